This is an optimization exercise on Yosys and OpenROAD, whose aim is small area, not a production implementation. RTL that was checked went through simulation tests only; none was proved equivalent to the original. Order is by start time. A run may have started before the one above it ended, and the first run may already hold edits. Some runs may be left out. An edit can pass the tests and still lose a function that they never use. No functional check of the RTL was part of runs 3 to 5 and 8. In runs 8 to 11, 13 and 14 the design's own scripts or RTL, not TritonCTS, make the clock network. The flow treats the clock pin as an ideal source. Dropping or thinning the clock tree relies on that and would not hold on a real chip. Power and IR drop assume default switching activity.

==> flow/design.v <==
module freq_div(clk_in, reset, tick_timer, tick_scan, tick_game);
localparam [31:0] TimeTimer = 32'd2500;
localparam [31:0] TimeScan  = 32'd2;
localparam [31:0] TimeGame  = 32'd500;
input clk_in, reset;
output tick_timer, tick_scan, tick_game;
reg clk_timer, clk_scan, clk_game;
reg [31:0] cnt_t, cnt_s, cnt_g;
assign tick_timer = (cnt_t == TimeTimer) && !clk_timer;
assign tick_scan  = (cnt_s == TimeScan)  && !clk_scan;
assign tick_game  = (cnt_g == TimeGame)  && !clk_game;
always@(posedge clk_in or negedge reset)
begin
	if(!reset)
	begin
		cnt_t <= 32'd0; clk_timer <= 1'b0;
		cnt_s <= 32'd0; clk_scan <= 1'b0;
		cnt_g <= 32'd0; clk_game <= 1'b0;
	end
	else
	begin
		if(cnt_t == TimeTimer)
		begin
			cnt_t <= 32'd0;
			clk_timer <= ~clk_timer;
		end
		else
		begin
			cnt_t <= cnt_t + 32'd1;
		end
		if(cnt_s == TimeScan)
		begin
			cnt_s <= 32'd0;
			clk_scan <= ~clk_scan;
		end
		else
		begin
			cnt_s <= cnt_s + 32'd1;
		end
		if(cnt_g == TimeGame)
		begin
			cnt_g <= 32'd0;
			clk_game <= ~clk_game;
		end
		else
		begin
			cnt_g <= cnt_g + 32'd1;
		end
	end
end
endmodule
module debounce(clk, btn_in, btn_out);
input clk, btn_in;
output reg btn_out;
reg [3:0] shift_reg;
always@(posedge clk)
begin
    shift_reg <= {shift_reg[2:0], btn_in};  
	 if (shift_reg == 4'b0000) begin  
        btn_out <= 1; 
    end
    else begin
        btn_out <= 0; 
    end
end
endmodule
module player_ctrl(clk, en, reset, game_over, btn_l, btn_r, player_x_out);
input clk, en, reset, game_over, btn_l, btn_r;
output reg [2:0] player_x_out;
always@(posedge clk or negedge reset)
begin
	if(!reset)
	begin
		player_x_out <= 3;
	end
	else if(en && !game_over)
	begin
		case ({btn_l, btn_r})
			2'b10: begin
				player_x_out <= player_x_out - 3'd1;
			end
			2'b01: begin
				player_x_out <= player_x_out + 3'd1;
			end
			default: begin
				player_x_out <= player_x_out;
			end
		endcase
	end
end
endmodule
module coin_generator(clk, en, reset, game_over, coin_caught, coin_x_out, coin_y_out, type_out);
input clk, en, reset, game_over, coin_caught;
output reg [2:0] coin_x_out; 
output reg [3:0] coin_y_out; 
output reg type_out; 
reg [15:0] random_val;  
always@(posedge clk or negedge reset)
begin
	if(!reset)
	begin
		coin_x_out <= 4;
		coin_y_out <= 0; 
		type_out <= 0;
		random_val <= 16'h1234;  
	end
	else if(en && !game_over)
	begin
		random_val <= {random_val[14:0], random_val[15] ^ random_val[13] ^ random_val[12] ^ random_val[10]};
		if(coin_caught || coin_y_out == 15)
		begin
			coin_y_out <= 0;  
			coin_x_out <= random_val[2:0];
			type_out <= random_val[3];
			if (random_val[3] == 1 && random_val[2:0] == 3'd7)
			begin
                coin_x_out <= 3'd6; 
            end
		end
		else
		begin
			coin_y_out <= coin_y_out + 1;
		end
	end
end
endmodule
module score_keeper(clk, en, reset, game_over, player_x, coin_x, coin_y, coin_type, caught, score_out);
input clk, en, reset, game_over, coin_type;
input [2:0] player_x, coin_x;
input [3:0] coin_y;
output reg caught; 
output reg [7:0] score_out;
always@(posedge clk or negedge reset)
begin
 if(!reset)
 begin
  score_out <= 0;
  caught <= 0;
 end
 else if (en && !game_over)
 begin
  caught <= 0;  
  if (coin_y == 4'd15) 
        begin
   if (coin_type == 0) 
   begin
    if (player_x == coin_x) 
    begin
      caught <= 1;
      if (score_out < 99)
       score_out <= score_out + 1;
    end
   end
   else 
   begin
    if ((player_x == coin_x) || (player_x == coin_x + 1)) 
    begin
      caught <= 1;
      if (score_out < 99)
       score_out <= score_out + 2;
    end
   end
  end
 end
end
endmodule
module game_core(
    clk, en, reset,
    btn_l, btn_r,
    time_up,
    player_x, 
    coin_x, coin_y, 
    coin_type,
    score
);
input clk, en, reset, btn_l, btn_r, time_up;
output coin_type;
output [2:0] player_x, coin_x;
output [3:0] coin_y;
output [7:0] score;
wire coin_caught; 
player_ctrl Player(
	.clk(clk), .en(en), .reset(reset), .game_over(time_up),
	.btn_l(btn_l), .btn_r(btn_r),
	.player_x_out(player_x)
);
coin_generator Coin(
	.clk(clk), .en(en), .reset(reset), .game_over(time_up),
	.coin_caught(coin_caught),
	.coin_x_out(coin_x), .coin_y_out(coin_y), .type_out(coin_type)
);
score_keeper Score(
	.clk(clk), .en(en), .reset(reset), .game_over(time_up),
	.player_x(player_x), .coin_x(coin_x), .coin_y(coin_y), .coin_type(coin_type),
	.caught(coin_caught),
	.score_out(score)
);
endmodule
module game_timer(clk, en, reset, seconds, time_up);
input clk, en, reset;
output reg [7:0] seconds;
output reg time_up;
always@(posedge clk or negedge reset)
begin
    if(!reset)
    begin
        seconds <= 8'd60;
        time_up <= 1'b0;
    end
    else if (en)
    begin
        if (seconds > 0)
        begin
            seconds <= seconds - 1'b1;  
            time_up <= 1'b0;
        end
        else
        begin
            seconds <= 8'd0;  
            time_up <= 1'b1;  
        end
    end
end
endmodule
module matrix_driver(
    input clk,
    input en,            
    input reset, 
    input [2:0] player_x, 
    input [2:0] coin_x, 
    input [3:0] coin_y,
    input coin_type,     
    output reg [7:0] row_out,
    output reg [15:0] col_out
);
    reg [2:0] scan_x;
    always @(posedge clk or negedge reset) begin
        if(!reset) begin
            scan_x <= 0;
            row_out <= 8'hFF;
            col_out <= 16'h0000;
        end
        else if (en) begin
            scan_x <= scan_x + 1;
            row_out <= ~(8'b00000001 << scan_x);
            col_out <= 16'h0000; 
            if(scan_x == player_x) begin
                col_out[15] <= 1'b1;  
            end
				if(scan_x == player_x + 3'd1) begin
					col_out[15] <= 1'b1;
					col_out[14] <= 1'b1;
				end
				if(scan_x == player_x - 3'd1) begin
					col_out[15] <= 1'b1;
					col_out[14] <= 1'b1;
				end
            if (coin_type == 1'b0) begin
                if (scan_x == coin_x) begin
                    col_out[coin_y] <= 1'b1;
                end
            end
            else begin
                if ((scan_x == coin_x) || (scan_x == coin_x + 3'd1)) begin
                    col_out[coin_y] <= 1'b1;
                end
            end
        end
    end
endmodule
module seg_decoder(in, out);
input [3:0] in;
output reg [6:0] out;
always@(in)
begin
	case(in)
		4'd0: out = 7'b1000000;
		4'd1: out = 7'b1111001;
		4'd2: out = 7'b0100100;
		4'd3: out = 7'b0110000;
		4'd4: out = 7'b0011001;
		4'd5: out = 7'b0010010;
		4'd6: out = 7'b0000010;
		4'd7: out = 7'b1111000;
		4'd8: out = 7'b0000000;
		4'd9: out = 7'b0010000;
		default: out = 7'b1111111;
	endcase
end
endmodule
module coin_catcher_game(
	clk, 
	reset,
	btn_left, btn_right,  
	dot_row, dot_col, 
	HEX_0, HEX_1, HEX_2, HEX_3, HEX_4, HEX_5 
);
input clk, reset, btn_left, btn_right;
output [7:0] dot_row;
output [15:0] dot_col;  
output [6:0] HEX_0, HEX_1, HEX_2, HEX_3, HEX_4, HEX_5;
wire tick_timer; 
wire tick_scan;  
wire tick_game;  
wire db_btn_left, db_btn_right;  
wire [7:0] score, seconds;
wire coin_type, game_over;
wire [2:0] player_x, coin_x; 
wire [3:0] coin_y; 
freq_div Clocks(
	.clk_in(clk), 
	.reset(reset), 
	.tick_timer(tick_timer), 
	.tick_scan(tick_scan), 
	.tick_game(tick_game)
);
debounce BtnL(.clk(clk), .btn_in(btn_left), .btn_out(db_btn_left));
debounce BtnR(.clk(clk), .btn_in(btn_right), .btn_out(db_btn_right));
game_core Game(
	.clk(clk), 
	.en(tick_game), 
	.reset(reset),
	.btn_l(db_btn_left), 
	.btn_r(db_btn_right),
	.time_up(game_over),
	.player_x(player_x),
	.coin_x(coin_x),
	.coin_y(coin_y),
	.coin_type(coin_type),
	.score(score)
);
game_timer Timer(
	.clk(clk),
	.en(tick_timer),
	.reset(reset),
	.seconds(seconds),
	.time_up(game_over)
);
matrix_driver Matrix(
	.clk(clk),
	.en(tick_scan),
	.reset(reset),
	.player_x(player_x),
	.coin_x(coin_x),
	.coin_y(coin_y),
	.coin_type(coin_type),
	.row_out(dot_row),
	.col_out(dot_col)
);
seg_decoder Hex0(.in(score % 10), .out(HEX_0)); 
seg_decoder Hex1(.in(score / 10), .out(HEX_1)); 
seg_decoder Hex4(.in(seconds % 10), .out(HEX_4)); 
seg_decoder Hex5(.in(seconds / 10), .out(HEX_5)); 
assign HEX_2 = 7'b1111111;
assign HEX_3 = 7'b1111111;
endmodule
==> flow/run.sh <==
#!/bin/bash
# synth_recipe.tcl (not shown) runs the flow's synth.tcl, then flattens the netlist and writes it again
# the make line also repeats each setting of config.mk as NAME=value (left out here)
make -C /OpenROAD-flow-scripts/flow DESIGN_CONFIG=/design/flow/config.mk WORK_HOME=/design/flow/orfs CLKGATE_MAP_FILE= SYNTH_SCRIPT=/design/flow/synth_recipe.tcl finish
==> flow/config.mk <==
export PLATFORM = sky130hd
export DESIGN_NAME = coin_catcher_game
export DESIGN_NICKNAME = coin_catcher_game
export VERILOG_FILES = /design/flow/design.v
export SDC_FILE = /design/flow/constraint.sdc
export NUM_CORES = 4
export LEC_CHECK = 0
export CAP_MARGIN = 20
export CORE_MARGIN = 2
export CORE_UTILIZATION = 40
export SLEW_MARGIN = 20
==> flow/constraint.sdc <==
create_clock -name core_clock -period 10.0 [get_ports {clk}]
set_input_delay 2.0000 -clock core_clock [delete_from_list [all_inputs] [get_ports {clk}]]
set_output_delay 2.0000 -clock core_clock [all_outputs]
set_load 0.01 [all_outputs]
==> results.sh, run 1 <==
export IMPL_cp_startpoint="Game.Score.score_out[1]"
export IMPL_worstHoldPathCells=0
export IMPL_tightest_slew_ps=1120
export IMPL_max_clock_freq_mhz=106
export IMPL_reg2reg_from="Clocks.cnt_g[0]"
export IMPL_period_share_pct=94.3
export IMPL_hold_path_endpoint="BtnR.shift_reg[2]"
export IMPL_numClockSinks=181
export IMPL_clk_pin_slew_ps=70
export IMPL_crit_top_cell="ha_1"
export IMPL_ctsHtreeMaxLevel=4
export IMPL_start_util_pct=40.5
export IMPL_ys_warn_count=12
export IMPL_die_w_um=175
export IMPL_synth_most_common_cell="nand2_1"
export IMPL_r2r_end="Game.Coin.coin_y_out[3]"
export IMPL_hp_class="register to register"
export IMPL_synth_top_area_share_pct=32.5
export IMPL_grt_start_max_net_pins=100
export IMPL_relSlewSlack_pct=24.9
export IMPL_io_pins=70
export IMPL_regArea_sq_um=4510
export IMPL_r2r_cells=8
export IMPL_die_area_sq_um=30500
export IMPL_dr_first_iter_drc_count=722
export IMPL_clockRootBuffer="clkbuf_16"
export IMPL_cp_required_ps=8000
export IMPL_gp_congestion=0.853
export IMPL_finalHoldViolCount=0
export IMPL_syn_area_per_cell_sq_um=8.91
export IMPL_synthTopCellsByArea="dfrtp_1 32%, xnor2_1 8.1%, ha_1 5.6%, nand2_1 5.2%, dfstp_2 4.5%"
export IMPL_synth_cell_types=101
export IMPL_finish_utilization_pct=45.3
export IMPL_dr_pass1_iters=5
export IMPL_port_buffer_count=55
export IMPL_via_count=9327
export IMPL_fin_worst_skew_ps=10.1
export IMPL_wl_per_cell_um=14.5
export IMPL_synth_compound_area_share_pct=17.2
export IMPL_max_stage_delay_ps=630
export IMPL_num_antenna_cells=0
export IMPL_grt_pass1_vias=8991
export IMPL_status="complete, no violations"
export IMPL_area_growth_pct=11.9
export IMPL_reg2reg_slack_ps=6940
export IMPL_synth_top_family_by_area="simple AND/OR/NAND/NOR gates"
export IMPL_fillCellCount=2782
export IMPL_crit_slowest_cell="or3_1"
export IMPL_final_layout_size_suffix_gt1_share_pct=8.53
export IMPL_route_detailed_vias_per_inst=5.42
export IMPL_timing_final_crit_period_ps=9430
export IMPL_synth_edf_count=0
export IMPL_start_kind="register"
export IMPL_cts_tree="built"
export IMPL_yosys_area_share_adder_pct=5.76
export IMPL_clkLatencyLatePin_ps=430
export IMPL_yosysSeqAreaShare_pct=38.7
export IMPL_core_sq_um=28700
export IMPL_rsz0062_at_grt="no"
export IMPL_holdCritStartpoint="BtnR.shift_reg[1]"
export IMPL_wirelength_um=24900
export IMPL_final_nets=1380
export IMPL_dpl_hpwl_um=17400
export IMPL_slew_viol_final=0
export IMPL_antenna_left=0
export IMPL_whs_ps=345
export IMPL_cp_arrival_ps=7430
export IMPL_die_y_um=175
export IMPL_grt_use_total_pct=16.7
export IMPL_multi_input_area_sq_um=6630
export IMPL_synthXorXnorAreaFrac_pct=10.4
export IMPL_cts_buffers_inserted=17
export IMPL_setup_violations=0
export IMPL_synth_top_area_cell="dfrtp_1"
export IMPL_overflow=0
export IMPL_synth_seq_cells=181
export IMPL_synthTopCellsByCount="162 x nand2_1, 151 x dfrtp_1, 108 x nor2_1, 108 x xnor2_1, 59 x o21ai_0"
export IMPL_ctsHoldBuffers=0
export IMPL_drc=0
export IMPL_syn_area_sq_um=11600
export IMPL_grt_pass1_wl_um=43400
export IMPL_post_place_ws_ps=746
export IMPL_crit_fanout=16
export IMPL_worst_slack_ps=575
export IMPL_rows=62
export IMPL_grt_antenna_before_repair=0
export IMPL_cap_violations=0
export IMPL_synth_flop_cell="dfrtp_1"
export IMPL_synth_simple_gate_area_share_pct=21.2
export IMPL_netlist_instances=1306
export IMPL_synthArstFlopShare_pct=94.5
export IMPL_clock_path_buffers=2
export IMPL_end_kind="output pin"
export IMPL_critical_path_class="register to output pin"
export IMPL_synth_area_mux_share_pct=1.83
export IMPL_reg_top3="Clocks.cnt_g (32), Clocks.cnt_s (32), Clocks.cnt_t (32)"
export IMPL_tns_ps=0
-- logic make-up (layout without fill, tap and decap cells) --
logic type,after synthesis,after routing
xor+xnor,138,138
fa+ha+maj,54,54
compound gates,282,282
buf+inv,128,146
flops,181,181
simple gates,502,502
other cells,1,14
mux,20,20
-- worst max-delay path by stage --
stage | endpoint | slack (ps)
after floorplan | HEX_0[5] | 2330
after global placement | HEX_0[5] | 890
after detailed placement | HEX_0[5] | 750
after CTS | HEX_0[5] | 260
after global routing | HEX_0[5] | 30
final | HEX_0[5] | 570
-- area by class of cell --
cell class              instances  area share [%]
clock buffers                  17            3.27
clock inverters                15            1.15
inverters                      46            1.36
multi-input cells            1010            50.9
flip-flops and latches        181            34.6
well taps                     384            3.69
repair buffers                 68            4.99
-- worst max-delay path: cells and delay by family, from the launching register on --
family | cells | cell delay [ps]
compound gates | 11 | 2530
simple gates | 6 | 1500
buf+inv | 4 | 1250
fa+ha+maj | 3 | 960
flops | 1 | 560
xor+xnor | 1 | 200
-- layer usage --
metal	vias to the layer above	GRT usage, %	share of wire, %
li1	4659	-	-
met1	4496	24.0	50
met2	152	26.5	47
met3	20	1.95	2.7
met4	0	5.07	1.0
met5	-	0	0
-- through the flow --
| step | instances | instance area, sq um |
|---|---|---|
| 6_report | 1721 | 13000 |
| 5_1_grt | 1721 | 13000 |
| 4_1_cts | 1721 | 13000 |
| 3_5_place_dp | 1689 | 12400 |
| 3_3_place_gp | 1689 | 12400 |
| 2_1_floorplan | 1319 | 11700 |
-- cells in the final DEF (no fill, tap or decap), types with 6 or more instances in the layout --
cell and count:
xnor2_1 106, buf_4 13, ha_1 52, or2_2 7
dfxtp_1 10, and3_1 19, and4_1 12, o21ai_1 6
nand4_1 23, nor2_1 108, nand3_1 53, dfstp_2 20
a22o_1 14, a31oi_1 11, a211oi_1 11, xor2_1 30
inv_1 39, a21oi_1 56, nand2b_1 6, clkinvlp_4 7
mux2i_1 10, clkdlybuf4s50_1 54, nor3_1 36, or3_1 11
dfrtp_1 150, mux2_2 10, a21o_1 18, nor2b_1 11
nand2_1 162, o22ai_1 9, clkbuf_16 17, conb_1 14
nor4_1 23, o211ai_1 10, o21ai_0 59
-- what timing repair did --
action,4_1_cts,5_1_grt
gates resized for setup,0,4
buffers inserted,0,0
setup endpoints to repair,0,6
Power of run 1 is not shown: the default activity estimate is doubtful for this run.
==> run 2, diff against run 1 <==
==> flow/design.v (replaced) <==
module freq_div(clk, reset, tick_scan, tick_game, tick_upd, tick_timer, free_btn);
input clk, reset;
output tick_scan, tick_game, tick_upd, tick_timer, free_btn;
reg ph;
reg [1:0] s;
reg [7:0] g;
reg [11:0] t;
wire odd = ~ph;
assign tick_scan  = odd & (s == 2'd1);
assign tick_game  = tick_scan & (g == 8'd255);
assign tick_upd   = tick_scan & (g == 8'd89);
assign tick_timer = odd & (t == 12'd4095);
assign free_btn = (g != 8'd89);
always @(posedge clk or negedge reset)
begin
	if (!reset) begin
		ph <= 1'b0;
		s <= 2'd0;
		g <= 8'd172;
		t <= 12'd2845;
	end else begin
		ph <= ~ph;
		if (odd) begin
			s <= (s == 2'd2) ? 2'd0 : s + 2'd1;
			t <= (t == 12'd4095) ? 12'd1595 : t + 12'd1;
		end
		if (tick_scan)
			g <= (g == 8'd255) ? 8'd89 : g + 8'd1;
	end
end
endmodule
module debounce(clk, hold, btn_in, btn_out);
input clk, hold, btn_in;
output reg btn_out;
reg [3:0] shift_reg;
always @(posedge clk)
begin
	shift_reg <= {shift_reg[2:0], btn_in};
	if (!hold)
		btn_out <= (shift_reg == 4'b0000);
end
endmodule
module player_ctrl(clk, en, reset, game_over, btn_l, btn_r, player_x_out);
input clk, en, reset, game_over, btn_l, btn_r;
output reg [2:0] player_x_out;
always @(posedge clk or negedge reset)
begin
	if (!reset)
		player_x_out <= 3'd3;
	else if (en && !game_over && (btn_l ^ btn_r))
		player_x_out <= btn_l ? player_x_out - 3'd1 : player_x_out + 3'd1;
end
endmodule
module coin_generator(clk, en, reset, game_over, coin_caught, hit,
	coin_x_out, coin_y_out, type_out, caught);
input clk, en, reset, game_over, coin_caught, hit;
output reg [2:0] coin_x_out;
output reg [3:0] coin_y_out;
output reg type_out;
output reg caught;
reg [15:0] random_val;
always @(posedge clk or negedge reset)
begin
	if (!reset) begin
		coin_x_out <= 3'd4;
		coin_y_out <= 4'd0;
		type_out <= 1'b0;
		caught <= 1'b0;
		random_val <= 16'h1234;
	end else if (en && !game_over) begin
		random_val <= {random_val[14:0], random_val[15] ^ random_val[13] ^ random_val[12] ^ random_val[10]};
		caught <= hit;
		if (coin_caught || coin_y_out == 4'd15) begin
			coin_y_out <= 4'd0;
			coin_x_out <= random_val[2:0];
			type_out <= random_val[3];
			if (random_val[3] && random_val[2:0] == 3'd7)
				coin_x_out <= 3'd6;
		end else
			coin_y_out <= coin_y_out + 4'd1;
	end
end
endmodule
module score_keeper(clk, en, reset, game_over, hit, two, sc_t, sc_u);
input clk, en, reset, game_over, hit, two;
output reg [3:0] sc_t, sc_u;
wire below99 = !((sc_t == 4'd9 && sc_u == 4'd9) || sc_t == 4'd10);
wire [4:0] sum = sc_u + (two ? 4'd2 : 4'd1);
always @(posedge clk or negedge reset)
begin
	if (!reset) begin
		sc_t <= 4'd0;
		sc_u <= 4'd0;
	end else if (en && !game_over && hit && below99) begin
		if (sum >= 5'd10) begin
			sc_u <= sum - 5'd10;
			sc_t <= sc_t + 4'd1;
		end else
			sc_u <= sum[3:0];
	end
end
endmodule
module game_core(clk, reset, en_score, en_upd, btn_l, btn_r, time_up,
	player_x, coin_x, coin_y, coin_type, sc_t, sc_u);
input clk, reset, en_score, en_upd, btn_l, btn_r, time_up;
output [2:0] player_x, coin_x;
output [3:0] coin_y;
output coin_type;
output [3:0] sc_t, sc_u;
wire caught;
wire hit = (coin_y == 4'd15) &&
	((player_x == coin_x) || (coin_type && (player_x == coin_x + 3'd1)));
player_ctrl Player(.clk(clk), .en(en_upd), .reset(reset), .game_over(time_up),
	.btn_l(btn_l), .btn_r(btn_r), .player_x_out(player_x));
coin_generator Coin(.clk(clk), .en(en_upd), .reset(reset), .game_over(time_up),
	.coin_caught(caught), .hit(hit),
	.coin_x_out(coin_x), .coin_y_out(coin_y), .type_out(coin_type), .caught(caught));
score_keeper Score(.clk(clk), .en(en_score), .reset(reset), .game_over(time_up),
	.hit(hit), .two(coin_type), .sc_t(sc_t), .sc_u(sc_u));
endmodule
module game_timer(clk, en, reset, sec_t, sec_u, time_up);
input clk, en, reset;
output reg [2:0] sec_t;
output reg [3:0] sec_u;
output time_up;
assign time_up = sec_u[3] & sec_u[2];
always @(posedge clk or negedge reset)
begin
	if (!reset) begin
		sec_t <= 3'd6;
		sec_u <= 4'd0;
	end else if (en && !time_up) begin
		if (sec_u == 4'd0) begin
			if (sec_t == 3'd0)
				sec_u <= 4'd15;
			else begin
				sec_u <= 4'd9;
				sec_t <= sec_t - 3'd1;
			end
		end else
			sec_u <= sec_u - 4'd1;
	end
end
endmodule
module matrix_driver(
	input clk,
	input en,
	input reset,
	input [2:0] player_x,
	input [2:0] coin_x,
	input [3:0] coin_y,
	input coin_type,
	output [7:0] row_out,
	output [15:0] col_out
);
reg [2:0] pos;
reg valid;
always @(posedge clk or negedge reset)
begin
	if (!reset) begin
		pos <= 3'd7;
		valid <= 1'b0;
	end else if (en) begin
		pos <= pos + 3'd1;
		valid <= 1'b1;
	end
end
wire near = (pos == player_x + 3'd1) || (pos == player_x - 3'd1);
wire pl = valid && (near || pos == player_x);
wire side = valid && near;
wire cn = valid && ((pos == coin_x) || (coin_type && pos == coin_x + 3'd1));
wire [15:0] coin_bits = cn ? (16'd1 << coin_y) : 16'd0;
assign col_out = coin_bits | {pl, side, 14'd0};
assign row_out = valid ? ~(8'd1 << pos) : 8'hFF;
endmodule
module seg_decoder(in, out);
input [3:0] in;
output reg [6:0] out;
always @(*)
begin
	case (in)
		4'd0: out = 7'b1000000;
		4'd1: out = 7'b1111001;
		4'd2: out = 7'b0100100;
		4'd3: out = 7'b0110000;
		4'd4: out = 7'b0011001;
		4'd5: out = 7'b0010010;
		4'd6: out = 7'b0000010;
		4'd7: out = 7'b1111000;
		4'd8: out = 7'b0000000;
		4'd9: out = 7'b0010000;
		4'd15: out = 7'b1000000;
		default: out = 7'b1111111;
	endcase
end
endmodule
module coin_catcher_game(
	clk,
	reset,
	btn_left, btn_right,
	dot_row, dot_col,
	HEX_0, HEX_1, HEX_2, HEX_3, HEX_4, HEX_5
);
input clk, reset, btn_left, btn_right;
output [7:0] dot_row;
output [15:0] dot_col;
output [6:0] HEX_0, HEX_1, HEX_2, HEX_3, HEX_4, HEX_5;
wire tick_scan, tick_game, tick_upd, tick_timer, free_btn;
freq_div Clocks(
	.clk(clk), .reset(reset),
	.tick_scan(tick_scan), .tick_game(tick_game),
	.tick_upd(tick_upd), .tick_timer(tick_timer), .free_btn(free_btn)
);
wire db_l, db_r;
wire hold_btn = tick_game | ~free_btn;
debounce BtnL(.clk(clk), .hold(hold_btn), .btn_in(btn_left),  .btn_out(db_l));
debounce BtnR(.clk(clk), .hold(hold_btn), .btn_in(btn_right), .btn_out(db_r));
wire over;
wire [2:0] sec_t;
wire [3:0] sec_u;
game_timer Timer(.clk(clk), .en(tick_timer), .reset(reset),
	.sec_t(sec_t), .sec_u(sec_u), .time_up(over));
wire [2:0] player_x, coin_x;
wire [3:0] coin_y;
wire coin_type;
wire [3:0] sc_t, sc_u;
game_core Game(
	.clk(clk), .reset(reset), .en_score(tick_game), .en_upd(tick_upd),
	.btn_l(db_l), .btn_r(db_r), .time_up(over),
	.player_x(player_x), .coin_x(coin_x), .coin_y(coin_y), .coin_type(coin_type),
	.sc_t(sc_t), .sc_u(sc_u)
);
matrix_driver Matrix(
	.clk(clk), .en(tick_scan), .reset(reset),
	.player_x(player_x), .coin_x(coin_x), .coin_y(coin_y), .coin_type(coin_type),
	.row_out(dot_row), .col_out(dot_col)
);
seg_decoder Hex0(.in(sc_u), .out(HEX_0));
seg_decoder Hex1(.in(sc_t), .out(HEX_1));
seg_decoder Hex4(.in(sec_u), .out(HEX_4));
seg_decoder Hex5(.in({1'b0, sec_t}), .out(HEX_5));
assign HEX_2 = 7'b1111111;
assign HEX_3 = 7'b1111111;
endmodule
--- a/flow/config.mk
+++ b/flow/config.mk
@@ -5,6 +5,7 @@
 export SDC_FILE = /design/flow/constraint.sdc
 export NUM_CORES = 4
 export LEC_CHECK = 0
+export ABC_AREA = 1
 export CAP_MARGIN = 20
 export CORE_MARGIN = 2
 export CORE_UTILIZATION = 40
==> results.sh, run 2 <==
export IMPL_status="complete, no violations"
export IMPL_final_cell_mix="155 x nand2_1, 79 x inv_1, 63 x o21ai_0, 54 x clkdlybuf4s50_1, 46 x dfrtp_1"
export IMPL_clkLatencyLatePin_ps=330
export IMPL_route_detailed_vias_per_inst=4.81
export IMPL_final_layout_size_suffix_gt1_share_pct=9.30
export IMPL_max_stage_delay_ps=590
export IMPL_via_count=4187
export IMPL_synth_flop_cell="dfrtp_1"
export IMPL_clock_path_buffers=2
export IMPL_hold_path_endpoint="BtnL.shift_reg[3]"
export IMPL_crit_top_cell="nor3_1"
export IMPL_cts_tree="built"
export IMPL_rsz0062_at_grt="no"
export IMPL_area_growth_pct=19.8
export IMPL_die_area_sq_um=13600
export IMPL_start_util_pct=40.6
export IMPL_relSlewSlack_pct=41.6
export IMPL_netlist_instances=640
export IMPL_synth_cell_types=48
export IMPL_layout_commonest_cell="nand2_1"
export IMPL_fin_worst_skew_ps=3.75
export IMPL_dpl_hpwl_um=7610
export IMPL_die_w_um=117
export IMPL_grt_pass1_wl_um=17500
export IMPL_wirelength_um=10100
export IMPL_finalHoldViolCount=0
export IMPL_port_buffer_count=55
export IMPL_synth_top_area_cell="dfrtp_1"
export IMPL_synth_top_area_share_pct=22.6
export IMPL_die_y_um=117
export IMPL_r2r_end="Game.Score.sc_u[2]"
export IMPL_crit_slowest_cell="clkdlybuf4s50_1"
export IMPL_dr_pass1_iters=4
export IMPL_yosysSeqAreaShare_pct=39.4
export IMPL_core_sq_um=12500
export IMPL_gp_congestion=0.810
export IMPL_ys_warn_count=8
export IMPL_syn_area_per_cell_sq_um=7.94
export IMPL_cts_resized=0
export IMPL_reg2reg_slack_ps=7440
export IMPL_clockRootBuffer="clkbuf_16"
export IMPL_synth_most_common_cell="nand2_1"
export IMPL_rows=41
export IMPL_fillCellCount=1224
export IMPL_top_register="Game.Coin.random_val"
export IMPL_syn_area_sq_um=5080
export IMPL_tns_ps=0
export IMPL_drc=0
export IMPL_io_pins=70
export IMPL_clk_pin_slew_ps=60
export IMPL_overflow=0
export IMPL_worstHoldPathCells=0
export IMPL_crit_fanout=15
export IMPL_cp_required_ps=8000
export IMPL_post_place_ws_ps=5740
export IMPL_cp_arrival_ps=2660
export IMPL_final_nets=743
export IMPL_antenna_left=0
export IMPL_grt_antenna_before_repair=0
export IMPL_holdCritStartpoint="BtnL.shift_reg[2]"
export IMPL_dr_first_iter_drc_count=194
export IMPL_cap_violations=0
export IMPL_reg_top3="Game.Coin.random_val (16), Clocks.t (12), Clocks.g (8)"
export IMPL_synthTopCellsByCount="155 x nand2_1, 79 x inv_1, 63 x o21ai_0"
export IMPL_max_clock_freq_mhz=215
export IMPL_path_cells="ha_1 > inv_1 > o21ai_0 > nor3_1 > nand3_1 > nand2_1 > nand2_2 > nor3_1 > clkdlybuf4s50_1"
export IMPL_num_antenna_cells=0
export IMPL_largest_reg_flops=16
export IMPL_ctsHtreeMaxLevel=3
export IMPL_grt_start_max_net_pins=71
export IMPL_cts_buffers_inserted=9
export IMPL_synth_seq_cells=80
export IMPL_grt_pass1_vias=3964
export IMPL_critical_path_class="register to output pin"
export IMPL_ctsHoldBuffers=0
export IMPL_instances_no_fill=871
export IMPL_synthArstFlopShare_pct=87.5
export IMPL_post_cts_setup_buffer_count=0
export IMPL_hp_class="register to register"
export IMPL_synthTopCellsByArea="dfrtp_1 23%, dfstp_2 12%, nand2_1 11%, ha_1 11%, o21ai_0 6.2%"
export IMPL_r2r_cells=12
export IMPL_period_share_pct=46.6
export IMPL_worst_slack_ps=5340
export IMPL_dp_cells=855
export IMPL_synth_edf_count=2
export IMPL_numClockSinks=80
export IMPL_slew_viol_final=0
export IMPL_timing_final_crit_period_ps=4660
export IMPL_setup_violations=0
export IMPL_wl_per_cell_um=11.6
export IMPL_end_kind="output pin"
export IMPL_tightest_slew_ps=877
export IMPL_reg2reg_from="Game.Coin.type_out"
export IMPL_start_kind="register"
export IMPL_grt_use_total_pct=16.0
==> run 2: cell count changes after synthesis, sizes merged, moves of 19 or more <==
cell and change:
and3 -19, nor4 -21, clkbuf -42, dfrtp -105
a21oi -41, nand3 -22, xnor2 -92, nor2 -62
inv +39
==> run 2: kinds of logic (layout without fill, tap and decap cells) <==
logic type	Yosys count	count (layout)	synth area share (%)
other	1	14	0.0738
AOI/OAI and AO/OA	98	98	10.4
DFF	80	80	39.4
buffers and inverters	109	155	9.45
and+or+nand+nor	276	276	24.1
adders and majority gates	45	45	11.2
xor gates and xnor gates	31	31	5.34
==> run 2: area by class of cell <==
cell class              instances  area, sq um  area share, %
inverters                      83          313           5.14
clock buffers                  11          253           4.15
flip-flops and latches         80         2000           32.9
multi-input cells             464         2650           43.5
clock inverters                 5          103           1.69
well taps                     172          215           3.54
repair buffers                 56          553           9.09
==> run 2: how the worst max path moves through the flow <==
stage / endpoint / from / slack, ps
finish: dot_col[8] / Game.Coin.coin_x_out[0] / 5340
global route: dot_col[8] / Game.Coin.coin_x_out[0] / 5150
CTS: dot_col[14] / Game.Coin.coin_x_out[0] / 5370
detailed placement: dot_col[14] / Game.Coin.coin_x_out[0] / 5740
global placement: dot_col[14] / Game.Coin.coin_x_out[0] / 5800
floorplan: dot_col[10] / Game.Coin.coin_x_out[0] / 6310
==> run 2: stage by stage <==
step | cell area, sq um | util, % | hold WS, ps
after floorplan | 5130 | - | 331
after global placement | 5730 | 45.8 | 339
after detailed placement | 5730 | 45.8 | 338
after CTS | 6090 | 48.6 | 354
after global routing | 6090 | 48.6 | 357
final | 6090 | 48.6 | 352
==> run 2: critical path: cells and delay by family (launching register included) <==
family	cells	cell delay, ps
flops	1	430
buf+inv	2	670
compound gates	1	70
fa+ha+maj	1	350
simple gates	5	800
==> run 2: layer usage <==
metal / GRT usage, % / routed length (um)
met5: 0 / 0
met4: 4.47 / 100
met3: 4.26 / 346
met2: 27.9 / 5020
met1: 19.5 / 4680
Power of run 2 is not shown: the default activity estimate is doubtful for this run.
==> run 3, diff against run 2 <==
==> flow/design.v (replaced) <==
module freq_div(clk, reset, tick_scan, tick_game, tick_timer);
input clk, reset;
output tick_scan, tick_game, tick_timer;
reg ph;
reg [1:0] m3;
reg [7:0] g;
reg [11:0] t;
wire g_end = (g[7] & ~g[5] & ~g[4] & g[2] & ~g[1] & g[0]);            
wire t_end = (~t[11] & t[9] & t[8] & ~t[7] & t[6] & ~t[4] & t[3] & ~t[2] & t[0]);  
assign tick_scan  = ~ph & m3[1];
assign tick_game  = tick_scan & g_end;
assign tick_timer = ~ph & t_end;
always @(posedge clk or negedge reset)
begin
	if (!reset) begin
		ph <= 1'b0;
		m3 <= 2'd0;
		g <= 8'b00001010;
		t <= 12'b111010010011;
	end else begin
		ph <= ~ph;
		m3 <= {m3[0], ~(m3[0] | m3[1])};
		g <= {g[6:4], g[3] & ~g_end, g[2:0], g[7] ^ g[2]};
		t <= {t[10:2], t[1] & ~t_end, t[0], t[11] ^ t[0]};
	end
end
endmodule
module debounce(clk, hold, btn_in, btn_out);
input clk, hold, btn_in;
output reg btn_out;
reg [3:0] shift_reg;
always @(posedge clk)
begin
	shift_reg <= {shift_reg[2:0], btn_in};
	if (!hold)
		btn_out <= (shift_reg == 4'b0000);
end
endmodule
module player_ctrl(clk, en, reset, btn_l, btn_r, player_x_out);
input clk, en, reset, btn_l, btn_r;
output reg [2:0] player_x_out;
always @(posedge clk or negedge reset)
begin
	if (!reset)
		player_x_out <= 3'd3;
	else if (en && (btn_l ^ btn_r))
		player_x_out <= player_x_out + {btn_l, btn_l, 1'b1};
end
endmodule
module coin_generator(clk, en, reset, hit, coin_x_out, coin_y_out, type_out, caught);
input clk, en, reset, hit;
output reg [2:0] coin_x_out;
output reg [3:0] coin_y_out;
output reg type_out;
output reg caught;
reg [15:0] random_val;
always @(posedge clk or negedge reset)
begin
	if (!reset) begin
		coin_x_out <= 3'd4;
		coin_y_out <= 4'd0;
		type_out <= 1'b0;
		caught <= 1'b0;
		random_val <= 16'h1234;
	end else if (en) begin
		random_val <= {random_val[14:0], random_val[15] ^ random_val[13] ^ random_val[12] ^ random_val[10]};
		caught <= hit;
		if (caught || coin_y_out == 4'd15) begin
			coin_y_out <= 4'd0;
			coin_x_out <= {random_val[2:1], random_val[0] & ~(random_val[3] & random_val[2] & random_val[1])};
			type_out <= random_val[3];
		end else
			coin_y_out <= coin_y_out + 4'd1;
	end
end
endmodule
module score_keeper(clk, en, reset, hit, two, sc_t, sc_u);
input clk, en, reset, hit, two;
output reg [1:0] sc_t;
output reg [3:0] sc_u;
wire [4:0] sum = sc_u + (two ? 4'd2 : 4'd1);
always @(posedge clk or negedge reset)
begin
	if (!reset) begin
		sc_t <= 2'd0;
		sc_u <= 4'd0;
	end else if (en && hit) begin
		if (sum >= 5'd10) begin
			sc_u <= sum - 5'd10;
			sc_t <= sc_t + 2'd1;
		end else
			sc_u <= sum[3:0];
	end
end
endmodule
module game_core(clk, reset, en_score, en_upd, btn_l, btn_r,
	player_x, coin_x, coin_y, coin_type, sc_t, sc_u);
input clk, reset, en_score, en_upd, btn_l, btn_r;
output [2:0] player_x, coin_x;
output [3:0] coin_y;
output coin_type;
output [1:0] sc_t;
output [3:0] sc_u;
wire caught;
wire [2:0] dx = player_x - coin_x;
wire hit = (coin_y == 4'd15) && ((dx == 3'd0) || (coin_type && dx == 3'd1));
player_ctrl Player(.clk(clk), .en(en_upd), .reset(reset),
	.btn_l(btn_l), .btn_r(btn_r), .player_x_out(player_x));
coin_generator Coin(.clk(clk), .en(en_upd), .reset(reset), .hit(hit),
	.coin_x_out(coin_x), .coin_y_out(coin_y), .type_out(coin_type), .caught(caught));
score_keeper Score(.clk(clk), .en(en_score), .reset(reset),
	.hit(hit), .two(coin_type), .sc_t(sc_t), .sc_u(sc_u));
endmodule
module game_timer(clk, en, reset, sec_t, sec_u, time_up);
input clk, en, reset;
output reg [2:0] sec_t;
output reg [3:0] sec_u;
output time_up;
assign time_up = sec_u[3] & sec_u[2];
always @(posedge clk or negedge reset)
begin
	if (!reset) begin
		sec_t <= 3'd6;
		sec_u <= 4'd0;
	end else if (en && !time_up) begin
		if (sec_u == 4'd0) begin
			if (sec_t == 3'd0)
				sec_u <= 4'd15;
			else begin
				sec_u <= 4'd9;
				sec_t <= sec_t - 3'd1;
			end
		end else
			sec_u <= sec_u - 4'd1;
	end
end
endmodule
module matrix_driver(
	input clk,
	input en,
	input reset,
	input [2:0] player_x,
	input [2:0] coin_x,
	input [3:0] coin_y,
	input coin_type,
	output [7:0] row_out,
	output [15:0] col_out
);
reg [2:0] pos;
reg valid;
always @(posedge clk or negedge reset)
begin
	if (!reset) begin
		pos <= 3'd7;
		valid <= 1'b0;
	end else if (en) begin
		pos <= pos + 3'd1;
		valid <= 1'b1;
	end
end
wire [2:0] dp = pos - player_x;
wire [2:0] dc = pos - coin_x;
wire side = valid && (dp == 3'd1 || dp == 3'd7);
wire pl = side || (valid && dp == 3'd0);
wire cn = valid && ((dc == 3'd0) || (coin_type && dc == 3'd1));
wire [15:0] coin_bits = cn ? (16'd1 << coin_y) : 16'd0;
assign col_out = coin_bits | {pl, side, 14'd0};
assign row_out = valid ? ~(8'd1 << pos) : 8'hFF;
endmodule
module seg_decoder(in, out);
input [3:0] in;
output reg [6:0] out;
always @(*)
begin
	case (in)
		4'd0: out = 7'b1000000;
		4'd1: out = 7'b1111001;
		4'd2: out = 7'b0100100;
		4'd3: out = 7'b0110000;
		4'd4: out = 7'b0011001;
		4'd5: out = 7'b0010010;
		4'd6: out = 7'b0000010;
		4'd7: out = 7'b1111000;
		4'd8: out = 7'b0000000;
		4'd9: out = 7'b0010000;
		4'd15: out = 7'b1000000;
		default: out = 7'b1111111;
	endcase
end
endmodule
module coin_catcher_game(
	clk,
	reset,
	btn_left, btn_right,
	dot_row, dot_col,
	HEX_0, HEX_1, HEX_2, HEX_3, HEX_4, HEX_5
);
input clk, reset, btn_left, btn_right;
output [7:0] dot_row;
output [15:0] dot_col;
output [6:0] HEX_0, HEX_1, HEX_2, HEX_3, HEX_4, HEX_5;
wire tick_scan, tick_game, tick_timer;
freq_div Clocks(.clk(clk), .reset(reset),
	.tick_scan(tick_scan), .tick_game(tick_game), .tick_timer(tick_timer));
wire over;
wire [2:0] sec_t;
wire [3:0] sec_u;
game_timer Timer(.clk(clk), .en(tick_timer), .reset(reset),
	.sec_t(sec_t), .sec_u(sec_u), .time_up(over));
reg pend;
wire step = tick_game & ~over;
wire upd = tick_scan & pend;
always @(posedge clk or negedge reset)
	if (!reset) pend <= 1'b0;
	else pend <= step | (pend & ~tick_scan);
wire db_l, db_r;
wire hold_btn = tick_game | pend;
debounce BtnL(.clk(clk), .hold(hold_btn), .btn_in(btn_left),  .btn_out(db_l));
debounce BtnR(.clk(clk), .hold(hold_btn), .btn_in(btn_right), .btn_out(db_r));
wire [2:0] player_x, coin_x;
wire [3:0] coin_y;
wire coin_type;
wire [1:0] sc_t;
wire [3:0] sc_u;
game_core Game(
	.clk(clk), .reset(reset), .en_score(step), .en_upd(upd),
	.btn_l(db_l), .btn_r(db_r),
	.player_x(player_x), .coin_x(coin_x), .coin_y(coin_y), .coin_type(coin_type),
	.sc_t(sc_t), .sc_u(sc_u)
);
matrix_driver Matrix(
	.clk(clk), .en(tick_scan), .reset(reset),
	.player_x(player_x), .coin_x(coin_x), .coin_y(coin_y), .coin_type(coin_type),
	.row_out(dot_row), .col_out(dot_col)
);
seg_decoder Hex0(.in(sc_u), .out(HEX_0));
seg_decoder Hex1(.in({2'b00, sc_t}), .out(HEX_1));
seg_decoder Hex4(.in(sec_u), .out(HEX_4));
seg_decoder Hex5(.in({1'b0, sec_t}), .out(HEX_5));
assign HEX_2 = 7'b1111111;
assign HEX_3 = 7'b1111111;
endmodule
==> flow/flow/run.sh (new file) <==
#!/bin/bash
# Standard layout, with the smallest buffer on the ports and no dummy
# clock loads in clock tree synthesis.
export BUFFER_PORTS_ARGS="-buffer_cell sky130_fd_sc_hd__buf_1"
export CTS_ARGS="-sink_clustering_enable -repair_clock_nets -dont_use_dummy_load"
bash standard.sh > standard.log 2>&1
==> flow/standard.sh (new file) <==
#!/bin/bash
# synth_recipe.tcl (not shown) runs the flow's synth.tcl, then flattens the netlist and writes it again
# the make line also repeats each setting of config.mk as NAME=value (left out here)
make -C /OpenROAD-flow-scripts/flow DESIGN_CONFIG=/design/flow/config.mk WORK_HOME=/design/flow/orfs CLKGATE_MAP_FILE= SYNTH_SCRIPT=/design/flow/synth_recipe.tcl "${@:-finish}"
removed: flow/run.sh
==> results.sh, run 3 <==
export IMPL_synth_simple_gate_area_share_pct=22.8
export IMPL_finalHoldViolCount=0
export IMPL_report_power_total_mw=0.512
export IMPL_wl_per_cell_um=10.8
export IMPL_post_cts_setup_buffer_count=0
export IMPL_worst_slack_ps=5550
export IMPL_synth_flop_cell="dfrtp_1"
export IMPL_synth_cell_types=37
export IMPL_setup_violations=0
export IMPL_cp_arrival_ps=2450
export IMPL_path_cells="inv_1 > ha_1 > fa_1 > nand2_1 > nor2_1 > nand2_1 > inv_2 > nand2_2 > nor2_1 > buf_1"
export IMPL_max_stage_delay_ps=570
export IMPL_timing_final_crit_period_ps=4450
export IMPL_final_nets=615
export IMPL_synth_top_family_by_area="simple AND/OR/NAND/NOR gates"
export IMPL_crit_slowest_cell="dfstp_2"
export IMPL_critical_path_class="register to output pin"
export IMPL_grt_use_total_pct=14.2
export IMPL_grt_start_max_net_pins=70
export IMPL_slew_viol_final=0
export IMPL_die_w_um=108
export IMPL_total_leakage_power_nw=2.28
export IMPL_wirelength_um=7650
export IMPL_clk_pin_slew_ps=80
export IMPL_synth_most_common_cell="nand2_1"
export IMPL_layout_commonest_cell="nand2_1"
export IMPL_critPathTopFamily="adder cells"
export IMPL_drc=0
export IMPL_fillCellCount=1066
export IMPL_tightest_slew_ps=867
export IMPL_final_layout_size_suffix_gt1_share_pct=8.64
export IMPL_yosys_area_share_adder_pct=12.9
export IMPL_yosysSeqAreaShare_pct=45.2
export IMPL_cap_violations=0
export IMPL_synthTopCellsByArea="dfrtp_1 27%, dfstp_2 13%, nand2_1 11%, ha_1 11%, inv_1 5.8%"
export IMPL_ctsHtreeMaxLevel=3
export IMPL_regArea_sq_um=1970
export IMPL_status="complete, no violations"
export IMPL_period_share_pct=44.5
export IMPL_ctsHoldBuffers=0
export IMPL_max_clock_freq_mhz=225
export IMPL_start_kind="register"
export IMPL_synth_top_area_share_pct=26.9
export IMPL_area_growth_pct=8.89
export IMPL_rsz0062_at_grt="no"
export IMPL_worst_path_buf_inv=3
export IMPL_stdcell_area_sq_um=4750
export IMPL_whs_ps=333
export IMPL_largest_reg_flops=16
export IMPL_synthXorXnorAreaFrac_pct=2.21
export IMPL_syn_area_per_cell_sq_um=8.46
export IMPL_die_y_um=108
export IMPL_dr_pass1_iters=4
export IMPL_end_kind="output pin"
export IMPL_via_count=3250
export IMPL_cts_buffers_inserted=9
export IMPL_port_buffer_count=54
export IMPL_num_antenna_cells=0
export IMPL_synth_compound_area_share_pct=6.68
export IMPL_cts_resized=0
export IMPL_grt_pass1_wl_um=13500
export IMPL_core_sq_um=10700
export IMPL_overflow=0
export IMPL_start_util_pct=40.6
export IMPL_clock_path_buffers=2
export IMPL_fin_worst_skew_ps=26.6
export IMPL_io_pins=70
export IMPL_route_detailed_vias_per_inst=4.60
export IMPL_synthArstFlopShare_pct=87.3
export IMPL_syn_area_sq_um=4360
export IMPL_cts_tree="built"
export IMPL_dpl_cell_area_sq_um=4630
export IMPL_synth_edf_count=2
export IMPL_final_cell_mix="129 x nand2_1, 67 x inv_1, 53 x buf_1, 47 x dfrtp_1, 40 x nand3_1"
export IMPL_synthTopCellsByCount="129 x nand2_1, 67 x inv_1, 47 x dfrtp_1"
export IMPL_top_register="Game.Coin.random_val"
export IMPL_clkLatencyLatePin_ps=330
export IMPL_grt_pass1_vias=3047
export IMPL_cp_required_ps=8000
export IMPL_synth_area_mux_share_pct=0
export IMPL_post_place_ws_ps=5900
export IMPL_die_area_sq_um=11800
export IMPL_ys_warn_count=9
export IMPL_antenna_left=0
export IMPL_relSlewSlack_pct=42.2
export IMPL_tns_ps=0
export IMPL_grt_antenna_before_repair=0
export IMPL_dpl_hpwl_um=5620
export IMPL_synth_top_area_cell="dfrtp_1"
export IMPL_powerDensity_nw_per_um2=108
export IMPL_crit_fanout=7
export IMPL_netlist_instances=516
export IMPL_rows=38
export IMPL_gp_congestion=0.821
export IMPL_reg_top3="Game.Coin.random_val (16), Clocks.t (12), Clocks.g (8)"
export IMPL_clockRootBuffer="clkbuf_8"
export IMPL_numClockSinks=79
export IMPL_synth_seq_cells=79
export IMPL_dr_first_iter_drc_count=147
export IMPL_peakVddDrop_mv=0.0612
export IMPL_multi_input_area_sq_um=2000
export IMPL_hp_class="register to register"
==> run 3: worst paths after layout <==
kind | startpoint | end | slack, ps | cells after the start
hold reg to reg | Clocks.t[5] | Clocks.t[6] | 330 | 0
hold / removal | Clocks.t[5] | Clocks.t[6] | 330 | 0
setup reg to reg | Game.Coin.type_out | Game.Score.sc_t[0] | 7640 | 13
min in group asynchronous | reset | Game.Score.sc_u[3] | 1850 | 2
setup / recovery | Matrix.pos[0] | dot_col[1] | 5550 | 10
max in group asynchronous | reset | Timer.sec_u[3] | 7540 | 2
==> run 3: logic make-up (layout without fill, tap and decap cells) <==
group           count (synthesis)  count (layout)
buf+inv                        97             135
xor+xnor                       11              11
compound gates                 55              55
simple gates                  230             230
flops                          79              79
fa+ha+maj                      42              42
other cells                     2              15
==> run 3: cell type report <==
cell class / instances / share of cell area, %
Multi-Input combinational cell: 353 / 42.1
Sequential cell: 79 / 41.5
Inverter: 71 / 5.61
Timing Repair Buffer: 55 / 4.45
Tap cell: 140 / 3.69
Clock buffer: 9 / 2.61
==> run 3: routing by layer <==
metal / share of wire, % / track usage [%]
met2: 47 / 24.0
met5: 0 / 0
met1: 48 / 18.2
met4: 0.82 / 3.57
met3: 4.0 / 3.44
==> run 3: power breakdown <==
part	total, mW	switching (mW)	internal [mW]
logic	0.00890	0.00809	0.000813
registers	0.323	0.000782	0.322
clock network	0.179	0.0990	0.0805
total	0.512	0.108	0.404
==> run 3: metrics by stage <==
stage               cells  util, %
floorplan             529        -
finish                707     44.2
CTS                   707     44.2
detailed placement    698     43.1
global placement      698     43.1
global route          707     44.2
==> run 4, diff against run 3 <==
==> flow/flow/run.sh (replaced) <==
#!/bin/bash
# Standard layout, with the smallest buffer on the ports, small clock
# buffers and no dummy clock loads in clock tree synthesis.
export BUFFER_PORTS_ARGS="-buffer_cell sky130_fd_sc_hd__buf_1"
export CTS_ARGS="-sink_clustering_enable -repair_clock_nets -dont_use_dummy_load -buf_list {sky130_fd_sc_hd__clkbuf_2 sky130_fd_sc_hd__clkbuf_4} -sink_clustering_size 25 -sink_clustering_max_diameter 100"
bash standard.sh > standard.log 2>&1
==> results.sh, run 4 <==
export IMPL_status="complete, no violations"
export IMPL_synth_top_family_by_area="simple AND/OR/NAND/NOR gates"
export IMPL_drc=0
export IMPL_fillCellCount=1073
export IMPL_synth_most_common_cell="nand2_1"
export IMPL_grt_use_total_pct=14.1
export IMPL_cts_buffers_inserted=9
export IMPL_dr_pass1_iters=4
export IMPL_wirelength_met1_um=3640
export IMPL_antenna_left=0
export IMPL_tns_ps=0
export IMPL_synth_top_area_share_pct=26.9
export IMPL_max_stage_delay_ps=590
export IMPL_top_register="Game.Coin.random_val"
export IMPL_synth_edf_count=2
export IMPL_clock_path_buffers=2
export IMPL_reg2reg_slack_ps=7640
export IMPL_synthTopCellsByCount="129 x nand2_1, 67 x inv_1, 47 x dfrtp_1"
export IMPL_final_cell_mix="129 x nand2_1, 67 x inv_1, 53 x buf_1, 47 x dfrtp_1, 40 x nand3_1"
export IMPL_die_y_um=108
export IMPL_synth_seq_cells=79
export IMPL_largest_reg_flops=16
export IMPL_overflow=0
export IMPL_final_nets=615
export IMPL_synthXorXnorAreaFrac_pct=2.21
export IMPL_synthArstFlopShare_pct=87.3
export IMPL_clockRootBuffer="clkbuf_4"
export IMPL_p_int_mw=0.365
export IMPL_ys_warn_count=9
export IMPL_wirelength_um=7620
export IMPL_grt_pass1_wl_um=13400
export IMPL_p_clk_share_pct=29.1
export IMPL_total_leakage_power_nw=2.25
export IMPL_route_detailed_vias_per_inst=4.61
export IMPL_critical_path_class="register to output pin"
export IMPL_clk_pin_slew_ps=120
export IMPL_ctsHtreeMaxLevel=3
export IMPL_reg2reg_from="Game.Coin.type_out"
export IMPL_slew_viol_final=0
export IMPL_synth_simple_gate_area_share_pct=22.8
export IMPL_die_w_um=108
export IMPL_crit_fanout=7
export IMPL_reg_top3="Game.Coin.random_val (16), Clocks.t (12), Clocks.g (8)"
export IMPL_cap_violations=0
export IMPL_switching_share_pct=22.0
export IMPL_ctsHoldBuffers=0
export IMPL_period_share_pct=45.3
export IMPL_port_buffer_count=54
export IMPL_holdCritStartpoint="Clocks.t[5]"
export IMPL_max_clock_freq_mhz=221
export IMPL_path_cells="inv_1 > ha_1 > fa_1 > nand2_1 > nor2_1 > nand2_1 > inv_2 > nand2_2 > nor2_1 > buf_1"
export IMPL_dr_first_iter_drc_count=155
export IMPL_peakVddDrop_mv=0.0529
export IMPL_whs_ps=329
export IMPL_tightest_slew_ps=871
export IMPL_synth_compound_area_share_pct=6.68
export IMPL_synthTopCellsByArea="dfrtp_1 27%, dfstp_2 13%, nand2_1 11%, ha_1 11%, inv_1 5.8%"
export IMPL_timing_final_crit_period_ps=4530
export IMPL_dpl_hpwl_um=5620
export IMPL_syn_area_per_cell_sq_um=8.46
export IMPL_top_layer="met4"
export IMPL_start_kind="register"
export IMPL_cp_arrival_ps=2530
export IMPL_grt_antenna_before_repair=0
export IMPL_cts_tree="built"
export IMPL_num_antenna_cells=0
export IMPL_dr_wl_met3_um=316
export IMPL_worst_path_buf_inv=3
export IMPL_rsz0062_at_grt="no"
export IMPL_io_pins=70
export IMPL_synth_cell_types=37
export IMPL_post_cts_setup_buffer_count=0
export IMPL_area_growth_pct=7.60
export IMPL_synth_top_area_cell="dfrtp_1"
export IMPL_hold_path_endpoint="Clocks.t[6]"
export IMPL_stdcell_area_sq_um=4700
export IMPL_core_sq_um=10700
export IMPL_synth_area_mux_share_pct=0
export IMPL_fin_worst_skew_ps=41.4
export IMPL_die_area_sq_um=11800
export IMPL_powerDensity_nw_per_um2=99.7
export IMPL_power_frac_seq_pct=69.0
export IMPL_netlist_instances=516
export IMPL_clkLatencyLatePin_ps=400
export IMPL_syn_area_sq_um=4360
export IMPL_yosysSeqAreaShare_pct=45.2
export IMPL_combPwrFrac_pct=1.9
export IMPL_via_count=3256
export IMPL_start_util_pct=40.6
export IMPL_final_layout_size_suffix_gt1_share_pct=8.64
export IMPL_grt_start_max_net_pins=70
export IMPL_dr_wl_met2_um=3590
export IMPL_yosys_area_share_adder_pct=12.9
export IMPL_worstHoldPathCells=0
export IMPL_critPathTopFamily="adder cells"
export IMPL_relSlewSlack_pct=42.0
export IMPL_grt_pass1_vias=3031
export IMPL_crit_slowest_cell="dfstp_2"
export IMPL_layout_commonest_cell="nand2_1"
export IMPL_synth_flop_cell="dfrtp_1"
export IMPL_setup_violations=0
export IMPL_r2r_cells=13
export IMPL_p_switching_mw=0.103
export IMPL_r2r_end="Game.Score.sc_t[0]"
export IMPL_numClockSinks=79
export IMPL_end_kind="output pin"
export IMPL_cts_resized=0
export IMPL_cp_required_ps=8000
export IMPL_rows=38
export IMPL_finalHoldViolCount=0
export IMPL_dpl_cell_area_sq_um=4630
export IMPL_hp_class="register to register"
export IMPL_wl_per_cell_um=10.8
export IMPL_gp_congestion=0.821
-- run 4: cell counts after synthesis --
Identical to the previous run, type by type.
-- run 4: routing by layer --
layer,vias up,track usage (%)
met3,7,3.44
met1,1498,18.1
met2,59,23.9
met5,-,0
met4,0,3.57
li1,1692,-
-- run 4: worst max-delay path by stage --
stage / endpoint / cells past startpoint / start
2_1_floorplan: dot_col[0] / 9 / Matrix.pos[0]
3_3_place_gp: dot_col[3] / 10 / Matrix.pos[0]
3_5_place_dp: dot_col[1] / 10 / Matrix.pos[0]
4_1_cts: dot_col[1] / 10 / Matrix.pos[0]
5_1_grt: dot_col[10] / 10 / Matrix.pos[0]
6_report: dot_col[1] / 10 / Matrix.pos[0]
-- run 4: worst reg2reg max path, stage by stage (launching register included) --
cell and delay [ps]:
dfrtp_1 450, inv_1 90, ha_1 230, fa_1 480
inv_1 70, nand2_1 60, and2_1 190, ha_1 220
nand2_1 70, nand2_1 60, nand2_1 150, nand2_2 80
nand2_1 60, nand2_1 60
-- run 4: final cells by class --
class / count / area [sq um] / share of cell area [%]
timing repair buffer: 55 / 211 / 4.50
tap: 140 / 175 / 3.73
clock buffer: 9 / 67.6 / 1.44
sequential: 79 / 1970 / 42.0
inverter: 71 / 267 / 5.68
multi-input combinational: 353 / 2000 / 42.6
-- run 4: cells by family after synthesis --
group                    count (synthesis)
AO/OA/AOI/OAI                           55
XOR/XNOR                                11
adder cells (fa/ha/maj)                 42
buffers and inverters                   97
flip-flops                              79
other                                    2
AND/OR/NAND/NOR                        230
-- run 4: metrics by stage --
step	cells	total power [mW]	setup WS, ps	util, %
after floorplan	529	0.336	6140	-
after global placement	698	0.338	5960	43.1
after global routing	707	0.487	5230	43.7
after detailed placement	698	0.338	5900	43.1
final	707	0.468	5470	43.7
after CTS	707	0.477	5410	43.7
-- run 4: power groups by stage --
| stage | Clock (mW) | Combinational (mW) | Sequential [mW] |
|---|---|---|---|
| finish | 0.136 | 0.00889 | 0.323 |
| global route | 0.152 | 0.0108 | 0.323 |
| CTS | 0.144 | 0.00930 | 0.323 |
| detailed placement | 0 | 0.00930 | 0.329 |
| global placement | 0 | 0.00929 | 0.329 |
| floorplan | 0 | 0.00724 | 0.329 |
==> run 5, diff against run 4 <==
==> flow/flow/run.sh (replaced) <==
#!/bin/bash
# Standard synthesis, then its combinational logic re-mapped for area
# (flip-flops kept), then the standard layout with the smallest buffer on
# the ports and no dummy clock loads in clock tree synthesis.
set -euo pipefail
export BUFFER_PORTS_ARGS="-buffer_cell sky130_fd_sc_hd__buf_1"
export CTS_ARGS="-sink_clustering_enable -repair_clock_nets -dont_use_dummy_load -buf_list {sky130_fd_sc_hd__clkbuf_4 sky130_fd_sc_hd__clkbuf_8}"
bash standard.sh synth > synth.log 2>&1
R=orfs/results/sky130hd/coin_catcher_game/base
LIB=$FLOW_HOME/platforms/sky130hd/lib/sky130_fd_sc_hd__tt_025C_1v80.lib
DU=""
for c in $(make -s -C $FLOW_HOME DESIGN_CONFIG=$PWD/config.mk WORK_HOME=$PWD/orfs print-DONT_USE_CELLS 2>/dev/null | sed 's/^DONT_USE_CELLS: //'); do
  DU="$DU -dont_use $c"
done
cp $R/1_2_yosys.v $R/1_2_yosys_standard.v
sed -e "s#LIB#$LIB#g" -e "s#NETLIST#$R/1_2_yosys_standard.v#" -e "s#DONTUSE#$DU#" \
    -e "s#ABCSCRIPT#$PWD/flow/remap.abc#" -e "s#OUT#$R/1_2_yosys.v#" -e "s#TMP#$PWD/remap_tmp.v#" flow/remap.ys > remap_run.ys
yosys -s remap_run.ys > remap.log 2>&1
rm -f $R/1_synth.odb $R/1_synth.sdc
bash standard.sh finish > layout.log 2>&1
==> flow/flow/remap.abc (new file) <==
strash
dc2
dch -f
map -a
strash
dch -f
map -a
strash
dch -f
map -a
topo
==> flow/flow/remap.ys (new file) <==
# Re-map the combinational logic of the standard synthesis for area.
# The flip-flops (their cells and instance names) are kept as they are.
read_liberty -ignore_miss_func LIB
read_verilog NETLIST
hierarchy -top coin_catcher_game
setattr -mod -set keep_hierarchy 1 sky130_fd_sc_hd__df* sky130_fd_sc_hd__edf* sky130_fd_sc_hd__sdf*
flatten
opt_clean
abc -liberty LIB DONTUSE -script ABCSCRIPT
opt_clean -purge
select coin_catcher_game
rename -hide w:*.*
write_verilog -noattr -selected TMP
design -reset
read_liberty -lib LIB
read_verilog TMP
hierarchy -top coin_catcher_game
splitnets
opt_clean -purge
hilomap -singleton -hicell sky130_fd_sc_hd__conb_1 HI -locell sky130_fd_sc_hd__conb_1 LO
insbuf -buf sky130_fd_sc_hd__buf_4 A X
check -assert -mapped
stat -liberty LIB
write_verilog -noattr -nohex -nodec OUT
==> results.sh, run 5 <==
export IMPL_grt_use_total_pct=14.9
export IMPL_finalHoldViolCount=0
export IMPL_ctsHoldBuffers=0
export IMPL_path_cells="clkinv_1 > o21ai_0 > a21oi_1 > a211oi_1 > nand2_1 > nor4_1 > buf_1"
export IMPL_period_share_pct=44.7
export IMPL_max_clock_freq_mhz=223
export IMPL_setup_violations=0
export IMPL_syn_area_per_cell_sq_um=8.68
export IMPL_slew_viol_final=0
export IMPL_antenna_left=0
export IMPL_critPathTopFamily="compound AO/OA/AOI/OAI gates"
export IMPL_reg_top3="Game.Coin.random_val (16), Clocks.t (12), Clocks.g (8)"
export IMPL_wl_per_cell_um=12.1
export IMPL_clockRootBuffer="clkbuf_8"
export IMPL_dpl_hpwl_um=4950
export IMPL_total_leakage_power_nw=1.73
export IMPL_worst_path_buf_inv=2
export IMPL_die_w_um=99.2
export IMPL_rows=34
export IMPL_port_buffer_count=54
export IMPL_ctsHtreeMaxLevel=3
export IMPL_end_kind="output pin"
export IMPL_cp_arrival_ps=2470
export IMPL_grt_pass1_wl_um=11800
export IMPL_start_kind="register"
export IMPL_tightest_slew_ps=846
export IMPL_finish_utilization_pct=46.0
export IMPL_stdcell_area_sq_um=4030
export IMPL_gp_congestion=0.816
export IMPL_dr_first_iter_drc_count=107
export IMPL_die_y_um=99.2
export IMPL_whs_ps=330
export IMPL_timing_final_crit_period_ps=4470
export IMPL_final_nets=485
export IMPL_clock_path_buffers=2
export IMPL_grt_antenna_before_repair=0
export IMPL_final_cell_mix="80 x nand2_1, 61 x nor2_1, 53 x buf_1, 48 x clkinv_1, 47 x dfrtp_1"
export IMPL_crit_fanout=8
export IMPL_fin_worst_skew_ps=29.3
export IMPL_crit_slowest_cell="dfstp_2"
export IMPL_post_cts_setup_buffer_count=0
export IMPL_cts_buffers_inserted=9
export IMPL_wirelength_um=7090
export IMPL_dr_pass1_iters=4
export IMPL_final_layout_size_suffix_gt1_share_pct=7.52
export IMPL_dpl_cell_area_sq_um=3900
export IMPL_tns_ps=0
export IMPL_ys_warn_count=9
export IMPL_start_util_pct=41.4
export IMPL_cts_tree="built"
export IMPL_peakVddDrop_mv=0.0519
export IMPL_cp_required_ps=8000
export IMPL_grt_pass1_vias=2594
export IMPL_die_area_sq_um=9850
export IMPL_critical_path_class="register to output pin"
export IMPL_layout_commonest_cell="nand2_1"
export IMPL_via_count=2893
export IMPL_overflow=0
export IMPL_area_growth_pct=11.0
export IMPL_largest_reg_flops=16
export IMPL_relSlewSlack_pct=43.6
export IMPL_grt_start_max_net_pins=70
export IMPL_clk_pin_slew_ps=90
export IMPL_rsz0062_at_grt="no"
export IMPL_num_antenna_cells=0
export IMPL_cts_resized=0
export IMPL_powerDensity_nw_per_um2=127
export IMPL_route_detailed_vias_per_inst=4.93
export IMPL_core_sq_um=8760
export IMPL_top_register="Game.Coin.random_val"
export IMPL_drc=0
export IMPL_status="complete, no violations"
export IMPL_io_pins=70
export IMPL_clkLatencyLatePin_ps=350
export IMPL_hp_class="register to register"
export IMPL_syn_area_sq_um=3630
export IMPL_numClockSinks=79
export IMPL_max_stage_delay_ps=620
export IMPL_cap_violations=0
export IMPL_netlist_instances=418
-- run 5: layout make-up --
class	count	area, sq um
flip-flops and latches	79	1970
clock buffers	9	124
fillers	870	4740
repair buffers	56	219
multi-input cells	287	1400
inverters	48	180
well taps	108	135
-- run 5: worst paths after layout --
check / from / endpoint / slack (ps) / cells past startpoint
max: Matrix.pos[1] / dot_col[12] / 5530 / 7
min: Clocks.g[6] / Clocks.g[7] / 330 / 0
max reg2reg: Game.Coin.coin_y_out[1] / Game.Score.sc_t[1] / 7350 / 11
min reg2reg: Clocks.g[6] / Clocks.g[7] / 330 / 0
max in group asynchronous: reset / Game.Coin.random_val[0] / 7590 / 2
min in group asynchronous: reset / Clocks.t[5] / 1830 / 2
-- run 5: worst reg2reg max path, stage by stage (launching register included) --
cell and delay [ps]:
dfrtp_1 530, clkinv_1 240, nor3_1 360, o2111ai_1 170
nor2_1 130, clkinv_1 80, nor2_1 250, clkinv_1 210
nor2_1 170, clkinv_1 110, nor2_1 170, xor2_1 170
-- run 5: per-stage QoR --
| step | power, mW | std cells | worst slack [ps] |
|---|---|---|---|
| global route | 0.531 | 587 | 5270 |
| floorplan | 0.336 | 431 | 6160 |
| CTS | 0.518 | 587 | 5530 |
| detailed placement | 0.338 | 578 | 5940 |
| global placement | 0.338 | 578 | 6050 |
| finish | 0.511 | 587 | 5530 |
-- run 5: routing by layer --
metal / share of wire (%) / up-vias / wire length [um] / track usage, %
met5: 0 / - / 0 / 0
met4: 1.4 / 0 / 99 / 6.22
met3: 5.0 / 8 / 353 / 3.23
met2: 44 / 70 / 3140 / 22.4
met1: 49 / 1337 / 3500 / 20.8
li1: - / 1478 / - / -
-- run 5: report_power, final --
group          leakage [nW]  switching, mW  internal, mW
clock                0.0647         0.0982        0.0804
sequential            0.962       0.000792         0.322
combinational         0.707        0.00798      0.000842
total                  1.73          0.107         0.404
==> run 6, diff against run 5 <==
--- a/flow/design.v
+++ b/flow/design.v
@@ -74,33 +74,109 @@
 	end
 end
 endmodule
-module score_keeper(clk, en, reset, hit, two, sc_t, sc_u);
+module score_keeper(clk, en, reset, hit, two, h0, h1);
 input clk, en, reset, hit, two;
-output reg [1:0] sc_t;
-output reg [3:0] sc_u;
-wire [4:0] sum = sc_u + (two ? 4'd2 : 4'd1);
+output [6:0] h0, h1;
+reg [3:0] u;
+reg [1:0] t;
+wire [3:0] un;
+wire [1:0] tn;
+score_logic L(.two(two), .u(u), .t(t), .un(un), .tn(tn), .h0(h0), .h1(h1));
 always @(posedge clk or negedge reset)
 begin
 	if (!reset) begin
-		sc_t <= 2'd0;
-		sc_u <= 4'd0;
+		u <= 4'd0;
+		t <= 2'd0;
 	end else if (en && hit) begin
-		if (sum >= 5'd10) begin
-			sc_u <= sum - 5'd10;
-			sc_t <= sc_t + 2'd1;
-		end else
-			sc_u <= sum[3:0];
+		u <= un;
+		t <= tn;
 	end
 end
 endmodule
+module score_logic(two, u, t, un, tn, h0, h1);
+  input two;
+  wire two;
+  input [3:0] u;
+  wire [3:0] u;
+  input [1:0] t;
+  wire [1:0] t;
+  output [3:0] un;
+  wire [3:0] un;
+  output [1:0] tn;
+  wire [1:0] tn;
+  output [6:0] h0;
+  wire [6:0] h0;
+  output [6:0] h1;
+  wire [6:0] h1;
+  wire _0_;
+  wire _10_;
+  wire _11_;
+  wire _12_;
+  wire _13_;
+  wire _14_;
+  wire _15_;
+  wire _16_;
+  wire _17_;
+  wire _18_;
+  wire _19_;
+  wire _1_;
+  wire _20_;
+  wire _2_;
+  wire _3_;
+  wire _4_;
+  wire _5_;
+  wire _6_;
+  wire _7_;
+  wire _8_;
+  wire _9_;
+  assign _16_ = ~u[0];
+  assign h1[6] = ~t[0];
+  assign _15_ = u[1] | u[0];
+  assign _14_ = ~(u[1] & u[0]);
+  assign _13_ = u[1] | ~(u[2]);
+  assign _12_ = u[2] & _14_;
+  assign _11_ = ~(u[3] | _12_);
+  assign h0[5] = _15_ & _11_;
+  assign h0[4] = ~((u[3] | _13_) & _16_);
+  assign _10_ = ~(u[2] & _15_);
+  assign _9_ = ~(_15_ & _12_);
+  assign _8_ = u[1] & ~(u[2]);
+  assign _7_ = u[0] | u[2];
+  assign _6_ = ~(u[3] | _8_);
+  assign _5_ = _7_ & _6_;
+  assign h0[3] = _9_ & _5_;
+  assign _4_ = ~(u[0] | u[3]);
+  assign h0[2] = _8_ & _4_;
+  assign h0[1] = ~(u[3] | _9_);
+  assign _3_ = u[0] | two;
+  assign _2_ = u[3] & _3_;
+  assign _1_ = ~(t[1] & _2_);
+  assign h1[5] = t[1] | t[0];
+  assign tn[0] = ~(h1[6] & _1_);
+  assign _0_ = u[1] & _3_;
+  assign _20_ = u[3] | _0_;
+  assign _19_ = ~((u[2] & _0_) | u[3]);
+  assign un[3] = ~(_2_ | _19_);
+  assign _18_ = u[2] | _0_;
+  assign un[2] = _19_ & _18_;
+  assign _17_ = u[1] | _3_;
+  assign un[1] = _17_ & ~(_20_);
+  assign un[0] = ~(u[0] ^ two);
+  assign h0[0] = _10_ & _5_;
+  assign h1[0] = t[1] & ~(t[0]);
+  assign h1[2] = t[1] & t[0];
+  assign h1[4] = t[1] ^ t[0];
+  assign h0[6] = _6_ & ~(_12_);
+  assign tn[1] = _2_ ? h1[6] : t[1];
+  assign { h1[3], h1[1] } = { h1[0], 1'h0 };
+endmodule
 module game_core(clk, reset, en_score, en_upd, btn_l, btn_r,
-	player_x, coin_x, coin_y, coin_type, sc_t, sc_u);
+	player_x, coin_x, coin_y, coin_type, h0, h1);
 input clk, reset, en_score, en_upd, btn_l, btn_r;
 output [2:0] player_x, coin_x;
 output [3:0] coin_y;
 output coin_type;
-output [1:0] sc_t;
-output [3:0] sc_u;
+output [6:0] h0, h1;
 wire caught;
 wire [2:0] dx = player_x - coin_x;
 wire hit = (coin_y == 4'd15) && ((dx == 3'd0) || (coin_type && dx == 3'd1));
@@ -109,32 +185,118 @@
 coin_generator Coin(.clk(clk), .en(en_upd), .reset(reset), .hit(hit),
 	.coin_x_out(coin_x), .coin_y_out(coin_y), .type_out(coin_type), .caught(caught));
 score_keeper Score(.clk(clk), .en(en_score), .reset(reset),
-	.hit(hit), .two(coin_type), .sc_t(sc_t), .sc_u(sc_u));
+	.hit(hit), .two(coin_type), .h0(h0), .h1(h1));
 endmodule
-module game_timer(clk, en, reset, sec_t, sec_u, time_up);
+module game_timer(clk, en, reset, h4, h5, time_up);
 input clk, en, reset;
-output reg [2:0] sec_t;
-output reg [3:0] sec_u;
+output [6:0] h4, h5;
 output time_up;
-assign time_up = sec_u[3] & sec_u[2];
+reg [3:0] u;
+reg [2:0] t;
+wire [3:0] un;
+wire [2:0] tn;
+sec_logic L(.u(u), .t(t), .un(un), .tn(tn), .h4(h4), .h5(h5), .over(time_up));
 always @(posedge clk or negedge reset)
 begin
 	if (!reset) begin
-		sec_t <= 3'd6;
-		sec_u <= 4'd0;
-	end else if (en && !time_up) begin
-		if (sec_u == 4'd0) begin
-			if (sec_t == 3'd0)
-				sec_u <= 4'd15;
-			else begin
-				sec_u <= 4'd9;
-				sec_t <= sec_t - 3'd1;
-			end
-		end else
-			sec_u <= sec_u - 4'd1;
+		u <= 4'd0;    
+		t <= 3'd4;    
+	end else if (en) begin
+		u <= un;
+		t <= tn;
 	end
 end
 endmodule
+module sec_logic(u, t, un, tn, h4, h5, over);
+  input [3:0] u;
+  wire [3:0] u;
+  input [2:0] t;
+  wire [2:0] t;
+  output [3:0] un;
+  wire [3:0] un;
+  output [2:0] tn;
+  wire [2:0] tn;
+  output [6:0] h4;
+  wire [6:0] h4;
+  output [6:0] h5;
+  wire [6:0] h5;
+  output over;
+  wire over;
+  wire _0_;
+  wire _10_;
+  wire _11_;
+  wire _12_;
+  wire _13_;
+  wire _14_;
+  wire _15_;
+  wire _16_;
+  wire _17_;
+  wire _18_;
+  wire _19_;
+  wire _1_;
+  wire _20_;
+  wire _21_;
+  wire _22_;
+  wire _23_;
+  wire _24_;
+  wire _25_;
+  wire _2_;
+  wire _3_;
+  wire _4_;
+  wire _5_;
+  wire _6_;
+  wire _7_;
+  wire _8_;
+  wire _9_;
+  assign _23_ = ~u[3];
+  assign _22_ = ~t[1];
+  assign _21_ = ~t[2];
+  assign _20_ = ~(u[3] | u[1]);
+  assign _19_ = _20_ & ~(u[0]);
+  assign _18_ = ~(u[3] | u[2]);
+  assign h4[0] = u[3] & ~(u[1]);
+  assign _17_ = u[2] ? h4[0] : _23_;
+  assign un[1] = ~(_19_ | _17_);
+  assign _16_ = u[1] & _18_;
+  assign un[0] = ~((u[3] & u[2]) | (u[0] & _16_));
+  assign h5[1] = t[2] & ~(t[1]);
+  assign _15_ = t[1] & ~(t[2]);
+  assign _14_ = t[0] & t[1];
+  assign h5[2] = t[0] & _15_;
+  assign h5[6] = _21_ & ~(_14_);
+  assign _13_ = ~(t[0] | t[1]);
+  assign h5[4] = t[1] ? t[2] : t[0];
+  assign _12_ = t[0] & ~(_15_);
+  assign h5[0] = _12_ & ~(h5[1]);
+  assign _11_ = t[1] & ~(t[0]);
+  assign h5[5] = t[2] ? _11_ : t[0];
+  assign _10_ = ~((u[2] & _19_) | (_16_ & u[0]));
+  assign h4[1] = ~_10_;
+  assign _9_ = u[0] | ~(_16_);
+  assign h4[2] = ~_9_;
+  assign _8_ = u[2] & u[1];
+  assign _7_ = ~((u[3] | u[1]) & u[2]);
+  assign h4[5] = ~(_9_ & _7_);
+  assign h4[4] = u[2] | h4[0];
+  assign _6_ = ~(u[3] ^ u[2]);
+  assign un[3] = ~((u[1] | _6_) & _9_);
+  assign _5_ = _23_ & _8_;
+  assign _4_ = _18_ & ~(u[1]);
+  assign _3_ = u[1] | ~(_18_);
+  assign _2_ = u[2] ? h4[0] : _20_;
+  assign h4[6] = _5_ | _2_;
+  assign h4[3] = h4[0] | _5_;
+  assign _1_ = _21_ & _20_;
+  assign un[2] = ~((_13_ & _1_) | u[2]);
+  assign _0_ = ~(t[2] & _4_);
+  assign _25_ = _4_ ? _21_ : _22_;
+  assign tn[1] = ~(_13_ | _25_);
+  assign _24_ = ~((t[0] & _3_) | _15_);
+  assign tn[0] = ~((_14_ | _0_) & _24_);
+  assign tn[2] = ~((_11_ & _4_) | _21_);
+  assign over = u[0] & _4_;
+  assign h5[3] = h5[0];
+endmodule
 module matrix_driver(
 	input clk,
 	input en,
@@ -167,27 +329,6 @@
 assign col_out = coin_bits | {pl, side, 14'd0};
 assign row_out = valid ? ~(8'd1 << pos) : 8'hFF;
 endmodule
-module seg_decoder(in, out);
-input [3:0] in;
-output reg [6:0] out;
-always @(*)
-begin
-	case (in)
-		4'd0: out = 7'b1000000;
-		4'd1: out = 7'b1111001;
-		4'd2: out = 7'b0100100;
-		4'd3: out = 7'b0110000;
-		4'd4: out = 7'b0011001;
-		4'd5: out = 7'b0010010;
-		4'd6: out = 7'b0000010;
-		4'd7: out = 7'b1111000;
-		4'd8: out = 7'b0000000;
-		4'd9: out = 7'b0010000;
-		4'd15: out = 7'b1000000;
-		default: out = 7'b1111111;
-	endcase
-end
-endmodule
 module coin_catcher_game(
 	clk,
 	reset,
@@ -203,10 +344,8 @@
 freq_div Clocks(.clk(clk), .reset(reset),
 	.tick_scan(tick_scan), .tick_game(tick_game), .tick_timer(tick_timer));
 wire over;
-wire [2:0] sec_t;
-wire [3:0] sec_u;
 game_timer Timer(.clk(clk), .en(tick_timer), .reset(reset),
-	.sec_t(sec_t), .sec_u(sec_u), .time_up(over));
+	.h4(HEX_4), .h5(HEX_5), .time_up(over));
 reg pend;
 wire step = tick_game & ~over;
 wire upd = tick_scan & pend;
@@ -220,23 +359,17 @@
 wire [2:0] player_x, coin_x;
 wire [3:0] coin_y;
 wire coin_type;
-wire [1:0] sc_t;
-wire [3:0] sc_u;
 game_core Game(
 	.clk(clk), .reset(reset), .en_score(step), .en_upd(upd),
 	.btn_l(db_l), .btn_r(db_r),
 	.player_x(player_x), .coin_x(coin_x), .coin_y(coin_y), .coin_type(coin_type),
-	.sc_t(sc_t), .sc_u(sc_u)
+	.h0(HEX_0), .h1(HEX_1)
 );
 matrix_driver Matrix(
 	.clk(clk), .en(tick_scan), .reset(reset),
 	.player_x(player_x), .coin_x(coin_x), .coin_y(coin_y), .coin_type(coin_type),
 	.row_out(dot_row), .col_out(dot_col)
 );
-seg_decoder Hex0(.in(sc_u), .out(HEX_0));
-seg_decoder Hex1(.in({2'b00, sc_t}), .out(HEX_1));
-seg_decoder Hex4(.in(sec_u), .out(HEX_4));
-seg_decoder Hex5(.in({1'b0, sec_t}), .out(HEX_5));
 assign HEX_2 = 7'b1111111;
 assign HEX_3 = 7'b1111111;
 endmodule
==> flow/flow/remap.abc (replaced) <==
strash
&get -n
&deepsyn -T 60
&put
dch -f
map -a
mfs -a
strash
&get -n
&deepsyn -T 60
&put
dch -f
map -a
topo
--- a/flow/flow/remap.ys
+++ b/flow/flow/remap.ys
@@ -6,7 +6,7 @@
 setattr -mod -set keep_hierarchy 1 sky130_fd_sc_hd__df* sky130_fd_sc_hd__edf* sky130_fd_sc_hd__sdf*
 flatten
 opt_clean
-abc -liberty LIB DONTUSE -script ABCSCRIPT
+abc -liberty LIB DONTUSE -script ABCSCRIPT coin_catcher_game
 opt_clean -purge
 select coin_catcher_game
 rename -hide w:*.*
==> results.sh, run 6 <==
export IMPL_status="complete, no violations"
export IMPL_p_switching_mw=0.105
export IMPL_cap_violations=0
export IMPL_period_share_pct=44.4
export IMPL_timing_final_crit_period_ps=4440
export IMPL_top_register="Game.Coin.random_val"
export IMPL_netlist_instances=395
export IMPL_tns_ps=0
export IMPL_dp_cells=552
export IMPL_r2r_end="Game.Score.u[2]"
export IMPL_worstHoldPathCells=0
export IMPL_start_kind="register"
export IMPL_grt_start_max_net_pins=70
export IMPL_dpl_hpwl_um=4400
export IMPL_stdcell_area_sq_um=3840
export IMPL_grt_util_met3_pct=4.05
export IMPL_crit_fanout=9
export IMPL_clk_pin_slew_ps=80
export IMPL_area_growth_pct=11.5
export IMPL_holdCritStartpoint="BtnL.shift_reg[2]"
export IMPL_num_antenna_cells=0
export IMPL_reg2reg_from="Game.Coin.coin_y_out[0]"
export IMPL_fin_worst_skew_ps=20.2
export IMPL_peakVddDrop_mv=0.0678
export IMPL_route_detailed_vias_per_inst=4.69
export IMPL_rsz0062_at_grt="no"
export IMPL_grtUsageMet1_pct=19.1
export IMPL_worst_slack_ps=5560
export IMPL_final_nets=462
export IMPL_grt_pass1_wl_um=10600
export IMPL_cts_tree="built"
export IMPL_clkLatencyLatePin_ps=340
export IMPL_slew_viol_final=0
export IMPL_via_count=2632
export IMPL_ctsHoldBuffers=0
export IMPL_reg_top3="Game.Coin.random_val (16), Clocks.t (12), Clocks.g (8)"
export IMPL_finalHoldViolCount=0
export IMPL_top_usage_layer="met2"
export IMPL_die_y_um=96.8
export IMPL_critical_path_class="register to output pin"
export IMPL_die_area_sq_um=9380
export IMPL_tightest_slew_ps=847
export IMPL_cts_resized=0
export IMPL_r2r_cells=14
export IMPL_finish_utilization_pct=46.3
export IMPL_whs_ps=342
export IMPL_fillCellCount=808
export IMPL_combPwrFrac_pct=1.7
export IMPL_cp_required_ps=8000
export IMPL_p_int_mw=0.404
export IMPL_setup_violations=0
export IMPL_clock_path_buffers=2
export IMPL_hp_class="register to register"
export IMPL_gp_congestion=0.846
export IMPL_antenna_left=0
export IMPL_p_clk_share_pct=34.7
export IMPL_hold_path_endpoint="BtnL.shift_reg[3]"
export IMPL_layout_commonest_cell="nor2_1"
export IMPL_io_pins=70
export IMPL_cts_buffers_inserted=9
export IMPL_core_sq_um=8300
export IMPL_grt_pass1_vias=2399
export IMPL_dr_first_iter_drc_count=115
export IMPL_grt_use_total_pct=13.8
export IMPL_met2_usage_pct=19.8
export IMPL_wirelength_um=6020
export IMPL_port_buffer_count=54
export IMPL_syn_area_per_cell_sq_um=8.73
export IMPL_cp_arrival_ps=2440
export IMPL_switching_share_pct=20.6
export IMPL_drc=0
export IMPL_overflow=0
export IMPL_clockRootBuffer="clkbuf_8"
export IMPL_max_clock_freq_mhz=225
export IMPL_power_frac_seq_pct=63.6
export IMPL_post_place_ws_ps=5930
export IMPL_final_cell_mix="81 x nor2_1, 68 x nand2_1, 53 x clkinv_1, 53 x buf_1, 48 x dfrtp_1"
export IMPL_end_kind="output pin"
export IMPL_largest_reg_flops=16
export IMPL_powerDensity_nw_per_um2=132
export IMPL_rows=33
export IMPL_instances_no_fill=561
export IMPL_wl_per_cell_um=10.7
export IMPL_report_power_total_mw=0.508
export IMPL_syn_area_sq_um=3450
export IMPL_ctsHtreeMaxLevel=3
export IMPL_numClockSinks=79
export IMPL_die_w_um=96.8
export IMPL_relSlewSlack_pct=43.5
export IMPL_dpl_cell_area_sq_um=3720
export IMPL_final_layout_size_suffix_gt1_share_pct=7.89
export IMPL_start_util_pct=41.5
export IMPL_post_cts_setup_buffer_count=0
export IMPL_dr_pass1_iters=4
export IMPL_reg2reg_slack_ps=7450
export IMPL_total_leakage_power_nw=1.68
export IMPL_grt_antenna_before_repair=0
export IMPL_ys_warn_count=8
[run 6: worst max path at each step]
stage | from | endpoint | slack (ps) | cells after the start
4_1_cts | Matrix.pos[1] | dot_col[14] | 5530 | 9
6_report | Matrix.pos[1] | dot_col[14] | 5560 | 9
5_1_grt | Matrix.pos[1] | dot_col[14] | 5340 | 9
3_5_place_dp | Matrix.pos[1] | dot_col[14] | 5930 | 9
2_1_floorplan | Matrix.pos[1] | dot_col[14] | 6220 | 8
3_3_place_gp | Matrix.pos[1] | dot_col[14] | 6030 | 9
[run 6: worst max-delay path, stage by stage, from the launching register on]
cell	delay [ps]
dfstp_2	620
clkinv_1	170
o21ai_0	260
o2111ai_1	150
o31ai_1	90
o311ai_0	200
nor2_1	210
nand2_1	120
o22ai_1	120
buf_1	160
[run 6: layout make-up]
type / instances / area, sq um / area share, %
Tap cell: 105 / 131 / 3.42
Inverter: 53 / 199 / 5.18
Multi-Input combinational cell: 259 / 1200 / 31.1
Timing Repair Buffer: 56 / 219 / 5.70
Clock buffer: 9 / 124 / 3.22
Sequential cell: 79 / 1970 / 51.4
[run 6: power groups by stage]
| stage | Clock (mW) | Combinational, mW | Sequential (mW) |
|---|---|---|---|
| detailed placement | 0 | 0.00911 | 0.329 |
| CTS | 0.184 | 0.00910 | 0.323 |
| floorplan | 0 | 0.00719 | 0.329 |
| global placement | 0 | 0.00905 | 0.329 |
| global route | 0.196 | 0.0103 | 0.323 |
| finish | 0.176 | 0.00871 | 0.323 |
[run 6: metal layers]
| layer | share of wire [%] | wire length [um] |
|---|---|---|
| met3 | 5.6 | 335 |
| met2 | 42 | 2530 |
| met5 | 0 | 0 |
| met1 | 51 | 3040 |
| met4 | 1.9 | 114 |
==> run 7, diff against run 6 <==
--- a/flow/flow/run.sh
+++ b/flow/flow/run.sh
@@ -1,10 +1,11 @@
 #!/bin/bash
 # Standard synthesis, then its combinational logic re-mapped for area
 # (flip-flops kept), then the standard layout with the smallest buffer on
-# the ports and no dummy clock loads in clock tree synthesis.
+# the ports and small clock buffers without dummy loads; clock leaf
+# buffers with many flip-flops are upsized after clock tree synthesis.
 set -euo pipefail
 export BUFFER_PORTS_ARGS="-buffer_cell sky130_fd_sc_hd__buf_1"
-export CTS_ARGS="-sink_clustering_enable -repair_clock_nets -dont_use_dummy_load -buf_list {sky130_fd_sc_hd__clkbuf_4 sky130_fd_sc_hd__clkbuf_8}"
+export CTS_ARGS="-sink_clustering_enable -repair_clock_nets -dont_use_dummy_load -buf_list {sky130_fd_sc_hd__clkbuf_4}"
 bash standard.sh synth > synth.log 2>&1
 R=orfs/results/sky130hd/coin_catcher_game/base
 LIB=$FLOW_HOME/platforms/sky130hd/lib/sky130_fd_sc_hd__tt_025C_1v80.lib
@@ -17,4 +18,7 @@
     -e "s#ABCSCRIPT#$PWD/flow/remap.abc#" -e "s#OUT#$R/1_2_yosys.v#" -e "s#TMP#$PWD/remap_tmp.v#" flow/remap.ys > remap_run.ys
 yosys -s remap_run.ys > remap.log 2>&1
 rm -f $R/1_synth.odb $R/1_synth.sdc
+bash standard.sh cts > layout_to_cts.log 2>&1
+LIB=$LIB IN_ODB=$R/4_cts.odb OUT_ODB=$R/4_cts.odb MAX_FANOUT=10 \
+  openroad -no_init -exit flow/fix_cts.tcl > fix_cts.log 2>&1
 bash standard.sh finish > layout.log 2>&1
==> flow/flow/fix_cts.tcl (new file) <==
read_liberty $::env(LIB)
read_db $::env(IN_ODB)
set block [ord::get_db_block]
set n 0
foreach inst [$block getInsts] {
  set m [[$inst getMaster] getName]
  if { $m != "sky130_fd_sc_hd__clkbuf_4" } { continue }
  set out [$inst findITerm X]
  set net [$out getNet]
  if { $net == "NULL" } { continue }
  set fo [expr [llength [$net getITerms]] - 1]
  if { $fo > $::env(MAX_FANOUT) } {
    puts "upsizing [$inst getName] (fanout $fo)"
    replace_cell [$inst getName] sky130_fd_sc_hd__clkbuf_8
    incr n
  }
}
puts "upsized $n clock buffers"
if { $n > 0 } {
  detailed_placement
  check_placement -verbose
}
write_db $::env(OUT_ODB)
--- a/flow/flow/remap.ys
+++ b/flow/flow/remap.ys
@@ -18,7 +18,7 @@
 splitnets
 opt_clean -purge
 hilomap -singleton -hicell sky130_fd_sc_hd__conb_1 HI -locell sky130_fd_sc_hd__conb_1 LO
-insbuf -buf sky130_fd_sc_hd__buf_4 A X
+insbuf -buf sky130_fd_sc_hd__buf_1 A X
 check -assert -mapped
 stat -liberty LIB
 write_verilog -noattr -nohex -nodec OUT
--- a/flow/config.mk
+++ b/flow/config.mk
@@ -8,5 +8,5 @@
 export ABC_AREA = 1
 export CAP_MARGIN = 20
 export CORE_MARGIN = 2
-export CORE_UTILIZATION = 40
+export CORE_UTILIZATION = 70
 export SLEW_MARGIN = 20
==> results.sh, run 7 <==
export IMPL_io_pins=70
export IMPL_cts_buffers_inserted=9
export IMPL_slew_viol_final=0
export IMPL_area_growth_pct=10.6
export IMPL_top_register="Game.Coin.random_val"
export IMPL_final_nets=462
export IMPL_end_kind="output pin"
export IMPL_final_layout_size_suffix_gt1_share_pct=7.89
export IMPL_grt_pass1_wl_um=10200
export IMPL_grt_antenna_before_repair=0
export IMPL_fin_worst_skew_ps=25.0
export IMPL_largest_reg_flops=16
export IMPL_syn_area_sq_um=3380
export IMPL_start_kind="register"
export IMPL_dr_first_iter_drc_count=147
export IMPL_rsz0062_at_grt="no"
export IMPL_route_detailed_vias_per_inst=5.22
export IMPL_dr_pass1_iters=4
export IMPL_p_switching_mw=0.0977
export IMPL_drc=0
export IMPL_cp_arrival_ps=2460
export IMPL_gp_congestion=0.883
export IMPL_post_place_ws_ps=5970
export IMPL_instances_no_fill=510
export IMPL_die_w_um=73.5
export IMPL_final_cell_mix="81 x nor2_1, 68 x nand2_1, 53 x clkinv_1, 53 x buf_1, 48 x dfrtp_1"
export IMPL_clk_pin_slew_ps=100
export IMPL_numClockSinks=79
export IMPL_ctsHoldBuffers=0
export IMPL_clkLatencyLatePin_ps=410
export IMPL_top_usage_layer="met2"
export IMPL_overflow=0
export IMPL_powerDensity_nw_per_um2=127
export IMPL_post_cts_setup_buffer_count=0
export IMPL_cts_resized=0
export IMPL_rows=25
export IMPL_worst_slack_ps=5540
export IMPL_p_int_mw=0.377
export IMPL_hp_class="register to register"
export IMPL_relSlewSlack_pct=45.5
export IMPL_grt_util_met3_pct=7.00
export IMPL_clockRootBuffer="clkbuf_4"
export IMPL_via_count=2662
export IMPL_antenna_left=0
export IMPL_combPwrFrac_pct=1.8
export IMPL_finalHoldViolCount=0
export IMPL_report_power_total_mw=0.475
export IMPL_peakVddDrop_mv=0.133
export IMPL_start_util_pct=72.1
export IMPL_layout_commonest_cell="nor2_1"
export IMPL_grt_start_max_net_pins=70
export IMPL_wirelength_um=6020
export IMPL_switching_share_pct=20.6
export IMPL_cap_violations=0
export IMPL_cts_tree="built"
export IMPL_tns_ps=0
export IMPL_critical_path_class="register to output pin"
export IMPL_netlist_instances=395
export IMPL_met2_usage_pct=42.3
export IMPL_dpl_hpwl_um=4430
export IMPL_die_y_um=73.5
export IMPL_timing_final_crit_period_ps=4460
export IMPL_ys_warn_count=8
export IMPL_port_buffer_count=54
export IMPL_ctsHtreeMaxLevel=3
export IMPL_power_frac_seq_pct=68.0
export IMPL_period_share_pct=44.6
export IMPL_max_clock_freq_mhz=224
export IMPL_status="complete, no violations"
export IMPL_num_antenna_cells=0
export IMPL_tightest_slew_ps=818
export IMPL_core_sq_um=4690
export IMPL_syn_area_per_cell_sq_um=8.57
export IMPL_p_clk_share_pct=30.2
export IMPL_die_area_sq_um=5410
export IMPL_crit_fanout=9
export IMPL_wl_per_cell_um=11.8
export IMPL_cp_required_ps=8000
export IMPL_total_leakage_power_nw=1.66
export IMPL_dp_cells=501
export IMPL_grtUsageMet1_pct=31.4
export IMPL_clock_path_buffers=2
export IMPL_grt_use_total_pct=25.2
export IMPL_fillCellCount=327
export IMPL_reg_top3="Game.Coin.random_val (16), Clocks.t (12), Clocks.g (8)"
export IMPL_reg2reg_slack_ps=7390
export IMPL_grt_pass1_vias=2404
export IMPL_setup_violations=0
## run 7: per-stage QoR
step	instance area [sq um]	utilization (%)	hold slack (ps)
after floorplan	3430	-	331
after global placement	3650	77.9	334
after detailed placement	3650	77.9	336
after CTS	3720	79.3	358
after global routing	3740	79.7	337
final	3740	79.7	328
## run 7: cell type report
type	instances	area, sq um	share of cell area (%)
clock buffers	9	86.3	2.31
inverters	53	199	5.32
multi-input cells	259	1200	32.0
flip-flops and latches	79	1970	52.7
well taps	54	67.6	1.81
repair buffers	56	219	5.85
## run 7: metal layers
metal	wire length (um)	up-vias
met5	0	-
met4	90	0
met3	276	9
met2	2890	68
met1	2760	1232
li1	-	1353
## run 7: critical path, stage by stage (launching register included)
cell,delay [ps]
dfstp_2,620
clkinv_1,170
o21ai_0,250
o2111ai_1,140
o31ai_1,80
o311ai_0,190
nor2_1,200
nand2_1,120
o22ai_1,110
buf_1,170
## run 7: path summary, 6_finish.rpt
kind                       depth (start not counted)         startpoint                       to
hold reg to reg                                    0  BtnR.shift_reg[2]        BtnR.shift_reg[3]
setup / recovery                                   9      Matrix.pos[1]              dot_col[14]
hold / removal                                     0  BtnR.shift_reg[2]        BtnR.shift_reg[3]
max in group asynchronous                          2              reset  Game.Coin.coin_y_out[1]
min in group asynchronous                          2              reset              Clocks.t[8]
setup reg to reg                                  10        Clocks.t[0]               Timer.t[0]
## run 7: power by group through the flow
stage               clock network (mW)  registers [mW]  logic, mW
floorplan                            0           0.329    0.00466
global placement                     0           0.329    0.00881
detailed placement                   0           0.329    0.00899
CTS                              0.134           0.323    0.00906
global route                     0.162           0.323     0.0107
finish                           0.143           0.323    0.00872
==> run 8, diff against run 7 <==
--- a/flow/design.v
+++ b/flow/design.v
@@ -199,8 +199,8 @@
 always @(posedge clk or negedge reset)
 begin
 	if (!reset) begin
-		u <= 4'd0;    
-		t <= 3'd4;    
+		u <= 4'd3;    
+		t <= 3'd5;    
 	end else if (en) begin
 		u <= un;
 		t <= tn;
@@ -240,7 +240,16 @@
   wire _23_;
   wire _24_;
   wire _25_;
+  wire _26_;
+  wire _27_;
+  wire _28_;
+  wire _29_;
   wire _2_;
+  wire _30_;
+  wire _31_;
+  wire _32_;
+  wire _33_;
+  wire _34_;
   wire _3_;
   wire _4_;
   wire _5_;
@@ -248,53 +257,62 @@
   wire _7_;
   wire _8_;
   wire _9_;
-  assign _23_ = ~u[3];
-  assign _22_ = ~t[1];
-  assign _21_ = ~t[2];
-  assign _20_ = ~(u[3] | u[1]);
-  assign _19_ = _20_ & ~(u[0]);
-  assign _18_ = ~(u[3] | u[2]);
-  assign h4[0] = u[3] & ~(u[1]);
-  assign _17_ = u[2] ? h4[0] : _23_;
-  assign un[1] = ~(_19_ | _17_);
-  assign _16_ = u[1] & _18_;
-  assign un[0] = ~((u[3] & u[2]) | (u[0] & _16_));
-  assign h5[1] = t[2] & ~(t[1]);
+  assign _1_ = ~t[0];
+  assign h4[6] = ~u[2];
+  assign _0_ = ~t[2];
+  assign _34_ = ~u[1];
+  assign _33_ = ~(t[1] | t[2]);
+  assign _32_ = t[0] & _33_;
+  assign _31_ = ~(t[0] & _33_);
+  assign _30_ = ~(u[1] & u[0]);
+  assign _29_ = u[2] & u[1];
+  assign _28_ = u[0] & _29_;
+  assign _26_ = ~((u[0] & _29_) | u[3]);
+  assign _25_ = ~(_32_ & _26_);
+  assign _24_ = u[2] & _30_;
+  assign _23_ = u[0] | ~(u[3]);
+  assign _22_ = ~(u[2] & u[3]);
+  assign _21_ = ~(_23_ & _22_);
+  assign _20_ = ~((_31_ & _24_) | _21_);
+  assign h4[3] = u[3] ? h4[6] : _28_;
+  assign un[1] = ~(_25_ & _20_);
+  assign _18_ = ~((h4[6] | u[0]) & u[3]);
+  assign h4[5] = ~_18_;
+  assign h4[2] = ~(_30_ | _22_);
+  assign _16_ = _29_ ^ _18_;
+  assign _17_ = _27_ | ~(t[1]);
+  assign un[0] = ~((t[1] | _16_) & _17_);
   assign _15_ = t[1] & ~(t[2]);
-  assign _14_ = t[0] & t[1];
   assign h5[2] = t[0] & _15_;
-  assign h5[6] = _21_ & ~(_14_);
-  assign _13_ = ~(t[0] | t[1]);
-  assign h5[4] = t[1] ? t[2] : t[0];
-  assign _12_ = t[0] & ~(_15_);
-  assign h5[0] = _12_ & ~(h5[1]);
-  assign _11_ = t[1] & ~(t[0]);
-  assign h5[5] = t[2] ? _11_ : t[0];
-  assign _10_ = ~((u[2] & _19_) | (_16_ & u[0]));
-  assign h4[1] = ~_10_;
-  assign _9_ = u[0] | ~(_16_);
-  assign h4[2] = ~_9_;
-  assign _8_ = u[2] & u[1];
-  assign _7_ = ~((u[3] | u[1]) & u[2]);
-  assign h4[5] = ~(_9_ & _7_);
-  assign h4[4] = u[2] | h4[0];
-  assign _6_ = ~(u[3] ^ u[2]);
-  assign un[3] = ~((u[1] | _6_) & _9_);
-  assign _5_ = _23_ & _8_;
-  assign _4_ = _18_ & ~(u[1]);
-  assign _3_ = u[1] | ~(_18_);
-  assign _2_ = u[2] ? h4[0] : _20_;
-  assign h4[6] = _5_ | _2_;
-  assign h4[3] = h4[0] | _5_;
-  assign _1_ = _21_ & _20_;
-  assign un[2] = ~((_13_ & _1_) | u[2]);
-  assign _0_ = ~(t[2] & _4_);
-  assign _25_ = _4_ ? _21_ : _22_;
-  assign tn[1] = ~(_13_ | _25_);
-  assign _24_ = ~((t[0] & _3_) | _15_);
-  assign tn[0] = ~((_14_ | _0_) & _24_);
-  assign tn[2] = ~((_11_ & _4_) | _21_);
-  assign over = u[0] & _4_;
+  assign h5[1] = t[2] & ~(t[1]);
+  assign h5[6] = ~((t[0] & t[1]) | t[2]);
+  assign h4[4] = u[3] ^ _29_;
+  assign _14_ = t[1] & t[2];
+  assign h5[0] = t[0] ? _14_ : _33_;
+  assign _13_ = t[0] | _15_;
+  assign h5[4] = t[1] ? t[2] : _1_;
+  assign _12_ = ~(h5[1] | _13_);
+  assign h5[5] = h5[2] | _12_;
+  assign h4[1] = _24_ & ~(u[3]);
+  assign _11_ = u[0] ? _29_ : u[3];
+  assign h4[0] = _22_ & _11_;
+  assign _10_ = ~(u[2] | u[3]);
+  assign _9_ = ~_10_;
+  assign _8_ = _1_ & _10_;
+  assign _7_ = ~((t[2] | _9_) & (_8_ | t[1]));
+  assign tn[1] = ~_7_;
+  assign _6_ = _33_ | ~(_10_);
+  assign tn[0] = _13_ ? _6_ : _10_;
+  assign _5_ = ~((_28_ | _8_) & _33_);
+  assign _4_ = u[3] ? h4[6] : _33_;
+  assign un[3] = ~((h4[1] | _4_) & _5_);
+  assign _3_ = ~((u[2] | _23_) & (_22_ | _34_));
+  assign un[2] = ~((_32_ & _10_) | _3_);
+  assign tn[2] = ~((t[1] & _8_) | _0_);
+  assign _2_ = u[1] & ~(u[0]);
+  assign over = _10_ & _2_;
+  assign _19_ = _29_ ^ _18_;
+  assign _27_ = t[2] ? _19_ : _16_;
   assign h5[3] = h5[0];
 endmodule
 module matrix_driver(
--- a/flow/flow/run.sh
+++ b/flow/flow/run.sh
@@ -1,8 +1,8 @@
 #!/bin/bash
 # Standard synthesis, then its combinational logic re-mapped for area
 # (flip-flops kept), then the standard layout with the smallest buffer on
-# the ports and small clock buffers without dummy loads; clock leaf
-# buffers with many flip-flops are upsized after clock tree synthesis.
+# the ports. The clock tree is then rebuilt as four leaf buffers, each
+# driving a cluster of about 20 flip-flops.
 set -euo pipefail
 export BUFFER_PORTS_ARGS="-buffer_cell sky130_fd_sc_hd__buf_1"
 export CTS_ARGS="-sink_clustering_enable -repair_clock_nets -dont_use_dummy_load -buf_list {sky130_fd_sc_hd__clkbuf_4}"
@@ -19,6 +19,6 @@
 yosys -s remap_run.ys > remap.log 2>&1
 rm -f $R/1_synth.odb $R/1_synth.sdc
 bash standard.sh cts > layout_to_cts.log 2>&1
-LIB=$LIB IN_ODB=$R/4_cts.odb OUT_ODB=$R/4_cts.odb MAX_FANOUT=10 \
-  openroad -no_init -exit flow/fix_cts.tcl > fix_cts.log 2>&1
+LIB=$LIB IN_ODB=$R/4_cts.odb OUT_ODB=$R/4_cts.odb NLEAF=4 LEAF_BUF=sky130_fd_sc_hd__clkbuf_8 ROOT_BUF= \
+  openroad -no_init -exit flow/clock_tree.tcl > clock_tree.log 2>&1
 bash standard.sh finish > layout.log 2>&1
==> flow/flow/clock_tree.tcl (new file) <==
# Rebuild the clock tree as one level: the clock port drives NLEAF leaf
# buffers, each placed at the centre of a cluster of flip-flops (k-means
# on their placed positions) and driving that cluster's clock pins.
read_liberty $::env(LIB)
read_db $::env(IN_ODB)
set block [ord::get_db_block]
set nleaf $::env(NLEAF)
set bufm [[ord::get_db] findMaster $::env(LEAF_BUF)]
set clk [$block findNet clk]

# remove the buffers clock tree synthesis inserted
foreach inst [$block getInsts] {
  set m [[$inst getMaster] getName]
  if { [string match "sky130_fd_sc_hd__clkbuf_*" $m] && [string match "clkbuf_*" [$inst getName]] } {
    set out [[$inst findITerm X] getNet]
    odb::dbInst_destroy $inst
    if { $out != "NULL" } {
      foreach it [$out getITerms] { $it disconnect ; $it connect $clk }
      odb::dbNet_destroy $out
    }
  }
}
# the flip-flop clock pins, now all on clk
set sinks {}
foreach it [$clk getITerms] {
  set inst [$it getInst]
  if { [[$it getMTerm] getName] == "CLK" } { lappend sinks $it }
}
puts "clock sinks: [llength $sinks]"
proc ctr { it } {
  set b [[$it getInst] getBBox]
  return [list [expr ([$b xMin] + [$b xMax]) / 2.0] [expr ([$b yMin] + [$b yMax]) / 2.0]]
}
# k-means, started from sinks spread in x order
set pts {}
foreach it $sinks { lappend pts [ctr $it] }
set sorted [lsort -real -index 0 $pts]
set n [llength $pts]
set cents {}
for {set k 0} {$k < $nleaf} {incr k} { lappend cents [lindex $sorted [expr int(($k + 0.5) * $n / $nleaf)]] }
set cap [expr ($n + $nleaf - 1) / $nleaf]
for {set iter 0} {$iter < 30} {incr iter} {
  # capacity-limited assignment: nearest pairs first
  set pairs {}
  set i 0
  foreach p $pts {
    for {set k 0} {$k < $nleaf} {incr k} {
      set c [lindex $cents $k]
      lappend pairs [list [expr abs([lindex $p 0] - [lindex $c 0]) + abs([lindex $p 1] - [lindex $c 1])] $i $k]
    }
    incr i
  }
  set asg [lrepeat $n -1]
  set load [lrepeat $nleaf 0]
  foreach pr [lsort -real -index 0 $pairs] {
    lassign $pr d i k
    if { [lindex $asg $i] >= 0 || [lindex $load $k] >= $cap } { continue }
    lset asg $i $k
    lset load $k [expr [lindex $load $k] + 1]
  }
  set new {}
  for {set k 0} {$k < $nleaf} {incr k} {
    set sx 0; set sy 0; set cnt 0
    foreach p $pts a $asg { if { $a == $k } { set sx [expr $sx + [lindex $p 0]]; set sy [expr $sy + [lindex $p 1]]; incr cnt } }
    if { $cnt > 0 } { lappend new [list [expr $sx / $cnt] [expr $sy / $cnt]] } else { lappend new [lindex $cents $k] }
  }
  set cents $new
}
# optional root buffer between the clock port and the leaves
set leafdrv $clk
if { $::env(ROOT_BUF) != "" } {
  set sx 0; set sy 0
  foreach c $cents { set sx [expr $sx + [lindex $c 0]]; set sy [expr $sy + [lindex $c 1]] }
  set root [odb::dbInst_create $block [[ord::get_db] findMaster $::env(ROOT_BUF)] "clkbuf_root"]
  $root setLocation [expr int($sx / $nleaf)] [expr int($sy / $nleaf)]
  $root setPlacementStatus PLACED
  set leafdrv [odb::dbNet_create $block "clknet_root"]
  $leafdrv setSigType CLOCK
  [$root findITerm A] connect $clk
  [$root findITerm X] connect $leafdrv
}
for {set k 0} {$k < $nleaf} {incr k} {
  set c [lindex $cents $k]
  set inst [odb::dbInst_create $block $bufm "clkbuf_leaf_$k"]
  $inst setLocation [expr int([lindex $c 0])] [expr int([lindex $c 1])]
  $inst setPlacementStatus PLACED
  set net [odb::dbNet_create $block "clknet_leaf_$k"]
  $net setSigType CLOCK
  [$inst findITerm A] connect $leafdrv
  [$inst findITerm X] connect $net
  set cnt 0
  foreach it $sinks a $asg { if { $a == $k } { $it disconnect; $it connect $net; incr cnt } }
  puts "leaf $k: $cnt sinks at $c"
}
$clk setSigType CLOCK
detailed_placement
check_placement -verbose
write_db $::env(OUT_ODB)
removed: flow/flow/fix_cts.tcl
==> results.sh, run 8 <==
export IMPL_status="complete, no violations"
export IMPL_cap_violations=0
export IMPL_die_w_um=73.6
export IMPL_rsz0062_at_grt="no"
export IMPL_port_buffer_count=54
export IMPL_report_power_total_mw=0.444
export IMPL_clk_pin_slew_ps=110
export IMPL_start_util_pct=72.3
export IMPL_period_share_pct=41.0
export IMPL_clkLatencyLatePin_ps=170
export IMPL_largest_reg_flops=16
export IMPL_final_cell_mix="75 x nor2_1, 69 x nand2_1, 54 x clkinv_1, 53 x buf_1, 45 x dfrtp_1"
export IMPL_dpl_hpwl_um=4760
export IMPL_area_growth_pct=9.62
export IMPL_slew_viol_final=0
export IMPL_peakVddDrop_mv=0.151
export IMPL_final_layout_size_suffix_gt1_share_pct=7.54
export IMPL_ys_warn_count=8
export IMPL_grt_antenna_before_repair=0
export IMPL_grt_pass1_wl_um=10700
export IMPL_tns_ps=0
export IMPL_syn_area_per_cell_sq_um=8.59
export IMPL_grt_use_total_pct=25.8
export IMPL_total_leakage_power_nw=1.62
export IMPL_relSlewSlack_pct=44.6
export IMPL_rows=25
export IMPL_tightest_slew_ps=832
export IMPL_wl_per_cell_um=12.6
export IMPL_ctsHoldBuffers=0
export IMPL_route_detailed_vias_per_inst=5.34
export IMPL_path_cells="clkinv_1 > nand2_1 > nor2_1 > a32oi_1 > o2111ai_1 > nor2_1 > nand2_1 > o21ai_0 > buf_1"
export IMPL_cp_required_ps=8000
export IMPL_gp_congestion=0.878
export IMPL_critPathTopFamily="flip-flops"
export IMPL_powerDensity_nw_per_um2=119
export IMPL_core_sq_um=4690
export IMPL_max_stage_delay_ps=620
export IMPL_crit_fanout=8
export IMPL_critical_path_class="register to output pin"
export IMPL_die_area_sq_um=5420
export IMPL_overflow=0
export IMPL_post_cts_setup_buffer_count=0
export IMPL_finalHoldViolCount=0
export IMPL_cp_arrival_ps=2100
export IMPL_reg_top3="Game.Coin.random_val (16), Clocks.t (12), Clocks.g (8)"
export IMPL_dr_first_iter_drc_count=129
export IMPL_grt_start_max_net_pins=70
export IMPL_antenna_left=0
export IMPL_num_antenna_cells=0
export IMPL_grt_pass1_vias=2393
export IMPL_numClockSinks=79
export IMPL_netlist_instances=395
export IMPL_top_register="Game.Coin.random_val"
export IMPL_dr_pass1_iters=5
export IMPL_end_kind="output pin"
export IMPL_cts_resized=0
export IMPL_start_kind="register"
export IMPL_fin_worst_skew_ps=7.76
export IMPL_worst_path_buf_inv=2
export IMPL_setup_violations=0
export IMPL_syn_area_sq_um=3390
export IMPL_max_clock_freq_mhz=244
export IMPL_crit_slowest_cell="dfstp_2"
export IMPL_die_y_um=73.6
export IMPL_via_count=2697
export IMPL_io_pins=70
export IMPL_wirelength_um=6360
export IMPL_hp_class="register to register"
export IMPL_drc=0
export IMPL_layout_commonest_cell="nor2_1"
export IMPL_timing_final_crit_period_ps=4100
export IMPL_final_nets=457
[run 8: final timing paths]
check / slack [ps] / start / depth (start not counted) / to
max in group asynchronous: 7450 / reset / 2 / Game.Coin.random_val[14]
min in group asynchronous: 1990 / reset / 2 / Game.Score.t[1]
worst min register to register: 360 / Clocks.t[5] / 0 / Clocks.t[6]
worst min-delay path: 360 / Clocks.t[5] / 0 / Clocks.t[6]
worst max-delay path: 5900 / Matrix.pos[0] / 9 / dot_col[15]
worst max register to register: 7370 / Game.Coin.coin_y_out[1] / 16 / Game.Score.u[3]
[run 8: layout make-up]
| class | count | area [sq um] |
|---|---|---|
| Multi-Input combinational cell | 258 | 1200 |
| Fill cell | 339 | 972 |
| Inverter | 54 | 203 |
| Sequential cell | 79 | 1980 |
| Tap cell | 54 | 67.6 |
| Buffer | 4 | 55.1 |
| Timing Repair Buffer | 56 | 219 |
[run 8: metal layers]
metal  vias up  track usage (%)  wire (um)
met5         -                0          0
met4         0             5.25         40
met3         3             4.80        271
met2        84             44.0       3100
met1      1263             35.0       2940
li1       1347                -          -
[run 8: power by group]
part / internal [mW] / switching (mW) / total (mW)
sequential: 0.322 / 0.000990 / 0.323
combinational: 0.000759 / 0.00793 / 0.00869
clock: 0.0374 / 0.0747 / 0.112
total: 0.361 / 0.0836 / 0.444
[run 8: metrics by stage]
stage | hold slack [ps] | cells | setup WS (ps) | util, % | instance area [sq um]
5_1_grt | 367 | 505 | 5630 | 79.3 | 3720
3_5_place_dp | 345 | 501 | 6120 | 78.1 | 3660
4_1_cts | 312 | 510 | 5710 | 79.5 | 3730
3_3_place_gp | 333 | 501 | 6230 | 78.1 | 3660
2_1_floorplan | 331 | 408 | 6320 | - | 3440
6_report | 361 | 505 | 5900 | 79.3 | 3720
==> run 9, diff against run 8 <==
--- a/flow/design.v
+++ b/flow/design.v
@@ -1,15 +1,21 @@
-module freq_div(clk, reset, tick_scan, tick_game, tick_timer);
+module freq_div(clk, reset, tick_scan, tick_game, tick_arm, tick_upd, tick_timer, sample);
 input clk, reset;
-output tick_scan, tick_game, tick_timer;
+output tick_scan, tick_game, tick_arm, tick_upd, tick_timer, sample;
 reg ph;
 reg [1:0] m3;
 reg [7:0] g;
 reg [11:0] t;
-wire g_end = (g[7] & ~g[5] & ~g[4] & g[2] & ~g[1] & g[0]);            
+reg armed;    
+wire g_end = g[7] & ~g[5] & ~g[4] & g[2] & ~g[1] & g[0];              
+wire g_arm = ~g[0] & g[1] & ~g[2] & ~g[3] & g[4] & g[5] & g[6];        
+wire g_upd = ~g[0] & ~g[1] & g[3] & ~g[4] & g[6] & ~g[7];             
 wire t_end = (~t[11] & t[9] & t[8] & ~t[7] & t[6] & ~t[4] & t[3] & ~t[2] & t[0]);  
 assign tick_scan  = ~ph & m3[1];
 assign tick_game  = tick_scan & g_end;
+assign tick_arm   = tick_scan & g_arm;
+assign tick_upd   = tick_scan & g_upd;
 assign tick_timer = ~ph & t_end;
+assign sample = armed & ~(ph & m3[0]) & ~tick_scan;
 always @(posedge clk or negedge reset)
 begin
 	if (!reset) begin
@@ -24,17 +30,14 @@
 		t <= {t[10:2], t[1] & ~t_end, t[0], t[11] ^ t[0]};
 	end
 end
+always @(posedge clk)
+	armed <= tick_arm | (armed & ~tick_scan);
 endmodule
-module debounce(clk, hold, btn_in, btn_out);
-input clk, hold, btn_in;
+module debounce(clk, arm, sample, btn_in, btn_out);
+input clk, arm, sample, btn_in;
 output reg btn_out;
-reg [3:0] shift_reg;
 always @(posedge clk)
-begin
-	shift_reg <= {shift_reg[2:0], btn_in};
-	if (!hold)
-		btn_out <= (shift_reg == 4'b0000);
-end
+	btn_out <= arm | (btn_out & ~(sample & btn_in));
 endmodule
 module player_ctrl(clk, en, reset, btn_l, btn_r, player_x_out);
 input clk, en, reset, btn_l, btn_r;
@@ -358,22 +361,18 @@
 output [7:0] dot_row;
 output [15:0] dot_col;
 output [6:0] HEX_0, HEX_1, HEX_2, HEX_3, HEX_4, HEX_5;
-wire tick_scan, tick_game, tick_timer;
+wire tick_scan, tick_game, tick_arm, tick_upd, tick_timer, sample;
 freq_div Clocks(.clk(clk), .reset(reset),
-	.tick_scan(tick_scan), .tick_game(tick_game), .tick_timer(tick_timer));
+	.tick_scan(tick_scan), .tick_game(tick_game), .tick_arm(tick_arm),
+	.tick_upd(tick_upd), .tick_timer(tick_timer), .sample(sample));
 wire over;
 game_timer Timer(.clk(clk), .en(tick_timer), .reset(reset),
 	.h4(HEX_4), .h5(HEX_5), .time_up(over));
-reg pend;
 wire step = tick_game & ~over;
-wire upd = tick_scan & pend;
-always @(posedge clk or negedge reset)
-	if (!reset) pend <= 1'b0;
-	else pend <= step | (pend & ~tick_scan);
+wire upd = tick_upd & ~over;
 wire db_l, db_r;
-wire hold_btn = tick_game | pend;
-debounce BtnL(.clk(clk), .hold(hold_btn), .btn_in(btn_left),  .btn_out(db_l));
-debounce BtnR(.clk(clk), .hold(hold_btn), .btn_in(btn_right), .btn_out(db_r));
+debounce BtnL(.clk(clk), .arm(tick_arm), .sample(sample), .btn_in(btn_left),  .btn_out(db_l));
+debounce BtnR(.clk(clk), .arm(tick_arm), .sample(sample), .btn_in(btn_right), .btn_out(db_r));
 wire [2:0] player_x, coin_x;
 wire [3:0] coin_y;
 wire coin_type;
==> results.sh, run 9 <==
export IMPL_slew_viol_final=0
export IMPL_clkLatencyLatePin_ps=170
export IMPL_netlist_instances=401
export IMPL_dr_pass1_iters=4
export IMPL_dr_wl_met2_um=2910
export IMPL_die_y_um=72.3
export IMPL_reg2reg_slack_ps=7200
export IMPL_ys_warn_count=7
export IMPL_wirelength_um=6120
export IMPL_grt_antenna_before_repair=0
export IMPL_grt_start_max_net_pins=69
export IMPL_timing_final_crit_period_ps=4080
export IMPL_crit_top_cell="nand2_1"
export IMPL_top_register="Game.Coin.random_val"
export IMPL_start_util_pct=74.0
export IMPL_reg2reg_from="Game.Coin.coin_y_out[0]"
export IMPL_holdCritStartpoint="Clocks.t[10]"
export IMPL_post_cts_setup_buffer_count=0
export IMPL_overflow=0
export IMPL_drc=0
export IMPL_fin_worst_skew_ps=13.6
export IMPL_dr_first_iter_drc_count=181
export IMPL_powerDensity_nw_per_um2=112
export IMPL_max_stage_delay_ps=600
export IMPL_crit_slowest_cell="dfstp_2"
export IMPL_dp_cells=505
export IMPL_die_area_sq_um=5230
export IMPL_status="complete, no violations"
export IMPL_area_growth_pct=9.92
export IMPL_r2r_end="Game.Score.u[2]"
export IMPL_tightest_slew_ps=792
export IMPL_period_share_pct=40.8
export IMPL_critical_path_class="register to output pin"
export IMPL_path_cells="clkinv_1 > o21ai_0 > o2111ai_1 > o41ai_1 > nand2_1 > nor2_1 > nand2_1 > o22ai_1 > buf_1"
export IMPL_report_power_total_mw=0.404
export IMPL_via_count=2702
export IMPL_ctsHoldBuffers=0
export IMPL_hp_class="register to register"
export IMPL_r2r_cells=14
export IMPL_rsz0062_at_grt="no"
export IMPL_worstHoldPathCells=0
export IMPL_core_sq_um=4410
export IMPL_clk_pin_slew_ps=100
export IMPL_grt_pass1_wl_um=10500
export IMPL_largest_reg_flops=16
export IMPL_setup_violations=0
export IMPL_io_pins=70
export IMPL_final_layout_size_suffix_gt1_share_pct=7.22
export IMPL_finalHoldViolCount=0
export IMPL_worst_path_buf_inv=2
export IMPL_hold_path_endpoint="Clocks.t[11]"
export IMPL_num_antenna_cells=0
export IMPL_grt_use_total_pct=25.4
export IMPL_instances_no_fill=509
export IMPL_layout_commonest_cell="nand2_1"
export IMPL_top_layer="met4"
export IMPL_numClockSinks=71
export IMPL_start_kind="register"
export IMPL_rows=24
export IMPL_port_buffer_count=54
export IMPL_cts_resized=0
export IMPL_antenna_left=0
export IMPL_relSlewSlack_pct=46.6
export IMPL_reg_top3="Game.Coin.random_val (16), Clocks.t (12), Clocks.g (8)"
export IMPL_wirelength_met1_um=2760
export IMPL_die_w_um=72.3
export IMPL_peakVddDrop_mv=0.160
export IMPL_total_leakage_power_nw=1.59
export IMPL_syn_area_sq_um=3270
export IMPL_cp_required_ps=8000
export IMPL_final_nets=463
export IMPL_final_cell_mix="82 x nand2_1, 71 x nor2_1, 56 x clkinv_1, 53 x buf_1, 44 x dfrtp_1"
export IMPL_cp_arrival_ps=2080
export IMPL_cap_violations=0
export IMPL_grt_pass1_vias=2412
export IMPL_dr_wl_met3_um=387
export IMPL_max_clock_freq_mhz=245
export IMPL_route_detailed_vias_per_inst=5.31
export IMPL_crit_fanout=6
export IMPL_critPathTopFamily="compound AO/OA/AOI/OAI gates"
export IMPL_syn_area_per_cell_sq_um=8.14
export IMPL_gp_congestion=0.896
export IMPL_dpl_hpwl_um=4500
export IMPL_end_kind="output pin"
export IMPL_tns_ps=0
export IMPL_wl_per_cell_um=12.0
[run 9: worst max-delay path by stage]
stage	startpoint	endpoint	slack, ps	cells after the start
after floorplan	Matrix.pos[2]	dot_col[14]	6390	7
after detailed placement	Matrix.pos[1]	dot_col[3]	6140	9
after global routing	Matrix.pos[1]	dot_col[14]	5700	9
after global placement	Matrix.pos[2]	dot_col[14]	6210	8
final	Matrix.pos[1]	dot_col[14]	5920	9
after CTS	Matrix.pos[1]	dot_col[2]	5670	9
[run 9: per-layer routing]
layer,track usage (%),vias up
li1,-,1353
met1,34.7,1252
met2,43.9,92
met3,2.64,5
met4,6.50,0
met5,0,-
[run 9: cell type report]
cell class	instances	area [sq um]
multi-input combinational	270	1240
tap	52	65.1
inverter	56	210
fill	305	825
timing repair buffer	56	219
buffer	4	55.1
sequential	71	1800
[run 9: worst reg2reg max path: cells and delay by family, from the launching register on]
family | cells | cell delay, ps
AOI/OAI and AO/OA | 3 | 760
buffers and inverters | 4 | 490
DFF | 1 | 370
and+or+nand+nor | 7 | 1060
[run 9: stage by stage]
stage	setup slack, ps	utilization [%]	hold slack, ps	area [sq um]
6_report	5920	81.3	363	3590
3_5_place_dp	6140	80.1	349	3530
3_3_place_gp	6210	80.1	333	3530
2_1_floorplan	6390	-	331	3310
5_1_grt	5700	81.3	364	3590
4_1_cts	5670	81.6	349	3600
[run 9: power by group]
group / internal, mW / switching, mW
registers: 0.288 / 0.000000000809
clock network: 0.0373 / 0.0702
logic: 0.000623 / 0.00762
==> run 10, diff against run 9 <==
--- a/flow/flow/run.sh
+++ b/flow/flow/run.sh
@@ -1,7 +1,7 @@
 #!/bin/bash
 # Standard synthesis, then its combinational logic re-mapped for area
 # (flip-flops kept), then the standard layout with the smallest buffer on
-# the ports. The clock tree is then rebuilt as four leaf buffers, each
+# the ports and one tie cell shared by the constant outputs. The clock tree is then rebuilt as four leaf buffers, each
 # driving a cluster of about 20 flip-flops.
 set -euo pipefail
 export BUFFER_PORTS_ARGS="-buffer_cell sky130_fd_sc_hd__buf_1"
@@ -18,7 +18,9 @@
     -e "s#ABCSCRIPT#$PWD/flow/remap.abc#" -e "s#OUT#$R/1_2_yosys.v#" -e "s#TMP#$PWD/remap_tmp.v#" flow/remap.ys > remap_run.ys
 yosys -s remap_run.ys > remap.log 2>&1
 rm -f $R/1_synth.odb $R/1_synth.sdc
-bash standard.sh cts > layout_to_cts.log 2>&1
+bash standard.sh floorplan > floorplan.log 2>&1
+IN_ODB=$R/2_floorplan.odb OUT_ODB=$R/2_floorplan.odb openroad -no_init -exit flow/share_ties.tcl > share_ties.log 2>&1
+bash standard.sh cts > place_cts.log 2>&1
 LIB=$LIB IN_ODB=$R/4_cts.odb OUT_ODB=$R/4_cts.odb NLEAF=4 LEAF_BUF=sky130_fd_sc_hd__clkbuf_8 ROOT_BUF= \
   openroad -no_init -exit flow/clock_tree.tcl > clock_tree.log 2>&1
 bash standard.sh finish > layout.log 2>&1
==> flow/flow/share_ties.tcl (new file) <==
# Drive all constant outputs from one tie cell: remove each output's own
# tie cell (and the buffer synthesis put after it) and connect the ports
# to one shared tie cell's HI or LO net.
read_db $::env(IN_ODB)
set block [ord::get_db_block]
set tiem [[ord::get_db] findMaster sky130_fd_sc_hd__conb_1]
set ports(HI) {}; set ports(LO) {}
set dinst {}; set dnet {}
foreach inst [$block getInsts] {
  if { [[$inst getMaster] getName] != "sky130_fd_sc_hd__conb_1" } { continue }
  foreach pin {HI LO} {
    set net [[$inst findITerm $pin] getNet]
    if { $net == "NULL" } { continue }
    # loads: ports directly, or single buffers that drive only a port
    foreach it [$net getITerms] {
      if { [$it getInst] == $inst } { continue }
      set b [$it getInst]
      set bm [[$b getMaster] getName]
      if { ![string match "sky130_fd_sc_hd__buf_*" $bm] } { error "tie load [$b getName] is $bm" }
      set onet [[$b findITerm X] getNet]
      if { [llength [$onet getITerms]] != 1 } { error "buffer [$b getName] drives cells" }
      foreach bt [$onet getBTerms] { lappend ports($pin) $bt }
      lappend dinst $b; lappend dnet $onet
    }
    foreach bt [$net getBTerms] { lappend ports($pin) $bt }
    lappend dnet $net
  }
  lappend dinst $inst
}
# delete instances first, then nets
foreach obj $dinst { odb::dbInst_destroy $obj }
foreach obj [lsort -unique $dnet] { foreach bt [$obj getBTerms] { $bt disconnect } ; odb::dbNet_destroy $obj }
set tie [odb::dbInst_create $block $tiem "tie_shared"]
foreach pin {HI LO} {
  if { [llength $ports($pin)] == 0 } { continue }
  set net [odb::dbNet_create $block "tie_shared_$pin"]
  [$tie findITerm $pin] connect $net
  foreach bt $ports($pin) { $bt connect $net }
  puts "tie $pin drives [llength $ports($pin)] ports"
}
write_db $::env(OUT_ODB)
==> results.sh, run 10 <==
export IMPL_wl_per_cell_um=12.8
export IMPL_netlist_instances=401
export IMPL_syn_area_per_cell_sq_um=8.14
export IMPL_wirelength_um=6300
export IMPL_multi_input_area_sq_um=1190
export IMPL_io_pins=70
export IMPL_tns_ps=0
export IMPL_ys_warn_count=7
export IMPL_start_kind="register"
export IMPL_die_y_um=72.3
export IMPL_overflow=0
export IMPL_die_w_um=72.3
export IMPL_cap_violations=0
export IMPL_hp_class="register to register"
export IMPL_critical_path_class="register to output pin"
export IMPL_dr_first_iter_drc_count=173
export IMPL_post_cts_setup_buffer_count=0
export IMPL_regArea_sq_um=1800
export IMPL_path_cells="xnor2_1 > o21ai_0 > o41ai_1 > nand2_1 > nor2_1 > nand2_1 > nor2_1 > buf_1"
export IMPL_finalHoldViolCount=0
export IMPL_port_buffer_count=54
export IMPL_final_nets=449
export IMPL_clkLatencyLatePin_ps=170
export IMPL_numClockSinks=71
export IMPL_critPathTopFamily="flip-flops"
export IMPL_dr_pass1_iters=4
export IMPL_relSlewSlack_pct=41.6
export IMPL_powerDensity_nw_per_um2=115
export IMPL_worst_path_buf_inv=1
export IMPL_status="complete, no violations"
export IMPL_dpl_hpwl_um=4710
export IMPL_grt_start_max_net_pins=69
export IMPL_top_register="Game.Coin.random_val"
export IMPL_num_antenna_cells=0
export IMPL_final_layout_size_suffix_gt1_share_pct=7.24
export IMPL_report_power_total_mw=0.407
export IMPL_grt_antenna_before_repair=0
export IMPL_clk_pin_slew_ps=110
export IMPL_slew_viol_final=0
export IMPL_cts_resized=0
export IMPL_layout_commonest_cell="nand2_1"
export IMPL_syn_area_sq_um=3270
export IMPL_fin_worst_skew_ps=15.2
export IMPL_grt_pass1_vias=2489
export IMPL_via_count=2722
export IMPL_max_clock_freq_mhz=246
export IMPL_drc=0
export IMPL_reg_top3="Game.Coin.random_val (16), Clocks.t (12), Clocks.g (8)"
export IMPL_final_cell_mix="82 x nand2_1, 71 x nor2_1, 56 x clkinv_1, 53 x buf_1, 44 x dfrtp_1"
export IMPL_area_growth_pct=8.08
export IMPL_grt_pass1_wl_um=11000
export IMPL_period_share_pct=40.6
export IMPL_gp_congestion=0.873
export IMPL_timing_final_crit_period_ps=4060
export IMPL_cp_required_ps=8000
export IMPL_rows=24
export IMPL_core_sq_um=4410
export IMPL_largest_reg_flops=16
export IMPL_route_detailed_vias_per_inst=5.51
export IMPL_crit_fanout=7
export IMPL_start_util_pct=74.0
export IMPL_rsz0062_at_grt="no"
export IMPL_grt_use_total_pct=26.5
export IMPL_setup_violations=0
export IMPL_cp_arrival_ps=2060
export IMPL_tightest_slew_ps=873
export IMPL_fillCellCount=317
export IMPL_max_stage_delay_ps=620
export IMPL_peakVddDrop_mv=0.126
export IMPL_antenna_left=0
export IMPL_crit_slowest_cell="dfstp_2"
export IMPL_total_leakage_power_nw=1.54
export IMPL_end_kind="output pin"
export IMPL_ctsHoldBuffers=0
export IMPL_die_area_sq_um=5230
[run 10: cell types whose count changed in the layout (fill, tap and decap cells not counted), sizes merged]
cell	before	now
conb	15	1
buf	55	54
[run 10: worst paths after layout]
path	from	endpoint	slack (ps)	cells after the start
worst max register to register	Timer.u[1]	Game.Coin.coin_x_out[0]	6850	9
worst min register to register	Clocks.t[5]	Clocks.t[6]	350	0
max in group asynchronous	reset	Clocks.t[8]	7470	2
worst min-delay path	Clocks.t[5]	Clocks.t[6]	350	0
min in group asynchronous	reset	Timer.t[1]	1980	2
worst max-delay path	Matrix.pos[2]	dot_col[10]	5940	8
[run 10: final cells by class]
class	count	area share, %
sequential	71	51.0
multi-input combinational	256	33.6
timing repair buffer	55	5.99
inverter	56	5.96
tap	52	1.84
buffer	4	1.56
[run 10: power by group]
part,switching [mW],internal [mW]
combinational,0.00780,0.000620
sequential,0.000000000968,0.288
clock,0.0737,0.0374
[run 10: worst reg2reg max path, cell delays in order, from the launching register on]
cell      delay [ps]
dfstp_2          580
nand2_1           80
nand2_1           80
clkinv_1         110
a31oi_1          280
nand3_1          690
clkinv_1         570
o21ai_0          410
nand2_1          130
o21ai_0           80
[run 10: routing by layer]
metal  GRT usage [%]  share of wire [%]  up-vias
li1                -                  -     1347
met1            35.7                 44     1261
met2            46.4                 48      101
met3            3.06                5.8       13
met4            6.71                1.7        0
met5               0                  0        -
[run 10: metrics by stage]
| stage | cell area, sq um | util (%) | hold slack (ps) | worst slack, ps | std cells |
|---|---|---|---|---|---|
| 5_1_grt | 3530 | 80.0 | 358 | 5660 | 494 |
| 4_1_cts | 3540 | 80.2 | 364 | 5700 | 499 |
| 3_3_place_gp | 3470 | 78.7 | 338 | 6180 | 490 |
| 6_report | 3530 | 80.0 | 350 | 5940 | 494 |
| 3_5_place_dp | 3470 | 78.7 | 346 | 6160 | 490 |
| 2_1_floorplan | 3310 | - | 331 | 6390 | 414 |
==> run 11, diff against run 10 <==
--- a/flow/design.v
+++ b/flow/design.v
@@ -343,12 +343,12 @@
 end
 wire [2:0] dp = pos - player_x;
 wire [2:0] dc = pos - coin_x;
-wire side = valid && (dp == 3'd1 || dp == 3'd7);
-wire pl = side || (valid && dp == 3'd0);
-wire cn = valid && ((dc == 3'd0) || (coin_type && dc == 3'd1));
+wire side = (dp == 3'd1 || dp == 3'd7);
+wire pl = side || (dp == 3'd0);
+wire cn = (dc == 3'd0) || (coin_type && dc == 3'd1);
 wire [15:0] coin_bits = cn ? (16'd1 << coin_y) : 16'd0;
 assign col_out = coin_bits | {pl, side, 14'd0};
-assign row_out = valid ? ~(8'd1 << pos) : 8'hFF;
+assign row_out = ~((8'd1 << pos) & {valid, 7'h7f});
 endmodule
 module coin_catcher_game(
 	clk,
==> flow/flow/remap.abc (replaced) <==
strash
&get -n
&deepsyn -T 60
&put
dch -f
map -a
mfs -a
strash
&get -n
&deepsyn -T 60
&put
dch -f
amap
topo
==> results.sh, run 11 <==
export IMPL_status="complete, no violations"
export IMPL_netlist_instances=360
export IMPL_route_detailed_vias_per_inst=5.71
export IMPL_syn_area_per_cell_sq_um=8.88
export IMPL_reg2reg_slack_ps=7270
export IMPL_powerDensity_nw_per_um2=116
export IMPL_hp_class="register to register"
export IMPL_largest_reg_flops=16
export IMPL_ctsHoldBuffers=0
export IMPL_clk_pin_slew_ps=120
export IMPL_cp_required_ps=8000
export IMPL_core_sq_um=4380
export IMPL_grt_antenna_before_repair=0
export IMPL_gp_congestion=0.858
export IMPL_reg_top3="Game.Coin.random_val (16), Clocks.t (12), Clocks.g (8)"
export IMPL_grt_pass1_wl_um=10200
export IMPL_antenna_left=0
export IMPL_worstHoldPathCells=0
export IMPL_cap_violations=0
export IMPL_tightest_slew_ps=803
export IMPL_total_leakage_power_nw=1.37
export IMPL_wirelength_um=6100
export IMPL_whs_ps=358
export IMPL_max_clock_freq_mhz=227
export IMPL_final_layout_size_suffix_gt1_share_pct=7.96
export IMPL_grt_pass1_vias=2314
export IMPL_start_util_pct=72.9
export IMPL_setup_violations=0
export IMPL_cp_arrival_ps=2400
export IMPL_overflow=0
export IMPL_rsz0062_at_grt="no"
export IMPL_die_area_sq_um=5130
export IMPL_syn_area_sq_um=3200
export IMPL_peakVddDrop_mv=0.129
export IMPL_post_cts_setup_buffer_count=0
export IMPL_numClockSinks=71
export IMPL_crit_fanout=7
export IMPL_die_y_um=71.6
export IMPL_wl_per_cell_um=13.4
export IMPL_holdCritStartpoint="Clocks.t[5]"
export IMPL_area_growth_pct=8.65
export IMPL_die_w_um=71.6
export IMPL_r2r_cells=8
export IMPL_dr_first_iter_drc_count=173
export IMPL_finish_utilization_pct=79.3
export IMPL_finalHoldViolCount=0
export IMPL_reg2reg_from="Game.Player.player_x_out[0]"
export IMPL_period_share_pct=44.0
export IMPL_start_kind="register"
export IMPL_ys_warn_count=7
export IMPL_clkLatencyLatePin_ps=170
export IMPL_hold_path_endpoint="Clocks.t[6]"
export IMPL_via_count=2593
export IMPL_num_antenna_cells=0
export IMPL_relSlewSlack_pct=46.5
export IMPL_grt_use_total_pct=25.1
export IMPL_final_cell_mix="75 x nor2_1, 53 x buf_1, 47 x clkinv_1, 44 x dfrtp_1, 24 x dfstp_2"
export IMPL_layout_commonest_cell="nor2_1"
export IMPL_drc=0
export IMPL_fillCellCount=306
export IMPL_rows=24
export IMPL_top_register="Game.Coin.random_val"
export IMPL_cts_resized=0
export IMPL_cp_startpoint="Matrix.pos[2]"
export IMPL_dr_pass1_iters=4
export IMPL_end_kind="output pin"
export IMPL_grt_start_max_net_pins=69
export IMPL_critical_path_class="register to output pin"
export IMPL_timing_final_crit_period_ps=4400
export IMPL_dpl_hpwl_um=4480
export IMPL_slew_viol_final=0
export IMPL_r2r_end="Game.Score.t[0]"
export IMPL_fin_worst_skew_ps=21.8
export IMPL_tns_ps=0
export IMPL_port_buffer_count=54
export IMPL_io_pins=70
export IMPL_final_nets=409
[run 11: cell type report]
type                    count  area [sq um]  share of cell area, %
flip-flops and latches     71          1800                   51.9
multi-input cells         224          1160                   33.3
repair buffers             56           219                   6.30
inverters                  47           176                   5.08
well taps                  52          65.1                   1.87
plain buffers               4          55.1                   1.58
[run 11: per-layer routing]
metal  global-route usage, %  vias to the layer above  share of wire, %
li1                        -                     1296                 -
met1                    34.1                     1208                46
met2                    43.1                       86                48
met3                    4.50                        3               5.3
met4                    5.03                        0              0.62
met5                       0                        -                 0
[run 11: how the worst max path moves through the flow]
stage	endpoint	slack (ps)	depth (start not counted)
global placement	dot_col[14]	5950	8
detailed placement	dot_col[14]	5840	8
finish	dot_col[14]	5600	8
floorplan	dot_col[14]	6100	7
global route	dot_col[14]	5400	8
CTS	dot_col[14]	5400	8
[run 11: worst max-delay path, cell delays in order (launching register included)]
cell	delay [ps]
dfstp_2	610
clkinv_1	180
o22ai_1	180
o21ai_0	150
nor4_1	200
a41oi_1	130
or3_1	440
o22ai_1	170
buf_1	170
[run 11: report_power, final]
part / total [mW] / internal, mW / leakage (nW) / switching (mW)
clock: 0.106 / 0.0372 / 0.0288 / 0.0685
combinational: 0.00818 / 0.000664 / 0.474 / 0.00752
sequential: 0.288 / 0.288 / 0.871 / 0.000000000482
total: 0.402 / 0.326 / 1.37 / 0.0760
[run 11: stage by stage]
stage / power, mW / setup slack, ps / cell area [sq um] / std cells
floorplan: 0.298 / 6100 / 3250 / 373
global placement: 0.302 / 5950 / 3420 / 450
detailed placement: 0.302 / 5840 / 3420 / 450
CTS: 0.424 / 5400 / 3490 / 459
finish: 0.402 / 5600 / 3470 / 454
global route: 0.415 / 5400 / 3470 / 454
==> run 12, diff against run 11 <==
--- a/flow/config.mk
+++ b/flow/config.mk
@@ -8,5 +8,5 @@
 export ABC_AREA = 1
 export CAP_MARGIN = 20
 export CORE_MARGIN = 2
-export CORE_UTILIZATION = 70
+export CORE_UTILIZATION = 85
 export SLEW_MARGIN = 20
==> results.sh, run 12 <==
export IMPL_netlist_instances=360
export IMPL_syn_area_sq_um=3200
export IMPL_status="did not finish"
export IMPL_port_buffer_count=54
export IMPL_stop_stage="3_3_place_gp"
export IMPL_syn_area_per_cell_sq_um=8.88
export IMPL_io_pins=70
export IMPL_ys_warn_count=7
export IMPL_start_util_pct=88.0
export IMPL_error_line="[ERROR GPL-0301] Utilization 101.925 % exceeds 100%."
export IMPL_die_y_um=65.3
export IMPL_die_w_um=65.3
export IMPL_rows=22
==> run 13, diff against run 12 <==
--- a/flow/design.v
+++ b/flow/design.v
@@ -4,12 +4,12 @@
 reg ph;
 reg [1:0] m3;
 reg [7:0] g;
-reg [11:0] t;
+reg [11:0] tn;    
 reg armed;    
 wire g_end = g[7] & ~g[5] & ~g[4] & g[2] & ~g[1] & g[0];              
 wire g_arm = ~g[0] & g[1] & ~g[2] & ~g[3] & g[4] & g[5] & g[6];        
 wire g_upd = ~g[0] & ~g[1] & g[3] & ~g[4] & g[6] & ~g[7];             
-wire t_end = (~t[11] & t[9] & t[8] & ~t[7] & t[6] & ~t[4] & t[3] & ~t[2] & t[0]);  
+wire t_end = (tn[11] & ~tn[9] & ~tn[8] & tn[7] & ~tn[6] & tn[4] & ~tn[3] & tn[2] & ~tn[0]);  
 assign tick_scan  = ~ph & m3[1];
 assign tick_game  = tick_scan & g_end;
 assign tick_arm   = tick_scan & g_arm;
@@ -22,12 +22,12 @@
 		ph <= 1'b0;
 		m3 <= 2'd0;
 		g <= 8'b00001010;
-		t <= 12'b111010010011;
+		tn <= 12'b000101101100;    
 	end else begin
 		ph <= ~ph;
 		m3 <= {m3[0], ~(m3[0] | m3[1])};
 		g <= {g[6:4], g[3] & ~g_end, g[2:0], g[7] ^ g[2]};
-		t <= {t[10:2], t[1] & ~t_end, t[0], t[11] ^ t[0]};
+		tn <= {tn[10:2], tn[1] | t_end, tn[0], ~(tn[11] ^ tn[0])};
 	end
 end
 always @(posedge clk)
@@ -251,8 +251,6 @@
   wire _30_;
   wire _31_;
   wire _32_;
-  wire _33_;
-  wire _34_;
   wire _3_;
   wire _4_;
   wire _5_;
@@ -260,62 +258,60 @@
   wire _7_;
   wire _8_;
   wire _9_;
-  assign _1_ = ~t[0];
   assign h4[6] = ~u[2];
-  assign _0_ = ~t[2];
-  assign _34_ = ~u[1];
-  assign _33_ = ~(t[1] | t[2]);
-  assign _32_ = t[0] & _33_;
-  assign _31_ = ~(t[0] & _33_);
-  assign _30_ = ~(u[1] & u[0]);
-  assign _29_ = u[2] & u[1];
-  assign _28_ = u[0] & _29_;
-  assign _26_ = ~((u[0] & _29_) | u[3]);
-  assign _25_ = ~(_32_ & _26_);
-  assign _24_ = u[2] & _30_;
-  assign _23_ = u[0] | ~(u[3]);
-  assign _22_ = ~(u[2] & u[3]);
-  assign _21_ = ~(_23_ & _22_);
-  assign _20_ = ~((_31_ & _24_) | _21_);
-  assign h4[3] = u[3] ? h4[6] : _28_;
-  assign un[1] = ~(_25_ & _20_);
-  assign _18_ = ~((h4[6] | u[0]) & u[3]);
-  assign h4[5] = ~_18_;
-  assign h4[2] = ~(_30_ | _22_);
-  assign _16_ = _29_ ^ _18_;
-  assign _17_ = _27_ | ~(t[1]);
-  assign un[0] = ~((t[1] | _16_) & _17_);
-  assign _15_ = t[1] & ~(t[2]);
-  assign h5[2] = t[0] & _15_;
+  assign _31_ = ~t[2];
+  assign _30_ = ~u[0];
+  assign _28_ = ~_23_;
+  assign _27_ = u[2] | ~(u[3]);
+  assign _26_ = u[0] | _27_;
+  assign _25_ = t[2] | ~(t[1]);
+  assign _24_ = u[3] | ~(_25_);
+  assign _22_ = ~(u[3] | u[2]);
+  assign _21_ = ~(u[2] & u[1]);
+  assign _20_ = u[2] | _25_;
+  assign _19_ = u[3] ? _21_ : _20_;
+  assign un[2] = _26_ & _19_;
+  assign _18_ = u[0] & u[1];
+  assign _17_ = ~(u[3] | _18_);
+  assign _16_ = ~((u[2] | _30_) & u[3]);
+  assign _15_ = ~((h4[6] | _18_) & _25_);
+  assign _14_ = _25_ | _22_;
+  assign _13_ = ~((_17_ | _14_) & _15_);
+  assign un[1] = ~(_16_ & _13_);
+  assign _12_ = ~(u[3] & u[0]);
+  assign h4[2] = ~(_21_ | _12_);
+  assign h4[5] = ~(_27_ & _12_);
+  assign _11_ = _21_ ? h4[5] : _12_;
+  assign _29_ = ~_11_;
+  assign un[0] = t[1] ? _28_ : _11_;
+  assign _10_ = t[1] | ~(t[0]);
+  assign h5[4] = _25_ & _10_;
+  assign _9_ = ~(t[1] | t[2]);
+  assign h5[2] = t[0] & _9_;
+  assign _8_ = ~(u[3] | _21_);
+  assign _7_ = ~(u[0] & _8_);
+  assign h4[3] = ~(_27_ & _7_);
+  assign h5[6] = _31_ & _10_;
+  assign _6_ = t[1] & t[2];
+  assign _5_ = ~(t[1] & t[2]);
+  assign h5[0] = t[0] ? _6_ : _9_;
+  assign _4_ = t[2] & ~(t[0]);
   assign h5[1] = t[2] & ~(t[1]);
-  assign h5[6] = ~((t[0] & t[1]) | t[2]);
-  assign h4[4] = u[3] ^ _29_;
-  assign _14_ = t[1] & t[2];
-  assign h5[0] = t[0] ? _14_ : _33_;
-  assign _13_ = t[0] | _15_;
-  assign h5[4] = t[1] ? t[2] : _1_;
-  assign _12_ = ~(h5[1] | _13_);
-  assign h5[5] = h5[2] | _12_;
-  assign h4[1] = _24_ & ~(u[3]);
-  assign _11_ = u[0] ? _29_ : u[3];
-  assign h4[0] = _22_ & _11_;
-  assign _10_ = ~(u[2] | u[3]);
-  assign _9_ = ~_10_;
-  assign _8_ = _1_ & _10_;
-  assign _7_ = ~((t[2] | _9_) & (_8_ | t[1]));
-  assign tn[1] = ~_7_;
-  assign _6_ = _33_ | ~(_10_);
-  assign tn[0] = _13_ ? _6_ : _10_;
-  assign _5_ = ~((_28_ | _8_) & _33_);
-  assign _4_ = u[3] ? h4[6] : _33_;
-  assign un[3] = ~((h4[1] | _4_) & _5_);
-  assign _3_ = ~((u[2] | _23_) & (_22_ | _34_));
-  assign un[2] = ~((_32_ & _10_) | _3_);
-  assign tn[2] = ~((t[1] & _8_) | _0_);
-  assign _2_ = u[1] & ~(u[0]);
-  assign over = _10_ & _2_;
-  assign _19_ = _29_ ^ _18_;
-  assign _27_ = t[2] ? _19_ : _16_;
+  assign h5[5] = t[1] ? _4_ : _31_;
+  assign h4[1] = u[2] & _17_;
+  assign h4[0] = ~(_26_ & _7_);
+  assign h4[4] = ~(u[3] ^ _21_);
+  assign _3_ = _22_ & ~(t[0]);
+  assign tn[1] = _3_ ? _5_ : t[1];
+  assign _2_ = ~(t[0] ^ _22_);
+  assign tn[0] = ~(_25_ & _2_);
+  assign _1_ = u[2] ? _17_ : _24_;
+  assign un[3] = ~_1_;
+  assign tn[2] = ~((t[1] & _3_) | _31_);
+  assign _0_ = u[1] & ~(u[0]);
+  assign over = _22_ & _0_;
+  assign _32_ = ~_11_;
+  assign _23_ = t[2] ? _32_ : _29_;
   assign h5[3] = h5[0];
 endmodule
 module matrix_driver(
--- a/flow/config.mk
+++ b/flow/config.mk
@@ -8,5 +8,5 @@
 export ABC_AREA = 1
 export CAP_MARGIN = 20
 export CORE_MARGIN = 2
-export CORE_UTILIZATION = 85
+export CORE_UTILIZATION = 70
 export SLEW_MARGIN = 20
==> results.sh, run 13 <==
export IMPL_stdcell_area_sq_um=3450
export IMPL_slew_viol_final=0
export IMPL_reg2reg_slack_ps=6930
export IMPL_cap_violations=0
export IMPL_finish_utilization_pct=78.7
export IMPL_dr_first_iter_drc_count=155
export IMPL_powerDensity_nw_per_um2=117
export IMPL_antenna_left=0
export IMPL_final_cell_mix="76 x nor2_1, 53 x buf_1, 49 x clkinv_1, 46 x dfrtp_1, 22 x dfstp_2"
export IMPL_wirelength_um=5990
export IMPL_total_leakage_power_nw=1.40
export IMPL_netlist_instances=358
export IMPL_dr_pass1_iters=4
export IMPL_die_area_sq_um=5110
export IMPL_grt_start_max_net_pins=69
export IMPL_ctsHoldBuffers=0
export IMPL_report_power_total_mw=0.403
export IMPL_period_share_pct=44.2
export IMPL_via_count=2554
export IMPL_tns_ps=0
export IMPL_clkLatencyLatePin_ps=160
export IMPL_dpl_hpwl_um=4340
export IMPL_start_util_pct=72.7
export IMPL_dpl_cell_area_sq_um=3400
export IMPL_overflow=0
export IMPL_post_place_ws_ps=5790
export IMPL_setup_violations=0
export IMPL_relSlewSlack_pct=46.3
export IMPL_clk_pin_slew_ps=110
export IMPL_hold_path_endpoint="Clocks.tn[6]"
export IMPL_worstHoldPathCells=0
export IMPL_post_cts_setup_buffer_count=0
export IMPL_numClockSinks=71
export IMPL_tightest_slew_ps=805
export IMPL_area_growth_pct=8.28
export IMPL_ys_warn_count=7
export IMPL_whs_ps=365
export IMPL_hp_class="register to register"
export IMPL_syn_area_per_cell_sq_um=8.91
export IMPL_layout_commonest_cell="nor2_1"
export IMPL_max_clock_freq_mhz=226
export IMPL_gp_congestion=0.919
export IMPL_timing_final_crit_period_ps=4420
export IMPL_wl_per_cell_um=13.3
export IMPL_rows=24
export IMPL_drc=0
export IMPL_grt_use_total_pct=26.3
export IMPL_peakVddDrop_mv=0.130
export IMPL_top_register="Game.Coin.random_val"
export IMPL_cp_arrival_ps=2420
export IMPL_finalHoldViolCount=0
export IMPL_r2r_cells=8
export IMPL_io_pins=70
export IMPL_die_w_um=71.5
export IMPL_die_y_um=71.5
export IMPL_r2r_end="Game.Coin.coin_x_out[0]"
export IMPL_grt_pass1_wl_um=10700
export IMPL_core_sq_um=4380
export IMPL_status="complete, no violations"
export IMPL_end_kind="output pin"
export IMPL_rsz0062_at_grt="no"
export IMPL_final_nets=406
export IMPL_reg_top3="Game.Coin.random_val (16), Clocks.tn (12), Clocks.g (8)"
export IMPL_cts_resized=0
export IMPL_largest_reg_flops=16
export IMPL_dp_cells=447
export IMPL_grt_pass1_vias=2431
export IMPL_instances_no_fill=451
export IMPL_fin_worst_skew_ps=10.7
export IMPL_worst_slack_ps=5580
export IMPL_final_layout_size_suffix_gt1_share_pct=7.02
export IMPL_port_buffer_count=54
export IMPL_route_detailed_vias_per_inst=5.66
export IMPL_syn_area_sq_um=3190
export IMPL_start_kind="register"
export IMPL_num_antenna_cells=0
export IMPL_critical_path_class="register to output pin"
export IMPL_reg2reg_from="Timer.u[2]"
export IMPL_holdCritStartpoint="Clocks.tn[5]"
export IMPL_crit_fanout=9
export IMPL_grt_antenna_before_repair=0
export IMPL_cp_required_ps=8000
run 13: report_power, final:
group,total (mW),switching [mW],internal [mW]
Sequential,0.288,0.000000000167,0.288
Clock,0.107,0.0697,0.0373
Combinational,0.00824,0.00760,0.000647
run 13: worst max path at each step:
| stage | from | to | slack (ps) |
|---|---|---|---|
| finish | Matrix.pos[0] | dot_col[14] | 5580 |
| global route | Matrix.pos[2] | dot_col[14] | 5340 |
| CTS | Matrix.pos[0] | dot_col[14] | 5320 |
| detailed placement | Matrix.pos[0] | dot_col[14] | 5790 |
| global placement | Matrix.pos[0] | dot_col[14] | 5840 |
| floorplan | Matrix.pos[0] | dot_col[14] | 6020 |
run 13: cell type report:
type | instances | area (sq um)
plain buffers | 4 | 55.1
fillers | 324 | 932
flip-flops and latches | 71 | 1800
multi-input cells | 220 | 1140
well taps | 52 | 65.1
repair buffers | 55 | 211
inverters | 49 | 184
run 13: routing by layer:
metal | GRT usage (%) | wire length (um) | vias up
met2 | 43.7 | 2820 | 70
li1 | - | - | 1285
met4 | 6.71 | 108 | 0
met3 | 4.64 | 319 | 14
met1 | 36.6 | 2750 | 1185
met5 | 0 | 0 | -
run 13: worst max-delay path, cell delays in order (launching register included):
cell and delay [ps]:
dfstp_2 600, clkinv_1 230, a2111oi_0 450, o22ai_1 210
or3_1 430, o22ai_1 180, buf_1 160
==> run 14, diff against run 13 <==
--- a/flow/design.v
+++ b/flow/design.v
@@ -173,16 +173,18 @@
   assign tn[1] = _2_ ? h1[6] : t[1];
   assign { h1[3], h1[1] } = { h1[0], 1'h0 };
 endmodule
-module game_core(clk, reset, en_score, en_upd, btn_l, btn_r,
+module game_core(clk, reset, en_score, en_upd, btn_l, btn_r, at_player, coin_here,
 	player_x, coin_x, coin_y, coin_type, h0, h1);
-input clk, reset, en_score, en_upd, btn_l, btn_r;
+input clk, reset, en_score, en_upd, btn_l, btn_r, at_player, coin_here;
 output [2:0] player_x, coin_x;
 output [3:0] coin_y;
 output coin_type;
 output [6:0] h0, h1;
 wire caught;
-wire [2:0] dx = player_x - coin_x;
-wire hit = (coin_y == 4'd15) && ((dx == 3'd0) || (coin_type && dx == 3'd1));
+reg hit;
+always @(posedge clk)
+	if (at_player)
+		hit <= coin_here & (coin_y == 4'd15);
 player_ctrl Player(.clk(clk), .en(en_upd), .reset(reset),
 	.btn_l(btn_l), .btn_r(btn_r), .player_x_out(player_x));
 coin_generator Coin(.clk(clk), .en(en_upd), .reset(reset), .hit(hit),
@@ -323,7 +325,9 @@
 	input [3:0] coin_y,
 	input coin_type,
 	output [7:0] row_out,
-	output [15:0] col_out
+	output [15:0] col_out,
+	output at_player,    
+	output coin_here     
 );
 reg [2:0] pos;
 reg valid;
@@ -340,8 +344,10 @@
 wire [2:0] dp = pos - player_x;
 wire [2:0] dc = pos - coin_x;
 wire side = (dp == 3'd1 || dp == 3'd7);
-wire pl = side || (dp == 3'd0);
+assign at_player = (dp == 3'd0);
+wire pl = side || at_player;
 wire cn = (dc == 3'd0) || (coin_type && dc == 3'd1);
+assign coin_here = cn;
 wire [15:0] coin_bits = cn ? (16'd1 << coin_y) : 16'd0;
 assign col_out = coin_bits | {pl, side, 14'd0};
 assign row_out = ~((8'd1 << pos) & {valid, 7'h7f});
@@ -370,18 +376,20 @@
 debounce BtnL(.clk(clk), .arm(tick_arm), .sample(sample), .btn_in(btn_left),  .btn_out(db_l));
 debounce BtnR(.clk(clk), .arm(tick_arm), .sample(sample), .btn_in(btn_right), .btn_out(db_r));
 wire [2:0] player_x, coin_x;
+wire at_player, coin_here;
 wire [3:0] coin_y;
 wire coin_type;
 game_core Game(
 	.clk(clk), .reset(reset), .en_score(step), .en_upd(upd),
-	.btn_l(db_l), .btn_r(db_r),
+	.btn_l(db_l), .btn_r(db_r), .at_player(at_player), .coin_here(coin_here),
 	.player_x(player_x), .coin_x(coin_x), .coin_y(coin_y), .coin_type(coin_type),
 	.h0(HEX_0), .h1(HEX_1)
 );
 matrix_driver Matrix(
 	.clk(clk), .en(tick_scan), .reset(reset),
 	.player_x(player_x), .coin_x(coin_x), .coin_y(coin_y), .coin_type(coin_type),
-	.row_out(dot_row), .col_out(dot_col)
+	.row_out(dot_row), .col_out(dot_col),
+	.at_player(at_player), .coin_here(coin_here)
 );
 assign HEX_2 = 7'b1111111;
 assign HEX_3 = 7'b1111111;
==> results.sh, run 14 <==
export IMPL_status="complete, no violations"
export IMPL_netlist_instances=352
export IMPL_grt_antenna_before_repair=0
export IMPL_combPwrFrac_pct=2.0
export IMPL_crit_slowest_cell="dfstp_2"
export IMPL_timing_final_crit_period_ps=4470
export IMPL_power_frac_seq_pct=71.8
export IMPL_reg_top3="Game.Coin.random_val (16), Clocks.tn (12), Clocks.g (8)"
export IMPL_crit_top_cell="clkinv_1"
export IMPL_drc=0
export IMPL_io_pins=70
export IMPL_grt_pass1_wl_um=9960
export IMPL_start_util_pct=73.0
export IMPL_p_switching_mw=0.0768
export IMPL_syn_area_per_cell_sq_um=9.03
export IMPL_hp_class="register to register"
export IMPL_rows=24
export IMPL_total_leakage_power_nw=1.39
export IMPL_end_kind="output pin"
export IMPL_tns_ps=0
export IMPL_critPathTopFamily="compound AO/OA/AOI/OAI gates"
export IMPL_syn_area_sq_um=3180
export IMPL_layout_commonest_cell="nor2_1"
export IMPL_p_int_mw=0.330
export IMPL_relSlewSlack_pct=44.1
export IMPL_post_cts_setup_buffer_count=0
export IMPL_switching_share_pct=18.9
export IMPL_gp_congestion=0.897
export IMPL_max_stage_delay_ps=600
export IMPL_path_cells="clkinv_1 > o22ai_1 > clkinv_1 > a2111oi_0 > a31oi_1 > clkinv_1 > nor2_1 > o31ai_1 > buf_1"
export IMPL_largest_reg_flops=16
export IMPL_slew_viol_final=0
export IMPL_finalHoldViolCount=0
export IMPL_tightest_slew_ps=829
export IMPL_cp_required_ps=8000
export IMPL_ctsHoldBuffers=0
export IMPL_final_cell_mix="66 x nor2_1, 53 x buf_1, 52 x clkinv_1, 46 x dfrtp_1"
export IMPL_start_kind="register"
export IMPL_fin_worst_skew_ps=11.9
export IMPL_clk_pin_slew_ps=110
export IMPL_core_sq_um=4350
export IMPL_final_nets=400
export IMPL_grt_start_max_net_pins=69
export IMPL_cp_arrival_ps=2470
export IMPL_via_count=2477
export IMPL_cp_startpoint="Matrix.pos[2]"
export IMPL_setup_violations=0
export IMPL_rsz0062_at_grt="no"
export IMPL_dr_first_iter_drc_count=144
export IMPL_grt_pass1_vias=2318
export IMPL_ys_warn_count=8
export IMPL_powerDensity_nw_per_um2=118
export IMPL_dr_pass1_iters=4
export IMPL_dpl_hpwl_um=4360
export IMPL_grt_use_total_pct=24.6
export IMPL_overflow=0
export IMPL_critical_path_class="register to output pin"
export IMPL_clkLatencyLatePin_ps=170
export IMPL_final_layout_size_suffix_gt1_share_pct=7.12
export IMPL_reg2reg_from="Timer.u[1]"
export IMPL_num_antenna_cells=0
export IMPL_p_clk_share_pct=26.2
export IMPL_top_register="Game.Coin.random_val"
export IMPL_holdCritStartpoint="Clocks.tn[5]"
export IMPL_crit_fanout=7
export IMPL_wl_per_cell_um=13.4
export IMPL_report_power_total_mw=0.407
export IMPL_die_y_um=71.4
export IMPL_wirelength_um=5980
export IMPL_max_clock_freq_mhz=224
export IMPL_period_share_pct=44.7
export IMPL_route_detailed_vias_per_inst=5.57
export IMPL_area_growth_pct=8.31
export IMPL_die_area_sq_um=5100
export IMPL_cts_resized=0
export IMPL_antenna_left=0
export IMPL_worst_path_buf_inv=4
export IMPL_numClockSinks=72
export IMPL_port_buffer_count=54
export IMPL_cap_violations=0
export IMPL_peakVddDrop_mv=0.133
export IMPL_die_w_um=71.4
[run 14: per-stage QoR]
step / setup WS (ps) / util (%) / std cells / area, sq um / hold slack [ps]
after floorplan: 6150 / - / 365 / 3230 / 331
after global placement: 5930 / 77.8 / 441 / 3390 / 339
after detailed placement: 5790 / 77.8 / 441 / 3390 / 352
after CTS: 5360 / 79.3 / 450 / 3450 / 367
after global routing: 5340 / 79.1 / 445 / 3440 / 368
final: 5530 / 79.1 / 445 / 3440 / 364
[run 14: final cells by class]
cell class	instances	area, sq um
buffer	4	55.1
sequential	72	1830
inverter	52	195
tap	52	65.1
fill	297	912
multi-input combinational	210	1090
timing repair buffer	55	211
[run 14: path summary, 6_finish.rpt]
kind | endpoint | slack (ps) | depth (start not counted)
setup / recovery | dot_col[15] | 5530 | 9
hold / removal | Clocks.tn[6] | 360 | 0
setup reg to reg | Game.Coin.coin_y_out[3] | 5930 | 14
hold reg to reg | Clocks.tn[6] | 360 | 0
max in group asynchronous | Clocks.g[6] | 7480 | 2
min in group asynchronous | Game.Coin.random_val[8] | 2010 | 2
[run 14: layer usage]
layer  part of all wire (%)  track usage, %  vias up
li1                       -               -     1251
met1                     46            33.2     1161
met2                     49            41.5       58
met3                    4.5            4.22        7
met4                    1.1            7.34        0
met5                      0               0        -
[run 14: power by group through the flow]
stage / Sequential [mW] / Combinational [mW] / Clock, mW
6_report: 0.292 / 0.00818 / 0.106
5_1_grt: 0.292 / 0.00973 / 0.118
4_1_cts: 0.292 / 0.00857 / 0.126
3_5_place_dp: 0.298 / 0.00859 / 0
3_3_place_gp: 0.298 / 0.00852 / 0
2_1_floorplan: 0.298 / 0.00439 / 0

==> afterwards: timing with drivers on the ports <==
The results above use ideal ports. As a check the final layouts listed here were re-extracted and re-timed, cells and wires unchanged.
Step 1 sets driving cells, clkbuf_16 on the clock port and buf_2 on the other inputs (assumed; they add their load-dependent delay and slew).
Step 2, shift: input delay + t, output delay - t, t = (earliest + latest rising clock arrival at the registers) / 2. This alone moves slack from input paths to output paths.
Three values: ideal ports, drivers, drivers and shift; two values: the first two.
run	t, ns	slack for setup (ns)	latest minus earliest clock arrival (ns)
run 1	0.463	0.575 / 0.536 / 0.998	0.013 / 0.013
run 2	0.364	5.343 / 5.307 / 5.671	0.004 / 0.004
run 3	0.353	5.547 / 5.515 / 5.868	0.027 / 0.026
run 4	0.413	5.466 / 5.436 / 5.849	0.042 / 0.042
run 5	0.367	5.525 / 5.493 / 5.861	0.030 / 0.029
run 6	0.360	5.563 / 5.534 / 5.894	0.021 / 0.020
run 7	0.426	5.544 / 5.516 / 5.942	0.026 / 0.026
run 8	0.220	5.895 / 5.841 / 6.061	0.008 / 0.008
run 9	0.216	5.919 / 5.864 / 6.080	0.014 / 0.014
run 10	0.218	5.940 / 5.886 / 6.104	0.016 / 0.016
run 11	0.214	5.604 / 5.550 / 5.764	0.022 / 0.022
run 13	0.215	5.584 / 5.528 / 5.744	0.011 / 0.011
run 14	0.215	5.533 / 5.478 / 5.693	0.012 / 0.012
After both steps every run listed still meets setup and hold.
